This design comes from an exercise in tuning for small area on the open sky130 flow, not from production work.
Where RTL was checked, it was by simulation tests only, not by an equivalence proof against the original.
Order is by start time. A run may have started before the one above it ended, and the first run may already hold edits.
The series may have gaps, and a smaller design here may also do less where the tests do not look.
Only the layout flow was run in runs 4 to 8 and 20 to 22; the RTL was not checked for function there.

### design/flow/design.v
module clockdiv #(
    parameter           I_CLK_FRQ = 100_000_000,
    parameter           FREQUENCY = 1  
) (
    input wire          i_rst,
    input wire          i_clk,
    output reg          o_clk
);
    localparam integer  divider = I_CLK_FRQ / FREQUENCY;
    localparam integer  width   = $clog2(divider);
    reg [width-1:0]     counter;
    always @( posedge i_clk ) begin
        if ( i_rst ) begin
            counter <= 0;
            o_clk <= 0;
        end else if ( counter == divider - 1 ) begin
            counter <= 0;
            o_clk <= 1;
        end else begin
            counter <= counter + 1;
            o_clk <= 0;
        end
    end
endmodule
module uarttx #(
    parameter I_CLK_FRQ = 100_000_000,
    parameter [20:0] BAUD = 9600,
    parameter [0:0] PARITY = 0,
    parameter [3:0] FRAME = 8,
    parameter [1:0] STOP = 1
) (
    input wire i_clk,
    input wire i_en,
    input wire i_rst,
    input wire [FRAME-1:0] i_data,
    output reg o_tx,
    output wire o_busy
);
    localparam integer FRAMESIZE = FRAME - 1;
    localparam integer PACKETSIZE = FRAMESIZE + 1 + PARITY + STOP;
    wire baud_enable;
    clockdiv #(
        .I_CLK_FRQ(I_CLK_FRQ),
        .FREQUENCY(BAUD)
    ) baud_clock (
        .i_rst(i_rst),
        .i_clk(i_clk),
        .o_clk(baud_enable)
    );
    reg [$clog2(PACKETSIZE)-1:0] bit_idx;
    reg [FRAMESIZE:0] frame;
    wire [PACKETSIZE:0] packet;
    wire parity = ^frame;
    wire [STOP-1:0] stop = {STOP{1'b1}};
    assign packet = PARITY ? {stop, parity, frame, 1'b0} : {stop, frame, 1'b0};
    localparam [1:0] IDLE = 'b01;
    localparam [1:0] SEND = 'b10;
    reg [1:0] state;
    assign o_busy = state != IDLE;
    always @ ( posedge i_clk ) begin
        if ( i_rst ) begin
            state <= IDLE;
            frame <= 0;
            bit_idx <= 0;
            o_tx <= 1;
        end else begin
            case ( state )
            IDLE: begin
                o_tx <= 1;
                if ( i_en ) begin
                    state <= SEND;
                    frame <= i_data;
                    bit_idx <= 0;
                end
            end
            SEND: begin
                if ( baud_enable ) begin
                    if ( bit_idx == PACKETSIZE ) begin
                        state <= IDLE;
                    end
                    o_tx <= packet[bit_idx];
                    bit_idx <= bit_idx + 1;
                end else begin
                    o_tx <= o_tx;
                end
            end
            endcase
        end
    end
endmodule
module txnum #(
    parameter               I_CLK_FRQ = 96_000,
    parameter [20:0]        BAUD = 9600,
    parameter [0:0]         PARITY = 0,
    parameter [1:0]         STOP = 1,
    parameter [4:0]         RADIX = 10,
    parameter               SIZE = 32,
    parameter [4:0]         DIGITS = 0
) (
    input                   i_clk,
    input                   i_rst,
    input                   i_en,
    input signed [SIZE-1:0] i_data,
    output wire             o_tx,
    output wire             o_busy
);
    localparam IDLE = 'b001;
    localparam CALC = 'b010;
    localparam SEND = 'b100;
    reg [2:0] state;
    assign o_busy = state != IDLE;
    reg signed [SIZE-1:0] data;
    reg f_negative;
    reg [4:0] idx, padding;
    reg uart_en;
    wire uart_busy, uart_ready;
    assign uart_ready = ~uart_busy;
    reg [7:0] char [0:63];
    reg [7:0] current_char;
    integer i;
    uarttx #(
        .I_CLK_FRQ(I_CLK_FRQ),
        .BAUD(BAUD),
        .PARITY(PARITY),
        .FRAME(8),
        .STOP(STOP)
    ) uart_tx_driver (
        .i_clk(i_clk),
        .i_rst(i_rst),
        .i_en(uart_en),
        .i_data(current_char),
        .o_tx(o_tx),
        .o_busy(uart_busy)
    );
    always @ ( posedge i_clk ) begin
        uart_en <= 0;
        if ( i_rst ) begin
            state <= IDLE;
            data <= 0;
            for ( i = 0; i < 64; i = i + 1 ) begin
                char[i] = "0";
            end
            char[DIGITS] = "\n";
            idx <= 0;
            current_char <= 0;
            padding <= 0;
            f_negative <= 0;
        end else
        case ( state )
            IDLE: begin
                if ( i_en ) begin
                    data <= i_data < 0 ? i_data * -1 : i_data;
                    f_negative <= i_data < 0;
                    idx <= 0;
                    state <= CALC;
                end
            end
            CALC: begin
                if ( data > 0 ) begin
                    if ( !( RADIX == 2 || RADIX == 10 || RADIX == 16 ) )
                        char[idx] <= "?";
                    else case ( data % RADIX )
                        0:      char[idx] <= "0";
                        1:      char[idx] <= "1";
                        2:      char[idx] <= "2";
                        3:      char[idx] <= "3";
                        4:      char[idx] <= "4";
                        5:      char[idx] <= "5";
                        6:      char[idx] <= "6";
                        7:      char[idx] <= "7";
                        8:      char[idx] <= "8";
                        9:      char[idx] <= "9";
                        10:     char[idx] <= "A";
                        11:     char[idx] <= "B";
                        12:     char[idx] <= "C";
                        13:     char[idx] <= "D";
                        14:     char[idx] <= "E";
                        15:     char[idx] <= "F";
                        default:char[idx] <= "?";
                    endcase
                    idx <= idx + 1;
                    data <= data / RADIX;
                end else if ( idx < DIGITS ) begin
                    padding <= DIGITS - idx;
                end else begin
                    char[idx] = "\n";
                    idx <= 0;
                    current_char <= f_negative ? "-" : " ";
                    uart_en <= 1;
                    state <= SEND;
                end
            end
            SEND: begin
                if ( uart_ready && !uart_en ) begin
                    uart_en <= 1;
                    if ( padding > 0 ) begin
                        current_char <= "0";
                        padding <= padding - 1;
                    end else begin
                        current_char <= char[idx];
                        if ( char[idx] == "\n" ) begin
                            state <= IDLE;
                        end else begin
                            idx <= idx + 1;
                        end
                    end
                end
            end
        endcase
    end
endmodule
### design/flow/run.sh
#!/bin/bash
# synth_recipe.tcl (not shown) runs the flow's synth.tcl, then flattens the netlist and writes it again
# the make line also repeats each setting of config.mk as NAME=value (left out here)
make -C /OpenROAD-flow-scripts/flow DESIGN_CONFIG=/design/flow/config.mk WORK_HOME=/design/flow/orfs CLKGATE_MAP_FILE= SYNTH_SCRIPT=/design/flow/synth_recipe.tcl finish
### design/flow/config.mk
export PLATFORM = sky130hd
export DESIGN_NAME = txnum
export DESIGN_NICKNAME = txnum
export VERILOG_FILES = /design/flow/design.v
export SDC_FILE = /design/flow/constraint.sdc
export NUM_CORES = 4
export LEC_CHECK = 0
export CAP_MARGIN = 20
export CORE_MARGIN = 2
export CORE_UTILIZATION = 40
export SLEW_MARGIN = 20
### design/flow/constraint.sdc
create_clock -name core_clock -period 14.0 [get_ports {i_clk}]
set_input_delay 2.8000 -clock core_clock [delete_from_list [all_inputs] [get_ports {i_clk}]]
set_output_delay 2.8000 -clock core_clock [all_outputs]
set_load 0.01 [all_outputs]
==> key figures, run 1 <==
Outcome
  • Run status: timing/DRC/antenna clean

STA
  • Total count of hold-check failures in the final report: 0
  • Slew of the pin with the lowest slew margin: 1.07 ns
  • Worst path setup slack after routing: 0.748 ns
  • Setup Skew: 0.0158 ns
  • Achievable Freq: 75.5 MHz
  • Number of setup violations in the final report: 0
  • Hold_ws: ~0.45 ns
  • Max Transition Viols Final: 0
  • Final critical-path required period: about 13 ns
  • Share of the clock period used by the worst path after layout: 0.947
  • Tightest slew margin relative to the limit: 0.287

Synthesis
  • Proportion of synthesized chip area in sequential cells: 0.286
  • Synthesized instance count: 2441
  • Share of synthesized flip-flops with an asynchronous set or reset: 0
  • Mean instance size in the synthesized netlist: approximately 7.6 µm²
  • Yosys synthesis warning count: 4
  • Netlist cell types: between 100 and 150
  • Synth Net Count: 2493
  • Number of flops mapped to enable cells by yosys: 0
  • Cell area after synthesis: 18500 µm²
  • Leading register cell type out of synthesis: sky130_fd_sc_hd__dfxtp_1
  • Flops & latches, synth: between 200 and 300

Worst hold path
  • Worst hold path startpoint: char[7][0]
  • Hold crit path type: flop to flop
  • Hold path cells: 2

Clocking
  • Number of levels in the clock H-tree: 1
  • Clock insertion delay at the later pin of the skew report: 0.58 ns
  • Clock tree from TritonCTS: built
  • Root Buffer: sky130_fd_sc_hd__clkbuf_16
  • Clock sinks: 265
  • Worst-path clk slew: 0.07 ns
  • TritonCTS buffer count: 29
  • Maximum root-to-sink buffer count: 3

Die
  • Overall die area: 48100 µm²
  • Horizontal die dimension: ~220 µm
  • Num rows: between 70 and 80
  • Initial core utilization: 0.407
  • Die height: 219 µm
  • Core box area: between 40000 and 50000 µm²
  • Top-Level Pins: 37

Global route
  • Maximum number of pins on one net before global-route repair: a little under 100
  • Overall global routing resource usage: 0.262
  • First-pass GRT wire length: 101 mm
  • Grt ovf: 0
  • Via count of the first global-routing pass: 17.7k
  • Antenna violations before repair: 0

Route
  • Number of design rule violations left after detail routing: 0
  • Detailed-route vias per instance: between 6 and 7
  • Total wirelength of the detailed-routed design: roughly 65 mm
  • Remaining antenna violation count after routing: 0
  • Length of the first detailed-routing pass in iterations: 6
  • Number of DRC markers in iteration 0: 2137
  • Via count: 19.2k
  • Per-cell routed wire length: 21.6 µm

Flow run
  • Number of maximum-capacitance violations: 0

Placed design
  • Worst slack after detailed placement: 0.220 ns
  • DP Wirelength: ~45 mm
  • Number of port buffers: 36
  • Weighted congestion at the end of routability-driven global placement: 0.932

Finish
  • Commonest non-fill, non-tap cell in the layout: sky130_fd_sc_hd__nor2_1
  • Area Growth Syn to Fin: 10.9%
  • Fill cell count: ~4.5k
  • Share of final-layout standard cells stronger than drive strength 1: 0.101
  • Top library cells by usage in the layout, fill and taps aside: 302 x sky130_fd_sc_hd__nor2_1, 260 x sky130_fd_sc_hd__dfxtp_1, 210 x sky130_fd_sc_hd__nand2_1
  • Number of antenna diodes: 0
  • Net count of the finished layout: approximately 2.4k

Critical path
  • CP max stage cell: sky130_fd_sc_hd__or4_4
  • CP Data Arrival Time: 13.75 ns
  • Sort of element at the start of the critical path: flop
  • Reg2reg start: data[27]
  • Type of destination of the critical path: flop
  • Worst setup path endpoint: char[18][6]
  • Flop-to-flop setup slack: roughly 0.75 ns
  • R2R depth: 41
  • Slowest stage delay, CP: slightly above 0.7 ns
  • Launch point of the worst path: data[27]
  • Max Fanout on Critical Path: 21
  • WS Path Type: flop to flop
  • Critical Path RT: 14.50 ns
  • Destination of the worst register-to-register timing path: char[18][6]
==> worst max-delay path: cells and delay by family (launching register included) <==
kind,cells,cell delay [ns]
AO/OA/AOI/OAI,16,4.57
AND/OR/NAND/NOR,19,6.11
buffers and inverters,1,0.14
adder cells (fa/ha/maj),2,0.71
flip-flops,1,0.57
multiplexers,3,1.06
==> metal layers <==
layer	share of wire	wire length, µm	vias to the layer above	GRT usage
li1	-	-	9064	-
met4	0.025	1620	0	0.0646
met3	0.077	4990	118	0.0439
met2	0.44	28600	800	0.406
met5	0	0	-	0
met1	0.46	29800	9208	0.376
==> area by class of cell <==
cell class | count | area [µm²] | area share
Clock inverter | 15 | 216 | 0.0105
Tap cell | 600 | 751 | 0.0365
Sequential cell | 265 | 5320 | 0.258
Multi-Input combinational cell | 1882 | 12200 | 0.592
Timing Repair Buffer | 94 | 837 | 0.0407
Inverter | 124 | 465 | 0.0226
Clock buffer | 37 | 816 | 0.0397
==> cell families after synthesis <==
logic type,after synthesis,synth area share
buffers and inverters,295,0.0659
multiplexers,74,0.0434
XOR/XNOR,56,0.0273
AND/OR/NAND/NOR,895,0.238
adder cells (fa/ha/maj),19,0.0126
flip-flops,265,0.286
AO/OA/AOI/OAI,837,0.327
==> registers in the layout, summed over array words and instances (netlist names) <==
name and count:
char 192, current_char 7, data 32, f_negative 1, idx 5, padding 5, state 3, uart_en 1
uart_tx_driver.baud_clock.counter 4, uart_tx_driver.baud_clock.o_clk 1, uart_tx_driver.bit_idx 4, uart_tx_driver.frame 7, uart_tx_driver.o_tx 1, uart_tx_driver.state 2
==> cell usage after synthesis (43+ instances only) <==
master	count	area (µm²)
sky130_fd_sc_hd__a21oi_1	153	766
sky130_fd_sc_hd__a221oi_1	43	377
sky130_fd_sc_hd__a22oi_1	62	465
sky130_fd_sc_hd__clkbuf_1	120	450
sky130_fd_sc_hd__dfxtp_1	265	5310
sky130_fd_sc_hd__inv_1	119	447
sky130_fd_sc_hd__mux2i_1	62	621
sky130_fd_sc_hd__nand2_1	210	788
sky130_fd_sc_hd__nand3_1	62	310
sky130_fd_sc_hd__nor2_1	305	1140
sky130_fd_sc_hd__nor3_1	56	280
sky130_fd_sc_hd__o21ai_0	117	586
sky130_fd_sc_hd__o21ai_1	59	295
sky130_fd_sc_hd__o32ai_1	49	429
==> worst min path at each step <==
stage                         endpoint  slack (ns)
2_1_floorplan               char[0][2]        0.42
5_1_grt        uart_tx_driver.frame[5]        0.48
3_3_place_gp                char[7][0]        0.43
6_report                    char[7][0]        0.45
3_5_place_dp                char[5][2]        0.44
4_1_cts                     char[7][0]        0.45
==> per-stage QoR <==
stage / util / TNS, ns / cells / cell area (µm²)
after global routing: 0.451 / -0.0164 / 3017 / 20600
after detailed placement: 0.425 / 0 / 2959 / 19400
after floorplan: - / 0 / 2441 / 18500
after CTS: 0.448 / 0 / 3011 / 20400
after global placement: 0.425 / 0 / 2959 / 19400
final: 0.451 / 0 / 3017 / 20600
==> what timing repair did <==
item | CTS | global route
setup endpoints to repair | 0 | 192
resized for setup | 0 | 23
hold buffers | 0 | 0
buffers inserted | 0 | 5
Power of run 1 is left out: the tool's default activity adds up to more than one toggle a clock period on the data nets, which glitch-free logic cannot reach.
==> run 2, diff against run 1 <==
==> design/flow/design.v (replaced) <==
module txnum #(
    parameter               I_CLK_FRQ = 96_000,
    parameter [20:0]        BAUD = 9600,
    parameter [0:0]         PARITY = 0,
    parameter [1:0]         STOP = 1,
    parameter [4:0]         RADIX = 10,
    parameter               SIZE = 32,
    parameter [4:0]         DIGITS = 0
) (
    input                   i_clk,
    input                   i_rst,
    input                   i_en,
    input signed [SIZE-1:0] i_data,
    output wire             o_tx,
    output wire             o_busy
);
    reg [3:0] bd;
    wire tick = (bd == 4'd10);
    always @(posedge i_clk)
        if (i_rst)      bd <= 4'd0;
        else if (tick)  bd <= 4'd1;
        else            bd <= bd + 4'd1;
    localparam [1:0] S_IDLE = 2'd0, S_CALC = 2'd1, S_SIGN = 2'd2, S_SEND = 2'd3;
    reg  [1:0] st;
    assign o_busy = (st != S_IDLE);
    reg  [3:0] u;
    reg        td, tn;           
    wire       uidle = (u == 4'd10);
    reg [31:0] v;                
    reg        sc;               
    reg  [3:0] r;                
    reg  [3:0] k;                
    reg        z;                
    wire [9:0] dk;
    genvar gi;
    generate for (gi = 0; gi < 10; gi = gi + 1) begin : g_dk
        assign dk[gi] = (k == gi);
    end endgenerate
    wire k10 = k[3] & k[1];
    wire [30:0] K0;
    assign K0[0] = dk[1] | dk[2] | dk[3] | dk[4] | dk[5] | dk[6] | dk[7] | dk[8] | dk[9] | k10;
    assign K0[1] = dk[2] | dk[3] | dk[4] | dk[5] | dk[6] | dk[7] | dk[8] | dk[9] | k10;
    assign K0[2] = dk[3] | dk[4] | dk[5] | dk[6] | dk[7] | dk[8] | dk[9] | k10;
    assign K0[3] = dk[1] | dk[4] | dk[5] | dk[6] | dk[7] | dk[8] | dk[9] | k10;
    assign K0[4] = dk[5] | dk[6] | dk[7] | dk[8] | dk[9] | k10;
    assign K0[5] = dk[2] | dk[3] | dk[6] | dk[7] | dk[8] | dk[9] | k10;
    assign K0[6] = dk[2] | dk[3] | dk[7] | dk[8] | dk[9] | k10;
    assign K0[7] = dk[3] | dk[5] | dk[8] | dk[9] | k10;
    assign K0[8] = dk[3] | dk[4] | dk[9] | k10;
    assign K0[9] = dk[3] | dk[4] | dk[5] | dk[6] | dk[7] | k10;
    assign K0[10] = dk[4] | dk[5] | dk[7] | k10;
    assign K0[11] = dk[9] | k10;
    assign K0[12] = dk[7] | k10;
    assign K0[13] = dk[4] | dk[8] | k10;
    assign K0[14] = dk[6] | dk[8] | dk[9] | k10;
    assign K0[15] = dk[5] | dk[7] | dk[8] | dk[9] | k10;
    assign K0[16] = dk[5] | dk[6] | dk[8] | k10;
    assign K0[17] = dk[6] | dk[9] | k10;
    assign K0[18] = dk[6] | dk[8] | k10;
    assign K0[19] = dk[6] | dk[7] | dk[9] | k10;
    assign K0[20] = dk[7] | dk[8] | dk[9] | k10;
    assign K0[21] = dk[8] | k10;
    assign K0[22] = dk[8] | k10;
    assign K0[23] = dk[7] | dk[8] | dk[9] | k10;
    assign K0[24] = dk[8] | dk[9] | k10;
    assign K0[25] = dk[9] | k10;
    assign K0[26] = dk[8] | k10;
    assign K0[27] = dk[9] | k10;
    assign K0[28] = dk[9] | k10;
    assign K0[29] = dk[9] | k10;
    assign K0[30] = k10;
    wire inv  = sc & ~dk[0] & ~k10;
    wire [30:0] nK = ~K0 ^ {31{inv}};
    wire [31:0] g;
    assign g[0] = 1'b0;
    generate for (gi = 0; gi < 31; gi = gi + 1) begin : g_cmp
        assign g[gi+1] = (v[gi] & g[gi]) | (v[gi] & nK[gi]) | (g[gi] & nK[gi]);
    end endgenerate
    wire cmp  = g[31] ^ inv;
    wire trig0 = (st == S_SIGN) & z;
    wire trigd = tick & (u == 4'd5) & td;
    wire step  = trig0 | trigd | (k != 4'd0 && st != S_CALC && st != S_IDLE);
    wire pass0 = ~(td & ~u[3] & u[2]);    
    wire xs    = sc & pass0;
    wire y1    = v[31] ^ xs;
    wire y0    = v[30] ^ xs;
    wire [3:0] ri = (k == 4'd0) ? 4'd0 : r;
    wire q1 = (ri >= 4'd5);
    wire [3:0] r1 = {ri, y1} - (q1 ? 5'd10 : 5'd0);
    wire q0 = (r1 >= 4'd5);
    wire [3:0] r2 = {r1, y0} - (q0 ? 5'd10 : 5'd0);
    wire cn = trigd ? (sc & (r == 4'd9)) : sc;
    wire [3:0] d = sc ? ((r == 4'd9) ? 4'd0 : r + 4'd1) : r;
    reg f;
    always @(*) case (u)
        4'd1: f = 1'b0;
        4'd2: f = td ? d[0] : (~tn & sc);
        4'd3: f = td ? d[1] : tn;
        4'd4: f = td ? d[2] : (~tn & sc);
        4'd5: f = td ? d[3] : (tn | sc);
        4'd6: f = td;
        4'd7: f = ~tn;
        4'd8: f = 1'b0;
        4'd9: f = 1'b0;
        default: f = 1'b1;
    endcase
    assign o_tx = f;
    always @(posedge i_clk) begin
        if (i_rst) begin
            st <= S_IDLE;
            u  <= 4'd10;
            k  <= 4'd0;
        end else begin
            if (u == 4'd15)                 u <= 4'd0;
            else if (tick && u <= 4'd9)     u <= u + 4'd1;
            else if (uidle && st == S_SIGN) begin
                u <= 4'd0; td <= 1'b0; tn <= 1'b0;
            end else if (uidle && st == S_SEND) begin
                u <= 4'd15; td <= z; tn <= ~z;
            end
            case (st)
            S_IDLE: begin
                v  <= i_data;
                sc <= i_data[31];
                k  <= 4'd0;
                if (i_en) st <= S_CALC;
            end
            S_CALC: begin
                z <= (k != 4'd0);
                if (cmp) k <= k + 4'd1;
                else begin
                    k  <= 4'd0;
                    st <= S_SIGN;
                end
            end
            S_SIGN: st <= S_SEND;
            S_SEND: if (uidle && !z) st <= S_IDLE;
            endcase
            if (step) begin
                k  <= k + 4'd1;
                v  <= {v[29:0], q1, q0};
                r  <= r2;
                sc <= cn;
                z  <= (z & ~trigd) | y1 | y0 | cn;
            end
        end
    end
endmodule
--- a/design/flow/config.mk
+++ b/design/flow/config.mk
@@ -5,6 +5,7 @@
 export SDC_FILE = /design/flow/constraint.sdc
 export NUM_CORES = 4
 export LEC_CHECK = 0
+export ABC_AREA = 1
 export CAP_MARGIN = 20
 export CORE_MARGIN = 2
 export CORE_UTILIZATION = 40
==> key figures, run 2 <==
Finish
  • Top library cells by usage in the layout, fill and taps aside: 185 x sky130_fd_sc_hd__nand2_1, 89 x sky130_fd_sc_hd__inv_1, 41 x sky130_fd_sc_hd__o21ai_0
  • Share of final-layout standard cells stronger than drive strength 1: 0.0618
  • Final standard cell utilization of the core: 0.474
  • Net count of the finished layout: between 600 and 700
  • Register with the most flip-flops: v
  • Final cell count without fillers: 732
  • Commonest non-fill, non-tap cell in the layout: sky130_fd_sc_hd__nand2_1
  • Number of antenna diodes: 0
  • Max FFs per register: 32
  • Area Growth Syn to Fin: 15.8%

Route
  • Number of DRC markers in iteration 0: 158
  • Via count: 3586
  • Remaining antenna violation count after routing: 0
  • Total wirelength of the detailed-routed design: between 8 and 9 mm
  • Length of the first detailed-routing pass in iterations: 4
  • Detailed-route vias per instance: 4.90
  • Number of design rule violations left after detail routing: 0
  • Per-cell routed wire length: 12.3 µm

Global route
  • Antenna violations before repair: 0
  • Grt ovf: 0
  • Via count of the first global-routing pass: between 3k and 4k
  • First-pass GRT wire length: 15.9 mm
  • Overall global routing resource usage: 0.175
  • Maximum number of pins on one net before global-route repair: 34

Synthesis
  • Count leader, synth: sky130_fd_sc_hd__nand2_1
  • Proportion of synthesized chip area in sequential cells: 0.372
  • Most common library cells after synthesis: 185 x sky130_fd_sc_hd__nand2_1, 89 x sky130_fd_sc_hd__inv_1, 41 x sky130_fd_sc_hd__o21ai_0
  • Synth area leaders: sky130_fd_sc_hd__edfxtp_1 30%, sky130_fd_sc_hd__nand2_1 17%, sky130_fd_sc_hd__inv_1 8.4%
  • Synthesized instance count: 565
  • Cell area after synthesis: about 4000 µm²
  • Flops & latches, synth: between 50 and 60
  • Mean instance size in the synthesized netlist: 7.04 µm²
  • Area share of the largest cell type after synthesis: 0.302
  • Synth Net Count: 619
  • Netlist cell types: 43
  • Share of synthesized flip-flops with an asynchronous set or reset: 0
  • Yosys synthesis warning count: 1
  • Number of flops mapped to enable cells by yosys: 40
  • Leading register cell type out of synthesis: sky130_fd_sc_hd__edfxtp_1
  • Cell type contributing the most total cell area after synthesis: sky130_fd_sc_hd__edfxtp_1

Die
  • Num rows: 36
  • Initial core utilization: 0.409
  • Horizontal die dimension: between 100 and 150 µm
  • Core box area: 9730 µm²
  • Overall die area: 10800 µm²
  • Die height: 104 µm
  • Top-Level Pins: 37

Critical path
  • Crit path max-delay family: buffers and inverters
  • Cell depth of the worst setup path: 7
  • WS Path Type: flop to output port
  • WP buf/inv: 2
  • Launch point of the worst path: sc
  • Critical Path RT: 11.20 ns
  • Flop-to-flop setup slack: slightly above 10 ns
  • Reg2reg start: k[0]
  • Sort of element at the start of the critical path: flop
  • CP max stage cell: sky130_fd_sc_hd__edfxtp_1
  • R2R depth: 46
  • Slowest stage delay, CP: 0.55 ns
  • Max Fanout on Critical Path: 8
  • Destination of the worst register-to-register timing path: k[2]
  • CP Data Arrival Time: between 2 and 2.5 ns
  • Critical Path Most Common Cell: sky130_fd_sc_hd__nor3_1
  • Type of destination of the critical path: output port
  • Cells along the critical path: inv_1, nor2_1, a221oi_1, nor3_1, nor3_1, nand4_1, clkdlybuf4s50_1

Worst hold path
  • Hold crit path type: flop to flop
  • Hold path cells: 2
  • Worst hold path startpoint: bd[3]
  • Capture endpoint of the worst hold path: bd[3]

STA
  • Sum Neg Setup Slack: 0 ns
  • Achievable Freq: 200 MHz
  • Setup repair after global routing missed its margin: no
  • Max Transition Viols Final: 0
  • Tightest slew margin relative to the limit: 0.516
  • Total count of hold-check failures in the final report: 0
  • Number of setup violations in the final report: 0
  • Final critical-path required period: 5.00 ns
  • Share of the clock period used by the worst path after layout: 0.357
  • Setup Skew: 0.00821 ns
  • Slew of the pin with the lowest slew margin: between 0.7 and 0.8 ns

Outcome
  • Run status: timing/DRC/antenna clean

Clocking
  • Post-CTS setup buffers: 0
  • Number of levels in the clock H-tree: 2
  • TritonCTS buffer count: 5
  • Clock tree from TritonCTS: built
  • Maximum root-to-sink buffer count: 2
  • Clock insertion delay at the later pin of the skew report: approximately 0.32 ns
  • Clock sinks: 54
  • Root Buffer: sky130_fd_sc_hd__clkbuf_8
  • Post-cts gate resize count: 0
  • Hold buffers post-CTS: 0
  • Worst-path clk slew: 0.11 ns

Placed design
  • Number of port buffers: 36
  • DP Wirelength: just under 7 mm
  • Number of instances in the placed design: 723
  • Weighted congestion at the end of routability-driven global placement: 0.867

Flow run
  • Number of maximum-capacitance violations: 0
-- run 2: cell count changes in the layout (fill, tap and decap cells not counted), moves of 40 or more --
cell,change
sky130_fd_sc_hd__a21oi_1,-135
sky130_fd_sc_hd__buf_4,-54
sky130_fd_sc_hd__mux2i_1,-62
sky130_fd_sc_hd__dfxtp_1,-246
sky130_fd_sc_hd__o32ai_1,-49
sky130_fd_sc_hd__a221oi_1,-42
sky130_fd_sc_hd__edfxtp_1,+40
sky130_fd_sc_hd__nor3_1,-49
sky130_fd_sc_hd__o21ai_1,-56
sky130_fd_sc_hd__nand3b_1,-42
sky130_fd_sc_hd__nor2_1,-266
sky130_fd_sc_hd__o21ai_0,-74
sky130_fd_sc_hd__a22oi_1,-61
-- run 2: worst register-to-register path: cells and delay by family (launching register included) --
family	cells	cell delay, ns
and+or+nand+nor	41	2.66
DFF	1	0.45
adders and majority gates	1	0.30
buffers and inverters	3	0.29
AOI/OAI and AO/OA	1	0.11
-- run 2: how the worst max path moves through the flow --
stage	end	slack (ns)
floorplan	sc	8.93
global placement	v[12]	9.26
detailed placement	v[12]	9.21
CTS	o_tx	8.99
global route	o_tx	8.81
finish	o_tx	9.00
-- run 2: layout make-up --
class | count | area [µm²]
Clock buffer | 5 | 68.8
Sequential cell | 54 | 1480
Fill cell | 1035 | 5120
Clock inverter | 3 | 26.3
Inverter | 95 | 360
Tap cell | 133 | 166
Multi-Input combinational cell | 404 | 2110
Timing Repair Buffer | 38 | 395
-- run 2: metal layers --
metal	wire length [µm]	share of wire	GRT usage
met5	0	0	0
met4	69	0.0077	0.0299
met3	320	0.036	0.0334
met2	4140	0.46	0.305
met1	4440	0.50	0.229
-- run 2: through the flow --
stage / hold slack (ns) / instance area (µm²) / setup slack (ns)
2_1_floorplan: 0.452 / 3980 / 8.93
3_3_place_gp: 0.472 / 4490 / 9.26
3_5_place_dp: 0.487 / 4490 / 9.21
4_1_cts: 0.504 / 4580 / 8.99
5_1_grt: 0.549 / 4610 / 8.81
6_report: 0.496 / 4610 / 9.00
-- run 2: cell families after synthesis --
kind of cell / Yosys count / share of synthesized area
XOR/XNOR: 16 / 0.0352
buffers and inverters: 107 / 0.103
AND/OR/NAND/NOR: 276 / 0.294
flip-flops: 54 / 0.372
AO/OA/AOI/OAI: 93 / 0.136
adder cells (fa/ha/maj): 19 / 0.0597
Power of run 2 is not shown: the default activity estimate is doubtful for this run.
==> run 3, diff against run 2 <==
==> design/flow/design.v (replaced) <==
module txnum #(
    parameter               I_CLK_FRQ = 96_000,
    parameter [20:0]        BAUD = 9600,
    parameter [0:0]         PARITY = 0,
    parameter [1:0]         STOP = 1,
    parameter [4:0]         RADIX = 10,
    parameter               SIZE = 32,
    parameter [4:0]         DIGITS = 0
) (
    input                   i_clk,
    input                   i_rst,
    input                   i_en,
    input signed [SIZE-1:0] i_data,
    output wire             o_tx,
    output wire             o_busy
);
    reg  [3:0] bd;
    wire tick = bd[3] & bd[1];
    wire [3:0] bd_inc = {bd[3] ^ (bd[2] & bd[1] & bd[0]), bd[2] ^ (bd[1] & bd[0]),
                         bd[1] ^ bd[0], ~bd[0]};
    always @(posedge i_clk)
        if (i_rst)      bd <= 4'd0;
        else if (tick)  bd <= 4'd1;
        else            bd <= bd_inc;
    localparam [1:0] S_IDLE = 2'd0, S_CALC = 2'd1, S_SIGN = 2'd2, S_SEND = 2'd3;
    reg  [1:0] st;
    assign o_busy = (st != S_IDLE);
    reg  [3:0] u;
    reg        td, tn;           
    wire       uidle = (u == 4'd10);
    wire [3:0] u_inc = {u[3] ^ (u[2] & u[1] & u[0]), u[2] ^ (u[1] & u[0]),
                        u[1] ^ u[0], ~u[0]};
    reg [31:0] v;                
    reg        sc;               
    reg  [3:0] r;                
    reg  [3:0] k;                
    reg        z;                
    wire [3:0] k_inc = {k[3] ^ (k[2] & k[1] & k[0]), k[2] ^ (k[1] & k[0]),
                        k[1] ^ k[0], ~k[0]};
    wire [9:0] dk;
    genvar gi;
    generate for (gi = 0; gi < 10; gi = gi + 1) begin : g_dk
        assign dk[gi] = (k == gi);
    end endgenerate
    wire k10 = k[3] & k[1];
    wire [30:0] K;
    assign K[0] = ~sc;
    assign K[1] = dk[2] | dk[3] | dk[4] | dk[5] | dk[6] | dk[7] | dk[8] | dk[9] | k10;
    assign K[2] = dk[3] | dk[4] | dk[5] | dk[6] | dk[7] | dk[8] | dk[9] | k10;
    assign K[3] = dk[1] | dk[4] | dk[5] | dk[6] | dk[7] | dk[8] | dk[9] | k10;
    assign K[4] = dk[5] | dk[6] | dk[7] | dk[8] | dk[9] | k10;
    assign K[5] = dk[2] | dk[3] | dk[6] | dk[7] | dk[8] | dk[9] | k10;
    assign K[6] = dk[2] | dk[3] | dk[7] | dk[8] | dk[9] | k10;
    assign K[7] = dk[3] | dk[5] | dk[8] | dk[9] | k10;
    assign K[8] = dk[3] | dk[4] | dk[9] | k10;
    assign K[9] = dk[3] | dk[4] | dk[5] | dk[6] | dk[7] | k10;
    assign K[10] = dk[4] | dk[5] | dk[7] | k10;
    assign K[11] = dk[9] | k10;
    assign K[12] = dk[7] | k10;
    assign K[13] = dk[4] | dk[8] | k10;
    assign K[14] = dk[6] | dk[8] | dk[9] | k10;
    assign K[15] = dk[5] | dk[7] | dk[8] | dk[9] | k10;
    assign K[16] = dk[5] | dk[6] | dk[8] | k10;
    assign K[17] = dk[6] | dk[9] | k10;
    assign K[18] = dk[6] | dk[8] | k10;
    assign K[19] = dk[6] | dk[7] | dk[9] | k10;
    assign K[20] = dk[7] | dk[8] | dk[9] | k10;
    assign K[21] = dk[8] | k10;
    assign K[22] = dk[8] | k10;
    assign K[23] = dk[7] | dk[8] | dk[9] | k10;
    assign K[24] = dk[8] | dk[9] | k10;
    assign K[25] = dk[9] | k10;
    assign K[26] = dk[8] | k10;
    assign K[27] = dk[9] | k10;
    assign K[28] = dk[9] | k10;
    assign K[29] = dk[9] | k10;
    assign K[30] = k10;
    wire [31:0] g;
    assign g[0] = 1'b0;
    generate for (gi = 0; gi < 31; gi = gi + 1) begin : g_cmp
        assign g[gi+1] = (v[gi] & g[gi]) | (v[gi] & ~K[gi]) | (g[gi] & ~K[gi]);
    end endgenerate
    wire cmp  = dk[0] ? z : g[31];
    wire trig0 = (st == S_SIGN) & z;
    wire trigd = tick & (u == 4'd5) & td;
    wire step  = trig0 | trigd | (k != 4'd0 && st[1]);
    wire y1    = v[31];
    wire y0    = v[30];
    wire [3:0] ri = (k == 4'd0) ? 4'd0 : r;
    wire q1 = ri[3] | (ri[2] & (ri[1] | ri[0]));
    wire [2:0] m1 = q1 ? {ri[3] & ri[0], ri[3] ? ~ri[0] : ri[1] & ri[0], ~ri[0]} : ri[2:0];
    wire [3:0] r1 = {m1, y1};
    wire q0 = r1[3] | (r1[2] & (r1[1] | r1[0]));
    wire [2:0] m0 = q0 ? {r1[3] & r1[0], r1[3] ? ~r1[0] : r1[1] & r1[0], ~r1[0]} : r1[2:0];
    wire [3:0] r2 = {m0, y0};
    wire cn = trigd ? (sc & r[3] & r[0]) : sc;
    wire [3:0] d = {r[3] ^ (sc & r[0] & (r[3] | (r[2] & r[1]))),
                    r[2] ^ (sc & r[1] & r[0]),
                    r[1] ^ (sc & r[0] & ~r[3]),
                    r[0] ^ sc};
    reg f;
    always @(*) case (u)
        4'd1: f = 1'b0;
        4'd2: f = td ? d[0] : (~tn & sc);
        4'd3: f = td ? d[1] : tn;
        4'd4: f = td ? d[2] : (~tn & sc);
        4'd5: f = td ? d[3] : (tn | sc);
        4'd6: f = td;
        4'd7: f = ~tn;
        4'd8: f = 1'b0;
        4'd9: f = 1'b0;
        default: f = 1'b1;
    endcase
    assign o_tx = f;
    always @(posedge i_clk) begin
        if (i_rst) begin
            st <= S_IDLE;
            u  <= 4'd10;
            k  <= 4'd0;
        end else begin
            if (u == 4'd15)                 u <= 4'd0;
            else if (tick && u <= 4'd9)     u <= u_inc;
            else if (uidle && st == S_SIGN) begin
                u <= 4'd0; td <= 1'b0; tn <= 1'b0;
            end else if (uidle && st == S_SEND) begin
                u <= 4'd15; td <= z; tn <= ~z;
            end
            case (st)
            S_IDLE: begin
                v  <= {1'b0, i_data[30:0] ^ {31{i_data[31]}}};
                sc <= i_data[31];
                z  <= |i_data[30:0];
                k  <= 4'd0;
                if (i_en) st <= S_CALC;
            end
            S_CALC: begin
                if (cmp) k <= k_inc;
                else begin
                    k  <= 4'd0;
                    st <= S_SIGN;
                end
            end
            S_SIGN: st <= S_SEND;
            S_SEND: if (uidle && !z) st <= S_IDLE;
            endcase
            if (step) begin
                k  <= k_inc;
                v  <= {v[29:0], q1, q0};
                r  <= r2;
                sc <= cn;
                z  <= (z & ~trigd) | y1 | y0 | cn;
            end
        end
    end
endmodule
==> key figures, run 3 <==
Outcome
  • Run status: timing/DRC/antenna clean

Clocking
  • Hold buffers post-CTS: 0
  • TritonCTS buffer count: 5
  • Post-cts gate resize count: 0
  • Post-CTS setup buffers: 0
  • Clock insertion delay at the later pin of the skew report: 0.32 ns
  • Maximum root-to-sink buffer count: 2
  • Root Buffer: sky130_fd_sc_hd__clkbuf_8
  • Clock sinks: 54
  • Clock tree from TritonCTS: built
  • Number of levels in the clock H-tree: 2
  • Worst-path clk slew: 0.10 ns

Finish
  • Commonest non-fill, non-tap cell in the layout: sky130_fd_sc_hd__nand2_1
  • Max FFs per register: 32
  • Final standard cell utilization of the core: 0.475
  • Register with the most flip-flops: v
  • Number of antenna diodes: 0
  • Share of final-layout standard cells stronger than drive strength 1: 0.0702
  • Post-route design area: 4620 µm²
  • Fill cell count: around 1.0k
  • Top library cells by usage in the layout, fill and taps aside: 119 x sky130_fd_sc_hd__nand2_1, 86 x sky130_fd_sc_hd__inv_1, 68 x sky130_fd_sc_hd__o21ai_0
  • Area Growth Syn to Fin: 15.4%
  • Net count of the finished layout: approximately 630

Route
  • Remaining antenna violation count after routing: 0
  • Total wirelength of the detailed-routed design: 9.11 mm
  • Number of design rule violations left after detail routing: 0
  • Detailed-route vias per instance: around 4.9
  • Length of the first detailed-routing pass in iterations: 5
  • Number of DRC markers in iteration 0: between 200 and 250
  • Via count: 3546
  • Per-cell routed wire length: roughly 13 µm

Critical path
  • R2R depth: 47
  • Sort of element at the start of the critical path: flop
  • Launch point of the worst path: u[0]
  • Critical Path RT: 11.20 ns
  • Slowest stage delay, CP: ~0.56 ns
  • CP max stage cell: sky130_fd_sc_hd__clkdlybuf4s50_1
  • CP Data Arrival Time: 2.17 ns
  • WP buf/inv: 2
  • Type of destination of the critical path: output port
  • Cell depth of the worst setup path: 8
  • Critical Path Most Common Cell: sky130_fd_sc_hd__nand2_1
  • Cells along the critical path: inv_1, ha_1, nand2_1, nand2_1, a31oi_1, nand4_1, o2111ai_1, clkdlybuf4s50_1
  • Reg2reg start: k[1]
  • Crit path max-delay family: buffers and inverters
  • Worst setup path endpoint: o_tx
  • WS Path Type: flop to output port
  • Destination of the worst register-to-register timing path: k[1]
  • Flop-to-flop setup slack: 10.27 ns
  • Max Fanout on Critical Path: 6

Die
  • Overall die area: 10800 µm²
  • Initial core utilization: 0.411
  • Die height: 104 µm
  • Num rows: 36
  • Horizontal die dimension: 104 µm
  • Top-Level Pins: 37
  • Core box area: about 9700 µm²

Placed design
  • DP Wirelength: 6.87 mm
  • Number of port buffers: 36
  • Weighted congestion at the end of routability-driven global placement: 0.849
  • Placement Cell Area: 4480 µm²
  • Worst slack after detailed placement: 9.20 ns

Synthesis
  • Synth area leaders: sky130_fd_sc_hd__edfxtp_1 30%, sky130_fd_sc_hd__nand2_1 11%, sky130_fd_sc_hd__o21ai_0 8.5%
  • Leading register cell type out of synthesis: sky130_fd_sc_hd__edfxtp_1
  • Flops & latches, synth: 54
  • Netlist cell types: 39
  • Share of synthesized flip-flops with an asynchronous set or reset: 0
  • Synth Net Count: 603
  • Cell area after synthesis: 4000 µm²
  • Proportion of synthesized chip area in sequential cells: 0.370
  • Cell type contributing the most total cell area after synthesis: sky130_fd_sc_hd__edfxtp_1
  • Mean instance size in the synthesized netlist: 7.24 µm²
  • Area share of the largest cell type after synthesis: 0.300
  • Most common library cells after synthesis: 119 x sky130_fd_sc_hd__nand2_1, 86 x sky130_fd_sc_hd__inv_1, 68 x sky130_fd_sc_hd__o21ai_0
  • Number of flops mapped to enable cells by yosys: 40
  • Synthesized instance count: 553
  • Count leader, synth: sky130_fd_sc_hd__nand2_1
  • Yosys synthesis warning count: 1

STA
  • Setup Skew: 0.00940 ns
  • Max Transition Viols Final: 0
  • Setup repair after global routing missed its margin: no
  • Number of setup violations in the final report: 0
  • Sum Neg Setup Slack: 0 ns
  • Achievable Freq: 201 MHz
  • Slew of the pin with the lowest slew margin: 0.951 ns
  • Worst path setup slack after routing: 9.03 ns
  • Share of the clock period used by the worst path after layout: 0.355
  • Tightest slew margin relative to the limit: 0.365
  • Final critical-path required period: 4.97 ns
  • Total count of hold-check failures in the final report: 0

Global route
  • Antenna violations before repair: 0
  • First-pass GRT wire length: 15.7 mm
  • Maximum number of pins on one net before global-route repair: between 40 and 50
  • Grt ovf: 0
  • Via count of the first global-routing pass: 3287
  • Overall global routing resource usage: 0.176

Worst hold path
  • Worst hold path startpoint: bd[3]
  • Hold crit path type: flop to flop

Flow run
  • Number of maximum-capacitance violations: 0
run 3: cell type report:
type / count / area, µm² / area share
sequential: 54 / 1480 / 0.321
clock inverter: 3 / 43.8 / 0.00948
timing repair buffer: 39 / 403 / 0.0872
multi-input combinational: 393 / 2120 / 0.458
inverter: 90 / 340 / 0.0737
tap: 133 / 166 / 0.0360
clock buffer: 5 / 68.8 / 0.0149
run 3: tightest hold or removal path: stages, from the launching register on:
cell and delay [ns]:
sky130_fd_sc_hd__dfxtp_1 0.33, sky130_fd_sc_hd__inv_1 0.05, sky130_fd_sc_hd__a21oi_1 0.05
run 3: metal layers:
layer,track usage,part of all wire,vias up
li1,-,-,1869
met1,0.253,0.50,1611
met2,0.285,0.46,59
met3,0.0251,0.034,7
met4,0.0347,0.0070,0
met5,0,0,-
run 3: cell families after synthesis:
logic type      synth area share
simple gates               0.276
compound gates             0.149
buf+inv                    0.104
xor+xnor                  0.0547
flops                      0.370
fa+ha+maj                 0.0469
run 3: how the worst min path moves through the flow:
stage,end,cells past startpoint
3_5_place_dp,r[0],0
2_1_floorplan,r[0],0
4_1_cts,r[0],0
3_3_place_gp,r[0],0
6_report,bd[3],2
5_1_grt,bd[3],2
run 3: per-stage QoR:
| step | hold WS (ns) | std cells |
|---|---|---|
| final | 0.467 | 717 |
| after global routing | 0.498 | 717 |
| after CTS | 0.465 | 716 |
| after detailed placement | 0.438 | 708 |
| after global placement | 0.437 | 708 |
| after floorplan | 0.426 | 553 |
Power of run 3 is not shown: the default activity estimate is doubtful for this run.
==> run 4, diff against run 3 <==
==> design/flow/design.v (replaced) <==
module txnum #(
    parameter               I_CLK_FRQ = 96_000,
    parameter [20:0]        BAUD = 9600,
    parameter [0:0]         PARITY = 0,
    parameter [1:0]         STOP = 1,
    parameter [4:0]         RADIX = 10,
    parameter               SIZE = 32,
    parameter [4:0]         DIGITS = 0
) (
    input                   i_clk,
    input                   i_rst,
    input                   i_en,
    input signed [SIZE-1:0] i_data,
    output wire             o_tx,
    output wire             o_busy
);
    reg  [3:0] bd;
    wire tick = bd[3] & bd[1];
    wire [3:0] bd_inc = {bd[3] ^ (bd[2] & bd[1] & bd[0]), bd[2] ^ (bd[1] & bd[0]),
                         bd[1] ^ bd[0], ~bd[0]};
    always @(posedge i_clk)
        if (i_rst)      bd <= 4'd0;
        else if (tick)  bd <= 4'd1;
        else            bd <= bd_inc;
    localparam [1:0] S_IDLE = 2'd0, S_CALC = 2'd1, S_SIGN = 2'd2, S_SEND = 2'd3;
    reg  [1:0] st;
    assign o_busy = (st != S_IDLE);
    wire idle = (st == S_IDLE);
    reg  [3:0] u;
    reg        td, tn;           
    wire       uidle = (u == 4'd10);
    wire [3:0] u_inc = {u[3] ^ (u[2] & u[1] & u[0]), u[2] ^ (u[1] & u[0]),
                        u[1] ^ u[0], ~u[0]};
    reg [30:0] v;                
    reg  [4:0] ph;               
    reg        s;                
    reg        a0;               
    reg        ba;               
    reg  [3:0] m;                
    reg  [2:0] C;                
    reg        G;                
    reg        Zh;               
    wire [4:0] ph_inc = {ph[4] ^ (ph[3] & ph[2] & ph[1] & ph[0]),
                         ph[3] ^ (ph[2] & ph[1] & ph[0]),
                         ph[2] ^ (ph[1] & ph[0]), ph[1] ^ ph[0], ~ph[0]};
    wire ph0  = (ph == 5'd0);
    wire ph30 = (ph == 5'd30);
    wire win    = td & ((u == 4'd5 & tick) | u == 4'd6 | u == 4'd7 | u == 4'd8);
    wire bstart = ph0 & win;
    wire bact   = ba | bstart;
    wire seen = C[0];
    wire vb   = v[0] ^ (s & seen);                   
    wire qa   = v[28] & ~(ph == 5'd1 | ph == 5'd2);  
    wire [3:0] cq;                                   
    wire q    = cq[3];
    wire hb = bact ? q : vb;
    wire [2:0] hh = m[3:1];
    wire [2:0] hn;
    wire Gn = G | (hb & (ph >= 5'd5));
    wire ge10 = G | v[4] | (v[3] & (v[2] | v[1]));    
    assign hn[0] = (~hh[2] & ~hh[1] & ~hh[0] & hb & bact) | (~hh[2] & ~hh[1] & hh[0] & ~hb & ~bact) | (~hh[2] & ~hh[1] & hh[0] & ~hb & bact) | (~hh[2] & hh[1] & ~hh[0] & ~hb & ~bact) | (~hh[2] & hh[1] & ~hh[0] & ~hb & bact) | (~hh[2] & hh[1] & ~hh[0] & hb & ~bact) | (~hh[2] & hh[1] & hh[0] & hb & ~bact) | (hh[2] & ~hh[1] & ~hh[0] & hb & bact);
    assign hn[1] = (~hh[2] & ~hh[1] & ~hh[0] & hb & ~bact) | (~hh[2] & ~hh[1] & hh[0] & ~hb & ~bact) | (~hh[2] & ~hh[1] & hh[0] & ~hb & bact) | (~hh[2] & hh[1] & ~hh[0] & hb & ~bact) | (~hh[2] & hh[1] & ~hh[0] & hb & bact) | (hh[2] & ~hh[1] & ~hh[0] & ~hb & ~bact) | (hh[2] & ~hh[1] & ~hh[0] & ~hb & bact) | (hh[2] & ~hh[1] & ~hh[0] & hb & bact);
    assign hn[2] = (~hh[2] & ~hh[1] & hh[0] & hb & bact) | (~hh[2] & hh[1] & hh[0] & ~hb & ~bact) | (~hh[2] & hh[1] & hh[0] & ~hb & bact) | (hh[2] & ~hh[1] & ~hh[0] & hb & ~bact);
    assign cq[0] = (~C[2] & ~C[1] & ~C[0] & qa & ~v[0]) | (~C[2] & ~C[1] & C[0] & ~qa & ~v[0]) | (~C[2] & ~C[1] & C[0] & qa & ~v[0]) | (~C[2] & ~C[1] & C[0] & qa & v[0]) | (~C[2] & C[1] & ~C[0] & ~qa & ~v[0]) | (~C[2] & C[1] & ~C[0] & ~qa & v[0]) | (~C[2] & C[1] & ~C[0] & qa & v[0]) | (~C[2] & C[1] & C[0] & ~qa & v[0]) | (C[2] & ~C[1] & ~C[0] & qa & ~v[0]);
    assign cq[1] = (~C[2] & C[1] & ~C[0] & qa & ~v[0]) | (~C[2] & C[1] & C[0] & ~qa & ~v[0]) | (~C[2] & C[1] & C[0] & qa & ~v[0]) | (~C[2] & C[1] & C[0] & qa & v[0]) | (C[2] & ~C[1] & ~C[0] & ~qa & ~v[0]) | (C[2] & ~C[1] & ~C[0] & ~qa & v[0]) | (C[2] & ~C[1] & ~C[0] & qa & ~v[0]) | (C[2] & ~C[1] & ~C[0] & qa & v[0]);
    assign cq[2] = 1'b0;
    assign cq[3] = (~C[2] & ~C[1] & ~C[0] & ~qa & v[0]) | (~C[2] & ~C[1] & ~C[0] & qa & ~v[0]) | (~C[2] & ~C[1] & C[0] & ~qa & ~v[0]) | (~C[2] & ~C[1] & C[0] & qa & v[0]) | (~C[2] & C[1] & ~C[0] & ~qa & v[0]) | (~C[2] & C[1] & ~C[0] & qa & ~v[0]) | (~C[2] & C[1] & C[0] & ~qa & ~v[0]) | (~C[2] & C[1] & C[0] & qa & v[0]) | (C[2] & ~C[1] & ~C[0] & ~qa & v[0]) | (C[2] & ~C[1] & ~C[0] & qa & ~v[0]);
    wire [10:0] ck;
    genvar gi;
    generate for (gi = 0; gi < 11; gi = gi + 1) begin : g_ck
        assign ck[gi] = (ph == gi);
    end endgenerate
    wire [20:0] p5;
    assign p5[0] = 1'b1;
    assign p5[1] = 1'b0;
    assign p5[2] = ck[1] | ck[3] | ck[5] | ck[7] | ck[9];
    assign p5[3] = ck[2] | ck[3] | ck[6] | ck[7];
    assign p5[4] = ck[2] | ck[3] | ck[4] | ck[5];
    assign p5[5] = ck[3] | ck[4] | ck[5] | ck[7] | ck[8] | ck[9];
    assign p5[6] = ck[3] | ck[4] | ck[8] | ck[9];
    assign p5[7] = ck[8];
    assign p5[8] = ck[6] | ck[7] | ck[8] | ck[9];
    assign p5[9] = ck[4];
    assign p5[10] = ck[5] | ck[6] | ck[8] | ck[9];
    assign p5[11] = ck[5] | ck[6] | ck[9];
    assign p5[12] = ck[6] | ck[7] | ck[8];
    assign p5[13] = ck[6] | ck[7] | ck[8];
    assign p5[14] = ck[8] | ck[9];
    assign p5[15] = ck[8] | ck[9];
    assign p5[16] = ck[7] | ck[8] | ck[9];
    assign p5[17] = 1'b0;
    assign p5[18] = ck[8] | ck[9];
    assign p5[19] = ck[9];
    assign p5[20] = ck[9];
    wire s_eff = s & ~ph0;
    wire [21:0] g;
    assign g[0] = s_eff ? seen : 1'b1;
    assign g[1] = v[0] & g[0];
    generate for (gi = 1; gi < 21; gi = gi + 1) begin : g_cmp
        wire t = p5[gi] ^ ~s_eff;
        assign g[gi+1] = (v[gi] & g[gi]) | (v[gi] & t) | (g[gi] & t);
    end endgenerate
    wire [30:21] upo, upa;
    generate for (gi = 21; gi < 31; gi = gi + 1) begin : g_up
        wire ok = (ph <= 30 - gi);
        assign upo[gi] = ok & v[gi];
        assign upa[gi] = ~ok | v[gi];
    end endgenerate
    wire cmp = ~ck[10] & (s_eff ? (~g[21] | ~(&upa)) : (g[21] | (|upo)));
    reg f;
    always @(*) case (u)
        4'd1: f = 1'b0;
        4'd2: f = td ? m[0] : (~tn & s);
        4'd3: f = td ? m[1] : tn;
        4'd4: f = td ? m[2] : (~tn & s);
        4'd5: f = td ? m[3] : (tn | s);
        4'd6: f = td;
        4'd7: f = ~tn;
        4'd8: f = 1'b0;
        4'd9: f = 1'b0;
        default: f = 1'b1;
    endcase
    assign o_tx = f;
    always @(posedge i_clk) begin
        if (i_rst) begin
            st <= S_IDLE;
            u  <= 4'd10;
        end else begin
            if (u == 4'd15)                 u <= 4'd0;
            else if (tick && u <= 4'd9)     u <= u_inc;
            else if (uidle && st == S_SIGN) begin
                u <= 4'd0; td <= 1'b0; tn <= 1'b0;
            end else if (uidle && st == S_SEND) begin
                u <= 4'd15; td <= Zh; tn <= ~Zh;
            end
            case (st)
            S_IDLE: if (i_en) st <= S_CALC;
            S_CALC: begin
                Zh <= ~ph0;
                if (!cmp) st <= S_SIGN;
            end
            S_SIGN: st <= S_SEND;
            S_SEND: if (uidle && !Zh) st <= S_IDLE;
            endcase
        end
        if (idle) begin
            v  <= i_data[30:0];
            s  <= i_data[31];
            ph <= 5'd0;
            a0 <= 1'b1;
            ba <= 1'b0;
            C  <= 3'd0;
            m  <= 4'd0;
            G  <= 1'b0;
        end else begin
            ph <= ph30 ? 5'd0 : ph_inc;
            v[28:0] <= v[29:1];
            v[29]   <= (bact & ~ph0) ? q : v[30];
            v[30]   <= bact ? 1'b0 : (a0 ? vb : v[0]);
            if (ph30) a0 <= 1'b0;
            ba <= bact & ~ph30;
            if (a0) begin
                C[0] <= seen | v[0];
                if (ph0) m[0] <= vb;
                else     m[3:1] <= hn;
                G <= Gn;
            end else if (bact) begin
                if (ph0) begin
                    C <= m[3:1];
                    m[3:1] <= 3'd0;
                    G <= 1'b0;
                    Zh <= ge10;
                end else begin
                    C <= cq[2:0];
                    if (ph == 5'd1) m[0] <= q;
                    else            m[3:1] <= hn;
                    G <= Gn;
                end
            end
        end
    end
endmodule
==> design/flow/flow/run.sh (new file) <==
#!/bin/bash
# Standard layout, with plain buf_1 cells as the port buffers.
set -euo pipefail
export BUFFER_PORTS_ARGS="-buffer_cell sky130_fd_sc_hd__buf_1"
bash standard.sh > standard.log 2>&1
==> design/flow/standard.sh (new file) <==
#!/bin/bash
# synth_recipe.tcl (not shown) runs the flow's synth.tcl, then flattens the netlist and writes it again
# the make line also repeats each setting of config.mk as NAME=value (left out here)
make -C /OpenROAD-flow-scripts/flow DESIGN_CONFIG=/design/flow/config.mk WORK_HOME=/design/flow/orfs CLKGATE_MAP_FILE= SYNTH_SCRIPT=/design/flow/synth_recipe.tcl "${@:-finish}"
removed: design/flow/run.sh
==> key figures, run 4 <==
Outcome
  • Run status: timing/DRC/antenna clean

Route
  • Detailed-route vias per instance: a little under 5
  • Number of DRC markers in iteration 0: 184
  • Per-cell routed wire length: 12.0 µm
  • Total wirelength of the detailed-routed design: 8.92 mm
  • Remaining antenna violation count after routing: 0
  • Length of the first detailed-routing pass in iterations: 4
  • Via count: 3637
  • Number of design rule violations left after detail routing: 0

STA
  • Number of setup violations in the final report: 0
  • Slew of the pin with the lowest slew margin: 0.565 ns
  • Sum Neg Setup Slack: 0 ns
  • Achievable Freq: 208 MHz
  • Final critical-path required period: 4.81 ns
  • Setup repair after global routing missed its margin: no
  • Total count of hold-check failures in the final report: 0
  • Share of the clock period used by the worst path after layout: 0.344
  • Max Transition Viols Final: 0
  • Setup Skew: 0.0141 ns
  • Tightest slew margin relative to the limit: 0.623

Finish
  • Share of final-layout standard cells stronger than drive strength 1: 0.0746
  • Area Growth Syn to Fin: 13.0%
  • Register with the most flip-flops: v
  • Fill cell count: 986
  • Top flop regs: v (31), ph (5)
  • Area occupied by multi-input gates: 2150 µm²
  • Area taken by flip-flops and latches: 1230 µm²
  • Number of antenna diodes: 0
  • Max FFs per register: 31
  • Net count of the finished layout: 660
  • Commonest non-fill, non-tap cell in the layout: sky130_fd_sc_hd__nand2_1
  • Top library cells by usage in the layout, fill and taps aside: 148 x sky130_fd_sc_hd__nand2_1, 96 x sky130_fd_sc_hd__inv_1, 57 x sky130_fd_sc_hd__dfxtp_1

Critical path
  • Sort of element at the start of the critical path: flop
  • Max Fanout on Critical Path: 5
  • Critical Path RT: 11.20 ns
  • Type of destination of the critical path: output port
  • CP Data Arrival Time: between 2 and 2.5 ns
  • Launch point of the worst path: u[1]
  • WS Path Type: flop to output port
  • Reg2reg start: ph[0]

Global route
  • Via count of the first global-routing pass: 3440
  • First-pass GRT wire length: 15.5 mm
  • Overall global routing resource usage: 0.188
  • Antenna violations before repair: 0
  • Grt ovf: 0
  • Maximum number of pins on one net before global-route repair: 66

Placed design
  • DP Wirelength: 6.90 mm
  • Weighted congestion at the end of routability-driven global placement: 0.873
  • Number of port buffers: 36

Synthesis
  • Synthesized instance count: 577
  • Area share of the largest cell type after synthesis: 0.299
  • Leading register cell type out of synthesis: sky130_fd_sc_hd__dfxtp_1
  • Synth Net Count: approximately 630
  • Count leader, synth: sky130_fd_sc_hd__nand2_1
  • Proportion of synthesized chip area in sequential cells: 0.322
  • Number of flops mapped to enable cells by yosys: 3
  • Cell type contributing the most total cell area after synthesis: sky130_fd_sc_hd__dfxtp_1
  • Synth area leaders: sky130_fd_sc_hd__dfxtp_1 30%, sky130_fd_sc_hd__nand2_1 15%, sky130_fd_sc_hd__inv_1 9.4%
  • Flops & latches, synth: 60
  • Mean instance size in the synthesized netlist: 6.62 µm²
  • Yosys synthesis warning count: 1
  • Most common library cells after synthesis: 148 x sky130_fd_sc_hd__nand2_1, 96 x sky130_fd_sc_hd__inv_1, 57 x sky130_fd_sc_hd__dfxtp_1
  • Netlist cell types: 47
  • Cell area after synthesis: between 3000 and 4000 µm²
  • Share of synthesized flip-flops with an asynchronous set or reset: 0

Clocking
  • Clock sinks: 60
  • Post-CTS setup buffers: 0
  • Clock insertion delay at the later pin of the skew report: 0.34 ns
  • Root Buffer: sky130_fd_sc_hd__clkbuf_8
  • Post-cts gate resize count: 0
  • Hold buffers post-CTS: 0
  • Maximum root-to-sink buffer count: 2
  • TritonCTS buffer count: 9
  • Number of levels in the clock H-tree: 3
  • Worst-path clk slew: 0.08 ns
  • Clock tree from TritonCTS: built

Flow run
  • Number of maximum-capacitance violations: 0

Die
  • Overall die area: about 10000 µm²
  • Num rows: 35
  • Top-Level Pins: 37
  • Core box area: 9240 µm²
  • Horizontal die dimension: 102 µm
  • Initial core utilization: 0.414
  • Die height: 102 µm

Worst hold path
  • Hold crit path type: flop to flop
  • Worst hold path startpoint: bd[3]
run 4: cell count changes in the layout (fill, tap and decap cells not counted), sizes merged, moves of 7 or more:
cell,change
dfxtp,+43
edfxtp,-37
xnor2,-21
nand2,+24
nand3,+12
clkbuf,+7
buf,+34
inv,+7
clkdlybuf4s50,-36
nor2,-17
o21ai,-10
run 4: final timing paths:
| check | to | slack (ns) | cells past startpoint |
|---|---|---|---|
| setup / recovery | o_tx | 9.19 | 11 |
| hold / removal | bd[3] | 0.46 | 2 |
| setup reg to reg | st[1] | 10.85 | 34 |
| hold reg to reg | bd[3] | 0.46 | 2 |
run 4: metrics by stage:
stage / utilization / hold WS [ns] / cell area [µm²] / cells / worst slack [ns]
5_1_grt: 0.467 / 0.495 / 4320 / 746 / 8.99
3_5_place_dp: 0.440 / 0.445 / 4070 / 730 / 9.53
3_3_place_gp: 0.440 / 0.439 / 4070 / 730 / 9.58
6_report: 0.467 / 0.458 / 4320 / 746 / 9.19
2_1_floorplan: - / 0.429 / 3820 / 577 / 9.79
4_1_cts: 0.467 / 0.457 / 4320 / 746 / 9.16
run 4: area by class of cell:
| class | count | share of cell area |
|---|---|---|
| clock inverter | 4 | 0.0220 |
| inverter | 100 | 0.0881 |
| timing repair buffer | 37 | 0.0330 |
| tap | 129 | 0.0374 |
| multi-input combinational | 404 | 0.498 |
| sequential | 60 | 0.285 |
| clock buffer | 12 | 0.0359 |
run 4: logic make-up (layout without fill, tap and decap cells):
logic type               count (synthesis)  after routing  synth area share
adder cells (fa/ha/maj)                 13             13            0.0426
AO/OA/AOI/OAI                          123            123             0.197
AND/OR/NAND/NOR                        260            260             0.302
flip-flops                              60             60             0.322
multiplexers                             2              2           0.00557
buffers and inverters                  113            153             0.115
XOR/XNOR                                 6              6            0.0157
run 4: worst max-delay path, stage by stage (launching register included):
cell	delay [ns]
sky130_fd_sc_hd__dfxtp_1	0.41
sky130_fd_sc_hd__inv_1	0.08
sky130_fd_sc_hd__ha_1	0.18
sky130_fd_sc_hd__inv_1	0.07
sky130_fd_sc_hd__nor2_1	0.05
sky130_fd_sc_hd__inv_1	0.10
sky130_fd_sc_hd__o21ai_0	0.15
sky130_fd_sc_hd__nor4_1	0.18
sky130_fd_sc_hd__nand2_1	0.08
sky130_fd_sc_hd__o221a_2	0.12
sky130_fd_sc_hd__o21ai_0	0.07
sky130_fd_sc_hd__buf_1	0.17
run 4: metal layers:
layer	GRT usage	routed length [µm]	up-vias
met1	0.250	4500	1616
met5	0	0	-
met2	0.304	4010	50
met3	0.0366	259	14
met4	0.0686	145	0
li1	-	-	1957
Power of run 4 is not shown: the default activity estimate is doubtful for this run.
==> run 5, diff against run 4 <==
==> design/flow/flow/run.sh (replaced) <==
#!/bin/bash
# Standard layout with: no adder extraction in synthesis (same registers),
# plain buf_1 cells as the port buffers, one sink cluster and no dummy loads in CTS.
set -euo pipefail
export ADDER_MAP_FILE=
export BUFFER_PORTS_ARGS="-buffer_cell sky130_fd_sc_hd__buf_1"
export CTS_ARGS="-sink_clustering_enable -repair_clock_nets -dont_use_dummy_load -sink_clustering_size 64 -sink_clustering_max_diameter 500 -buf_list sky130_fd_sc_hd__clkbuf_8"
bash standard.sh > standard.log 2>&1
==> key figures, run 5 <==
Die
  • Overall die area: approximately 9600 µm²
  • Num rows: 34
  • Initial core utilization: 0.408
  • Die height: 97.9 µm
  • Horizontal die dimension: 97.9 µm
  • Core box area: 8640 µm²
  • Top-Level Pins: 37

Placed design
  • Weighted congestion at the end of routability-driven global placement: 0.923
  • DP Wirelength: 6.47 mm
  • Number of port buffers: 36

Route
  • Number of DRC markers in iteration 0: 180
  • Via count: roughly 3.6k
  • Routed met2 length: 4.12 mm
  • Detailed route wirelength on metal3: 418 µm
  • Total wirelength of the detailed-routed design: 8.51 mm
  • Highest routed metal layer: met4
  • Total routed wire length on the met1 layer: 3.88 mm
  • Detailed-route vias per instance: a little over 5
  • Per-cell routed wire length: ~12 µm
  • Remaining antenna violation count after routing: 0
  • Length of the first detailed-routing pass in iterations: 5
  • Number of design rule violations left after detail routing: 0

Synthesis
  • Xor and xnor area share after synthesis: 0.0174
  • Leading register cell type out of synthesis: sky130_fd_sc_hd__dfxtp_1
  • Mean instance size in the synthesized netlist: 6.31 µm²
  • Synthesized instance count: 559
  • Compound-gate portion of the synthesized area: 0.167
  • Synth area leaders: sky130_fd_sc_hd__dfxtp_1 32%, sky130_fd_sc_hd__nand2_1 18%, sky130_fd_sc_hd__inv_1 9.2%
  • Netlist cell types: 49
  • Most common library cells after synthesis: 172 x sky130_fd_sc_hd__nand2_1, 86 x sky130_fd_sc_hd__inv_1, 60 x sky130_fd_sc_hd__nor2_1
  • Arithmetic-cell share of the synthesized area counting full adders, half adders and majority gates: 0
  • Count leader, synth: sky130_fd_sc_hd__nand2_1
  • Mux share of post-synthesis cell area: 0.00284
  • Number of flops mapped to enable cells by yosys: 3
  • Yosys synthesis warning count: 1
  • Synth Net Count: 594
  • Cell area after synthesis: between 3000 and 4000 µm²
  • Share of synthesized flip-flops with an asynchronous set or reset: 0
  • Post-synthesis simple-gate area fraction: 0.351
  • Cell type contributing the most total cell area after synthesis: sky130_fd_sc_hd__dfxtp_1
  • Area share of the largest cell type after synthesis: 0.324
  • Flops & latches, synth: 60
  • Proportion of synthesized chip area in sequential cells: 0.349
  • Combinational family with the most area after synthesis: simple AND/OR/NAND/NOR gates

Critical path
  • Destination of the worst register-to-register timing path: m[2]
  • Slowest stage delay, CP: around 0.65 ns
  • Type of destination of the critical path: output port
  • Flop-to-flop setup slack: 11.14 ns
  • Reg2reg start: ph[3]
  • Max Fanout on Critical Path: slightly below 60
  • WP buf/inv: 3
  • Cell depth of the worst setup path: 4
  • Cells along the critical path: nor2_4, buf_4, clkinv_1, buf_1
  • R2R depth: 16
  • CP Data Arrival Time: between 2 and 2.5 ns
  • WS Path Type: flop to output port
  • Sort of element at the start of the critical path: flop
  • Crit path max-delay family: buffers and inverters
  • CP max stage cell: sky130_fd_sc_hd__clkinv_1
  • Critical Path RT: 11.20 ns

STA
  • Share of the clock period used by the worst path after layout: 0.357
  • Number of setup violations in the final report: 0
  • Final critical-path required period: 4.99 ns
  • Setup Skew: between 0.02 and 0.03 ns
  • Setup repair after global routing missed its margin: no
  • Total count of hold-check failures in the final report: 0
  • Max Transition Viols Final: 0
  • Tightest slew margin relative to the limit: 0.597
  • Slew of the pin with the lowest slew margin: 0.600 ns
  • Sum Neg Setup Slack: 0 ns
  • Achievable Freq: 200 MHz

Worst hold path
  • Worst hold path startpoint: v[14]
  • Capture endpoint of the worst hold path: v[13]
  • Hold path cells: 2
  • Hold crit path type: flop to flop

Flow run
  • Number of maximum-capacitance violations: 0

Outcome
  • Run status: timing/DRC/antenna clean

Clocking
  • Maximum root-to-sink buffer count: 2
  • TritonCTS buffer count: 9
  • Number of levels in the clock H-tree: 3
  • Clock insertion delay at the later pin of the skew report: 0.34 ns
  • Worst-path clk slew: around 0.060 ns
  • Clock sinks: 60
  • Clock tree from TritonCTS: built
  • Root Buffer: sky130_fd_sc_hd__clkbuf_8
  • Post-CTS setup buffers: 0
  • Post-cts gate resize count: 0
  • Hold buffers post-CTS: 0

Finish
  • Net count of the finished layout: 630
  • Register with the most flip-flops: v
  • Share of final-layout standard cells stronger than drive strength 1: 0.0354
  • Commonest non-fill, non-tap cell in the layout: sky130_fd_sc_hd__nand2_1
  • Number of antenna diodes: 0
  • Area Growth Syn to Fin: 9.94%
  • Top library cells by usage in the layout, fill and taps aside: 172 x sky130_fd_sc_hd__nand2_1, 86 x sky130_fd_sc_hd__inv_1, 59 x sky130_fd_sc_hd__nor2_1
  • Max FFs per register: 31
  • Top flop regs: v (31), ph (5)

Global route
  • First-pass GRT wire length: 14.7 mm
  • Grt ovf: 0
  • Antenna violations before repair: 0
  • Overall global routing resource usage: 0.187
  • Maximum number of pins on one net before global-route repair: 59
  • Via count of the first global-routing pass: 3363
-- run 5: cell types whose count changed in the layout (fill, tap and decap cells not counted), sizes merged, moves of 3 or more --
cell	previous run	this run
o21ai	58	48
nand3	37	32
nand2	153	173
a31oi	6	1
bufinv	3	0
nand4	5	10
clkbuf	12	9
inv	98	88
ha	13	0
o221ai	4	0
nor2	47	62
a21oi	25	21
a22oi	3	0
-- run 5: worst max path at each step --
stage | start | end | slack, ns
after floorplan | s | o_tx | 9.91
after global placement | st[1] | o_busy | 9.42
after detailed placement | st[1] | o_busy | 9.34
after CTS | st[1] | o_busy | 8.98
after global routing | st[1] | o_busy | 8.80
final | st[1] | o_busy | 9.01
-- run 5: kinds of logic after synthesis --
group	after synthesis
and+or+nand+nor	292
buffers and inverters	101
AOI/OAI and AO/OA	98
DFF	60
xor gates and xnor gates	7
muxes	1
-- run 5: worst register-to-register path, cell delays in order, from the launching register on --
cell,delay [ns]
sky130_fd_sc_hd__dfxtp_1,0.55
sky130_fd_sc_hd__inv_1,0.18
sky130_fd_sc_hd__nand2_1,0.17
sky130_fd_sc_hd__nor2_1,0.13
sky130_fd_sc_hd__a21oi_4,0.28
sky130_fd_sc_hd__nand2_1,0.07
sky130_fd_sc_hd__o21ai_0,0.11
sky130_fd_sc_hd__inv_1,0.06
sky130_fd_sc_hd__nor2_1,0.10
sky130_fd_sc_hd__nand3b_1,0.22
sky130_fd_sc_hd__nand2_1,0.14
sky130_fd_sc_hd__o21ai_2,0.14
sky130_fd_sc_hd__inv_1,0.14
sky130_fd_sc_hd__a21oi_1,0.16
sky130_fd_sc_hd__nand4_1,0.10
sky130_fd_sc_hd__nand2_1,0.09
sky130_fd_sc_hd__a21oi_1,0.06
-- run 5: cell type report --
type / instances / area (µm²)
fill: 948 / 4760
multi-input combinational: 398 / 1910
sequential: 60 / 1230
inverter: 89 / 337
timing repair buffer: 37 / 143
tap: 108 / 135
clock buffer: 9 / 124
-- run 5: stage by stage --
step	instance area, µm²	cells	hold slack (ns)	setup slack, ns	utilization
6_report	3870	701	0.457	9.01	0.449
5_1_grt	3870	701	0.486	8.80	0.449
4_1_cts	3870	701	0.456	8.98	0.449
3_5_place_dp	3750	692	0.453	9.34	0.434
3_3_place_gp	3750	692	0.440	9.42	0.434
2_1_floorplan	3520	559	0.429	9.91	-
-- run 5: routing by layer --
metal / global-route usage / up-vias
met5: 0 / -
met4: 0.0662 / 0
met3: 0.0401 / 10
met2: 0.327 / 93
met1: 0.227 / 1616
li1: - / 1870
Power of run 5 is not shown: the default activity estimate is doubtful for this run.
==> run 6, diff against run 5 <==
==> design/flow/flow/run.sh (replaced) <==
#!/bin/bash
# Standard layout with: no adder extraction in synthesis (same registers),
# plain buf_1 cells as the port buffers.
set -euo pipefail
export ADDER_MAP_FILE=
export BUFFER_PORTS_ARGS="-buffer_cell sky130_fd_sc_hd__buf_1"
bash standard.sh > standard.log 2>&1
==> key figures, run 6 <==
Outcome
  • Run status: timing/DRC/antenna clean

Synthesis
  • Number of flops mapped to enable cells by yosys: 3
  • Synthesized instance count: 559
  • Leading register cell type out of synthesis: sky130_fd_sc_hd__dfxtp_1
  • Yosys synthesis warning count: 1
  • Synth Net Count: between 500 and 600
  • Count leader, synth: sky130_fd_sc_hd__nand2_1
  • Share of synthesized flip-flops with an asynchronous set or reset: 0
  • Area share of the largest cell type after synthesis: 0.324
  • Synth area leaders: sky130_fd_sc_hd__dfxtp_1 32%, sky130_fd_sc_hd__nand2_1 18%, sky130_fd_sc_hd__inv_1 9.2%
  • Cell type contributing the most total cell area after synthesis: sky130_fd_sc_hd__dfxtp_1
  • Netlist cell types: 49
  • Most common library cells after synthesis: 172 x sky130_fd_sc_hd__nand2_1, 86 x sky130_fd_sc_hd__inv_1, 60 x sky130_fd_sc_hd__nor2_1
  • Proportion of synthesized chip area in sequential cells: 0.349
  • Flops & latches, synth: 60
  • Mean instance size in the synthesized netlist: 6.31 µm²
  • Cell area after synthesis: 3520 µm²

Die
  • Overall die area: 9580 µm²
  • Num rows: 34
  • Die height: 97.9 µm
  • Top-Level Pins: 37
  • Horizontal die dimension: between 90 and 100 µm
  • Initial core utilization: 0.408
  • Core box area: 8640 µm²

Placed design
  • Weighted congestion at the end of routability-driven global placement: 0.923
  • DP Wirelength: 6.47 mm
  • Placement Cell Area: 3750 µm²
  • Number of port buffers: 36

Clocking
  • Number of levels in the clock H-tree: 3
  • Clock tree from TritonCTS: built
  • Clock sinks: 60
  • Maximum root-to-sink buffer count: 2
  • Post-CTS setup buffers: 0
  • Post-cts gate resize count: 0
  • Hold buffers post-CTS: 0
  • Root Buffer: sky130_fd_sc_hd__clkbuf_8
  • Worst-path clk slew: roughly 0.080 ns
  • TritonCTS buffer count: 9
  • Clock insertion delay at the later pin of the skew report: 0.36 ns

Route
  • Number of design rule violations left after detail routing: 0
  • Remaining antenna violation count after routing: 0
  • Per-cell routed wire length: 12.1 µm
  • Via count: 3559
  • Length of the first detailed-routing pass in iterations: 5
  • Number of DRC markers in iteration 0: 178
  • Detailed-route vias per instance: 5.03
  • Total wirelength of the detailed-routed design: about 8.6 mm

STA
  • Sum Neg Setup Slack: 0 ns
  • Total count of hold-check failures in the final report: 0
  • Final critical-path required period: 5.01 ns
  • Hold_ws: ~0.46 ns
  • Share of the clock period used by the worst path after layout: 0.358
  • Max Transition Viols Final: 0
  • Tightest slew margin relative to the limit: 0.600
  • Achievable Freq: 199 MHz
  • Setup repair after global routing missed its margin: no
  • Number of setup violations in the final report: 0
  • Slew of the pin with the lowest slew margin: 0.596 ns
  • Setup Skew: 0.00714 ns

Global route
  • Maximum number of pins on one net before global-route repair: 59
  • Antenna violations before repair: 0
  • First-pass GRT wire length: ~15 mm
  • Via count of the first global-routing pass: 3354
  • Grt ovf: 0
  • Overall global routing resource usage: 0.190

Critical path
  • Reg2reg start: ph[3]
  • R2R depth: 16
  • CP max stage cell: sky130_fd_sc_hd__clkinv_1
  • Destination of the worst register-to-register timing path: m[2]
  • CP Data Arrival Time: 2.21 ns
  • Sort of element at the start of the critical path: flop
  • Slowest stage delay, CP: 0.64 ns
  • Max Fanout on Critical Path: 58
  • Flop-to-flop setup slack: 11.12 ns
  • Type of destination of the critical path: output port
  • WS Path Type: flop to output port
  • Critical Path RT: 11.20 ns
  • Cells along the critical path: nor2_4, buf_4, clkinv_1, buf_1

Finish
  • Top library cells by usage in the layout, fill and taps aside: 172 x sky130_fd_sc_hd__nand2_1, 86 x sky130_fd_sc_hd__inv_1, 59 x sky130_fd_sc_hd__nor2_1
  • Commonest non-fill, non-tap cell in the layout: sky130_fd_sc_hd__nand2_1
  • Number of antenna diodes: 0
  • Area taken by flip-flops and latches: 1230 µm²
  • Area Growth Syn to Fin: 12.6%
  • Net count of the finished layout: 630
  • Top flop regs: v (31), ph (5)
  • Final standard cell utilization of the core: 0.460
  • Max FFs per register: 31
  • Register with the most flip-flops: v
  • Fill cell count: 945
  • Post-route design area: 3970 µm²
  • Share of final-layout standard cells stronger than drive strength 1: 0.0467
  • Area occupied by multi-input gates: around 1900 µm²

Worst hold path
  • Hold path cells: 2
  • Capture endpoint of the worst hold path: bd[3]
  • Hold crit path type: flop to flop
  • Worst hold path startpoint: bd[3]

Flow run
  • Number of maximum-capacitance violations: 0
[run 6: worst max path at each step]
stage                     start  endpoint  cells past startpoint
after floorplan               s      o_tx                      4
after global placement    st[1]    o_busy                      4
after detailed placement  st[1]    o_busy                      4
after CTS                 st[1]    o_busy                      4
after global routing      st[1]    o_busy                      4
final                     st[1]    o_busy                      4
[run 6: final cells by class]
class	instances	area share
clock inverters	6	0.0176
flip-flops and latches	60	0.310
multi-input cells	398	0.480
well taps	108	0.0340
inverters	89	0.0848
repair buffers	37	0.0359
clock buffers	10	0.0375
[run 6: worst max-delay path: cells and delay by family (launching register included)]
| kind | cells | cell delay (ns) |
|---|---|---|
| buffers and inverters | 3 | 1.33 |
| flip-flops | 1 | 0.38 |
| AND/OR/NAND/NOR | 1 | 0.11 |
[run 6: kinds of logic (layout without fill, tap and decap cells)]
logic type | Yosys count | after routing | share of synthesized area
xor gates and xnor gates | 7 | 7 | 0.0174
and+or+nand+nor | 292 | 292 | 0.351
AOI/OAI and AO/OA | 98 | 98 | 0.167
DFF | 60 | 60 | 0.349
buffers and inverters | 101 | 142 | 0.112
muxes | 1 | 1 | 0.00284
[run 6: per-stage QoR]
stage	setup WS [ns]	std cells
5_1_grt	8.78	708
3_5_place_dp	9.34	692
3_3_place_gp	9.42	692
2_1_floorplan	9.91	559
4_1_cts	8.95	708
6_report	8.99	708
[run 6: layer usage]
| layer | part of all wire | GRT usage | up-vias | wire (µm) |
|---|---|---|---|---|
| met4 | 0.015 | 0.0673 | 0 | 129 |
| met3 | 0.051 | 0.0515 | 13 | 439 |
| met5 | 0 | 0 | - | 0 |
| met1 | 0.46 | 0.230 | 1585 | 3930 |
| li1 | - | - | 1874 | - |
| met2 | 0.47 | 0.323 | 87 | 4070 |
Power of run 6 is not shown: the default activity estimate is doubtful for this run.
==> run 7, diff against run 6 <==
==> design/flow/flow/run.sh (replaced) <==
#!/bin/bash
# Standard layout with these changes, none of which touches the registers:
# - synthesis without adder extraction, and an area-oriented ABC script
#   (deepsyn, choices, area mapping) in place of ORFS's abc_area.script;
# - plain buf_1 cells as the port buffers;
# - one clock buffer level, no dummy loads.
set -euo pipefail
export ADDER_MAP_FILE=
export BUFFER_PORTS_ARGS="-buffer_cell sky130_fd_sc_hd__buf_1"
export CTS_ARGS="-sink_clustering_enable -repair_clock_nets -dont_use_dummy_load -sink_clustering_size 100 -sink_clustering_max_diameter 1000 -buf_list sky130_fd_sc_hd__clkbuf_4"
rm -rf scripts_abc
cp -r "$FLOW_HOME/scripts" scripts_abc
printf 'strash\n&get -n\n&deepsyn -T 20\n&put\ndch -f\namap\ntopo\n' > scripts_abc/abc_area.script
SCRIPTS_DIR="$PWD/scripts_abc" bash standard.sh synth > synth.log 2>&1
bash standard.sh > standard.log 2>&1
==> key figures, run 7 <==
Outcome
  • Run status: timing/DRC/antenna clean

Placed design
  • Worst slack after detailed placement: between 8 and 9 ns
  • DP Wirelength: ~5.7 mm
  • Number of port buffers: 36
  • Weighted congestion at the end of routability-driven global placement: between 0.8 and 0.9
  • Placement Cell Area: ~3300 µm²

Global route
  • Overall global routing resource usage: 0.192
  • First-pass GRT wire length: ~13 mm
  • Grt met3 use: 0.0440
  • Met2 usage in global routing: 0.306
  • Met1 Use GR: 0.247
  • Maximum number of pins on one net before global-route repair: 61
  • Antenna violations before repair: 0
  • Layer with the highest usage after global routing: met2
  • Grt ovf: 0
  • Via count of the first global-routing pass: around 2.8k

Finish
  • Number of antenna diodes: 0
  • Top library cells by usage in the layout, fill and taps aside: 87 x sky130_fd_sc_hd__nor2_1, 73 x sky130_fd_sc_hd__clkinv_1, 57 x sky130_fd_sc_hd__dfxtp_1
  • Register with the most flip-flops: v
  • Top flop regs: v (31), ph (5)
  • Post-route design area: ~3400 µm²
  • Share of final-layout standard cells stronger than drive strength 1: 0.0236
  • Area Growth Syn to Fin: 11.3%
  • Net count of the finished layout: ~500
  • Max FFs per register: 31
  • Commonest non-fill, non-tap cell in the layout: sky130_fd_sc_hd__nor2_1

Critical path
  • WS Path Type: flop to flop
  • Type of destination of the critical path: flop
  • Critical Path RT: 14.32 ns
  • Critical Path Most Common Cell: sky130_fd_sc_hd__clkinv_1
  • CP Data Arrival Time: approximately 6.0 ns
  • Max Fanout on Critical Path: 15
  • Sort of element at the start of the critical path: flop
  • Crit path max-delay family: compound AO/OA/AOI/OAI gates
  • WP buf/inv: 5
  • CP max stage cell: sky130_fd_sc_hd__dfxtp_1
  • Slowest stage delay, CP: 0.40 ns

Synthesis
  • Proportion of synthesized chip area in sequential cells: 0.406
  • Mean instance size in the synthesized netlist: 7.22 µm²
  • Number of flops mapped to enable cells by yosys: 3
  • Count leader, synth: sky130_fd_sc_hd__nor2_1
  • Flops & latches, synth: 60
  • Netlist cell types: 37
  • Cell type contributing the most total cell area after synthesis: sky130_fd_sc_hd__dfxtp_1
  • Area share of the largest cell type after synthesis: 0.376
  • Synthesized instance count: 420
  • Most common library cells after synthesis: 87 x sky130_fd_sc_hd__nor2_1, 73 x sky130_fd_sc_hd__clkinv_1, 57 x sky130_fd_sc_hd__dfxtp_1
  • Leading register cell type out of synthesis: sky130_fd_sc_hd__dfxtp_1
  • Cell area after synthesis: between 3000 and 4000 µm²
  • Yosys synthesis warning count: 1
  • Share of synthesized flip-flops with an asynchronous set or reset: 0
  • Synth area leaders: sky130_fd_sc_hd__dfxtp_1 38%, sky130_fd_sc_hd__nor2_1 11%, sky130_fd_sc_hd__clkinv_1 9.0%
  • Synth Net Count: 455

Clocking
  • Hold buffers post-CTS: 0
  • Clock tree from TritonCTS: built
  • Root Buffer: sky130_fd_sc_hd__clkbuf_4
  • Post-cts gate resize count: 0
  • Maximum root-to-sink buffer count: 2
  • TritonCTS buffer count: 9
  • Clock insertion delay at the later pin of the skew report: 0.41 ns
  • Clock sinks: 60
  • Number of levels in the clock H-tree: 3
  • Post-CTS setup buffers: 0
  • Worst-path clk slew: 0.09 ns

STA
  • Sum Neg Setup Slack: 0 ns
  • Final critical-path required period: 5.70 ns
  • Achievable Freq: 175 MHz
  • Worst path setup slack after routing: 8.30 ns
  • Total count of hold-check failures in the final report: 0
  • Max Transition Viols Final: 0
  • Setup repair after global routing missed its margin: no
  • Setup Skew: around 0.014 ns
  • Slew of the pin with the lowest slew margin: 0.558 ns
  • Share of the clock period used by the worst path after layout: 0.407
  • Tightest slew margin relative to the limit: 0.628
  • Number of setup violations in the final report: 0

Die
  • Overall die area: 8300 µm²
  • Core box area: roughly 7300 µm²
  • Top-Level Pins: 37
  • Initial core utilization: 0.416
  • Num rows: 31
  • Horizontal die dimension: a little over 90 µm
  • Die height: 91.1 µm

Route
  • Per-cell routed wire length: 13.2 µm
  • Number of design rule violations left after detail routing: 0
  • Detailed-route vias per instance: between 5 and 6
  • Number of DRC markers in iteration 0: 88
  • Length of the first detailed-routing pass in iterations: 4
  • Via count: between 3k and 4k
  • Total wirelength of the detailed-routed design: 7.49 mm
  • Remaining antenna violation count after routing: 0

Worst hold path
  • Hold crit path type: flop to flop

Flow run
  • Number of maximum-capacitance violations: 0
==> run 7: routing by layer <==
metal | part of all wire | vias up | wire [µm]
met3 | 0.042 | 12 | 317
met1 | 0.47 | 1352 | 3490
met4 | 0.020 | 0 | 151
li1 | - | 1579 | -
met2 | 0.47 | 64 | 3530
met5 | 0 | - | 0
==> run 7: area by class of cell <==
class | count | area (µm²)
fillers | 800 | 3920
multi-input cells | 287 | 1530
flip-flops and latches | 60 | 1230
clock buffers | 9 | 67.6
inverters | 73 | 274
repair buffers | 38 | 150
well taps | 99 | 124
==> run 7: logic make-up after synthesis <==
logic type             after synthesis  synth area share
buffers and inverters               73            0.0903
DFF                                 60             0.406
and+or+nand+nor                    148             0.205
AOI/OAI and AO/OA                  139             0.299
==> run 7: worst reg2reg max path: cells and delay by family (launching register included) <==
kind / cells / cell delay, ns
and+or+nand+nor: 10 / 1.48
DFF: 1 / 0.40
AOI/OAI and AO/OA: 17 / 2.85
buffers and inverters: 5 / 0.93
==> run 7: path summary, 6_finish.rpt <==
check / start / to / slack, ns / cells past startpoint
setup / recovery: ph[4] / st[1] / 8.30 / 32
hold reg to reg: v[13] / v[12] / 0.45 / 2
setup reg to reg: ph[4] / st[1] / 8.30 / 32
hold / removal: v[13] / v[12] / 0.45 / 2
==> run 7: per-stage QoR <==
step | cells | util | hold WS, ns
2_1_floorplan | 420 | - | 0.426
3_3_place_gp | 557 | 0.454 | 0.440
3_5_place_dp | 557 | 0.454 | 0.445
4_1_cts | 566 | 0.463 | 0.454
5_1_grt | 566 | 0.463 | 0.475
6_report | 566 | 0.463 | 0.450
Power of run 7 is not shown: the default activity estimate is doubtful for this run.
==> run 8, diff against run 7 <==
--- a/design/flow/flow/run.sh
+++ b/design/flow/flow/run.sh
@@ -7,7 +7,7 @@
 set -euo pipefail
 export ADDER_MAP_FILE=
 export BUFFER_PORTS_ARGS="-buffer_cell sky130_fd_sc_hd__buf_1"
-export CTS_ARGS="-sink_clustering_enable -repair_clock_nets -dont_use_dummy_load -sink_clustering_size 100 -sink_clustering_max_diameter 1000 -buf_list sky130_fd_sc_hd__clkbuf_4"
+export CTS_ARGS="-sink_clustering_enable -repair_clock_nets -dont_use_dummy_load -sink_clustering_size 100 -sink_clustering_max_diameter 1000 -buf_list sky130_fd_sc_hd__clkbuf_16"
 rm -rf scripts_abc
 cp -r "$FLOW_HOME/scripts" scripts_abc
 printf 'strash\n&get -n\n&deepsyn -T 20\n&put\ndch -f\namap\ntopo\n' > scripts_abc/abc_area.script
==> key figures, run 8 <==
Synthesis
  • Yosys synthesis warning count: 1
  • Share of synthesized flip-flops with an asynchronous set or reset: 0
  • Most common library cells after synthesis: 87 x sky130_fd_sc_hd__nor2_1, 73 x sky130_fd_sc_hd__clkinv_1, 57 x sky130_fd_sc_hd__dfxtp_1
  • Synth area leaders: sky130_fd_sc_hd__dfxtp_1 38%, sky130_fd_sc_hd__nor2_1 11%, sky130_fd_sc_hd__clkinv_1 9.0%
  • Count leader, synth: sky130_fd_sc_hd__nor2_1
  • Leading register cell type out of synthesis: sky130_fd_sc_hd__dfxtp_1
  • Cell area after synthesis: approximately 3000 µm²
  • Netlist cell types: 37
  • Synthesized instance count: 420
  • Number of flops mapped to enable cells by yosys: 3
  • Synth Net Count: 455
  • Area share of the largest cell type after synthesis: 0.376
  • Mean instance size in the synthesized netlist: 7.22 µm²
  • Cell type contributing the most total cell area after synthesis: sky130_fd_sc_hd__dfxtp_1
  • Proportion of synthesized chip area in sequential cells: 0.406
  • Flops & latches, synth: 60

Die
  • Top-Level Pins: 37
  • Overall die area: between 8000 and 9000 µm²
  • Die height: 91.1 µm
  • Initial core utilization: 0.416
  • Horizontal die dimension: 91.1 µm
  • Num rows: 31
  • Core box area: 7290 µm²

Critical path
  • Reg2reg start: ph[4]
  • Slowest stage delay, CP: 0.40 ns
  • Flop-to-flop setup slack: 8.33 ns
  • CP max stage cell: sky130_fd_sc_hd__dfxtp_1
  • R2R depth: 32
  • Sort of element at the start of the critical path: flop
  • Max Fanout on Critical Path: 15
  • CP Data Arrival Time: 5.89 ns
  • WS Path Type: flop to flop
  • Critical Path RT: 14.22 ns
  • Type of destination of the critical path: flop
  • Critical Path Most Common Cell: sky130_fd_sc_hd__clkinv_1
  • Destination of the worst register-to-register timing path: st[1]

Global route
  • Grt ovf: 0
  • Maximum number of pins on one net before global-route repair: 61
  • Met1 Use GR: 0.245
  • Overall global routing resource usage: 0.192
  • Via count of the first global-routing pass: 2825
  • Met2 usage in global routing: 0.307
  • Antenna violations before repair: 0
  • Layer with the highest usage after global routing: met2
  • Grt met3 use: 0.0448
  • First-pass GRT wire length: between 10 and 15 mm

Clocking
  • TritonCTS buffer count: 9
  • Post-CTS setup buffers: 0
  • Clock insertion delay at the later pin of the skew report: 0.32 ns
  • Number of levels in the clock H-tree: 3
  • Clock sinks: 60
  • Clock tree from TritonCTS: built
  • Maximum root-to-sink buffer count: 2
  • Root Buffer: sky130_fd_sc_hd__clkbuf_16
  • Hold buffers post-CTS: 0
  • Worst-path clk slew: ~0.05 ns
  • Post-cts gate resize count: 0

Finish
  • Commonest non-fill, non-tap cell in the layout: sky130_fd_sc_hd__nor2_1
  • Fill cell count: ~790
  • Top library cells by usage in the layout, fill and taps aside: 87 x sky130_fd_sc_hd__nor2_1, 73 x sky130_fd_sc_hd__clkinv_1, 57 x sky130_fd_sc_hd__dfxtp_1
  • Max FFs per register: 31
  • Number of antenna diodes: 0
  • Area occupied by multi-input gates: 1530 µm²
  • Net count of the finished layout: 504
  • Final cell count without fillers: 566
  • Share of final-layout standard cells stronger than drive strength 1: 0.0236
  • Register with the most flip-flops: v
  • Area Growth Syn to Fin: 16.5%
  • Area taken by flip-flops and latches: 1230 µm²
  • Top flop regs: v (31), ph (5)

STA
  • Sum Neg Setup Slack: 0 ns
  • Setup repair after global routing missed its margin: no
  • Share of the clock period used by the worst path after layout: 0.405
  • Slew of the pin with the lowest slew margin: 0.559 ns
  • Setup Skew: 0.00779 ns
  • Tightest slew margin relative to the limit: 0.627
  • Final critical-path required period: roughly 5.7 ns
  • Achievable Freq: roughly 180 MHz
  • Number of setup violations in the final report: 0
  • Total count of hold-check failures in the final report: 0
  • Max Transition Viols Final: 0

Route
  • Total wirelength of the detailed-routed design: 7.53 mm
  • Number of DRC markers in iteration 0: 100
  • Per-cell routed wire length: 13.3 µm
  • Number of design rule violations left after detail routing: 0
  • Via count: 3011
  • Detailed-route vias per instance: between 5 and 6
  • Length of the first detailed-routing pass in iterations: 5
  • Remaining antenna violation count after routing: 0

Worst hold path
  • Hold path cells: 2
  • Capture endpoint of the worst hold path: v[12]
  • Worst hold path startpoint: v[13]
  • Hold crit path type: flop to flop

Flow run
  • Number of maximum-capacitance violations: 0

Placed design
  • Number of port buffers: 36
  • DP Wirelength: between 5 and 6 mm
  • Weighted congestion at the end of routability-driven global placement: 0.892
  • Number of instances in the placed design: roughly 560

Outcome
  • Run status: timing/DRC/antenna clean
## run 8: cell type report
class,count,area share
inverter,73,0.0775
tap,99,0.0351
multi-input combinational,287,0.433
timing repair buffer,38,0.0425
sequential,60,0.348
clock buffer,9,0.0637
## run 8: logic make-up (layout without fill, tap and decap cells)
group / after synthesis / in the layout / share of synthesized area
AND/OR/NAND/NOR: 148 / 148 / 0.205
AO/OA/AOI/OAI: 139 / 139 / 0.299
buffers and inverters: 73 / 120 / 0.0903
flip-flops: 60 / 60 / 0.406
## run 8: worst max-delay path, delay by kind of cell, from the launching register on
| kind | cells | cell delay [ns] |
|---|---|---|
| buffers and inverters | 5 | 0.92 |
| AO/OA/AOI/OAI | 17 | 2.80 |
| AND/OR/NAND/NOR | 10 | 1.46 |
| flip-flops | 1 | 0.40 |
## run 8: per-layer routing
layer  share of wire  vias to the layer above
li1                -                     1585
met1            0.47                     1351
met2            0.48                       62
met3           0.035                       13
met4           0.020                        0
met5               0                        -
## run 8: how the worst max path moves through the flow
stage / slack, ns / end / startpoint / depth (start not counted)
floorplan: 9.17 / st[1] / ph[3] / 32
global placement: 8.49 / st[1] / ph[4] / 32
detailed placement: 8.37 / st[1] / ph[4] / 32
CTS: 8.35 / st[1] / ph[4] / 32
global route: 7.61 / st[1] / ph[4] / 32
finish: 8.33 / st[1] / ph[4] / 32
## run 8: metrics by stage
step	setup WS [ns]	utilization	hold slack, ns	area, µm²
after floorplan	9.17	-	0.426	3030
after CTS	8.35	0.485	0.453	3530
after detailed placement	8.37	0.454	0.445	3310
after global placement	8.49	0.454	0.440	3310
after global routing	7.61	0.485	0.474	3530
final	8.33	0.485	0.450	3530
Power of run 8 is not shown: the default activity estimate is doubtful for this run.
==> run 9, diff against run 8 <==
--- a/design/flow/design.v
+++ b/design/flow/design.v
@@ -31,7 +31,9 @@
     wire       uidle = (u == 4'd10);
     wire [3:0] u_inc = {u[3] ^ (u[2] & u[1] & u[0]), u[2] ^ (u[1] & u[0]),
                         u[1] ^ u[0], ~u[0]};
-    reg [30:0] v;                
+    localparam [30:0] POL = 31'h2aaaaaaa;
+    reg [30:0] w;
+    wire [30:0] v = w ^ POL;
     reg  [4:0] ph;               
     reg        s;                
     reg        a0;               
@@ -144,7 +146,7 @@
             endcase
         end
         if (idle) begin
-            v  <= i_data[30:0];
+            w  <= i_data[30:0] ^ POL;
             s  <= i_data[31];
             ph <= 5'd0;
             a0 <= 1'b1;
@@ -154,9 +156,9 @@
             G  <= 1'b0;
         end else begin
             ph <= ph30 ? 5'd0 : ph_inc;
-            v[28:0] <= v[29:1];
-            v[29]   <= (bact & ~ph0) ? q : v[30];
-            v[30]   <= bact ? 1'b0 : (a0 ? vb : v[0]);
+            w[28:0] <= v[29:1] ^ POL[28:0];
+            w[29]   <= ((bact & ~ph0) ? q : v[30]) ^ POL[29];
+            w[30]   <= (bact ? 1'b0 : (a0 ? vb : v[0])) ^ POL[30];
             if (ph30) a0 <= 1'b0;
             ba <= bact & ~ph30;
             if (a0) begin
--- a/design/flow/flow/run.sh
+++ b/design/flow/flow/run.sh
@@ -7,7 +7,7 @@
 set -euo pipefail
 export ADDER_MAP_FILE=
 export BUFFER_PORTS_ARGS="-buffer_cell sky130_fd_sc_hd__buf_1"
-export CTS_ARGS="-sink_clustering_enable -repair_clock_nets -dont_use_dummy_load -sink_clustering_size 100 -sink_clustering_max_diameter 1000 -buf_list sky130_fd_sc_hd__clkbuf_16"
+export CTS_ARGS="-sink_clustering_enable -repair_clock_nets -dont_use_dummy_load -sink_clustering_size 100 -sink_clustering_max_diameter 1000 -buf_list sky130_fd_sc_hd__clkbuf_4"
 rm -rf scripts_abc
 cp -r "$FLOW_HOME/scripts" scripts_abc
 printf 'strash\n&get -n\n&deepsyn -T 20\n&put\ndch -f\namap\ntopo\n' > scripts_abc/abc_area.script
==> key figures, run 9 <==
Route
  • Length of the first detailed-routing pass in iterations: 4
  • Detailed-route vias per instance: ~5.4
  • Per-cell routed wire length: 12.5 µm
  • Remaining antenna violation count after routing: 0
  • Total wirelength of the detailed-routed design: 6.90 mm
  • Number of design rule violations left after detail routing: 0
  • Number of DRC markers in iteration 0: 138
  • Via count: 2949

Die
  • Num rows: 31
  • Horizontal die dimension: around 89 µm
  • Top-Level Pins: 37
  • Initial core utilization: 0.407
  • Die height: 89.4 µm
  • Core box area: 7180 µm²
  • Overall die area: ~8000 µm²

Worst hold path
  • Hold path cells: 1
  • Capture endpoint of the worst hold path: w[8]
  • Worst hold path startpoint: w[9]
  • Hold crit path type: flop to flop

Global route
  • Maximum number of pins on one net before global-route repair: 53
  • Overall global routing resource usage: 0.190
  • Via count of the first global-routing pass: 2691
  • Antenna violations before repair: 0
  • First-pass GRT wire length: 11.7 mm
  • Grt ovf: 0

Synthesis
  • Synthesized instance count: ~400
  • Cell type contributing the most total cell area after synthesis: sky130_fd_sc_hd__dfxtp_1
  • Most common library cells after synthesis: 80 x sky130_fd_sc_hd__nor2_1, 57 x sky130_fd_sc_hd__dfxtp_1, 50 x sky130_fd_sc_hd__clkinv_1
  • Synth area leaders: sky130_fd_sc_hd__dfxtp_1 39%, sky130_fd_sc_hd__nor2_1 10%, sky130_fd_sc_hd__o21ai_0 8.2%
  • Number of flops mapped to enable cells by yosys: 3
  • Cell area after synthesis: 2920 µm²
  • Mean instance size in the synthesized netlist: between 7 and 8 µm²
  • Area share of the largest cell type after synthesis: 0.391
  • Proportion of synthesized chip area in sequential cells: 0.422
  • Flops & latches, synth: 60
  • Netlist cell types: 36
  • Count leader, synth: sky130_fd_sc_hd__nor2_1
  • Yosys synthesis warning count: 1
  • Leading register cell type out of synthesis: sky130_fd_sc_hd__dfxtp_1
  • Synth Net Count: 438
  • Share of synthesized flip-flops with an asynchronous set or reset: 0

STA
  • Tightest slew margin relative to the limit: 0.596
  • Share of the clock period used by the worst path after layout: 0.347
  • Final critical-path required period: approximately 5 ns
  • Max Transition Viols Final: 0
  • Setup Skew: 0.0241 ns
  • Sum Neg Setup Slack: 0 ns
  • Total count of hold-check failures in the final report: 0
  • Number of setup violations in the final report: 0
  • Worst path setup slack after routing: just over 9 ns
  • Achievable Freq: slightly above 200 MHz
  • Setup repair after global routing missed its margin: no
  • Hold_ws: 0.460 ns
  • Slew of the pin with the lowest slew margin: roughly 0.60 ns

Critical path
  • Slowest stage delay, CP: 0.49 ns
  • Flop-to-flop setup slack: a little over 9 ns
  • WS Path Type: flop to flop
  • Critical Path RT: 14.34 ns
  • CP Data Arrival Time: 5.20 ns
  • Destination of the worst register-to-register timing path: st[0]
  • Max Fanout on Critical Path: 10
  • R2R depth: 29
  • Reg2reg start: ph[2]
  • Type of destination of the critical path: flop
  • Sort of element at the start of the critical path: flop
  • CP max stage cell: sky130_fd_sc_hd__nor2_1

Finish
  • Area Growth Syn to Fin: 12.2%
  • Top library cells by usage in the layout, fill and taps aside: 79 x sky130_fd_sc_hd__nor2_1, 57 x sky130_fd_sc_hd__dfxtp_1, 50 x sky130_fd_sc_hd__clkinv_1
  • Post-route design area: 3270 µm²
  • Fill cell count: 764
  • Top flop regs: w (31), ph (5)
  • Commonest non-fill, non-tap cell in the layout: sky130_fd_sc_hd__nor2_1
  • Net count of the finished layout: between 400 and 500
  • Share of final-layout standard cells stronger than drive strength 1: 0.0288
  • Max FFs per register: 31
  • Area taken by flip-flops and latches: 1230 µm²
  • Register with the most flip-flops: w
  • Number of antenna diodes: 0
  • Area occupied by multi-input gates: 1510 µm²

Placed design
  • Weighted congestion at the end of routability-driven global placement: 0.881
  • Number of port buffers: 36
  • DP Wirelength: 5.18 mm
  • Placement Cell Area: between 3000 and 4000 µm²
  • Worst slack after detailed placement: 9.24 ns

Clocking
  • Hold buffers post-CTS: 0
  • Post-cts gate resize count: 0
  • Maximum root-to-sink buffer count: 2
  • TritonCTS buffer count: 9
  • Root Buffer: sky130_fd_sc_hd__clkbuf_4
  • Clock tree from TritonCTS: built
  • Number of levels in the clock H-tree: 3
  • Worst-path clk slew: 0.10 ns
  • Clock insertion delay at the later pin of the skew report: 0.40 ns
  • Clock sinks: 60
  • Post-CTS setup buffers: 0

Flow run
  • Number of maximum-capacitance violations: 0

Outcome
  • Run status: timing/DRC/antenna clean
==> run 9: worst max-delay path by stage <==
stage,slack [ns],endpoint,from,depth (start not counted)
6_report,9.14,st[0],ph[2],29
3_5_place_dp,9.24,st[0],ph[2],29
4_1_cts,9.17,st[0],ph[2],29
2_1_floorplan,8.31,o_busy,st[0],2
3_3_place_gp,9.42,st[0],ph[2],29
5_1_grt,8.39,st[0],ph[2],29
==> run 9: logic make-up (layout without fill, tap and decap cells) <==
logic type      after synthesis  in the layout  synth area share
compound gates              131            131             0.284
buf+inv                      50             98            0.0643
flops                        60             60             0.422
simple gates                162            162             0.230
==> run 9: critical path: cells and delay by family (launching register included) <==
family	cells	cell delay [ns]
compound gates	15	2.15
simple gates	12	1.64
flops	1	0.45
buf+inv	2	0.54
==> run 9: area by class of cell <==
class	instances	area share
flip-flops and latches	60	0.376
clock buffers	9	0.0206
well taps	99	0.0378
inverters	50	0.0573
repair buffers	39	0.0481
multi-input cells	293	0.460
==> run 9: through the flow <==
step | utilization | instances
floorplan | - | 403
global placement | 0.447 | 541
detailed placement | 0.447 | 541
CTS | 0.456 | 550
global route | 0.456 | 550
finish | 0.456 | 550
==> run 9: per-layer routing <==
layer	vias to the layer above	wire, µm	global-route usage
li1	1533	-	-
met1	1327	3240	0.238
met2	77	3230	0.307
met3	12	319	0.0443
met4	0	114	0.0950
met5	-	0	0
Power of run 9 is not shown: the default activity estimate is doubtful for this run.
==> run 10, diff against run 9 <==
--- a/design/flow/design.v
+++ b/design/flow/design.v
@@ -60,41 +60,50 @@
     wire [2:0] hn;
     wire Gn = G | (hb & (ph >= 5'd5));
     wire ge10 = G | v[4] | (v[3] & (v[2] | v[1]));    
-    assign hn[0] = (~hh[2] & ~hh[1] & ~hh[0] & hb & bact) | (~hh[2] & ~hh[1] & hh[0] & ~hb & ~bact) | (~hh[2] & ~hh[1] & hh[0] & ~hb & bact) | (~hh[2] & hh[1] & ~hh[0] & ~hb & ~bact) | (~hh[2] & hh[1] & ~hh[0] & ~hb & bact) | (~hh[2] & hh[1] & ~hh[0] & hb & ~bact) | (~hh[2] & hh[1] & hh[0] & hb & ~bact) | (hh[2] & ~hh[1] & ~hh[0] & hb & bact);
-    assign hn[1] = (~hh[2] & ~hh[1] & ~hh[0] & hb & ~bact) | (~hh[2] & ~hh[1] & hh[0] & ~hb & ~bact) | (~hh[2] & ~hh[1] & hh[0] & ~hb & bact) | (~hh[2] & hh[1] & ~hh[0] & hb & ~bact) | (~hh[2] & hh[1] & ~hh[0] & hb & bact) | (hh[2] & ~hh[1] & ~hh[0] & ~hb & ~bact) | (hh[2] & ~hh[1] & ~hh[0] & ~hb & bact) | (hh[2] & ~hh[1] & ~hh[0] & hb & bact);
-    assign hn[2] = (~hh[2] & ~hh[1] & hh[0] & hb & bact) | (~hh[2] & hh[1] & hh[0] & ~hb & ~bact) | (~hh[2] & hh[1] & hh[0] & ~hb & bact) | (hh[2] & ~hh[1] & ~hh[0] & hb & ~bact);
-    assign cq[0] = (~C[2] & ~C[1] & ~C[0] & qa & ~v[0]) | (~C[2] & ~C[1] & C[0] & ~qa & ~v[0]) | (~C[2] & ~C[1] & C[0] & qa & ~v[0]) | (~C[2] & ~C[1] & C[0] & qa & v[0]) | (~C[2] & C[1] & ~C[0] & ~qa & ~v[0]) | (~C[2] & C[1] & ~C[0] & ~qa & v[0]) | (~C[2] & C[1] & ~C[0] & qa & v[0]) | (~C[2] & C[1] & C[0] & ~qa & v[0]) | (C[2] & ~C[1] & ~C[0] & qa & ~v[0]);
-    assign cq[1] = (~C[2] & C[1] & ~C[0] & qa & ~v[0]) | (~C[2] & C[1] & C[0] & ~qa & ~v[0]) | (~C[2] & C[1] & C[0] & qa & ~v[0]) | (~C[2] & C[1] & C[0] & qa & v[0]) | (C[2] & ~C[1] & ~C[0] & ~qa & ~v[0]) | (C[2] & ~C[1] & ~C[0] & ~qa & v[0]) | (C[2] & ~C[1] & ~C[0] & qa & ~v[0]) | (C[2] & ~C[1] & ~C[0] & qa & v[0]);
+    assign hn[0] = (~hb & hh[0] & ~hh[1]) | (~bact & ~hh[0] & hh[1]) | (bact & hb & ~hh[0] & ~hh[1]) | (~bact & hb & hh[1]) | (~hb & ~hh[0] & hh[1]);
+    assign hn[1] = (~hb & hh[2]) | (~hb & hh[0] & ~hh[1]) | (hb & ~hh[0] & hh[1]) | (bact & hh[2]) | (~bact & hb & ~hh[0] & ~hh[2]);
+    assign hn[2] = (~hb & hh[0] & hh[1]) | (~bact & hb & hh[2]) | (bact & hb & hh[0] & ~hh[1]);
+    assign cq[0] = (~v[0] & qa & ~C[1]) | (~qa & ~C[0] & C[1]) | (qa & C[0] & ~C[1]) | (~v[0] & C[0] & ~C[1]) | (v[0] & ~qa & C[1]) | (v[0] & ~C[0] & C[1]);
+    assign cq[1] = (C[2]) | (~v[0] & qa & C[1]) | (qa & C[0] & C[1]) | (~v[0] & C[0] & C[1]);
     assign cq[2] = 1'b0;
-    assign cq[3] = (~C[2] & ~C[1] & ~C[0] & ~qa & v[0]) | (~C[2] & ~C[1] & ~C[0] & qa & ~v[0]) | (~C[2] & ~C[1] & C[0] & ~qa & ~v[0]) | (~C[2] & ~C[1] & C[0] & qa & v[0]) | (~C[2] & C[1] & ~C[0] & ~qa & v[0]) | (~C[2] & C[1] & ~C[0] & qa & ~v[0]) | (~C[2] & C[1] & C[0] & ~qa & ~v[0]) | (~C[2] & C[1] & C[0] & qa & v[0]) | (C[2] & ~C[1] & ~C[0] & ~qa & v[0]) | (C[2] & ~C[1] & ~C[0] & qa & ~v[0]);
-    wire [10:0] ck;
+    assign cq[3] = (v[0] & ~qa & ~C[0]) | (~v[0] & qa & ~C[0]) | (~v[0] & ~qa & C[0]) | (v[0] & qa & C[0]);
     genvar gi;
-    generate for (gi = 0; gi < 11; gi = gi + 1) begin : g_ck
-        assign ck[gi] = (ph == gi);
-    end endgenerate
+    wire [3:0] kk = ph[3:0];             
+    wire k0  = ~(kk[3] | kk[2] | kk[1] | kk[0]);
+    wire k10 = kk[3] & kk[1];
+    wire [30:22] okk;
     wire [20:0] p5;
     assign p5[0] = 1'b1;
     assign p5[1] = 1'b0;
-    assign p5[2] = ck[1] | ck[3] | ck[5] | ck[7] | ck[9];
-    assign p5[3] = ck[2] | ck[3] | ck[6] | ck[7];
-    assign p5[4] = ck[2] | ck[3] | ck[4] | ck[5];
-    assign p5[5] = ck[3] | ck[4] | ck[5] | ck[7] | ck[8] | ck[9];
-    assign p5[6] = ck[3] | ck[4] | ck[8] | ck[9];
-    assign p5[7] = ck[8];
-    assign p5[8] = ck[6] | ck[7] | ck[8] | ck[9];
-    assign p5[9] = ck[4];
-    assign p5[10] = ck[5] | ck[6] | ck[8] | ck[9];
-    assign p5[11] = ck[5] | ck[6] | ck[9];
-    assign p5[12] = ck[6] | ck[7] | ck[8];
-    assign p5[13] = ck[6] | ck[7] | ck[8];
-    assign p5[14] = ck[8] | ck[9];
-    assign p5[15] = ck[8] | ck[9];
-    assign p5[16] = ck[7] | ck[8] | ck[9];
+    assign p5[2] = (kk[0]);
+    assign p5[3] = (kk[1]);
+    assign p5[4] = (kk[1] & ~kk[2]) | (~kk[1] & kk[2]);
+    assign p5[5] = (kk[3]) | (kk[0] & kk[1]) | (~kk[1] & kk[2]);
+    assign p5[6] = (kk[3]) | (~kk[0] & ~kk[1] & kk[2]) | (kk[0] & kk[1] & ~kk[2]);
+    assign p5[7] = (~kk[0] & kk[3]);
+    assign p5[8] = (kk[3]) | (kk[1] & kk[2]);
+    assign p5[9] = (~kk[0] & ~kk[1] & kk[2]);
+    assign p5[10] = (kk[3]) | (~kk[0] & kk[1] & kk[2]) | (kk[0] & ~kk[1] & kk[2]);
+    assign p5[11] = (kk[0] & kk[3]) | (~kk[0] & kk[1] & kk[2]) | (kk[0] & ~kk[1] & kk[2]);
+    assign p5[12] = (kk[1] & kk[2]) | (~kk[0] & kk[3]);
+    assign p5[13] = (kk[1] & kk[2]) | (~kk[0] & kk[3]);
+    assign p5[14] = (kk[3]);
+    assign p5[15] = (kk[3]);
+    assign p5[16] = (kk[3]) | (kk[0] & kk[1] & kk[2]);
     assign p5[17] = 1'b0;
-    assign p5[18] = ck[8] | ck[9];
-    assign p5[19] = ck[9];
-    assign p5[20] = ck[9];
-    wire s_eff = s & ~ph0;
+    assign p5[18] = (kk[3]);
+    assign p5[19] = (kk[0] & kk[3]);
+    assign p5[20] = (kk[0] & kk[3]);
+    assign okk[22] = (~kk[3]) | (~kk[0]);
+    assign okk[23] = (~kk[3]);
+    assign okk[24] = (~kk[1] & ~kk[3]) | (kk[1] & ~kk[2]) | (~kk[0] & kk[2]);
+    assign okk[25] = (~kk[1] & ~kk[3]) | (kk[1] & ~kk[2]);
+    assign okk[26] = (~kk[2] & ~kk[3]) | (~kk[0] & ~kk[1] & kk[2]);
+    assign okk[27] = (~kk[2] & ~kk[3]);
+    assign okk[28] = (~kk[0] & ~kk[2] & ~kk[3]) | (~kk[1] & ~kk[2] & ~kk[3]);
+    assign okk[29] = (~kk[1] & ~kk[2] & ~kk[3]);
+    assign okk[30] = (~kk[0] & ~kk[1] & ~kk[2] & ~kk[3]);
+    wire s_eff = s & ~k0;
     wire [21:0] g;
     assign g[0] = s_eff ? seen : 1'b1;
     assign g[1] = v[0] & g[0];
@@ -104,11 +113,11 @@
     end endgenerate
     wire [30:21] upo, upa;
     generate for (gi = 21; gi < 31; gi = gi + 1) begin : g_up
-        wire ok = (ph <= 30 - gi);
+        wire ok = (gi == 21) ? 1'b1 : okk[gi];
         assign upo[gi] = ok & v[gi];
         assign upa[gi] = ~ok | v[gi];
     end endgenerate
-    wire cmp = ~ck[10] & (s_eff ? (~g[21] | ~(&upa)) : (g[21] | (|upo)));
+    wire cmp = ~k10 & (s_eff ? (~g[21] | ~(&upa)) : (g[21] | (|upo)));
     reg f;
     always @(*) case (u)
         4'd1: f = 1'b0;
@@ -138,7 +147,7 @@
             case (st)
             S_IDLE: if (i_en) st <= S_CALC;
             S_CALC: begin
-                Zh <= ~ph0;
+                Zh <= ~k0;
                 if (!cmp) st <= S_SIGN;
             end
             S_SIGN: st <= S_SEND;
==> key figures, run 10 <==
Clocking
  • Clock sinks: 60
  • Number of levels in the clock H-tree: 3
  • Hold buffers post-CTS: 0
  • Clock tree from TritonCTS: built
  • TritonCTS buffer count: 9
  • Post-cts gate resize count: 0
  • Clock insertion delay at the later pin of the skew report: between 0.4 and 0.5 ns
  • Worst-path clk slew: 0.09 ns
  • Maximum root-to-sink buffer count: 2
  • Post-CTS setup buffers: 0
  • Root Buffer: sky130_fd_sc_hd__clkbuf_4

Route
  • Detailed route wirelength on metal3: 442 µm
  • Number of design rule violations left after detail routing: 0
  • Detailed-route vias per instance: 5.33
  • Length of the first detailed-routing pass in iterations: 5
  • Routed met2 length: 3.28 mm
  • Total routed wire length on the met1 layer: 3.22 mm
  • Highest routed metal layer: met4
  • Number of DRC markers in iteration 0: 153
  • Via count: 2859
  • Remaining antenna violation count after routing: 0
  • Per-cell routed wire length: 13.2 µm
  • Total wirelength of the detailed-routed design: 7.09 mm

Global route
  • Maximum number of pins on one net before global-route repair: 53
  • Via count of the first global-routing pass: 2653
  • Overall global routing resource usage: 0.202
  • Antenna violations before repair: 0
  • Grt ovf: 0
  • First-pass GRT wire length: ~12 mm

Synthesis
  • Mean instance size in the synthesized netlist: 7.28 µm²
  • Cell area after synthesis: 2870 µm²
  • Flops & latches, synth: 60
  • Synthesized instance count: a little under 400
  • Count leader, synth: sky130_fd_sc_hd__nor2_1
  • Cell type contributing the most total cell area after synthesis: sky130_fd_sc_hd__dfxtp_1
  • Netlist cell types: 32
  • Synth area leaders: sky130_fd_sc_hd__dfxtp_1 40%, sky130_fd_sc_hd__nor2_1 12%, sky130_fd_sc_hd__o21ai_0 7.5%
  • Share of synthesized flip-flops with an asynchronous set or reset: 0
  • Leading register cell type out of synthesis: sky130_fd_sc_hd__dfxtp_1
  • Number of flops mapped to enable cells by yosys: 3
  • Proportion of synthesized chip area in sequential cells: 0.429
  • Yosys synthesis warning count: 1
  • Synth Net Count: between 400 and 500
  • Area share of the largest cell type after synthesis: 0.398
  • Most common library cells after synthesis: 88 x sky130_fd_sc_hd__nor2_1, 57 x sky130_fd_sc_hd__dfxtp_1, 53 x sky130_fd_sc_hd__clkinv_1

Critical path
  • Destination of the worst register-to-register timing path: st[0]
  • WS Path Type: flop to flop
  • R2R depth: 30
  • Slowest stage delay, CP: 0.47 ns
  • Type of destination of the critical path: flop
  • Worst setup path endpoint: st[0]
  • Flop-to-flop setup slack: 9.01 ns
  • Launch point of the worst path: ph[1]
  • Critical Path Most Common Cell: sky130_fd_sc_hd__nor2_1
  • CP max stage cell: sky130_fd_sc_hd__dfxtp_1
  • CP Data Arrival Time: about 5.3 ns
  • Sort of element at the start of the critical path: flop
  • Reg2reg start: ph[1]
  • Critical Path RT: roughly 14 ns
  • Max Fanout on Critical Path: 8

Die
  • Initial core utilization: 0.417
  • Overall die area: 7860 µm²
  • Top-Level Pins: 37
  • Core box area: 6870 µm²
  • Num rows: 30
  • Die height: around 89 µm
  • Horizontal die dimension: 88.7 µm

Finish
  • Area Growth Syn to Fin: 11.8%
  • Top library cells by usage in the layout, fill and taps aside: 87 x sky130_fd_sc_hd__nor2_1, 57 x sky130_fd_sc_hd__dfxtp_1, 53 x sky130_fd_sc_hd__clkinv_1
  • Max FFs per register: 31
  • Number of antenna diodes: 0
  • Post-route design area: 3210 µm²
  • Commonest non-fill, non-tap cell in the layout: sky130_fd_sc_hd__nor2_1
  • Register with the most flip-flops: w
  • Top flop regs: w (31), ph (5)
  • Net count of the finished layout: 477
  • Share of final-layout standard cells stronger than drive strength 1: 0.0250
  • Final standard cell utilization of the core: 0.467

STA
  • Sum Neg Setup Slack: 0 ns
  • Final critical-path required period: between 4 and 5 ns
  • Number of setup violations in the final report: 0
  • Achievable Freq: 200 MHz
  • Slew of the pin with the lowest slew margin: 0.773 ns
  • Tightest slew margin relative to the limit: 0.482
  • Setup Skew: 0.0234 ns
  • Setup repair after global routing missed its margin: no
  • Total count of hold-check failures in the final report: 0
  • Max Transition Viols Final: 0
  • Share of the clock period used by the worst path after layout: 0.356

Placed design
  • Number of port buffers: 36
  • Weighted congestion at the end of routability-driven global placement: 0.886
  • Placement Cell Area: 3140 µm²
  • DP Wirelength: 5.34 mm

Outcome
  • Run status: timing/DRC/antenna clean

Worst hold path
  • Hold crit path type: flop to flop

Flow run
  • Number of maximum-capacitance violations: 0
## run 10: cell families (layout without fill, tap and decap cells)
kind of cell,count (synthesis),in the layout,synth area share
buf+inv,53,99,0.0694
flops,60,60,0.429
compound gates,126,126,0.277
simple gates,155,155,0.224
## run 10: worst max-delay path, delay by kind of cell (launching register included)
kind	cells	cell delay [ns]
DFF	1	0.47
and+or+nand+nor	10	1.32
AOI/OAI and AO/OA	17	2.62
buffers and inverters	3	0.51
## run 10: worst min path at each step
stage | from | end | cells past startpoint
after floorplan | bd[3] | bd[3] | 2
after global placement | bd[3] | bd[3] | 2
after detailed placement | bd[3] | bd[3] | 2
after CTS | C[2] | C[2] | 2
after global routing | C[2] | C[2] | 2
final | C[2] | C[2] | 2
## run 10: stage by stage
step	worst slack (ns)	cells	hold WS, ns
6_report	9.01	536	0.462
5_1_grt	8.38	536	0.481
4_1_cts	9.01	536	0.465
3_5_place_dp	9.07	527	0.453
3_3_place_gp	9.18	527	0.448
2_1_floorplan	8.29	394	0.432
## run 10: cell type report
class | instances | area, µm²
fillers | 738 | 3660
multi-input cells | 281 | 1450
flip-flops and latches | 60 | 1230
inverters | 53 | 199
repair buffers | 37 | 143
well taps | 96 | 120
clock buffers | 9 | 67.6
## run 10: routing by layer
| layer | vias up | global-route usage |
|---|---|---|
| met2 | 88 | 0.336 |
| met1 | 1266 | 0.252 |
| met3 | 14 | 0.0522 |
| met4 | 0 | 0.0758 |
| li1 | 1491 | - |
| met5 | - | 0 |
Power of run 10 is not shown: the default activity estimate is doubtful for this run.
==> run 11, diff against run 10 <==
--- a/design/flow/flow/run.sh
+++ b/design/flow/flow/run.sh
@@ -7,7 +7,7 @@
 set -euo pipefail
 export ADDER_MAP_FILE=
 export BUFFER_PORTS_ARGS="-buffer_cell sky130_fd_sc_hd__buf_1"
-export CTS_ARGS="-sink_clustering_enable -repair_clock_nets -dont_use_dummy_load -sink_clustering_size 100 -sink_clustering_max_diameter 1000 -buf_list sky130_fd_sc_hd__clkbuf_4"
+export CTS_ARGS="-sink_clustering_enable -repair_clock_nets -dont_use_dummy_load -sink_clustering_size 100 -sink_clustering_max_diameter 1000 -sink_buffer_max_cap_derate 1.0 -buf_list sky130_fd_sc_hd__clkbuf_8"
 rm -rf scripts_abc
 cp -r "$FLOW_HOME/scripts" scripts_abc
 printf 'strash\n&get -n\n&deepsyn -T 20\n&put\ndch -f\namap\ntopo\n' > scripts_abc/abc_area.script
==> key figures, run 11 <==
Route
  • Detailed-route vias per instance: 5.32
  • Total wirelength of the detailed-routed design: between 7 and 8 mm
  • Length of the first detailed-routing pass in iterations: 4
  • Number of design rule violations left after detail routing: 0
  • Remaining antenna violation count after routing: 0
  • Per-cell routed wire length: 13.3 µm
  • Number of DRC markers in iteration 0: around 180
  • Via count: 2850

STA
  • Achievable Freq: 200 MHz
  • Total count of hold-check failures in the final report: 0
  • Setup repair after global routing missed its margin: no
  • Share of the clock period used by the worst path after layout: 0.357
  • Slew of the pin with the lowest slew margin: ~0.8 ns
  • Sum Neg Setup Slack: 0 ns
  • Number of setup violations in the final report: 0
  • Tightest slew margin relative to the limit: 0.478
  • Max Transition Viols Final: 0
  • Setup Skew: 0.0126 ns
  • Final critical-path required period: about 5.0 ns

Finish
  • Post-route design area: 3260 µm²
  • Top flop regs: w (31), ph (5)
  • Number of antenna diodes: 0
  • Commonest non-fill, non-tap cell in the layout: sky130_fd_sc_hd__nor2_1
  • Net count of the finished layout: 477
  • Register with the most flip-flops: w
  • Max FFs per register: 31
  • Top library cells by usage in the layout, fill and taps aside: 87 x sky130_fd_sc_hd__nor2_1, 57 x sky130_fd_sc_hd__dfxtp_1, 53 x sky130_fd_sc_hd__clkinv_1
  • Area Growth Syn to Fin: 13.7%
  • Share of final-layout standard cells stronger than drive strength 1: 0.0250

Die
  • Top-Level Pins: 37
  • Core box area: 6870 µm²
  • Overall die area: 7860 µm²
  • Initial core utilization: 0.417
  • Num rows: 30
  • Horizontal die dimension: 88.7 µm
  • Die height: just under 90 µm

Global route
  • Maximum number of pins on one net before global-route repair: 53
  • Antenna violations before repair: 0
  • Via count of the first global-routing pass: approximately 2.6k
  • First-pass GRT wire length: around 12 mm
  • Grt ovf: 0
  • Overall global routing resource usage: 0.200

Worst hold path
  • Hold crit path type: flop to flop

Synthesis
  • Leading register cell type out of synthesis: sky130_fd_sc_hd__dfxtp_1
  • Area share of the largest cell type after synthesis: 0.398
  • Count leader, synth: sky130_fd_sc_hd__nor2_1
  • Synthesized instance count: 394
  • Cell type contributing the most total cell area after synthesis: sky130_fd_sc_hd__dfxtp_1
  • Share of synthesized flip-flops with an asynchronous set or reset: 0
  • Proportion of synthesized chip area in sequential cells: 0.429
  • Synth Net Count: 429
  • Netlist cell types: 32
  • Most common library cells after synthesis: 88 x sky130_fd_sc_hd__nor2_1, 57 x sky130_fd_sc_hd__dfxtp_1, 53 x sky130_fd_sc_hd__clkinv_1
  • Cell area after synthesis: 2870 µm²
  • Yosys synthesis warning count: 1
  • Mean instance size in the synthesized netlist: just over 7 µm²
  • Flops & latches, synth: 60
  • Synth area leaders: sky130_fd_sc_hd__dfxtp_1 40%, sky130_fd_sc_hd__nor2_1 12%, sky130_fd_sc_hd__o21ai_0 7.5%
  • Number of flops mapped to enable cells by yosys: 3

Outcome
  • Run status: timing/DRC/antenna clean

Flow run
  • Number of maximum-capacitance violations: 0

Critical path
  • Crit path max-delay family: compound AO/OA/AOI/OAI gates
  • Slowest stage delay, CP: 0.46 ns
  • WP buf/inv: 3
  • WS Path Type: flop to flop
  • Critical Path Most Common Cell: sky130_fd_sc_hd__nor2_1
  • CP max stage cell: sky130_fd_sc_hd__dfxtp_1
  • Critical Path RT: 14.26 ns
  • Sort of element at the start of the critical path: flop
  • Max Fanout on Critical Path: 8
  • CP Data Arrival Time: 5.26 ns
  • Type of destination of the critical path: flop

Clocking
  • Root Buffer: sky130_fd_sc_hd__clkbuf_8
  • Maximum root-to-sink buffer count: 2
  • Post-cts gate resize count: 0
  • Hold buffers post-CTS: 0
  • Number of levels in the clock H-tree: 3
  • Post-CTS setup buffers: 0
  • Clock tree from TritonCTS: built
  • Clock insertion delay at the later pin of the skew report: 0.34 ns
  • Clock sinks: 60
  • Worst-path clk slew: approximately 0.060 ns
  • TritonCTS buffer count: 9

Placed design
  • DP Wirelength: 5.34 mm
  • Placement Cell Area: 3140 µm²
  • Weighted congestion at the end of routability-driven global placement: just under 0.9
  • Number of port buffers: 36
[run 11: metal layers]
metal / GRT usage / vias up / part of all wire
met2: 0.337 / 74 / 0.47
li1: - / 1490 / -
met1: 0.252 / 1274 / 0.46
met4: 0.0510 / 0 / 0.013
met5: 0 / - / 0
met3: 0.0578 / 12 / 0.060
[run 11: cell type report]
cell class	instances	area, µm²
clock buffer	9	124
tap	96	120
inverter	53	199
multi-input combinational	281	1450
sequential	60	1230
fill	733	3610
timing repair buffer	37	143
[run 11: logic make-up after synthesis]
logic type | count (synthesis) | synth area share
buffers and inverters | 53 | 0.0694
flip-flops | 60 | 0.429
AND/OR/NAND/NOR | 155 | 0.224
AO/OA/AOI/OAI | 126 | 0.277
[run 11: final timing paths]
check,from,to,slack [ns],cells after the start
worst max-delay path,ph[1],st[0],9.00,30
worst min-delay path,C[2],C[2],0.46,2
worst max register to register,ph[1],st[0],9.00,30
worst min register to register,C[2],C[2],0.46,2
[run 11: stage by stage]
stage	utilization	std cells	setup slack, ns	hold slack, ns
2_1_floorplan	-	394	8.29	0.432
3_3_place_gp	0.457	527	9.18	0.448
3_5_place_dp	0.457	527	9.07	0.453
4_1_cts	0.475	536	9.01	0.461
5_1_grt	0.475	536	8.38	0.476
6_report	0.475	536	9.00	0.458
[run 11: worst register-to-register path, delay by kind of cell (launching register included)]
kind / cells / cell delay (ns)
AOI/OAI and AO/OA: 17 / 2.63
buffers and inverters: 3 / 0.52
DFF: 1 / 0.46
and+or+nand+nor: 10 / 1.33
Power of run 11 is not shown: the default activity estimate is doubtful for this run.
==> run 12, diff against run 11 <==
--- a/design/flow/flow/run.sh
+++ b/design/flow/flow/run.sh
@@ -7,7 +7,7 @@
 set -euo pipefail
 export ADDER_MAP_FILE=
 export BUFFER_PORTS_ARGS="-buffer_cell sky130_fd_sc_hd__buf_1"
-export CTS_ARGS="-sink_clustering_enable -repair_clock_nets -dont_use_dummy_load -sink_clustering_size 100 -sink_clustering_max_diameter 1000 -sink_buffer_max_cap_derate 1.0 -buf_list sky130_fd_sc_hd__clkbuf_8"
+export CTS_ARGS="-repair_clock_nets -dont_use_dummy_load -buf_list sky130_fd_sc_hd__clkbuf_4"
 rm -rf scripts_abc
 cp -r "$FLOW_HOME/scripts" scripts_abc
 printf 'strash\n&get -n\n&deepsyn -T 20\n&put\ndch -f\namap\ntopo\n' > scripts_abc/abc_area.script
==> key figures, run 12 <==
Synthesis
  • Cell area after synthesis: 2870 µm²
  • Yosys synthesis warning count: 1
  • Proportion of synthesized chip area in sequential cells: 0.429
  • Synthesized instance count: 394
  • Count leader, synth: sky130_fd_sc_hd__nor2_1
  • Synth area leaders: sky130_fd_sc_hd__dfxtp_1 40%, sky130_fd_sc_hd__nor2_1 12%, sky130_fd_sc_hd__o21ai_0 7.5%
  • Share of synthesized flip-flops with an asynchronous set or reset: 0
  • Flops & latches, synth: 60
  • Area share of the largest cell type after synthesis: 0.398
  • Netlist cell types: 32
  • Mean instance size in the synthesized netlist: 7.28 µm²
  • Number of flops mapped to enable cells by yosys: 3
  • Cell type contributing the most total cell area after synthesis: sky130_fd_sc_hd__dfxtp_1
  • Most common library cells after synthesis: 88 x sky130_fd_sc_hd__nor2_1, 57 x sky130_fd_sc_hd__dfxtp_1, 53 x sky130_fd_sc_hd__clkinv_1
  • Leading register cell type out of synthesis: sky130_fd_sc_hd__dfxtp_1
  • Synth Net Count: approximately 430

Critical path
  • Critical Path RT: 14.34 ns
  • Critical Path Most Common Cell: sky130_fd_sc_hd__nor2_1
  • R2R depth: 30
  • Destination of the worst register-to-register timing path: st[0]
  • Slowest stage delay, CP: 0.47 ns
  • WS Path Type: flop to flop
  • CP max stage cell: sky130_fd_sc_hd__dfxtp_1
  • Type of destination of the critical path: flop
  • Reg2reg start: ph[1]
  • Flop-to-flop setup slack: 9.01 ns
  • Sort of element at the start of the critical path: flop
  • CP Data Arrival Time: between 5 and 6 ns
  • Max Fanout on Critical Path: 8

Global route
  • Via count of the first global-routing pass: 2653
  • First-pass GRT wire length: between 10 and 15 mm
  • Overall global routing resource usage: 0.202
  • Antenna violations before repair: 0
  • Maximum number of pins on one net before global-route repair: 53
  • Grt ovf: 0

Route
  • Via count: 2859
  • Length of the first detailed-routing pass in iterations: 5
  • Number of design rule violations left after detail routing: 0
  • Detailed-route vias per instance: 5.33
  • Per-cell routed wire length: 13.2 µm
  • Remaining antenna violation count after routing: 0
  • Total wirelength of the detailed-routed design: 7.09 mm
  • Number of DRC markers in iteration 0: 153

Die
  • Overall die area: 7860 µm²
  • Top-Level Pins: 37
  • Die height: between 80 and 90 µm
  • Core box area: 6870 µm²
  • Initial core utilization: 0.417
  • Num rows: 30
  • Horizontal die dimension: 88.7 µm

Clocking
  • Root Buffer: sky130_fd_sc_hd__clkbuf_4
  • Number of levels in the clock H-tree: 3
  • Clock sinks: 60
  • Post-CTS setup buffers: 0
  • Post-cts gate resize count: 0
  • Worst-path clk slew: roughly 0.090 ns
  • Hold buffers post-CTS: 0
  • Clock tree from TritonCTS: built
  • TritonCTS buffer count: 9
  • Maximum root-to-sink buffer count: 2
  • Clock insertion delay at the later pin of the skew report: 0.42 ns

STA
  • Number of setup violations in the final report: 0
  • Setup repair after global routing missed its margin: no
  • Final critical-path required period: ~5 ns
  • Setup Skew: 0.0234 ns
  • Max Transition Viols Final: 0
  • Achievable Freq: 200 MHz
  • Slew of the pin with the lowest slew margin: 0.773 ns
  • Total count of hold-check failures in the final report: 0
  • Tightest slew margin relative to the limit: 0.482
  • Share of the clock period used by the worst path after layout: 0.356
  • Sum Neg Setup Slack: 0 ns
  • Worst path setup slack after routing: 9.01 ns

Worst hold path
  • Hold crit path type: flop to flop
  • Hold path cells: 2
  • Worst hold path startpoint: C[2]
  • Capture endpoint of the worst hold path: C[2]

Placed design
  • Weighted congestion at the end of routability-driven global placement: 0.886
  • Number of instances in the placed design: 527
  • Number of port buffers: 36
  • DP Wirelength: ~5.3 mm
  • Worst slack after detailed placement: ~9.1 ns

Finish
  • Fill cell count: around 740
  • Number of antenna diodes: 0
  • Net count of the finished layout: between 400 and 500
  • Area Growth Syn to Fin: 11.8%
  • Top library cells by usage in the layout, fill and taps aside: 87 x sky130_fd_sc_hd__nor2_1, 57 x sky130_fd_sc_hd__dfxtp_1, 53 x sky130_fd_sc_hd__clkinv_1
  • Top flop regs: w (31), ph (5)
  • Share of final-layout standard cells stronger than drive strength 1: 0.0250
  • Register with the most flip-flops: w
  • Final cell count without fillers: 536
  • Commonest non-fill, non-tap cell in the layout: sky130_fd_sc_hd__nor2_1
  • Max FFs per register: 31

Outcome
  • Run status: timing/DRC/antenna clean

Flow run
  • Number of maximum-capacitance violations: 0
run 12: changes by cell type in the layout (fill, tap and decap cells not counted):
| cell | previous run | this run |
|---|---|---|
| sky130_fd_sc_hd__clkbuf_4 | 0 | 9 |
| sky130_fd_sc_hd__clkbuf_8 | 9 | 0 |
run 12: kinds of logic (layout without fill, tap and decap cells):
kind of cell           Yosys count  in the layout  share of synthesized area
AO/OA/AOI/OAI                  126            126                      0.277
flip-flops                      60             60                      0.429
buffers and inverters           53             99                     0.0694
AND/OR/NAND/NOR                155            155                      0.224
run 12: worst max path at each step:
stage	from	endpoint	slack, ns
5_1_grt	ph[1]	st[0]	8.38
3_5_place_dp	ph[1]	st[0]	9.07
6_report	ph[1]	st[0]	9.01
4_1_cts	ph[1]	st[0]	9.01
3_3_place_gp	ph[1]	st[0]	9.18
2_1_floorplan	st[0]	o_busy	8.29
run 12: layout make-up:
type | instances | area [µm²] | area share
Multi-Input combinational cell | 281 | 1450 | 0.451
Sequential cell | 60 | 1230 | 0.384
Inverter | 53 | 199 | 0.0621
Timing Repair Buffer | 37 | 143 | 0.0445
Tap cell | 96 | 120 | 0.0375
Clock buffer | 9 | 67.6 | 0.0211
run 12: routing by layer:
metal / GRT usage / up-vias / part of all wire
li1: - / 1491 / -
met1: 0.252 / 1266 / 0.45
met2: 0.336 / 88 / 0.46
met3: 0.0522 / 14 / 0.062
met4: 0.0758 / 0 / 0.019
met5: 0 / - / 0
run 12: worst max-delay path, delay by kind of cell (launching register included):
family | cells | cell delay (ns)
flip-flops | 1 | 0.47
AND/OR/NAND/NOR | 10 | 1.32
buffers and inverters | 3 | 0.51
AO/OA/AOI/OAI | 17 | 2.62
run 12: metrics by stage:
stage               hold slack [ns]  utilization  cell area (µm²)
global placement              0.448        0.457             3140
CTS                           0.465        0.467             3210
global route                  0.481        0.467             3210
detailed placement            0.453        0.457             3140
floorplan                     0.432            -             2870
finish                        0.462        0.467             3210
Power of run 12 is not shown: the default activity estimate is doubtful for this run.
==> run 13, diff against run 12 <==
--- a/design/flow/design.v
+++ b/design/flow/design.v
@@ -39,7 +39,7 @@
     reg        a0;               
     reg        ba;               
     reg  [3:0] m;                
-    reg  [2:0] C;                
+    reg  [1:0] C;                
     reg        G;                
     reg        Zh;               
     wire [4:0] ph_inc = {ph[4] ^ (ph[3] & ph[2] & ph[1] & ph[0]),
@@ -53,8 +53,9 @@
     wire seen = C[0];
     wire vb   = v[0] ^ (s & seen);                   
     wire qa   = v[28] & ~(ph == 5'd1 | ph == 5'd2);  
-    wire [3:0] cq;                                   
-    wire q    = cq[3];
+    wire [2:0] cq;                                   
+    wire [2:0] c1q;                                  
+    wire q    = (ph == 5'd1) ? c1q[2] : cq[2];
     wire hb = bact ? q : vb;
     wire [2:0] hh = m[3:1];
     wire [2:0] hn;
@@ -63,10 +64,12 @@
     assign hn[0] = (~hb & hh[0] & ~hh[1]) | (~bact & ~hh[0] & hh[1]) | (bact & hb & ~hh[0] & ~hh[1]) | (~bact & hb & hh[1]) | (~hb & ~hh[0] & hh[1]);
     assign hn[1] = (~hb & hh[2]) | (~hb & hh[0] & ~hh[1]) | (hb & ~hh[0] & hh[1]) | (bact & hh[2]) | (~bact & hb & ~hh[0] & ~hh[2]);
     assign hn[2] = (~hb & hh[0] & hh[1]) | (~bact & hb & hh[2]) | (bact & hb & hh[0] & ~hh[1]);
-    assign cq[0] = (~v[0] & qa & ~C[1]) | (~qa & ~C[0] & C[1]) | (qa & C[0] & ~C[1]) | (~v[0] & C[0] & ~C[1]) | (v[0] & ~qa & C[1]) | (v[0] & ~C[0] & C[1]);
-    assign cq[1] = (C[2]) | (~v[0] & qa & C[1]) | (qa & C[0] & C[1]) | (~v[0] & C[0] & C[1]);
-    assign cq[2] = 1'b0;
-    assign cq[3] = (v[0] & ~qa & ~C[0]) | (~v[0] & qa & ~C[0]) | (~v[0] & ~qa & C[0]) | (v[0] & qa & C[0]);
+    assign cq[0] = (~v[0] & C[0]) | (~qa & C[1]) | (v[0] & C[1]) | (qa & C[0]) | (~v[0] & qa & ~C[1]);
+    assign cq[1] = (~v[0] & qa & C[1]);
+    assign cq[2] = (v[0] & ~qa & ~C[0]) | (~v[0] & qa & ~C[0]) | (~v[0] & ~qa & C[0]) | (v[0] & qa & C[0]);
+    assign c1q[0] = (v[0] & hh[1]) | (~hh[0] & hh[1]) | (~v[0] & hh[0] & ~hh[1]);
+    assign c1q[1] = (hh[2]) | (~v[0] & hh[0] & hh[1]);
+    assign c1q[2] = (v[0] & ~hh[0]) | (~v[0] & hh[0]);
     genvar gi;
     wire [3:0] kk = ph[3:0];             
     wire k0  = ~(kk[3] | kk[2] | kk[1] | kk[0]);
@@ -160,7 +163,7 @@
             ph <= 5'd0;
             a0 <= 1'b1;
             ba <= 1'b0;
-            C  <= 3'd0;
+            C  <= 2'd0;
             m  <= 4'd0;
             G  <= 1'b0;
         end else begin
@@ -177,14 +180,14 @@
                 G <= Gn;
             end else if (bact) begin
                 if (ph0) begin
-                    C <= m[3:1];
-                    m[3:1] <= 3'd0;
                     G <= 1'b0;
                     Zh <= ge10;
+                end else if (ph == 5'd1) begin
+                    C <= c1q[1:0];
+                    m <= {3'd0, q};
                 end else begin
-                    C <= cq[2:0];
-                    if (ph == 5'd1) m[0] <= q;
-                    else            m[3:1] <= hn;
+                    C <= cq[1:0];
+                    m[3:1] <= hn;
                     G <= Gn;
                 end
             end
==> design/flow/flow/run.sh (replaced) <==
#!/bin/bash
# Standard layout with these changes, none of which touches the registers:
# - synthesis without adder extraction, and an area-oriented ABC script
#   (deepsyn, choices, area mapping, twice) in place of ORFS's abc_area.script;
# - plain buf_1 cells as the port buffers;
# - one clock buffer level, no dummy loads.
set -euo pipefail
export ADDER_MAP_FILE=
export BUFFER_PORTS_ARGS="-buffer_cell sky130_fd_sc_hd__buf_1"
export CTS_ARGS="-sink_clustering_enable -repair_clock_nets -dont_use_dummy_load -sink_clustering_size 100 -sink_clustering_max_diameter 1000 -buf_list sky130_fd_sc_hd__clkbuf_4"
rm -rf scripts_abc
cp -r "$FLOW_HOME/scripts" scripts_abc
printf 'strash\n&get -n\n&deepsyn -T 20\n&put\ndch -f\namap\nstrash\n&get -n\n&deepsyn -T 20\n&put\ndch -f\namap\ntopo\n' > scripts_abc/abc_area.script
SCRIPTS_DIR="$PWD/scripts_abc" bash standard.sh synth > synth.log 2>&1
bash standard.sh > standard.log 2>&1
--- a/design/flow/config.mk
+++ b/design/flow/config.mk
@@ -8,5 +8,5 @@
 export ABC_AREA = 1
 export CAP_MARGIN = 20
 export CORE_MARGIN = 2
-export CORE_UTILIZATION = 40
+export CORE_UTILIZATION = 70
 export SLEW_MARGIN = 20
==> key figures, run 13 <==
Flow run
  • Number of maximum-capacitance violations: 0

Die
  • Num rows: 23
  • Core box area: 3940 µm²
  • Overall die area: about 4600 µm²
  • Top-Level Pins: 37
  • Die height: 67.5 µm
  • Horizontal die dimension: 67.5 µm
  • Initial core utilization: 0.716

Finish
  • Area Growth Syn to Fin: 9.93%
  • Commonest non-fill, non-tap cell in the layout: sky130_fd_sc_hd__nor2_1
  • Net count of the finished layout: roughly 470
  • Final standard cell utilization of the core: 0.787
  • Top flop regs: w (31), ph (5)
  • Max FFs per register: 31
  • Share of final-layout standard cells stronger than drive strength 1: 0.0257
  • Register with the most flip-flops: w
  • Top library cells by usage in the layout, fill and taps aside: 65 x sky130_fd_sc_hd__nor2_1, 56 x sky130_fd_sc_hd__dfxtp_1, 44 x sky130_fd_sc_hd__clkinv_1
  • Number of antenna diodes: 0

Clocking
  • Post-CTS setup buffers: 0
  • Clock insertion delay at the later pin of the skew report: 0.40 ns
  • Post-cts gate resize count: 0
  • Worst-path clk slew: 0.08 ns
  • Hold buffers post-CTS: 0
  • Clock tree from TritonCTS: built
  • Maximum root-to-sink buffer count: 2
  • Root Buffer: sky130_fd_sc_hd__clkbuf_4
  • Clock sinks: 59
  • TritonCTS buffer count: 9
  • Number of levels in the clock H-tree: 3

Synthesis
  • Count leader, synth: sky130_fd_sc_hd__nor2_1
  • Yosys synthesis warning count: 1
  • Number of flops mapped to enable cells by yosys: 3
  • Synthesized instance count: 382
  • Cell area after synthesis: ~2800 µm²
  • Mean instance size in the synthesized netlist: 7.39 µm²
  • Leading register cell type out of synthesis: sky130_fd_sc_hd__dfxtp_1
  • Netlist cell types: 38
  • Synth Net Count: 417
  • Flops & latches, synth: 59
  • Most common library cells after synthesis: 66 x sky130_fd_sc_hd__nor2_1, 56 x sky130_fd_sc_hd__dfxtp_1, 44 x sky130_fd_sc_hd__clkinv_1
  • Share of synthesized flip-flops with an asynchronous set or reset: 0
  • Cell type contributing the most total cell area after synthesis: sky130_fd_sc_hd__dfxtp_1
  • Area share of the largest cell type after synthesis: 0.397
  • Synth area leaders: sky130_fd_sc_hd__dfxtp_1 40%, sky130_fd_sc_hd__nor2_1 8.8%, sky130_fd_sc_hd__o21ai_0 7.4%
  • Proportion of synthesized chip area in sequential cells: 0.429

Global route
  • Via count of the first global-routing pass: 2535
  • Maximum number of pins on one net before global-route repair: 55
  • Overall global routing resource usage: 0.321
  • Grt ovf: 0
  • First-pass GRT wire length: approximately 11 mm
  • Antenna violations before repair: 0

Critical path
  • Max Fanout on Critical Path: 6
  • Slowest stage delay, CP: roughly 0.43 ns
  • Type of destination of the critical path: output port
  • CP Data Arrival Time: 1.90 ns
  • CP max stage cell: sky130_fd_sc_hd__dfxtp_1
  • Critical Path RT: 11.20 ns
  • WS Path Type: flop to output port
  • Sort of element at the start of the critical path: flop
  • Cells along the critical path: clkinv_1, nor2_1, nor3_1, a21oi_1, o21ai_0, nand3_1, nand3_1, buf_1
  • Critical Path Most Common Cell: sky130_fd_sc_hd__nand3_1

STA
  • Max Transition Viols Final: 0
  • Achievable Freq: 213 MHz
  • Setup repair after global routing missed its margin: no
  • Number of setup violations in the final report: 0
  • Final critical-path required period: 4.70 ns
  • Tightest slew margin relative to the limit: 0.557
  • Sum Neg Setup Slack: 0 ns
  • Slew of the pin with the lowest slew margin: 0.659 ns
  • Total count of hold-check failures in the final report: 0
  • Share of the clock period used by the worst path after layout: 0.336
  • Setup Skew: 0.0197 ns

Route
  • Number of DRC markers in iteration 0: between 200 and 250
  • Number of design rule violations left after detail routing: 0
  • Length of the first detailed-routing pass in iterations: 6
  • Remaining antenna violation count after routing: 0
  • Via count: approximately 2.9k
  • Detailed-route vias per instance: ~6.0
  • Total wirelength of the detailed-routed design: between 6 and 7 mm
  • Per-cell routed wire length: 14.1 µm

Outcome
  • Run status: timing/DRC/antenna clean

Placed design
  • Number of port buffers: 36
  • DP Wirelength: 4.94 mm
  • Weighted congestion at the end of routability-driven global placement: 0.981

Worst hold path
  • Hold crit path type: flop to flop
run 13: through the flow:
step | hold WS, ns | std cells | setup slack [ns] | area (µm²)
5_1_grt | 0.475 | 478 | 9.11 | 3100
3_5_place_dp | 0.457 | 469 | 9.76 | 3040
6_report | 0.466 | 478 | 9.30 | 3100
4_1_cts | 0.467 | 478 | 9.31 | 3100
3_3_place_gp | 0.441 | 469 | 9.76 | 3040
2_1_floorplan | 0.432 | 382 | 8.28 | 2820
run 13: layout make-up:
type                            instances  area [µm²]
Timing Repair Buffer                   37         143
Multi-Input combinational cell        279        1450
Inverter                               44         165
Fill cell                             308         840
Tap cell                               50        62.6
Clock buffer                            9        67.6
Sequential cell                        59        1210
run 13: logic make-up after synthesis:
group	share of synthesized area
flip-flops	0.429
AO/OA/AOI/OAI	0.289
buffers and inverters	0.0585
AND/OR/NAND/NOR	0.223
run 13: metal layers:
layer	up-vias	share of wire	track usage
li1	1460	-	-
met3	21	0.062	0.0917
met2	119	0.49	0.528
met4	0	0.026	0.151
met1	1286	0.42	0.387
met5	-	0	0
run 13: path summary, 6_finish.rpt:
| path | from | endpoint | slack, ns | cells past startpoint |
|---|---|---|---|---|
| hold reg to reg | w[6] | w[5] | 0.47 | 1 |
| setup reg to reg | ph[0] | st[0] | 9.74 | 26 |
| setup / recovery | u[2] | o_tx | 9.30 | 8 |
| hold / removal | w[6] | w[5] | 0.47 | 1 |
run 13: critical path, delay by kind of cell (launching register included):
family | cells | cell delay, ns
AO/OA/AOI/OAI | 2 | 0.23
buffers and inverters | 2 | 0.35
flip-flops | 1 | 0.43
AND/OR/NAND/NOR | 4 | 0.51
Power of run 13 is not shown: the default activity estimate is doubtful for this run.
==> run 14, diff against run 13 <==
==> design/flow/design.v: back to that of run 10 <==
==> design/flow/flow/run.sh (replaced) <==
#!/bin/bash
# Standard layout with these changes, none of which touches the registers:
# - synthesis without adder extraction, and an area-oriented ABC script
#   (deepsyn, choices, area mapping) in place of ORFS's abc_area.script;
# - plain buf_1 cells as the port buffers;
# - one clock buffer level, no dummy loads.
set -euo pipefail
export ADDER_MAP_FILE=
export BUFFER_PORTS_ARGS="-buffer_cell sky130_fd_sc_hd__buf_1"
export CTS_ARGS="-sink_clustering_enable -repair_clock_nets -dont_use_dummy_load -sink_clustering_size 100 -sink_clustering_max_diameter 1000 -root_buf sky130_fd_sc_hd__clkbuf_8 -buf_list sky130_fd_sc_hd__clkbuf_2"
rm -rf scripts_abc
cp -r "$FLOW_HOME/scripts" scripts_abc
printf 'strash\n&get -n\n&deepsyn -T 20\n&put\ndch -f\namap\ntopo\n' > scripts_abc/abc_area.script
SCRIPTS_DIR="$PWD/scripts_abc" bash standard.sh synth > synth.log 2>&1
bash standard.sh > standard.log 2>&1
--- a/design/flow/config.mk
+++ b/design/flow/config.mk
@@ -8,5 +8,5 @@
 export ABC_AREA = 1
 export CAP_MARGIN = 20
 export CORE_MARGIN = 2
-export CORE_UTILIZATION = 70
+export CORE_UTILIZATION = 40
 export SLEW_MARGIN = 20
==> key figures, run 14 <==
Outcome
  • Run status: timing/DRC/antenna clean

Synthesis
  • Proportion of synthesized chip area in sequential cells: 0.429
  • Netlist cell types: 32
  • Leading register cell type out of synthesis: sky130_fd_sc_hd__dfxtp_1
  • Count leader, synth: sky130_fd_sc_hd__nor2_1
  • Area share of the largest cell type after synthesis: 0.398
  • Number of flops mapped to enable cells by yosys: 3
  • Synth Net Count: 429
  • Flops & latches, synth: 60
  • Synthesized instance count: 394
  • Most common library cells after synthesis: 88 x sky130_fd_sc_hd__nor2_1, 57 x sky130_fd_sc_hd__dfxtp_1, 53 x sky130_fd_sc_hd__clkinv_1
  • Mean instance size in the synthesized netlist: ~7.3 µm²
  • Cell type contributing the most total cell area after synthesis: sky130_fd_sc_hd__dfxtp_1
  • Cell area after synthesis: 2870 µm²
  • Yosys synthesis warning count: 1
  • Share of synthesized flip-flops with an asynchronous set or reset: 0
  • Synth area leaders: sky130_fd_sc_hd__dfxtp_1 40%, sky130_fd_sc_hd__nor2_1 12%, sky130_fd_sc_hd__o21ai_0 7.5%

Clocking
  • Clock tree from TritonCTS: built
  • Post-CTS setup buffers: 0
  • Post-cts gate resize count: 0
  • Root Buffer: sky130_fd_sc_hd__clkbuf_8
  • TritonCTS buffer count: 9
  • Worst-path clk slew: 0.06 ns
  • Hold buffers post-CTS: 0
  • Clock sinks: 60
  • Clock insertion delay at the later pin of the skew report: 0.34 ns
  • Number of levels in the clock H-tree: 3
  • Maximum root-to-sink buffer count: 2

Critical path
  • Critical Path Most Common Cell: sky130_fd_sc_hd__nor2_1
  • Flop-to-flop setup slack: approximately 9 ns
  • CP Data Arrival Time: 5.26 ns
  • Max Fanout on Critical Path: 8
  • Critical Path RT: ~14 ns
  • Type of destination of the critical path: flop
  • WS Path Type: flop to flop
  • Destination of the worst register-to-register timing path: st[0]
  • Crit path max-delay family: compound AO/OA/AOI/OAI gates
  • CP max stage cell: sky130_fd_sc_hd__dfxtp_1
  • Sort of element at the start of the critical path: flop
  • R2R depth: 30
  • Reg2reg start: ph[1]
  • WP buf/inv: 3
  • Launch point of the worst path: ph[1]
  • Slowest stage delay, CP: 0.46 ns

Worst hold path
  • Hold path cells: 2
  • Worst hold path startpoint: C[2]
  • Hold crit path type: flop to flop
  • Capture endpoint of the worst hold path: C[2]

Global route
  • First-pass GRT wire length: 12.2 mm
  • Antenna violations before repair: 0
  • Via count of the first global-routing pass: 2646
  • Grt ovf: 0
  • Maximum number of pins on one net before global-route repair: 53
  • Overall global routing resource usage: 0.200

Die
  • Overall die area: 7860 µm²
  • Top-Level Pins: 37
  • Num rows: 30
  • Horizontal die dimension: between 80 and 90 µm
  • Initial core utilization: 0.417
  • Die height: 88.7 µm
  • Core box area: 6870 µm²

Finish
  • Number of antenna diodes: 0
  • Top library cells by usage in the layout, fill and taps aside: 87 x sky130_fd_sc_hd__nor2_1, 57 x sky130_fd_sc_hd__dfxtp_1, 53 x sky130_fd_sc_hd__clkinv_1
  • Area taken by flip-flops and latches: 1230 µm²
  • Max FFs per register: 31
  • Share of final-layout standard cells stronger than drive strength 1: 0.0250
  • Register with the most flip-flops: w
  • Final cell count without fillers: 536
  • Commonest non-fill, non-tap cell in the layout: sky130_fd_sc_hd__nor2_1
  • Top flop regs: w (31), ph (5)
  • Net count of the finished layout: 477
  • Fill cell count: 733
  • Area occupied by multi-input gates: 1450 µm²
  • Area Growth Syn to Fin: 13.7%

Flow run
  • Number of maximum-capacitance violations: 0

Placed design
  • Number of port buffers: 36
  • Worst slack after detailed placement: roughly 9 ns
  • Number of instances in the placed design: roughly 530
  • Weighted congestion at the end of routability-driven global placement: about 0.89
  • DP Wirelength: 5.34 mm

Route
  • Number of DRC markers in iteration 0: approximately 180
  • Length of the first detailed-routing pass in iterations: 4
  • Total wirelength of the detailed-routed design: about 7.1 mm
  • Remaining antenna violation count after routing: 0
  • Detailed-route vias per instance: between 5 and 6
  • Per-cell routed wire length: about 13 µm
  • Number of design rule violations left after detail routing: 0
  • Via count: 2850

STA
  • Slew of the pin with the lowest slew margin: 0.779 ns
  • Achievable Freq: 200 MHz
  • Max Transition Viols Final: 0
  • Tightest slew margin relative to the limit: 0.478
  • Setup Skew: between 0.01 and 0.015 ns
  • Setup repair after global routing missed its margin: no
  • Sum Neg Setup Slack: 0 ns
  • Final critical-path required period: 5.00 ns
  • Share of the clock period used by the worst path after layout: 0.357
  • Number of setup violations in the final report: 0
  • Worst path setup slack after routing: 9.00 ns
  • Total count of hold-check failures in the final report: 0
[run 14: worst register-to-register path: cells and delay by family, from the launching register on]
family / cells / cell delay [ns]
and+or+nand+nor: 10 / 1.33
DFF: 1 / 0.46
buffers and inverters: 3 / 0.52
AOI/OAI and AO/OA: 17 / 2.63
[run 14: cell type report]
type                            instances  area share
Inverter                               53      0.0610
Tap cell                               96      0.0368
Multi-Input combinational cell        281       0.443
Clock buffer                            9      0.0380
Sequential cell                        60       0.377
Timing Repair Buffer                   37      0.0437
[run 14: layer usage]
metal,track usage,part of all wire,routed length (µm),up-vias
met4,0.0510,0.013,90,0
met3,0.0578,0.060,426,12
li1,-,-,-,1490
met1,0.252,0.46,3250,1274
met2,0.337,0.47,3340,74
met5,0,0,0,-
[run 14: kinds of logic after synthesis]
family                 share of synthesized area
AO/OA/AOI/OAI                              0.277
buffers and inverters                     0.0694
flip-flops                                 0.429
AND/OR/NAND/NOR                            0.224
[run 14: stage by stage]
step	area [µm²]	utilization	hold slack, ns
5_1_grt	3260	0.475	0.476
2_1_floorplan	2870	-	0.432
4_1_cts	3260	0.475	0.461
6_report	3260	0.475	0.458
3_3_place_gp	3140	0.457	0.448
3_5_place_dp	3140	0.457	0.453
[run 14: worst max path at each step]
stage / end / cells after the start
after floorplan: o_busy / 2
after global placement: st[0] / 30
after detailed placement: st[0] / 30
after CTS: st[0] / 30
after global routing: st[0] / 30
final: st[0] / 30
Power of run 14 is not shown: the default activity estimate is doubtful for this run.
==> run 15, diff against run 14 <==
--- a/design/flow/design.v
+++ b/design/flow/design.v
@@ -27,7 +27,8 @@
     assign o_busy = (st != S_IDLE);
     wire idle = (st == S_IDLE);
     reg  [3:0] u;
-    reg        td, tn;           
+    reg  [1:0] ty;               
+    wire       td = ty[1] & ~ty[0];
     wire       uidle = (u == 4'd10);
     wire [3:0] u_inc = {u[3] ^ (u[2] & u[1] & u[0]), u[2] ^ (u[1] & u[0]),
                         u[1] ^ u[0], ~u[0]};
@@ -35,11 +36,11 @@
     reg [30:0] w;
     wire [30:0] v = w ^ POL;
     reg  [4:0] ph;               
-    reg        s;                
     reg        a0;               
     reg        ba;               
     reg  [3:0] m;                
-    reg  [2:0] C;                
+    reg  [1:0] C;                
+    wire       s = C[1];
     reg        G;                
     reg        Zh;               
     wire [4:0] ph_inc = {ph[4] ^ (ph[3] & ph[2] & ph[1] & ph[0]),
@@ -53,8 +54,9 @@
     wire seen = C[0];
     wire vb   = v[0] ^ (s & seen);                   
     wire qa   = v[28] & ~(ph == 5'd1 | ph == 5'd2);  
-    wire [3:0] cq;                                   
-    wire q    = cq[3];
+    wire [2:0] cq;                                   
+    wire [2:0] c1q;                                  
+    wire q    = (ph == 5'd1) ? c1q[2] : cq[2];
     wire hb = bact ? q : vb;
     wire [2:0] hh = m[3:1];
     wire [2:0] hn;
@@ -63,10 +65,12 @@
     assign hn[0] = (~hb & hh[0] & ~hh[1]) | (~bact & ~hh[0] & hh[1]) | (bact & hb & ~hh[0] & ~hh[1]) | (~bact & hb & hh[1]) | (~hb & ~hh[0] & hh[1]);
     assign hn[1] = (~hb & hh[2]) | (~hb & hh[0] & ~hh[1]) | (hb & ~hh[0] & hh[1]) | (bact & hh[2]) | (~bact & hb & ~hh[0] & ~hh[2]);
     assign hn[2] = (~hb & hh[0] & hh[1]) | (~bact & hb & hh[2]) | (bact & hb & hh[0] & ~hh[1]);
-    assign cq[0] = (~v[0] & qa & ~C[1]) | (~qa & ~C[0] & C[1]) | (qa & C[0] & ~C[1]) | (~v[0] & C[0] & ~C[1]) | (v[0] & ~qa & C[1]) | (v[0] & ~C[0] & C[1]);
-    assign cq[1] = (C[2]) | (~v[0] & qa & C[1]) | (qa & C[0] & C[1]) | (~v[0] & C[0] & C[1]);
-    assign cq[2] = 1'b0;
-    assign cq[3] = (v[0] & ~qa & ~C[0]) | (~v[0] & qa & ~C[0]) | (~v[0] & ~qa & C[0]) | (v[0] & qa & C[0]);
+    assign cq[0] = (~v[0] & C[0]) | (~qa & C[1]) | (v[0] & C[1]) | (qa & C[0]) | (~v[0] & qa & ~C[1]);
+    assign cq[1] = (~v[0] & qa & C[1]);
+    assign cq[2] = (v[0] & ~qa & ~C[0]) | (~v[0] & qa & ~C[0]) | (~v[0] & ~qa & C[0]) | (v[0] & qa & C[0]);
+    assign c1q[0] = (v[0] & hh[1]) | (~hh[0] & hh[1]) | (~v[0] & hh[0] & ~hh[1]);
+    assign c1q[1] = (hh[2]) | (~v[0] & hh[0] & hh[1]);
+    assign c1q[2] = (v[0] & ~hh[0]) | (~v[0] & hh[0]);
     genvar gi;
     wire [3:0] kk = ph[3:0];             
     wire k0  = ~(kk[3] | kk[2] | kk[1] | kk[0]);
@@ -121,12 +125,12 @@
     reg f;
     always @(*) case (u)
         4'd1: f = 1'b0;
-        4'd2: f = td ? m[0] : (~tn & s);
-        4'd3: f = td ? m[1] : tn;
-        4'd4: f = td ? m[2] : (~tn & s);
-        4'd5: f = td ? m[3] : (tn | s);
-        4'd6: f = td;
-        4'd7: f = ~tn;
+        4'd2: f = ty[1] ? (~ty[0] & m[0]) : ty[0];
+        4'd3: f = ty[1] & (ty[0] | m[1]);
+        4'd4: f = ty[1] ? (~ty[0] & m[2]) : ty[0];
+        4'd5: f = ty[1] ? (ty[0] | m[3]) : ty[0];
+        4'd6: f = ty[1] & ~ty[0];
+        4'd7: f = ~(ty[1] & ty[0]);
         4'd8: f = 1'b0;
         4'd9: f = 1'b0;
         default: f = 1'b1;
@@ -140,9 +144,9 @@
             if (u == 4'd15)                 u <= 4'd0;
             else if (tick && u <= 4'd9)     u <= u_inc;
             else if (uidle && st == S_SIGN) begin
-                u <= 4'd0; td <= 1'b0; tn <= 1'b0;
+                u <= 4'd0; ty <= {1'b0, s};
             end else if (uidle && st == S_SEND) begin
-                u <= 4'd15; td <= Zh; tn <= ~Zh;
+                u <= 4'd15; ty <= {1'b1, ~Zh};
             end
             case (st)
             S_IDLE: if (i_en) st <= S_CALC;
@@ -156,11 +160,10 @@
         end
         if (idle) begin
             w  <= i_data[30:0] ^ POL;
-            s  <= i_data[31];
             ph <= 5'd0;
             a0 <= 1'b1;
             ba <= 1'b0;
-            C  <= 3'd0;
+            C  <= {i_data[31], 1'b0};
             m  <= 4'd0;
             G  <= 1'b0;
         end else begin
@@ -177,14 +180,14 @@
                 G <= Gn;
             end else if (bact) begin
                 if (ph0) begin
-                    C <= m[3:1];
-                    m[3:1] <= 3'd0;
                     G <= 1'b0;
                     Zh <= ge10;
+                end else if (ph == 5'd1) begin
+                    C <= c1q[1:0];
+                    m <= {3'd0, q};
                 end else begin
-                    C <= cq[2:0];
-                    if (ph == 5'd1) m[0] <= q;
-                    else            m[3:1] <= hn;
+                    C <= cq[1:0];
+                    m[3:1] <= hn;
                     G <= Gn;
                 end
             end
==> design/flow/flow/run.sh (replaced) <==
#!/bin/bash
# Standard layout with these changes, none of which touches the registers:
# - synthesis without adder extraction, and an area-oriented ABC script
#   (deepsyn, choices, area mapping, twice) in place of ORFS's abc_area.script;
# - plain buf_1 cells as the port buffers;
# - one clock buffer level, no dummy loads.
set -euo pipefail
export ADDER_MAP_FILE=
export BUFFER_PORTS_ARGS="-buffer_cell sky130_fd_sc_hd__buf_1"
export CTS_ARGS="-sink_clustering_enable -repair_clock_nets -dont_use_dummy_load -sink_clustering_size 100 -sink_clustering_max_diameter 1000 -buf_list sky130_fd_sc_hd__clkbuf_4"
rm -rf scripts_abc
cp -r "$FLOW_HOME/scripts" scripts_abc
printf 'strash\n&get -n\n&deepsyn -T 20\n&put\ndch -f\namap\nstrash\n&get -n\n&deepsyn -T 20\n&put\ndch -f\namap\ntopo\n' > scripts_abc/abc_area.script
SCRIPTS_DIR="$PWD/scripts_abc" bash standard.sh synth > synth.log 2>&1
bash standard.sh > standard.log 2>&1
--- a/design/flow/config.mk
+++ b/design/flow/config.mk
@@ -8,5 +8,5 @@
 export ABC_AREA = 1
 export CAP_MARGIN = 20
 export CORE_MARGIN = 2
-export CORE_UTILIZATION = 40
+export CORE_UTILIZATION = 70
 export SLEW_MARGIN = 20
==> key figures, run 15 <==
Flow run
  • Number of maximum-capacitance violations: 0

STA
  • Setup repair after global routing missed its margin: no
  • Worst path setup slack after routing: 8.42 ns
  • Setup Skew: 0.0164 ns
  • Max Transition Viols Final: 0
  • Sum Neg Setup Slack: 0 ns
  • Final critical-path required period: 5.58 ns
  • Number of setup violations in the final report: 0
  • Tightest slew margin relative to the limit: 0.328
  • Achievable Freq: 179 MHz
  • Total count of hold-check failures in the final report: 0
  • Slew of the pin with the lowest slew margin: approximately 1 ns
  • Share of the clock period used by the worst path after layout: 0.399

Clocking
  • Post-cts gate resize count: 0
  • Root Buffer: sky130_fd_sc_hd__clkbuf_4
  • Number of levels in the clock H-tree: 3
  • Maximum root-to-sink buffer count: 2
  • Clock insertion delay at the later pin of the skew report: ~0.39 ns
  • Worst-path clk slew: 0.09 ns
  • Clock tree from TritonCTS: built
  • Post-CTS setup buffers: 0
  • Hold buffers post-CTS: 0
  • Clock sinks: 58
  • TritonCTS buffer count: 9

Route
  • Number of DRC markers in iteration 0: approximately 250
  • Via count: just under 3k
  • Detailed-route vias per instance: about 6.0
  • Length of the first detailed-routing pass in iterations: 7
  • Total wirelength of the detailed-routed design: roughly 6.6 mm
  • Remaining antenna violation count after routing: 0
  • Per-cell routed wire length: roughly 14 µm
  • Number of design rule violations left after detail routing: 0

Synthesis
  • Proportion of synthesized chip area in sequential cells: 0.423
  • Most common library cells after synthesis: 69 x sky130_fd_sc_hd__nor2_1, 56 x sky130_fd_sc_hd__clkinv_1, 55 x sky130_fd_sc_hd__dfxtp_1
  • Cell area after synthesis: 2820 µm²
  • Leading register cell type out of synthesis: sky130_fd_sc_hd__dfxtp_1
  • Count leader, synth: sky130_fd_sc_hd__nor2_1
  • Area share of the largest cell type after synthesis: 0.391
  • Netlist cell types: 36
  • Mean instance size in the synthesized netlist: approximately 7.3 µm²
  • Number of flops mapped to enable cells by yosys: 3
  • Synthesized instance count: 386
  • Synth Net Count: 421
  • Post-synthesis simple-gate area fraction: 0.218
  • Cell type contributing the most total cell area after synthesis: sky130_fd_sc_hd__dfxtp_1
  • Combinational family with the most area after synthesis: compound AO/OA/AOI/OAI gates
  • Synth area leaders: sky130_fd_sc_hd__dfxtp_1 39%, sky130_fd_sc_hd__nor2_1 9.2%, sky130_fd_sc_hd__clkinv_1 7.5%
  • Yosys synthesis warning count: 1
  • Arithmetic-cell share of the synthesized area counting full adders, half adders and majority gates: 0
  • Compound-gate portion of the synthesized area: 0.284
  • Flops & latches, synth: 58
  • Mux share of post-synthesis cell area: 0
  • Xor and xnor area share after synthesis: 0
  • Share of synthesized flip-flops with an asynchronous set or reset: 0

Die
  • Top-Level Pins: 37
  • Horizontal die dimension: between 60 and 70 µm
  • Initial core utilization: 0.714
  • Overall die area: 4540 µm²
  • Die height: around 67 µm
  • Core box area: slightly below 4000 µm²
  • Num rows: 23

Global route
  • First-pass GRT wire length: 10.7 mm
  • Via count of the first global-routing pass: 2485
  • Maximum number of pins on one net before global-route repair: 54
  • Overall global routing resource usage: 0.314
  • Grt ovf: 0
  • Antenna violations before repair: 0

Critical path
  • Type of destination of the critical path: output port
  • Max Fanout on Critical Path: 53
  • WS Path Type: flop to output port
  • Flop-to-flop setup slack: a little over 9 ns
  • CP Data Arrival Time: 2.78 ns
  • Critical Path RT: 11.20 ns
  • Sort of element at the start of the critical path: flop

Placed design
  • DP Wirelength: 4.93 mm
  • Number of port buffers: 36
  • Weighted congestion at the end of routability-driven global placement: 0.916
  • Worst slack after detailed placement: 8.87 ns

Finish
  • Commonest non-fill, non-tap cell in the layout: sky130_fd_sc_hd__nor2_1
  • Max FFs per register: 31
  • Number of antenna diodes: 0
  • Top library cells by usage in the layout, fill and taps aside: 68 x sky130_fd_sc_hd__nor2_1, 56 x sky130_fd_sc_hd__clkinv_1, 55 x sky130_fd_sc_hd__dfxtp_1
  • Top flop regs: w (31), ph (5)
  • Share of final-layout standard cells stronger than drive strength 1: 0.0232
  • Area Growth Syn to Fin: 9.69%
  • Net count of the finished layout: around 470
  • Register with the most flip-flops: w
  • Final standard cell utilization of the core: 0.783

Outcome
  • Run status: timing/DRC/antenna clean

Worst hold path
  • Hold crit path type: flop to flop
run 15: cell count changes in the layout (fill, tap and decap cells not counted), sizes merged, moves of 3 or more:
cell    previous run  this run
a211oi             8         3
o32ai              2         6
clkinv            53        56
o21ai             43        37
nand2             35        47
nor2              88        69
a21o               0         4
o22ai             23        27
nor3              12        18
nand2b             3         0
o21a               5         2
run 15: final timing paths:
path | startpoint | to | depth (start not counted)
hold / removal | w[12] | w[11] | 1
hold reg to reg | w[12] | w[11] | 1
setup reg to reg | ph[0] | st[0] | 26
setup / recovery | st[0] | o_busy | 3
run 15: per-stage QoR:
stage                     instances  hold WS [ns]  instance area, µm²
final                           481         0.460                3090
after global routing            481         0.475                3090
after detailed placement        472         0.457                3020
after CTS                       481         0.460                3090
after floorplan                 386         0.432                2820
after global placement          472         0.441                3020
run 15: cell type report:
class / count / area (µm²)
inverters: 56 / 210
multi-input cells: 272 / 1420
well taps: 50 / 62.6
fillers: 310 / 855
flip-flops and latches: 58 / 1190
repair buffers: 36 / 135
clock buffers: 9 / 67.6
run 15: logic make-up (layout without fill, tap and decap cells):
group,Yosys count,count (layout)
DFF,58,58
AOI/OAI and AO/OA,123,123
buffers and inverters,56,101
and+or+nand+nor,149,149
run 15: worst max-delay path, stage by stage, from the launching register on:
cell and delay (ns):
sky130_fd_sc_hd__dfxtp_1 0.37, sky130_fd_sc_hd__nor2_4 0.77, sky130_fd_sc_hd__clkinv_1 0.92, sky130_fd_sc_hd__buf_1 0.31
run 15: per-layer routing:
metal  wire (µm)  track usage
met5           0            0
met4         145        0.173
met3         446       0.0617
met2        2840        0.474
met1        3130        0.421
Power of run 15 is not shown: the default activity estimate is doubtful for this run.
==> run 16, diff against run 15 <==
--- a/design/flow/design.v
+++ b/design/flow/design.v
@@ -29,7 +29,7 @@
     reg  [3:0] u;
     reg  [1:0] ty;               
     wire       td = ty[1] & ~ty[0];
-    wire       uidle = (u == 4'd10);
+    wire       uidle = (u == 4'd15);
     wire [3:0] u_inc = {u[3] ^ (u[2] & u[1] & u[0]), u[2] ^ (u[1] & u[0]),
                         u[1] ^ u[0], ~u[0]};
     localparam [30:0] POL = 31'h2aaaaaaa;
@@ -48,7 +48,7 @@
                          ph[2] ^ (ph[1] & ph[0]), ph[1] ^ ph[0], ~ph[0]};
     wire ph0  = (ph == 5'd0);
     wire ph30 = (ph == 5'd30);
-    wire win    = td & ((u == 4'd5 & tick) | u == 4'd6 | u == 4'd7 | u == 4'd8);
+    wire win    = td & ((u == 4'd10 & tick) | u == 4'd11 | u == 4'd12 | u == 4'd13);
     wire bstart = ph0 & win;
     wire bact   = ba | bstart;
     wire seen = C[0];
@@ -124,29 +124,28 @@
     wire cmp = ~k10 & (s_eff ? (~g[21] | ~(&upa)) : (g[21] | (|upo)));
     reg f;
     always @(*) case (u)
-        4'd1: f = 1'b0;
-        4'd2: f = ty[1] ? (~ty[0] & m[0]) : ty[0];
-        4'd3: f = ty[1] & (ty[0] | m[1]);
-        4'd4: f = ty[1] ? (~ty[0] & m[2]) : ty[0];
-        4'd5: f = ty[1] ? (ty[0] | m[3]) : ty[0];
-        4'd6: f = ty[1] & ~ty[0];
-        4'd7: f = ~(ty[1] & ty[0]);
-        4'd8: f = 1'b0;
-        4'd9: f = 1'b0;
+        4'd6: f = 1'b0;
+        4'd7: f = ty[1] ? (~ty[0] & m[0]) : ty[0];
+        4'd8: f = ty[1] & (ty[0] | m[1]);
+        4'd9: f = ty[1] ? (~ty[0] & m[2]) : ty[0];
+        4'd10: f = ty[1] ? (ty[0] | m[3]) : ty[0];
+        4'd11: f = ty[1] & ~ty[0];
+        4'd12: f = ~(ty[1] & ty[0]);
+        4'd13: f = 1'b0;
+        4'd14: f = 1'b0;
         default: f = 1'b1;
     endcase
     assign o_tx = f;
     always @(posedge i_clk) begin
         if (i_rst) begin
             st <= S_IDLE;
-            u  <= 4'd10;
+            u  <= 4'd15;
         end else begin
-            if (u == 4'd15)                 u <= 4'd0;
-            else if (tick && u <= 4'd9)     u <= u_inc;
+            if (u == 4'd4 || (tick && !uidle)) u <= u_inc;
             else if (uidle && st == S_SIGN) begin
-                u <= 4'd0; ty <= {1'b0, s};
+                u <= 4'd5; ty <= {1'b0, s};
             end else if (uidle && st == S_SEND) begin
-                u <= 4'd15; ty <= {1'b1, ~Zh};
+                u <= 4'd4; ty <= {1'b1, ~Zh};
             end
             case (st)
             S_IDLE: if (i_en) st <= S_CALC;
==> key figures, run 16 <==
Finish
  • Register with the most flip-flops: w
  • Net count of the finished layout: 466
  • Top flop regs: w (31), ph (5)
  • Area Growth Syn to Fin: 9.94%
  • Number of antenna diodes: 0
  • Share of final-layout standard cells stronger than drive strength 1: 0.0256
  • Fill cell count: 289
  • Top library cells by usage in the layout, fill and taps aside: 65 x sky130_fd_sc_hd__nor2_1, 57 x sky130_fd_sc_hd__clkinv_1, 55 x sky130_fd_sc_hd__dfxtp_1
  • Commonest non-fill, non-tap cell in the layout: sky130_fd_sc_hd__nor2_1
  • Max FFs per register: 31

Die
  • Die height: 67.2 µm
  • Core box area: 3740 µm²
  • Top-Level Pins: 37
  • Initial core utilization: 0.747
  • Horizontal die dimension: 67.2 µm
  • Overall die area: 4510 µm²
  • Num rows: 22

STA
  • Sum Neg Setup Slack: 0 ns
  • Slew of the pin with the lowest slew margin: between 0.6 and 0.7 ns
  • Tightest slew margin relative to the limit: 0.554
  • Number of setup violations in the final report: 0
  • Max Transition Viols Final: 0
  • Total count of hold-check failures in the final report: 0
  • Setup repair after global routing missed its margin: no
  • Share of the clock period used by the worst path after layout: 0.423
  • Final critical-path required period: 5.93 ns
  • Setup Skew: about 0.024 ns
  • Achievable Freq: 169 MHz

Synthesis
  • Compound-gate portion of the synthesized area: 0.290
  • Count leader, synth: sky130_fd_sc_hd__nor2_1
  • Mean instance size in the synthesized netlist: roughly 7.3 µm²
  • Proportion of synthesized chip area in sequential cells: 0.426
  • Synth Net Count: 418
  • Area share of the largest cell type after synthesis: 0.394
  • Synthesized instance count: 383
  • Yosys synthesis warning count: 1
  • Post-synthesis simple-gate area fraction: 0.208
  • Xor and xnor area share after synthesis: 0
  • Leading register cell type out of synthesis: sky130_fd_sc_hd__dfxtp_1
  • Synth area leaders: sky130_fd_sc_hd__dfxtp_1 39%, sky130_fd_sc_hd__nor2_1 8.9%, sky130_fd_sc_hd__clkinv_1 7.7%
  • Cell type contributing the most total cell area after synthesis: sky130_fd_sc_hd__dfxtp_1
  • Arithmetic-cell share of the synthesized area counting full adders, half adders and majority gates: 0
  • Number of flops mapped to enable cells by yosys: 3
  • Mux share of post-synthesis cell area: 0
  • Cell area after synthesis: about 2800 µm²
  • Flops & latches, synth: 58
  • Share of synthesized flip-flops with an asynchronous set or reset: 0
  • Combinational family with the most area after synthesis: compound AO/OA/AOI/OAI gates
  • Most common library cells after synthesis: 66 x sky130_fd_sc_hd__nor2_1, 57 x sky130_fd_sc_hd__clkinv_1, 55 x sky130_fd_sc_hd__dfxtp_1
  • Netlist cell types: 37

Clocking
  • Worst-path clk slew: 0.10 ns
  • Clock insertion delay at the later pin of the skew report: around 0.40 ns
  • Post-cts gate resize count: 0
  • Number of levels in the clock H-tree: 3
  • Clock tree from TritonCTS: built
  • Clock sinks: 58
  • Hold buffers post-CTS: 0
  • Post-CTS setup buffers: 0
  • TritonCTS buffer count: 9
  • Maximum root-to-sink buffer count: 2
  • Root Buffer: sky130_fd_sc_hd__clkbuf_4

Global route
  • Antenna violations before repair: 0
  • Via count of the first global-routing pass: 2690
  • First-pass GRT wire length: about 11 mm
  • Grt ovf: 0
  • Maximum number of pins on one net before global-route repair: 52
  • Overall global routing resource usage: 0.340

Placed design
  • DP Wirelength: 5.12 mm
  • Number of port buffers: 36
  • Weighted congestion at the end of routability-driven global placement: about 1

Critical path
  • Critical Path Most Common Cell: sky130_fd_sc_hd__nor2_1
  • Critical Path RT: approximately 14 ns
  • Slowest stage delay, CP: 0.45 ns
  • WS Path Type: flop to flop
  • Max Fanout on Critical Path: 7
  • Sort of element at the start of the critical path: flop
  • CP max stage cell: sky130_fd_sc_hd__dfxtp_1
  • Type of destination of the critical path: flop
  • CP Data Arrival Time: 6.27 ns

Route
  • Detailed-route vias per instance: 6.22
  • Total wirelength of the detailed-routed design: between 6 and 7 mm
  • Per-cell routed wire length: between 10 and 15 µm
  • Length of the first detailed-routing pass in iterations: 5
  • Via count: 2967
  • Number of DRC markers in iteration 0: 268
  • Number of design rule violations left after detail routing: 0
  • Remaining antenna violation count after routing: 0

Outcome
  • Run status: timing/DRC/antenna clean

Worst hold path
  • Hold crit path type: flop to flop

Flow run
  • Number of maximum-capacitance violations: 0
## run 16: changes by cell type after synthesis, sizes merged, moves of 2 or more
cell    before  now
o21ai       37   42
o32ai        6    2
nor3        18    9
a31oi        3    5
a21oi       16   12
a211oi       3    1
nand3        4    6
nor2b        1    3
o211ai       1    7
nor2        69   66
a21o         4    1
nand2       47   50
o21a         2    4
## run 16: layer usage
metal	vias up	global-route usage	wire length, µm
li1	1458	-	-
met1	1363	0.371	2830
met2	117	0.605	3430
met3	29	0.0883	392
met4	0	0.176	223
met5	-	0	0
## run 16: worst paths after layout
kind / from / to / slack, ns / cells after the start
max: ph[1] / st[1] / 8.07 / 36
min: w[9] / w[8] / 0.47 / 1
max reg2reg: ph[1] / st[1] / 8.07 / 36
min reg2reg: w[9] / w[8] / 0.47 / 1
## run 16: cell families after synthesis
kind of cell           after synthesis
buffers and inverters               57
AO/OA/AOI/OAI                      126
flip-flops                          58
AND/OR/NAND/NOR                    142
## run 16: per-stage QoR
step | util | cell area, µm² | setup WS (ns) | hold WS (ns) | std cells
3_5_place_dp | 0.803 | 3010 | 8.26 | 0.454 | 468
6_report | 0.821 | 3070 | 8.07 | 0.474 | 477
5_1_grt | 0.821 | 3070 | 7.29 | 0.491 | 477
2_1_floorplan | - | 2800 | 8.44 | 0.434 | 383
3_3_place_gp | 0.803 | 3010 | 8.55 | 0.441 | 468
4_1_cts | 0.821 | 3070 | 8.24 | 0.471 | 477
## run 16: layout make-up
| type | count | area [µm²] | share of cell area |
|---|---|---|---|
| clock buffers | 9 | 67.6 | 0.0220 |
| inverters | 57 | 214 | 0.0696 |
| multi-input cells | 268 | 1400 | 0.455 |
| flip-flops and latches | 58 | 1190 | 0.388 |
| well taps | 48 | 60.1 | 0.0195 |
| repair buffers | 37 | 143 | 0.0464 |
## run 16: critical path, delay by kind of cell (launching register included)
kind,cells,cell delay [ns]
AOI/OAI and AO/OA,17,2.41
DFF,1,0.45
and+or+nand+nor,14,2.22
buffers and inverters,5,0.78
Power of run 16 is not shown: the default activity estimate is doubtful for this run.
==> run 17, diff against run 16 <==
--- a/design/flow/flow/run.sh
+++ b/design/flow/flow/run.sh
@@ -7,7 +7,7 @@
 set -euo pipefail
 export ADDER_MAP_FILE=
 export BUFFER_PORTS_ARGS="-buffer_cell sky130_fd_sc_hd__buf_1"
-export CTS_ARGS="-sink_clustering_enable -repair_clock_nets -dont_use_dummy_load -sink_clustering_size 100 -sink_clustering_max_diameter 1000 -buf_list sky130_fd_sc_hd__clkbuf_4"
+export CTS_ARGS="-sink_clustering_enable -repair_clock_nets -dont_use_dummy_load -sink_clustering_size 100 -sink_clustering_max_diameter 1000 -buf_list sky130_fd_sc_hd__clkbuf_2 sky130_fd_sc_hd__clkbuf_4"
 rm -rf scripts_abc
 cp -r "$FLOW_HOME/scripts" scripts_abc
 printf 'strash\n&get -n\n&deepsyn -T 20\n&put\ndch -f\namap\nstrash\n&get -n\n&deepsyn -T 20\n&put\ndch -f\namap\ntopo\n' > scripts_abc/abc_area.script
==> key figures, run 17 <==
Synthesis
  • Mean instance size in the synthesized netlist: 7.30 µm²
  • Count leader, synth: sky130_fd_sc_hd__nor2_1
  • Cell area after synthesis: 2800 µm²
  • Proportion of synthesized chip area in sequential cells: 0.426
  • Netlist cell types: 37
  • Flops & latches, synth: 58
  • Leading register cell type out of synthesis: sky130_fd_sc_hd__dfxtp_1
  • Number of flops mapped to enable cells by yosys: 3
  • Synth area leaders: sky130_fd_sc_hd__dfxtp_1 39%, sky130_fd_sc_hd__nor2_1 8.9%, sky130_fd_sc_hd__clkinv_1 7.7%
  • Cell type contributing the most total cell area after synthesis: sky130_fd_sc_hd__dfxtp_1
  • Yosys synthesis warning count: 1
  • Most common library cells after synthesis: 66 x sky130_fd_sc_hd__nor2_1, 57 x sky130_fd_sc_hd__clkinv_1, 55 x sky130_fd_sc_hd__dfxtp_1
  • Share of synthesized flip-flops with an asynchronous set or reset: 0
  • Area share of the largest cell type after synthesis: 0.394
  • Synth Net Count: 418
  • Synthesized instance count: 383

Die
  • Top-Level Pins: 37
  • Horizontal die dimension: between 60 and 70 µm
  • Die height: 67.2 µm
  • Num rows: 22
  • Initial core utilization: 0.747

Placed design
  • Worst slack after detailed placement: slightly above 8 ns
  • Number of port buffers: 36
  • DP Wirelength: 5.12 mm
  • Weighted congestion at the end of routability-driven global placement: between 0.9 and 1

Outcome
  • Last stage the flow got to: clock tree synthesis
  • First error: [ERROR STA-0564] clock_tree_synthesis positional arguments not supported.
  • Run status: did not finish
run 17: cell counts after synthesis:
No cell type changed its count.
run 17: through the flow:
stage / area [µm²] / hold WS [ns] / std cells
detailed placement: 3010 / 0.454 / 468
global placement: 3010 / 0.441 / 468
floorplan: 2800 / 0.434 / 383
run 17: worst max path at each step:
stage,startpoint,end,slack (ns)
floorplan,st[0],o_busy,8.44
global placement,ph[1],st[1],8.55
detailed placement,ph[2],st[1],8.26
run 17: kinds of logic after synthesis:
logic type,Yosys count,synth area share
simple gates,142,0.208
compound gates,126,0.290
flops,58,0.426
buf+inv,57,0.0765
==> run 18, diff against run 17 <==
==> design/flow/flow/run.sh (replaced) <==
#!/bin/bash
# The standard layout (ORFS with the standard flow's config.mk), with these changes,
# none of which touches the registers (same names, count and cell types as
# the standard synthesis):
# - synthesis without Yosys adder extraction (ADDER_MAP_FILE empty), and an
#   area-oriented ABC script in place of ORFS's abc_area.script: two rounds
#   of deepsyn, choices and area mapping, the last with more area-recovery
#   iterations;
# - plain buf_1 cells as the port buffers (every port still gets one);
# - TritonCTS with clkbuf_4 only, large sink clusters and no dummy loads.
# Each step's output goes to synth.log / standard.log here, and ORFS's own
# logs to orfs/logs.
set -euo pipefail
export ADDER_MAP_FILE=
export BUFFER_PORTS_ARGS="-buffer_cell sky130_fd_sc_hd__buf_1"
export CTS_ARGS="-sink_clustering_enable -repair_clock_nets -dont_use_dummy_load -sink_clustering_size 100 -sink_clustering_max_diameter 1000 -buf_list sky130_fd_sc_hd__clkbuf_4"
rm -rf scripts_abc
cp -r "$FLOW_HOME/scripts" scripts_abc
printf 'strash\n&get -n\n&deepsyn -J 100 -T 100\n&put\ndch -f\namap\nstrash\n&get -n\n&deepsyn -J 100 -T 100\n&put\ndch -f\namap -F 10 -A 30\ntopo\n' > scripts_abc/abc_area.script
SCRIPTS_DIR="$PWD/scripts_abc" bash standard.sh synth > synth.log 2>&1
bash standard.sh > standard.log 2>&1
==> key figures, run 18 <==
Finish
  • Top flop regs: w (31), ph (5)
  • Number of antenna diodes: 0
  • Max FFs per register: 31
  • Share of final-layout standard cells stronger than drive strength 1: 0.0262
  • Register with the most flip-flops: w
  • Fill cell count: ~260
  • Commonest non-fill, non-tap cell in the layout: sky130_fd_sc_hd__nor2_1
  • Top library cells by usage in the layout, fill and taps aside: 56 x sky130_fd_sc_hd__nor2_1, 55 x sky130_fd_sc_hd__dfxtp_1, 54 x sky130_fd_sc_hd__clkinv_1
  • Net count of the finished layout: 457
  • Area Growth Syn to Fin: 9.97%

Synthesis
  • Netlist cell types: 39
  • Cell type contributing the most total cell area after synthesis: sky130_fd_sc_hd__dfxtp_1
  • Number of flops mapped to enable cells by yosys: 3
  • Synth area leaders: sky130_fd_sc_hd__dfxtp_1 40%, sky130_fd_sc_hd__o21ai_0 8.4%, sky130_fd_sc_hd__nor2_1 7.7%
  • Leading register cell type out of synthesis: sky130_fd_sc_hd__dfxtp_1
  • Proportion of synthesized chip area in sequential cells: 0.427
  • Share of synthesized flip-flops with an asynchronous set or reset: 0
  • Synth Net Count: approximately 410
  • Area share of the largest cell type after synthesis: 0.395
  • Count leader, synth: sky130_fd_sc_hd__nor2_1
  • Most common library cells after synthesis: 57 x sky130_fd_sc_hd__nor2_1, 55 x sky130_fd_sc_hd__dfxtp_1, 54 x sky130_fd_sc_hd__clkinv_1
  • Mean instance size in the synthesized netlist: 7.45 µm²
  • Synthesized instance count: roughly 370
  • Yosys synthesis warning count: 1
  • Flops & latches, synth: 58
  • Cell area after synthesis: 2790 µm²

Flow run
  • Number of maximum-capacitance violations: 0

Critical path
  • Launch point of the worst path: ph[1]
  • Max Fanout on Critical Path: 6
  • CP max stage cell: sky130_fd_sc_hd__or4_1
  • Slowest stage delay, CP: 0.45 ns
  • WS Path Type: flop to flop
  • WP buf/inv: 4
  • Type of destination of the critical path: flop
  • CP Data Arrival Time: 6.43 ns
  • Reg2reg start: ph[1]
  • Crit path max-delay family: compound AO/OA/AOI/OAI gates
  • Sort of element at the start of the critical path: flop
  • Critical Path RT: 14.26 ns

Clocking
  • Clock sinks: 58
  • Post-CTS setup buffers: 0
  • Clock insertion delay at the later pin of the skew report: 0.40 ns
  • Clock tree from TritonCTS: built
  • Hold buffers post-CTS: 0
  • Root Buffer: sky130_fd_sc_hd__clkbuf_4
  • TritonCTS buffer count: 9
  • Number of levels in the clock H-tree: 3
  • Post-cts gate resize count: 0
  • Maximum root-to-sink buffer count: 2
  • Worst-path clk slew: about 0.080 ns

Global route
  • Overall global routing resource usage: 0.328
  • First-pass GRT wire length: 10.9 mm
  • Via count of the first global-routing pass: 2624
  • Maximum number of pins on one net before global-route repair: 50
  • Antenna violations before repair: 0
  • Grt ovf: 0

Route
  • Per-cell routed wire length: 14.3 µm
  • Length of the first detailed-routing pass in iterations: 5
  • Number of DRC markers in iteration 0: 201
  • Via count: 2868
  • Remaining antenna violation count after routing: 0
  • Total wirelength of the detailed-routed design: 6.67 mm
  • Detailed-route vias per instance: 6.13
  • Number of design rule violations left after detail routing: 0

STA
  • Setup Skew: 0.0299 ns
  • Total count of hold-check failures in the final report: 0
  • Slew of the pin with the lowest slew margin: 0.792 ns
  • Tightest slew margin relative to the limit: 0.465
  • Number of setup violations in the final report: 0
  • Max Transition Viols Final: 0
  • Final critical-path required period: 6.18 ns
  • Achievable Freq: 162 MHz
  • Sum Neg Setup Slack: 0 ns
  • Setup repair after global routing missed its margin: no
  • Share of the clock period used by the worst path after layout: 0.441

Placed design
  • Weighted congestion at the end of routability-driven global placement: 0.954
  • Number of port buffers: 36
  • DP Wirelength: 4.93 mm

Outcome
  • Run status: timing/DRC/antenna clean

Die
  • Top-Level Pins: 37
  • Horizontal die dimension: 67.1 µm
  • Initial core utilization: 0.744
  • Die height: 67.1 µm
  • Core box area: 3740 µm²
  • Num rows: 22
  • Overall die area: 4500 µm²

Worst hold path
  • Hold crit path type: flop to flop
  • Worst hold path startpoint: w[20]
[run 18: cell count changes after synthesis, sizes merged, moves of 3 or more]
cell,before,now
nand2,50,41
nor2,66,57
o21ai,42,47
a21oi,12,16
clkinv,57,54
nor3,9,6
o221ai,5,2
[run 18: final cells by class]
class / instances / area (µm²) / area share
Inverter: 54 / 203 / 0.0661
Clock buffer: 9 / 67.6 / 0.0220
Tap cell: 48 / 60.1 / 0.0196
Timing Repair Buffer: 37 / 143 / 0.0465
Sequential cell: 58 / 1190 / 0.389
Multi-Input combinational cell: 262 / 1400 / 0.457
[run 18: worst register-to-register path, delay by kind of cell, from the launching register on]
family          cells  cell delay, ns
simple gates       11            2.28
compound gates     17            2.67
buf+inv             4            0.70
flops               1            0.43
[run 18: logic make-up (layout without fill, tap and decap cells)]
kind of cell | Yosys count | after routing | share of synthesized area
DFF | 58 | 58 | 0.427
AOI/OAI and AO/OA | 137 | 137 | 0.312
and+or+nand+nor | 125 | 125 | 0.188
buffers and inverters | 54 | 100 | 0.0727
[run 18: routing by layer]
| metal | up-vias | GRT usage | part of all wire |
|---|---|---|---|
| met5 | - | 0 | 0 |
| met3 | 16 | 0.118 | 0.054 |
| met1 | 1315 | 0.345 | 0.43 |
| met4 | 0 | 0.156 | 0.015 |
| met2 | 91 | 0.574 | 0.50 |
| li1 | 1446 | - | - |
[run 18: stage by stage]
stage | util | setup WS (ns) | std cells | hold WS, ns | cell area, µm²
3_3_place_gp | 0.800 | 8.21 | 459 | 0.452 | 3000
3_5_place_dp | 0.800 | 7.99 | 459 | 0.458 | 3000
5_1_grt | 0.819 | 7.20 | 468 | 0.473 | 3060
4_1_cts | 0.819 | 7.99 | 468 | 0.463 | 3060
6_report | 0.819 | 7.82 | 468 | 0.457 | 3060
2_1_floorplan | - | 8.43 | 374 | 0.434 | 2790
[run 18: final timing paths]
kind / end / slack [ns] / cells after the start
setup / recovery: st[0] / 7.82 / 32
hold / removal: w[19] / 0.46 / 1
setup reg to reg: st[0] / 7.82 / 32
hold reg to reg: w[19] / 0.46 / 1
Power of run 18 is not shown: the default activity estimate is doubtful for this run.
==> run 19, diff against run 18 <==
--- a/design/flow/flow/run.sh
+++ b/design/flow/flow/run.sh
@@ -13,7 +13,7 @@
 set -euo pipefail
 export ADDER_MAP_FILE=
 export BUFFER_PORTS_ARGS="-buffer_cell sky130_fd_sc_hd__buf_1"
-export CTS_ARGS="-sink_clustering_enable -repair_clock_nets -dont_use_dummy_load -sink_clustering_size 100 -sink_clustering_max_diameter 1000 -buf_list sky130_fd_sc_hd__clkbuf_4"
+export CTS_ARGS="-sink_clustering_enable -repair_clock_nets -dont_use_dummy_load -sink_clustering_size 32 -sink_clustering_max_diameter 200 -sink_clustering_levels 1 -buf_list sky130_fd_sc_hd__clkbuf_4"
 rm -rf scripts_abc
 cp -r "$FLOW_HOME/scripts" scripts_abc
 printf 'strash\n&get -n\n&deepsyn -J 100 -T 100\n&put\ndch -f\namap\nstrash\n&get -n\n&deepsyn -J 100 -T 100\n&put\ndch -f\namap -F 10 -A 30\ntopo\n' > scripts_abc/abc_area.script
==> key figures, run 19 <==
Outcome
  • Run status: timing/DRC/antenna clean

Die
  • Top-Level Pins: 37
  • Overall die area: approximately 4500 µm²
  • Core box area: between 3000 and 4000 µm²
  • Horizontal die dimension: 67.1 µm
  • Num rows: 22
  • Die height: between 60 and 70 µm
  • Initial core utilization: 0.744

Route
  • Remaining antenna violation count after routing: 0
  • Number of design rule violations left after detail routing: 0
  • Number of DRC markers in iteration 0: 201
  • Detailed-route vias per instance: approximately 6.1
  • Per-cell routed wire length: 14.3 µm
  • Via count: 2868
  • Length of the first detailed-routing pass in iterations: 5
  • Total wirelength of the detailed-routed design: 6.67 mm

Critical path
  • CP max stage cell: sky130_fd_sc_hd__or4_1
  • Sort of element at the start of the critical path: flop
  • Destination of the worst register-to-register timing path: st[0]
  • Type of destination of the critical path: flop
  • Max Fanout on Critical Path: 6
  • WS Path Type: flop to flop
  • Reg2reg start: ph[1]
  • Slowest stage delay, CP: 0.45 ns
  • R2R depth: 32
  • Critical Path RT: about 14 ns
  • Flop-to-flop setup slack: 7.82 ns
  • CP Data Arrival Time: 6.43 ns

STA
  • Max Transition Viols Final: 0
  • Slew of the pin with the lowest slew margin: roughly 0.8 ns
  • Setup Skew: 0.0299 ns
  • Achievable Freq: 162 MHz
  • Final critical-path required period: 6.18 ns
  • Setup repair after global routing missed its margin: no
  • Total count of hold-check failures in the final report: 0
  • Tightest slew margin relative to the limit: 0.465
  • Worst path setup slack after routing: 7.82 ns
  • Number of setup violations in the final report: 0
  • Share of the clock period used by the worst path after layout: 0.441
  • Sum Neg Setup Slack: 0 ns

Synthesis
  • Proportion of synthesized chip area in sequential cells: 0.427
  • Leading register cell type out of synthesis: sky130_fd_sc_hd__dfxtp_1
  • Count leader, synth: sky130_fd_sc_hd__nor2_1
  • Area share of the largest cell type after synthesis: 0.395
  • Cell area after synthesis: ~2800 µm²
  • Cell type contributing the most total cell area after synthesis: sky130_fd_sc_hd__dfxtp_1
  • Number of flops mapped to enable cells by yosys: 3
  • Netlist cell types: 39
  • Yosys synthesis warning count: 1
  • Mean instance size in the synthesized netlist: 7.45 µm²
  • Synthesized instance count: 374
  • Most common library cells after synthesis: 57 x sky130_fd_sc_hd__nor2_1, 55 x sky130_fd_sc_hd__dfxtp_1, 54 x sky130_fd_sc_hd__clkinv_1
  • Flops & latches, synth: 58
  • Synth area leaders: sky130_fd_sc_hd__dfxtp_1 40%, sky130_fd_sc_hd__o21ai_0 8.4%, sky130_fd_sc_hd__nor2_1 7.7%
  • Share of synthesized flip-flops with an asynchronous set or reset: 0
  • Synth Net Count: 409

Global route
  • Overall global routing resource usage: 0.328
  • Via count of the first global-routing pass: 2624
  • First-pass GRT wire length: 10.9 mm
  • Grt ovf: 0
  • Maximum number of pins on one net before global-route repair: 50
  • Antenna violations before repair: 0

Worst hold path
  • Worst hold path startpoint: w[20]
  • Capture endpoint of the worst hold path: w[19]
  • Hold path cells: 1
  • Hold crit path type: flop to flop

Placed design
  • Worst slack after detailed placement: 7.99 ns
  • Number of port buffers: 36
  • Weighted congestion at the end of routability-driven global placement: 0.954
  • DP Wirelength: 4.93 mm

Clocking
  • TritonCTS buffer count: 9
  • Clock tree from TritonCTS: built
  • Post-cts gate resize count: 0
  • Post-CTS setup buffers: 0
  • Number of levels in the clock H-tree: 3
  • Root Buffer: sky130_fd_sc_hd__clkbuf_4
  • Clock sinks: 58
  • Worst-path clk slew: 0.08 ns
  • Hold buffers post-CTS: 0
  • Maximum root-to-sink buffer count: 2
  • Clock insertion delay at the later pin of the skew report: around 0.40 ns

Finish
  • Top library cells by usage in the layout, fill and taps aside: 56 x sky130_fd_sc_hd__nor2_1, 55 x sky130_fd_sc_hd__dfxtp_1, 54 x sky130_fd_sc_hd__clkinv_1
  • Register with the most flip-flops: w
  • Max FFs per register: 31
  • Commonest non-fill, non-tap cell in the layout: sky130_fd_sc_hd__nor2_1
  • Number of antenna diodes: 0
  • Net count of the finished layout: approximately 460
  • Area Growth Syn to Fin: 9.97%
  • Share of final-layout standard cells stronger than drive strength 1: 0.0262
  • Top flop regs: w (31), ph (5)

Flow run
  • Number of maximum-capacitance violations: 0
-- run 19: cell counts in the layout (fill, tap and decap cells not counted) --
Identical to the previous run, type by type.
-- run 19: through the flow --
step	area, µm²	hold WS, ns	cells	utilization
CTS	3060	0.463	468	0.819
floorplan	2790	0.434	374	-
finish	3060	0.457	468	0.819
global placement	3000	0.452	459	0.800
detailed placement	3000	0.458	459	0.800
global route	3060	0.473	468	0.819
-- run 19: cell families (layout without fill, tap and decap cells) --
| logic type | count (synthesis) | in the layout | synth area share |
|---|---|---|---|
| AO/OA/AOI/OAI | 137 | 137 | 0.312 |
| AND/OR/NAND/NOR | 125 | 125 | 0.188 |
| flip-flops | 58 | 58 | 0.427 |
| buffers and inverters | 54 | 100 | 0.0727 |
-- run 19: worst max path at each step --
stage | from | end | slack (ns) | cells past startpoint
2_1_floorplan | st[1] | o_busy | 8.43 | 2
3_3_place_gp | ph[1] | st[0] | 8.21 | 32
3_5_place_dp | ph[1] | st[0] | 7.99 | 32
4_1_cts | ph[2] | st[0] | 7.99 | 32
5_1_grt | ph[2] | st[0] | 7.20 | 32
6_report | ph[1] | st[0] | 7.82 | 32
-- run 19: critical path, delay by kind of cell (launching register included) --
kind            cells  cell delay, ns
simple gates       11            2.28
buf+inv             4            0.68
flops               1            0.43
compound gates     17            2.67
-- run 19: layout make-up --
class                      instances  area (µm²)
clock buffer                       9        67.6
tap                               48        60.1
timing repair buffer              37         143
fill                             262         679
multi-input combinational        262        1400
inverter                          54         203
sequential                        58        1190
-- run 19: layer usage --
layer | routed length, µm | share of wire | global-route usage | up-vias
li1 | - | - | - | 1446
met1 | 2880 | 0.43 | 0.345 | 1315
met2 | 3340 | 0.50 | 0.574 | 91
met3 | 361 | 0.054 | 0.118 | 16
met4 | 98 | 0.015 | 0.156 | 0
met5 | 0 | 0 | 0 | -
Power of run 19 is not shown: the default activity estimate is doubtful for this run.
==> run 20, diff against run 19 <==
--- a/design/flow/design.v
+++ b/design/flow/design.v
@@ -29,7 +29,7 @@
     reg  [3:0] u;
     reg  [1:0] ty;               
     wire       td = ty[1] & ~ty[0];
-    wire       uidle = (u == 4'd15);
+    wire       uidle = (u == 4'd12);
     wire [3:0] u_inc = {u[3] ^ (u[2] & u[1] & u[0]), u[2] ^ (u[1] & u[0]),
                         u[1] ^ u[0], ~u[0]};
     localparam [30:0] POL = 31'h2aaaaaaa;
@@ -48,7 +48,7 @@
                          ph[2] ^ (ph[1] & ph[0]), ph[1] ^ ph[0], ~ph[0]};
     wire ph0  = (ph == 5'd0);
     wire ph30 = (ph == 5'd30);
-    wire win    = td & ((u == 4'd10 & tick) | u == 4'd11 | u == 4'd12 | u == 4'd13);
+    wire win    = td & ((u == 4'd7 & tick) | u == 4'd8 | u == 4'd9 | u == 4'd10);
     wire bstart = ph0 & win;
     wire bact   = ba | bstart;
     wire seen = C[0];
@@ -124,28 +124,28 @@
     wire cmp = ~k10 & (s_eff ? (~g[21] | ~(&upa)) : (g[21] | (|upo)));
     reg f;
     always @(*) case (u)
-        4'd6: f = 1'b0;
-        4'd7: f = ty[1] ? (~ty[0] & m[0]) : ty[0];
-        4'd8: f = ty[1] & (ty[0] | m[1]);
-        4'd9: f = ty[1] ? (~ty[0] & m[2]) : ty[0];
-        4'd10: f = ty[1] ? (ty[0] | m[3]) : ty[0];
-        4'd11: f = ty[1] & ~ty[0];
-        4'd12: f = ~(ty[1] & ty[0]);
-        4'd13: f = 1'b0;
-        4'd14: f = 1'b0;
+        4'd3:  f = 1'b0;
+        4'd4:  f = ty[1] ? (~ty[0] & m[0]) : ty[0];
+        4'd5:  f = ty[1] & (ty[0] | m[1]);
+        4'd6:  f = ty[1] ? (~ty[0] & m[2]) : ty[0];
+        4'd7:  f = ty[1] ? (ty[0] | m[3]) : ty[0];
+        4'd8:  f = ty[1] & ~ty[0];
+        4'd9:  f = ~(ty[1] & ty[0]);
+        4'd10: f = 1'b0;
+        4'd11: f = 1'b0;
         default: f = 1'b1;
     endcase
     assign o_tx = f;
     always @(posedge i_clk) begin
         if (i_rst) begin
             st <= S_IDLE;
-            u  <= 4'd15;
+            u  <= 4'd12;
         end else begin
-            if (u == 4'd4 || (tick && !uidle)) u <= u_inc;
+            if (u == 4'd1 || (tick && !uidle)) u <= u_inc;
             else if (uidle && st == S_SIGN) begin
-                u <= 4'd5; ty <= {1'b0, s};
+                u <= 4'd2; ty <= {1'b0, s};
             end else if (uidle && st == S_SEND) begin
-                u <= 4'd4; ty <= {1'b1, ~Zh};
+                u <= 4'd1; ty <= {1'b1, ~Zh};
             end
             case (st)
             S_IDLE: if (i_en) st <= S_CALC;
--- a/design/flow/flow/run.sh
+++ b/design/flow/flow/run.sh
@@ -13,7 +13,7 @@
 set -euo pipefail
 export ADDER_MAP_FILE=
 export BUFFER_PORTS_ARGS="-buffer_cell sky130_fd_sc_hd__buf_1"
-export CTS_ARGS="-sink_clustering_enable -repair_clock_nets -dont_use_dummy_load -sink_clustering_size 32 -sink_clustering_max_diameter 200 -sink_clustering_levels 1 -buf_list sky130_fd_sc_hd__clkbuf_4"
+export CTS_ARGS="-sink_clustering_enable -repair_clock_nets -dont_use_dummy_load -sink_clustering_size 100 -sink_clustering_max_diameter 1000 -buf_list sky130_fd_sc_hd__clkbuf_4"
 rm -rf scripts_abc
 cp -r "$FLOW_HOME/scripts" scripts_abc
 printf 'strash\n&get -n\n&deepsyn -J 100 -T 100\n&put\ndch -f\namap\nstrash\n&get -n\n&deepsyn -J 100 -T 100\n&put\ndch -f\namap -F 10 -A 30\ntopo\n' > scripts_abc/abc_area.script
==> key figures, run 20 <==
Clocking
  • Clock insertion delay at the later pin of the skew report: a little over 0.4 ns
  • Clock tree from TritonCTS: built
  • Worst-path clk slew: 0.09 ns
  • Post-CTS setup buffers: 0
  • Hold buffers post-CTS: 0
  • Root Buffer: sky130_fd_sc_hd__clkbuf_4
  • Clock sinks: 58
  • TritonCTS buffer count: 9
  • Maximum root-to-sink buffer count: 2
  • Number of levels in the clock H-tree: 3
  • Post-cts gate resize count: 0

STA
  • Setup Skew: 0.0203 ns
  • Achievable Freq: around 190 MHz
  • Share of the clock period used by the worst path after layout: 0.367
  • Total count of hold-check failures in the final report: 0
  • Tightest slew margin relative to the limit: 0.527
  • Sum Neg Setup Slack: 0 ns
  • Setup repair after global routing missed its margin: no
  • Final critical-path required period: 5.14 ns
  • Max Transition Viols Final: 0
  • Number of setup violations in the final report: 0
  • Slew of the pin with the lowest slew margin: 0.706 ns
  • Hold_ws: 0.459 ns

Critical path
  • CP Data Arrival Time: roughly 5.5 ns
  • Reg2reg start: ph[3]
  • R2R depth: 33
  • Slowest stage delay, CP: 0.38 ns
  • Sort of element at the start of the critical path: flop
  • Critical Path Most Common Cell: sky130_fd_sc_hd__nor2_1
  • Critical Path RT: 14.35 ns
  • Flop-to-flop setup slack: around 9 ns
  • Max Fanout on Critical Path: 12
  • Type of destination of the critical path: flop
  • Destination of the worst register-to-register timing path: st[0]
  • CP max stage cell: sky130_fd_sc_hd__dfxtp_1
  • WS Path Type: flop to flop

Synthesis
  • Most common library cells after synthesis: 64 x sky130_fd_sc_hd__nor2_1, 60 x sky130_fd_sc_hd__clkinv_1, 55 x sky130_fd_sc_hd__dfxtp_1
  • Number of flops mapped to enable cells by yosys: 3
  • Area share of the largest cell type after synthesis: 0.390
  • Netlist cell types: 34
  • Synth Net Count: 419
  • Synthesized instance count: 384
  • Proportion of synthesized chip area in sequential cells: 0.422
  • Leading register cell type out of synthesis: sky130_fd_sc_hd__dfxtp_1
  • Synth area leaders: sky130_fd_sc_hd__dfxtp_1 39%, sky130_fd_sc_hd__nor2_1 8.5%, sky130_fd_sc_hd__o21ai_0 8.2%
  • Mean instance size in the synthesized netlist: ~7.4 µm²
  • Cell type contributing the most total cell area after synthesis: sky130_fd_sc_hd__dfxtp_1
  • Yosys synthesis warning count: 1
  • Share of synthesized flip-flops with an asynchronous set or reset: 0
  • Cell area after synthesis: 2820 µm²
  • Count leader, synth: sky130_fd_sc_hd__nor2_1
  • Flops & latches, synth: slightly below 60

Worst hold path
  • Hold path cells: 1
  • Hold crit path type: flop to flop
  • Worst hold path startpoint: w[8]
  • Capture endpoint of the worst hold path: w[7]

Global route
  • Via count of the first global-routing pass: 2533
  • Maximum number of pins on one net before global-route repair: 54
  • Overall global routing resource usage: 0.315
  • First-pass GRT wire length: 10.7 mm
  • Antenna violations before repair: 0
  • Grt ovf: 0

Die
  • Num rows: 23
  • Core box area: 3940 µm²
  • Die height: around 68 µm
  • Top-Level Pins: 37
  • Overall die area: 4560 µm²
  • Horizontal die dimension: 67.5 µm
  • Initial core utilization: 0.716

Finish
  • Top library cells by usage in the layout, fill and taps aside: 63 x sky130_fd_sc_hd__nor2_1, 60 x sky130_fd_sc_hd__clkinv_1, 55 x sky130_fd_sc_hd__dfxtp_1
  • Fill cell count: 294
  • Share of final-layout standard cells stronger than drive strength 1: 0.0256
  • Net count of the finished layout: 467
  • Max FFs per register: 31
  • Commonest non-fill, non-tap cell in the layout: sky130_fd_sc_hd__nor2_1
  • Register with the most flip-flops: w
  • Number of antenna diodes: 0
  • Top flop regs: w (31), ph (5)
  • Area Growth Syn to Fin: 9.92%

Placed design
  • DP Wirelength: 4.91 mm
  • Number of port buffers: 36
  • Weighted congestion at the end of routability-driven global placement: 0.912

Route
  • Remaining antenna violation count after routing: 0
  • Total wirelength of the detailed-routed design: 6.66 mm
  • Per-cell routed wire length: 13.9 µm
  • Number of DRC markers in iteration 0: about 220
  • Length of the first detailed-routing pass in iterations: 5
  • Via count: 2916
  • Number of design rule violations left after detail routing: 0
  • Detailed-route vias per instance: 6.08

Outcome
  • Run status: timing/DRC/antenna clean

Flow run
  • Number of maximum-capacitance violations: 0
## run 20: worst max-delay path by stage
stage,to,from,slack [ns]
2_1_floorplan,o_busy,st[1],8.28
3_3_place_gp,st[0],ph[3],9.27
3_5_place_dp,st[0],ph[3],8.95
4_1_cts,o_busy,st[1],8.86
5_1_grt,st[0],ph[3],8.20
6_report,st[0],ph[3],8.86
## run 20: cell type report
class                   instances  area [µm²]  area share
well taps                      50        62.6      0.0202
clock buffers                   9        67.6      0.0218
flip-flops and latches         58        1190       0.384
multi-input cells             266        1420       0.456
repair buffers                 37         143      0.0459
inverters                      60         225      0.0726
## run 20: cells by family (layout without fill, tap and decap cells)
family / count (synthesis) / after routing / synth area share
buf+inv: 60 / 106 / 0.0798
compound gates: 141 / 141 / 0.314
simple gates: 125 / 125 / 0.184
flops: 58 / 58 / 0.422
## run 20: metal layers
metal / vias up / wire length [µm] / share of wire / GRT usage
met1: 1313 / 2940 / 0.44 / 0.375
met3: 27 / 330 / 0.050 / 0.0567
met5: - / 0 / 0 / 0
met2: 105 / 3210 / 0.48 / 0.532
met4: 0 / 181 / 0.027 / 0.176
li1: 1471 / - / - / -
## run 20: critical path, delay by kind of cell, from the launching register on
kind / cells / cell delay, ns
and+or+nand+nor: 10 / 1.32
buffers and inverters: 3 / 0.56
DFF: 1 / 0.38
AOI/OAI and AO/OA: 20 / 2.84
## run 20: through the flow
| stage | utilization | cells | area, µm² | setup WS, ns |
|---|---|---|---|---|
| 6_report | 0.787 | 480 | 3100 | 8.86 |
| 4_1_cts | 0.787 | 480 | 3100 | 8.86 |
| 5_1_grt | 0.787 | 480 | 3100 | 8.20 |
| 2_1_floorplan | - | 384 | 2820 | 8.28 |
| 3_5_place_dp | 0.770 | 471 | 3040 | 8.95 |
| 3_3_place_gp | 0.770 | 471 | 3040 | 9.27 |
Power of run 20 is not shown: the default activity estimate is doubtful for this run.
==> run 21, diff against run 20 <==
--- a/design/flow/design.v
+++ b/design/flow/design.v
@@ -29,7 +29,7 @@
     reg  [3:0] u;
     reg  [1:0] ty;               
     wire       td = ty[1] & ~ty[0];
-    wire       uidle = (u == 4'd12);
+    wire       uidle = (u == 4'd15);
     wire [3:0] u_inc = {u[3] ^ (u[2] & u[1] & u[0]), u[2] ^ (u[1] & u[0]),
                         u[1] ^ u[0], ~u[0]};
     localparam [30:0] POL = 31'h2aaaaaaa;
@@ -48,7 +48,7 @@
                          ph[2] ^ (ph[1] & ph[0]), ph[1] ^ ph[0], ~ph[0]};
     wire ph0  = (ph == 5'd0);
     wire ph30 = (ph == 5'd30);
-    wire win    = td & ((u == 4'd7 & tick) | u == 4'd8 | u == 4'd9 | u == 4'd10);
+    wire win    = td & ((u == 4'd10 & tick) | u == 4'd11 | u == 4'd12 | u == 4'd13);
     wire bstart = ph0 & win;
     wire bact   = ba | bstart;
     wire seen = C[0];
@@ -124,33 +124,34 @@
     wire cmp = ~k10 & (s_eff ? (~g[21] | ~(&upa)) : (g[21] | (|upo)));
     reg f;
     always @(*) case (u)
-        4'd3:  f = 1'b0;
-        4'd4:  f = ty[1] ? (~ty[0] & m[0]) : ty[0];
-        4'd5:  f = ty[1] & (ty[0] | m[1]);
-        4'd6:  f = ty[1] ? (~ty[0] & m[2]) : ty[0];
-        4'd7:  f = ty[1] ? (ty[0] | m[3]) : ty[0];
-        4'd8:  f = ty[1] & ~ty[0];
-        4'd9:  f = ~(ty[1] & ty[0]);
-        4'd10: f = 1'b0;
-        4'd11: f = 1'b0;
+        4'd6: f = 1'b0;
+        4'd7: f = ty[1] ? (~ty[0] & m[0]) : ty[0];
+        4'd8: f = ty[1] & (ty[0] | m[1]);
+        4'd9: f = ty[1] ? (~ty[0] & m[2]) : ty[0];
+        4'd10: f = ty[1] ? (ty[0] | m[3]) : ty[0];
+        4'd11: f = ty[1] & ~ty[0];
+        4'd12: f = ~(ty[1] & ty[0]);
+        4'd13: f = 1'b0;
+        4'd14: f = 1'b0;
         default: f = 1'b1;
     endcase
     assign o_tx = f;
     always @(posedge i_clk) begin
         if (i_rst) begin
             st <= S_IDLE;
-            u  <= 4'd12;
+            u  <= 4'd15;
         end else begin
-            if (u == 4'd1 || (tick && !uidle)) u <= u_inc;
+            if (u == 4'd4 || (tick && !uidle)) u <= u_inc;
             else if (uidle && st == S_SIGN) begin
-                u <= 4'd2; ty <= {1'b0, s};
+                u <= 4'd5; ty <= {1'b0, s};
             end else if (uidle && st == S_SEND) begin
-                u <= 4'd1; ty <= {1'b1, ~Zh};
+                u <= 4'd4; ty <= {1'b1, ~Zh};
             end
             case (st)
             S_IDLE: if (i_en) st <= S_CALC;
             S_CALC: begin
                 Zh <= ~k0;
+                if (ph == 5'd1) G <= cmp;
                 if (!cmp) st <= S_SIGN;
             end
             S_SIGN: st <= S_SEND;
@@ -164,7 +165,6 @@
             ba <= 1'b0;
             C  <= {i_data[31], 1'b0};
             m  <= 4'd0;
-            G  <= 1'b0;
         end else begin
             ph <= ph30 ? 5'd0 : ph_inc;
             w[28:0] <= v[29:1] ^ POL[28:0];
@@ -176,7 +176,6 @@
                 C[0] <= seen | v[0];
                 if (ph0) m[0] <= vb;
                 else     m[3:1] <= hn;
-                G <= Gn;
             end else if (bact) begin
                 if (ph0) begin
                     G <= 1'b0;
==> key figures, run 21 <==
Outcome
  • Run status: timing/DRC/antenna clean

Critical path
  • Launch point of the worst path: C[1]
  • Max Fanout on Critical Path: 13
  • WS Path Type: flop to flop
  • CP Data Arrival Time: between 5 and 6 ns
  • Sort of element at the start of the critical path: flop
  • Type of destination of the critical path: flop
  • Critical Path RT: 14.25 ns
  • Destination of the worst register-to-register timing path: st[0]
  • Slowest stage delay, CP: 0.45 ns
  • Flop-to-flop setup slack: 9.05 ns
  • R2R depth: 28
  • Reg2reg start: C[1]
  • CP max stage cell: sky130_fd_sc_hd__edfxtp_1

Die
  • Top-Level Pins: 37
  • Core box area: a little under 4000 µm²
  • Initial core utilization: 0.721
  • Die height: 67.7 µm
  • Overall die area: about 4600 µm²
  • Horizontal die dimension: 67.7 µm
  • Num rows: 23

Flow run
  • Number of maximum-capacitance violations: 0

Clocking
  • Worst-path clk slew: ~0.080 ns
  • Number of levels in the clock H-tree: 3
  • Clock tree from TritonCTS: built
  • Root Buffer: sky130_fd_sc_hd__clkbuf_4
  • Clock insertion delay at the later pin of the skew report: 0.38 ns
  • Clock sinks: 58
  • Maximum root-to-sink buffer count: 2
  • TritonCTS buffer count: 9
  • Post-cts gate resize count: 0
  • Hold buffers post-CTS: 0
  • Post-CTS setup buffers: 0

Finish
  • Area taken by flip-flops and latches: 1190 µm²
  • Commonest non-fill, non-tap cell in the layout: sky130_fd_sc_hd__clkinv_1
  • Net count of the finished layout: 472
  • Number of antenna diodes: 0
  • Fill cell count: ~310
  • Register with the most flip-flops: w
  • Top library cells by usage in the layout, fill and taps aside: 62 x sky130_fd_sc_hd__clkinv_1, 61 x sky130_fd_sc_hd__nor2_1, 55 x sky130_fd_sc_hd__dfxtp_1
  • Max FFs per register: 31
  • Share of final-layout standard cells stronger than drive strength 1: 0.0253
  • Top flop regs: w (31), ph (5)
  • Area Growth Syn to Fin: 9.86%
  • Area occupied by multi-input gates: 1430 µm²

Worst hold path
  • Hold path cells: 1
  • Worst hold path startpoint: w[22]
  • Capture endpoint of the worst hold path: w[21]
  • Hold crit path type: flop to flop

Placed design
  • Number of port buffers: 36
  • DP Wirelength: 4.90 mm
  • Weighted congestion at the end of routability-driven global placement: 0.969

Route
  • Number of DRC markers in iteration 0: between 200 and 250
  • Remaining antenna violation count after routing: 0
  • Total wirelength of the detailed-routed design: 6.65 mm
  • Number of design rule violations left after detail routing: 0
  • Per-cell routed wire length: 13.7 µm
  • Length of the first detailed-routing pass in iterations: 5
  • Detailed-route vias per instance: 6.05
  • Via count: 2933

Global route
  • First-pass GRT wire length: between 10 and 15 mm
  • Grt ovf: 0
  • Via count of the first global-routing pass: 2447
  • Maximum number of pins on one net before global-route repair: 55
  • Overall global routing resource usage: 0.309
  • Antenna violations before repair: 0

Synthesis
  • Cell type contributing the most total cell area after synthesis: sky130_fd_sc_hd__dfxtp_1
  • Compound-gate portion of the synthesized area: 0.307
  • Combinational family with the most area after synthesis: compound AO/OA/AOI/OAI gates
  • Synth area leaders: sky130_fd_sc_hd__dfxtp_1 39%, sky130_fd_sc_hd__o21ai_0 8.5%, sky130_fd_sc_hd__clkinv_1 8.2%
  • Xor and xnor area share after synthesis: 0
  • Area share of the largest cell type after synthesis: 0.387
  • Number of flops mapped to enable cells by yosys: 3
  • Cell area after synthesis: 2840 µm²
  • Most common library cells after synthesis: 62 x sky130_fd_sc_hd__clkinv_1, 62 x sky130_fd_sc_hd__nor2_1, 55 x sky130_fd_sc_hd__dfxtp_1
  • Synthesized instance count: 389
  • Proportion of synthesized chip area in sequential cells: 0.419
  • Flops & latches, synth: a little under 60
  • Mux share of post-synthesis cell area: 0
  • Leading register cell type out of synthesis: sky130_fd_sc_hd__dfxtp_1
  • Post-synthesis simple-gate area fraction: 0.192
  • Arithmetic-cell share of the synthesized area counting full adders, half adders and majority gates: 0
  • Mean instance size in the synthesized netlist: 7.31 µm²
  • Synth Net Count: 424
  • Yosys synthesis warning count: 1
  • Netlist cell types: 39
  • Share of synthesized flip-flops with an asynchronous set or reset: 0

STA
  • Setup Skew: around 0.023 ns
  • Number of setup violations in the final report: 0
  • Total count of hold-check failures in the final report: 0
  • Slew of the pin with the lowest slew margin: roughly 0.65 ns
  • Sum Neg Setup Slack: 0 ns
  • Max Transition Viols Final: 0
  • Setup repair after global routing missed its margin: no
  • Tightest slew margin relative to the limit: 0.564
  • Achievable Freq: between 200 and 250 MHz
  • Share of the clock period used by the worst path after layout: 0.353
  • Final critical-path required period: roughly 5 ns
[run 21: through the flow]
stage | worst slack, ns | utilization | std cells | hold slack, ns | area (µm²)
CTS | 9.16 | 0.792 | 485 | 0.463 | 3120
global route | 8.62 | 0.792 | 485 | 0.474 | 3120
detailed placement | 9.18 | 0.775 | 476 | 0.454 | 3060
floorplan | 8.28 | - | 389 | 0.433 | 2840
finish | 9.05 | 0.792 | 485 | 0.462 | 3120
global placement | 9.32 | 0.775 | 476 | 0.449 | 3060
[run 21: worst max path at each step]
stage	endpoint	slack, ns	cells after the start
floorplan	o_busy	8.28	2
global placement	st[0]	9.32	28
detailed placement	st[0]	9.18	28
CTS	st[0]	9.16	28
global route	st[0]	8.62	28
finish	st[0]	9.05	28
[run 21: kinds of logic after synthesis]
family / after synthesis
simple gates: 129
buf+inv: 62
compound gates: 140
flops: 58
[run 21: layer usage]
layer	vias to the layer above	part of all wire	global-route usage
li1	1487	-	-
met1	1323	0.44	0.369
met2	106	0.49	0.531
met3	17	0.048	0.0633
met4	0	0.020	0.138
met5	-	0	0
[run 21: layout make-up]
type | count | area share
multi-input combinational | 269 | 0.457
sequential | 58 | 0.381
inverter | 62 | 0.0745
timing repair buffer | 37 | 0.0457
clock buffer | 9 | 0.0216
tap | 50 | 0.0200
[run 21: worst max-delay path: cells and delay by family, from the launching register on]
family,cells,cell delay (ns)
flip-flops,1,0.45
buffers and inverters,3,0.75
AO/OA/AOI/OAI,13,1.71
AND/OR/NAND/NOR,12,1.93
Power of run 21 is not shown: the default activity estimate is doubtful for this run.
==> run 22, diff against run 21 <==
--- a/design/flow/design.v
+++ b/design/flow/design.v
@@ -22,7 +22,7 @@
         if (i_rst)      bd <= 4'd0;
         else if (tick)  bd <= 4'd1;
         else            bd <= bd_inc;
-    localparam [1:0] S_IDLE = 2'd0, S_CALC = 2'd1, S_SIGN = 2'd2, S_SEND = 2'd3;
+    localparam [1:0] S_IDLE = 2'd0, S_CALC = 2'd1, S_SEND = 2'd3;
     reg  [1:0] st;
     assign o_busy = (st != S_IDLE);
     wire idle = (st == S_IDLE);
@@ -141,20 +141,18 @@
             st <= S_IDLE;
             u  <= 4'd15;
         end else begin
-            if (u == 4'd4 || (tick && !uidle)) u <= u_inc;
-            else if (uidle && st == S_SIGN) begin
-                u <= 4'd5; ty <= {1'b0, s};
-            end else if (uidle && st == S_SEND) begin
+            if (st == S_CALC && !cmp && (uidle || (u == 4'd14 && tick))) begin
+                u <= 4'd4; ty <= {1'b0, s};
+            end else if (u == 4'd4 || (tick && !uidle)) u <= u_inc;
+            else if (uidle && st == S_SEND) begin
                 u <= 4'd4; ty <= {1'b1, ~Zh};
             end
             case (st)
             S_IDLE: if (i_en) st <= S_CALC;
             S_CALC: begin
                 Zh <= ~k0;
-                if (ph == 5'd1) G <= cmp;
-                if (!cmp) st <= S_SIGN;
+                if (!cmp) st <= S_SEND;
             end
-            S_SIGN: st <= S_SEND;
             S_SEND: if (uidle && !Zh) st <= S_IDLE;
             endcase
         end
@@ -165,6 +163,7 @@
             ba <= 1'b0;
             C  <= {i_data[31], 1'b0};
             m  <= 4'd0;
+            G  <= 1'b0;
         end else begin
             ph <= ph30 ? 5'd0 : ph_inc;
             w[28:0] <= v[29:1] ^ POL[28:0];
@@ -176,6 +175,7 @@
                 C[0] <= seen | v[0];
                 if (ph0) m[0] <= vb;
                 else     m[3:1] <= hn;
+                G <= Gn;
             end else if (bact) begin
                 if (ph0) begin
                     G <= 1'b0;
==> key figures, run 22 <==
STA
  • Setup Skew: 0.0142 ns
  • Achievable Freq: 173 MHz
  • Tightest slew margin relative to the limit: 0.554
  • Max Transition Viols Final: 0
  • Final critical-path required period: 5.79 ns
  • Slew of the pin with the lowest slew margin: 0.665 ns
  • Setup repair after global routing missed its margin: no
  • Share of the clock period used by the worst path after layout: 0.414
  • Hold_ws: 0.468 ns
  • Total count of hold-check failures in the final report: 0
  • Number of setup violations in the final report: 0
  • Sum Neg Setup Slack: 0 ns

Die
  • Overall die area: 4550 µm²
  • Initial core utilization: 0.715
  • Horizontal die dimension: about 67 µm
  • Core box area: 3940 µm²
  • Num rows: 23
  • Top-Level Pins: 37
  • Die height: a little under 70 µm

Clocking
  • Worst-path clk slew: 0.09 ns
  • Clock insertion delay at the later pin of the skew report: around 0.4 ns
  • Root Buffer: sky130_fd_sc_hd__clkbuf_4
  • TritonCTS buffer count: 9
  • Maximum root-to-sink buffer count: 2
  • Post-CTS setup buffers: 0
  • Hold buffers post-CTS: 0
  • Clock tree from TritonCTS: built
  • Post-cts gate resize count: 0
  • Number of levels in the clock H-tree: 3
  • Clock sinks: 58

Global route
  • First-pass GRT wire length: 11.1 mm
  • Grt ovf: 0
  • Antenna violations before repair: 0
  • Via count of the first global-routing pass: 2527
  • Maximum number of pins on one net before global-route repair: 54
  • Overall global routing resource usage: 0.328

Finish
  • Fill cell count: 317
  • Top flop regs: w (31), ph (5)
  • Register with the most flip-flops: w
  • Commonest non-fill, non-tap cell in the layout: sky130_fd_sc_hd__nor2_1
  • Top library cells by usage in the layout, fill and taps aside: 64 x sky130_fd_sc_hd__nor2_1, 57 x sky130_fd_sc_hd__clkinv_1, 55 x sky130_fd_sc_hd__dfxtp_1
  • Area taken by flip-flops and latches: 1190 µm²
  • Area occupied by multi-input gates: around 1400 µm²
  • Number of antenna diodes: 0
  • Share of final-layout standard cells stronger than drive strength 1: 0.0252
  • Max FFs per register: 31
  • Final standard cell utilization of the core: 0.786
  • Area Growth Syn to Fin: 9.94%
  • Net count of the finished layout: 474

Worst hold path
  • Hold crit path type: flop to flop
  • Hold path cells: 1
  • Worst hold path startpoint: bd[3]
  • Capture endpoint of the worst hold path: bd[3]

Route
  • Detailed-route vias per instance: 6.15
  • Length of the first detailed-routing pass in iterations: 5
  • Number of design rule violations left after detail routing: 0
  • Via count: 2996
  • Total wirelength of the detailed-routed design: 7.03 mm
  • Per-cell routed wire length: 14.4 µm
  • Number of DRC markers in iteration 0: around 290
  • Remaining antenna violation count after routing: 0

Synthesis
  • Proportion of synthesized chip area in sequential cells: 0.423
  • Count leader, synth: sky130_fd_sc_hd__nor2_1
  • Number of flops mapped to enable cells by yosys: 3
  • Cell type contributing the most total cell area after synthesis: sky130_fd_sc_hd__dfxtp_1
  • Netlist cell types: 32
  • Area share of the largest cell type after synthesis: 0.391
  • Yosys synthesis warning count: 1
  • Synth Net Count: 426
  • Synth area leaders: sky130_fd_sc_hd__dfxtp_1 39%, sky130_fd_sc_hd__o21ai_0 9.1%, sky130_fd_sc_hd__nor2_1 8.7%
  • Most common library cells after synthesis: 65 x sky130_fd_sc_hd__nor2_1, 57 x sky130_fd_sc_hd__clkinv_1, 55 x sky130_fd_sc_hd__dfxtp_1
  • Cell area after synthesis: approximately 2800 µm²
  • Flops & latches, synth: 58
  • Mean instance size in the synthesized netlist: 7.21 µm²
  • Share of synthesized flip-flops with an asynchronous set or reset: 0
  • Synthesized instance count: between 300 and 400
  • Leading register cell type out of synthesis: sky130_fd_sc_hd__dfxtp_1

Critical path
  • Reg2reg start: C[1]
  • Critical Path RT: 14.08 ns
  • WS Path Type: flop to flop
  • Critical Path Most Common Cell: sky130_fd_sc_hd__nor2_1
  • CP max stage cell: sky130_fd_sc_hd__edfxtp_1
  • Sort of element at the start of the critical path: flop
  • Destination of the worst register-to-register timing path: ty[1]
  • CP Data Arrival Time: 5.87 ns
  • R2R depth: 31
  • Slowest stage delay, CP: 0.52 ns
  • Max Fanout on Critical Path: 12
  • Flop-to-flop setup slack: 8.21 ns
  • Type of destination of the critical path: flop

Placed design
  • Weighted congestion at the end of routability-driven global placement: 0.963
  • Number of port buffers: 36
  • DP Wirelength: 5.24 mm

Outcome
  • Run status: timing/DRC/antenna clean

Flow run
  • Number of maximum-capacitance violations: 0
-- run 22: cell families after synthesis --
| group | synth area share |
|---|---|
| compound gates | 0.309 |
| simple gates | 0.193 |
| buf+inv | 0.0759 |
| flops | 0.423 |
-- run 22: how the worst max path moves through the flow --
stage | start | to | slack (ns)
5_1_grt | C[1] | ty[1] | 7.67
3_5_place_dp | C[1] | ty[1] | 8.35
4_1_cts | C[1] | ty[1] | 8.33
2_1_floorplan | st[1] | o_busy | 8.27
3_3_place_gp | C[1] | ty[0] | 8.57
6_report | C[1] | ty[1] | 8.21
-- run 22: through the flow --
stage               setup slack (ns)  cells  instance area, µm²
finish                          8.21    487                3100
CTS                             8.33    487                3100
detailed placement              8.35    478                3030
global route                    7.67    487                3100
floorplan                       8.27    391                2820
global placement                8.57    478                3030
-- run 22: layer usage --
layer / track usage / vias up / share of wire
li1: - / 1489 / -
met1: 0.432 / 1367 / 0.45
met2: 0.511 / 128 / 0.45
met3: 0.103 / 12 / 0.090
met4: 0.102 / 0 / 0.013
met5: 0 / - / 0
-- run 22: final cells by class --
cell class                      instances  share of cell area
Multi-Input combinational cell        276               0.459
Tap cell                               50              0.0202
Clock buffer                            9              0.0218
Timing Repair Buffer                   37              0.0460
Sequential cell                        58               0.384
Inverter                               57              0.0690
-- run 22: worst max-delay path: cells and delay by family (launching register included) --
family / cells / cell delay, ns
AND/OR/NAND/NOR: 12 / 1.99
AO/OA/AOI/OAI: 17 / 2.33
buffers and inverters: 2 / 0.61
flip-flops: 1 / 0.52
Power of run 22 is not shown: the default activity estimate is doubtful for this run.

## static timing again, ports no longer ideal
Ports are ideal in the flow. The routed layouts listed here were re-timed in OpenROAD.
Step 1 assumes that a clkbuf_16 drives the clock port and a buf_2 every other input.
Step 2 adds t to the input delays and takes it off the output delays; t is the mean of the earliest and latest rising clock arrival at the registers after step 1. Input paths then give back, and output paths get back, about the clock's delay inside the block.
a / b / c = ideal ports / drivers / drivers and shift; a / b = the first two.
| run | t (ns) | setup slack, ns | worst setup path at the end |
|---|---|---|---|
| run 1 | 0.629 | 0.748 / 0.748 / 0.748 | register to register |
| run 2 | 0.345 | 9.003 / 8.973 / 9.318 | register to output |
| run 3 | 0.348 | 9.029 / 8.996 / 9.345 | register to output |
| run 4 | 0.370 | 9.188 / 9.155 / 9.525 | register to output |
| run 5 | 0.363 | 9.005 / 8.975 / 9.338 | register to output |
| run 6 | 0.383 | 8.985 / 8.955 / 9.337 | register to output |
| run 7 | 0.433 | 8.297 / 8.297 / 8.297 | register to register |
| run 8 | 0.354 | 8.330 / 8.330 / 8.330 | register to register |
| run 9 | 0.419 | 9.145 / 9.145 / 9.145 | register to register |
| run 10 | 0.438 | 9.011 / 9.011 / 9.011 | register to register |
| run 11 | 0.361 | 8.999 / 8.999 / 8.999 | register to register |
| run 12 | 0.438 | 9.011 / 9.011 / 9.011 | register to register |
| run 13 | 0.417 | 9.302 / 9.275 / 9.693 | register to output |
| run 14 | 0.361 | 8.999 / 8.999 / 8.999 | register to register |
| run 15 | 0.408 | 8.417 / 8.392 / 8.800 | register to output |
| run 16 | 0.408 | 8.071 / 8.071 / 8.071 | register to register |
| run 18 | 0.410 | 7.824 / 7.824 / 7.824 | register to register |
| run 19 | 0.410 | 7.824 / 7.824 / 7.824 | register to register |
| run 20 | 0.424 | 8.863 / 8.839 / 8.863 | register to register |
| run 21 | 0.394 | 9.052 / 9.051 / 9.051 | register to register |
| run 22 | 0.420 | 8.210 / 8.210 / 8.210 | register to register |
After both steps every run listed still meets setup and hold. The setup slack of run 21, which loses most, moves by -0.001 ns with the drivers and by -0.001 ns with both steps.
